From an optimization exercise on the open Yosys and OpenROAD flow, aimed at a short achievable clock period and few clock cycles; shortcuts taken in it are not production practice.
RTL that was checked went through simulation tests only; none was proved equivalent to the original.
Runs are listed by start time; runs that overlapped did not see each other's results, and the first one shown may already differ from the original design.
Not every run is shown, and edits may drop behaviour that the tests do not exercise.
Function not checked in runs 10, 12, 14, 16, 19 and 20: the RTL went through the layout flow alone.
Power figures rest on the tool's default switching activity, not on a simulated workload.

===== flow/design.v =====
module alu(A, B, C, Carry_in, Opcode, Flags);
input [15:0] A, B;
input [7:0] Opcode;
input Carry_in;
output reg [15:0] C;
output reg [4:0] Flags;
parameter WAIT    = 8'b00000000;
parameter ADD     = 8'b00000101;
parameter ADDI    = 8'b01010000;  
parameter ADDU    = 8'b00000110;
parameter ADDUI   = 8'b01100000;  
parameter ADDC    = 8'b00000111;
parameter ADDCI   = 8'b01110000;  
parameter SUB     = 8'b00001001;
parameter SUBI    = 8'b10010000;  
parameter SUBC    = 8'b00001010;
parameter SUBCI   = 8'b10100000;  
parameter CMP     = 8'b00001011;
parameter CMPI    = 8'b10110000;  
parameter CMPU    = 8'b00001111;
parameter CMPUI   = 8'b11110000;  
parameter AND     = 8'b00000001;
parameter ANDI    = 8'b00010000;  
parameter OR      = 8'b00000010;
parameter ORI     = 8'b00100000;  
parameter XOR     = 8'b00000011;
parameter XORI    = 8'b00110000;  
parameter NOT     = 8'b00000100;
parameter LSH     = 8'b10000100;
parameter LSHI    = 8'b10000000;
parameter RSH     = 8'b10000101;
parameter RSHI    = 8'b10000001;
parameter ALSH    = 8'b10000110;
parameter ARSH    = 8'b10000111;
parameter ALSHI   = 8'b10000010;
parameter ARSHI   = 8'b10000011;
wire [15:0] A_sf = {~A[15], A[14:0]};
wire [15:0] B_sf = {~B[15], B[14:0]};
wire cmp_lt  = A_sf < B_sf;
wire cmp_gt  = B_sf < A_sf;
wire cmpu_lt = A < B;
wire cmpu_gt = B < A;
wire [7:0] Op_n = (Opcode[7:4] == 4'b0000 || Opcode[7:4] == 4'b1000) ? Opcode : {Opcode[7:4], 4'b0000};
always @(A, B, Carry_in, Op_n, cmp_lt, cmp_gt, cmpu_lt, cmpu_gt)
begin
	case (Op_n)
	WAIT:
		begin
		Flags[4:0] = 5'b00000;
		C = 0;
		end
	ADD, ADDI:
		begin
			{Flags[4], C} = A + B;  
			if (C == 0) Flags[1] = 1'b1;
			else Flags[1] = 1'b0;
			if( (~A[15] & ~B[15] & C[15]) | (A[15] & B[15] & ~C[15]) ) Flags[2] = 1'b1;  
			else Flags[2] = 1'b0;
			Flags[0] = 1'b0; Flags[4:3] = 2'b00;
		end
	ADDU, ADDUI:
		begin
			C = A + B;
			Flags[4:0] = 5'b00000;
		end
	ADDC, ADDCI:
		begin
			{Flags[4], C} = A + B + Carry_in;  
			if (C == 0) Flags[1] = 1'b1; 
			else Flags[1] = 1'b0;
			if( (~A[15] & ~B[15] & C[15]) | (A[15] & B[15] & ~C[15]) ) Flags[2] = 1'b1;  
			else Flags[2] = 1'b0;
			Flags[0] = 1'b0; Flags[4:3] = 2'b00;
		end
	SUB, SUBI:
		begin
			{Flags[4], C} = A - B;  
			if (C == 0) Flags[1] = 1'b1;
			else Flags[1] = 1'b0;
			if( (~A[15] & B[15] & C[15]) | (A[15] & ~B[15] & ~C[15]) ) Flags[2] = 1'b1;  
			else Flags[2] = 1'b0;
			Flags[3] = 1'b0; Flags[0] = 1'b0;
		end
	SUBC, SUBCI:
		begin
			{Flags[4], C} = A - B - Carry_in;  
			if (C == 0) Flags[1] = 1'b1;
			else Flags[1] = 1'b0;
			if( (~A[15] & B[15] & C[15]) | (A[15] & ~B[15] & ~C[15]) ) Flags[2] = 1'b1;  
			else Flags[2] = 1'b0;
			Flags[3] = 1'b0; Flags[0] = 1'b0;
		end
	CMP, CMPI:
		begin
			Flags[4:0] = {1'b0, cmp_lt, 1'b0, ~cmp_lt & ~cmp_gt, ~cmp_lt & cmp_gt};
			C = A;  
		end
	CMPU, CMPUI:
		begin
			Flags[4:0] = {1'b0, cmpu_lt, 1'b0, ~cmpu_lt & ~cmpu_gt, ~cmpu_lt & cmpu_gt};
			C = A;  
		end
	AND, ANDI:
		begin
			C = A & B;
			Flags[4:0] = 5'b00000;
		end
	OR, ORI:
		begin
			C = A | B;
			Flags[4:0] = 5'b00000;
		end
	XOR, XORI:
		begin
			C = A ^ B;
			Flags[4:0] = 5'b00000;
		end
	NOT:
		begin
		C = ~A;
		Flags[4:0] = 5'b00000;
		end
	LSH, LSHI:
		begin
			C = A << B;
			Flags[4:0] = 5'b00000;
		end
	RSH, RSHI:
		begin
			C = A >> B;
			Flags[4:0] = 5'b00000;
		end
	ALSH, ALSHI:
		begin
			C = A <<< B;
			Flags[4:0] = 5'b00000;
		end
	ARSH, ARSHI:
		begin
			C = A >>> B;
			Flags[4:0] = 5'b00000;
		end
	default:
		begin
			C = 0;
			Flags[4:0] = 5'b11111;  
		end
	endcase
end
endmodule
module register(A,B,clock,en,reset);
	input [15:0] A;
	input reset, clock, en;
	output reg [15:0] B;
	always @(posedge clock, negedge reset) begin
		if (reset == 0) B <= 0;
		else if (en == 1) B <= A;
		else B <= B;
	end
endmodule
module program_counter(clock, reset, pc_en, pc_mux, addr, disp, j_en, dest);
input clock, reset, pc_en, pc_mux, j_en;
input [7:0] disp;
input [15:0] dest;
wire [15:0] increment;
output reg[15:0] addr;
assign increment = pc_mux ? $signed(disp) : 1;
always @(posedge clock, negedge reset) begin
	if (reset == 1'b0) addr <= 1'b0;
	else if (j_en == 1) addr <= dest;
	else if (pc_en == 1) addr <= addr + $signed(increment);
	else addr = addr;
end
endmodule
module datapath(clock, reset, flags_en, regfile_en, alu_mux, opcode, mem_in, flags_out, alu_bus, a_in, b_in, button_mux, accel_mux, button_in, accel_in);
input clock, reset, flags_en, regfile_en, alu_mux, button_mux, accel_mux;
input [15:0] opcode, mem_in, button_in, accel_in;
output reg [4:0] flags_out;
output reg [15:0] alu_bus;
output reg [15:0] a_in, b_in;
reg [15:0] b_in0, r_en;
wire [4:0] flags_in;
wire [15:0] c, r_out0, r_out1, r_out2, r_out3, r_out4, r_out5, r_out6, r_out7, r_out8, r_out9, r_out10, r_out11, r_out12, r_out13, r_out14, r_out15;
register r15 (alu_bus, r_out15, clock, r_en[15], reset);
register r14 (alu_bus, r_out14, clock, r_en[14], reset);
register r13 (alu_bus, r_out13, clock, r_en[13], reset);
register r12 (alu_bus, r_out12, clock, r_en[12], reset);
register r11 (alu_bus, r_out11, clock, r_en[11], reset);
register r10 (alu_bus, r_out10, clock, r_en[10], reset);
register r9 (alu_bus, r_out9, clock, r_en[9], reset);
register r8 (alu_bus, r_out8, clock, r_en[8], reset);
register r7 (alu_bus, r_out7, clock, r_en[7], reset);
register r6 (alu_bus, r_out6, clock, r_en[6], reset);
register r5 (alu_bus, r_out5, clock, r_en[5], reset);
register r4 (alu_bus, r_out4, clock, r_en[4], reset);
register r3 (alu_bus, r_out3, clock, r_en[3], reset);
register r2 (alu_bus, r_out2, clock, r_en[2], reset);
register r1 (alu_bus, r_out1, clock, r_en[1], reset);
register r0 (alu_bus, r_out0, clock, r_en[0], reset);
always @(opcode, regfile_en) begin
	if (regfile_en == 1'b0) r_en = 16'b0000000000000000;
	else begin
		case (opcode[11:8])
			4'b0000: r_en = 16'b0000000000000001;
			4'b0001: r_en = 16'b0000000000000010;
			4'b0010: r_en = 16'b0000000000000100;
			4'b0011: r_en = 16'b0000000000001000;
			4'b0100: r_en = 16'b0000000000010000;
			4'b0101: r_en = 16'b0000000000100000;
			4'b0110: r_en = 16'b0000000001000000;
			4'b0111: r_en = 16'b0000000010000000;
			4'b1000: r_en = 16'b0000000100000000;
			4'b1001: r_en = 16'b0000001000000000;
			4'b1010: r_en = 16'b0000010000000000;
			4'b1011: r_en = 16'b0000100000000000;
			4'b1100: r_en = 16'b0001000000000000;
			4'b1101: r_en = 16'b0010000000000000;
			4'b1110: r_en = 16'b0100000000000000;
			4'b1111: r_en = 16'b1000000000000000;
		endcase
	end
end
always @(opcode, r_out0, r_out1, r_out2, r_out3, r_out4, r_out5, r_out6, r_out7, r_out8, r_out9, r_out10, r_out11, r_out12, r_out13, r_out14, r_out15) begin
	case (opcode[11:8])
		4'b0000: a_in = r_out0;
		4'b0001: a_in = r_out1;
		4'b0010: a_in = r_out2;
		4'b0011: a_in = r_out3;
		4'b0100: a_in = r_out4;
		4'b0101: a_in = r_out5;
		4'b0110: a_in = r_out6;
		4'b0111: a_in = r_out7;
		4'b1000: a_in = r_out8;
		4'b1001: a_in = r_out9;
		4'b1010: a_in = r_out10;
		4'b1011: a_in = r_out11;
		4'b1100: a_in = r_out12;
		4'b1101: a_in = r_out13;
		4'b1110: a_in = r_out14;
		4'b1111: a_in = r_out15;
	endcase
	case (opcode[3:0])
		4'b0000: b_in0 = r_out0;
		4'b0001: b_in0 = r_out1;
		4'b0010: b_in0 = r_out2;
		4'b0011: b_in0 = r_out3;
		4'b0100: b_in0 = r_out4;
		4'b0101: b_in0 = r_out5;
		4'b0110: b_in0 = r_out6;
		4'b0111: b_in0 = r_out7;
		4'b1000: b_in0 = r_out8;
		4'b1001: b_in0 = r_out9;
		4'b1010: b_in0 = r_out10;
		4'b1011: b_in0 = r_out11;
		4'b1100: b_in0 = r_out12;
		4'b1101: b_in0 = r_out13;
		4'b1110: b_in0 = r_out14;
		4'b1111: b_in0 = r_out15;
	endcase
	if (opcode[13] | opcode[12]) b_in = (opcode[7:0]);
	else if (opcode[15] & ~opcode[14] & ~opcode[13] & ~opcode[12] & ~opcode[7] & ~opcode[6]) b_in = opcode[3:0];
	else b_in = b_in0;
end
alu alu1(.A(a_in), .B(b_in), .C(c), .Carry_in(flags_out[4]), .Opcode({opcode[15:12], opcode[7:4]}), .Flags(flags_in));
always @(alu_mux, button_mux, accel_mux, button_in, accel_in, mem_in, c) begin
	if (alu_mux == 1) alu_bus = mem_in;
	else if (button_mux == 1) alu_bus = button_in;
	else if (accel_mux == 1) alu_bus = accel_in;
	else alu_bus = c;
end
always @(negedge reset, posedge clock) begin
	if (reset == 0) flags_out <= 0;
	else if (flags_en == 1) flags_out <= flags_in;
	else flags_out <= flags_out;
end
endmodule
module fsm_v3 (clock, reset, opcode, flags, pc_en, regfile_en, we_a, alu_mux, ls_ctrl, ir_en, flags_en, pc_mux, j_en, button_mux, accel_mux);
input clock, reset;
input [15:0] opcode;
input [4:0] flags;
reg [3:0] current_state, next_state;
output reg pc_en, regfile_en, we_a, alu_mux, ls_ctrl, ir_en, flags_en, pc_mux, j_en;
output button_mux, accel_mux;
parameter [3:0]
 s0 = 4'b0000,
 s1 = 4'b0001,
 s2 = 4'b0010,
 s3 = 4'b0011,
 s4 = 4'b0100,
 s5 = 4'b0101,
 s6 = 4'b0110,
 s7 = 4'b0111,
 s8 = 4'b1000,
 s9 = 4'b1001,
 s10 = 4'b1010,
 s11 = 4'b1011,
 s12 = 4'b1100,
 s13 = 4'b1101,
 s14 = 4'b1110,
 s15 = 4'b1111;
assign button_mux = (current_state == s9) ? 1'b1 : 1'b0;
assign accel_mux = (current_state == s10) ? 1'b1 : 1'b0;
always @(posedge clock, negedge reset) begin
	if (reset == 0) current_state <= s15;
	else current_state <= next_state;
end
always @(current_state, flags, opcode) begin
	case(current_state)
		s0: next_state = s1;
		s1: begin
			case({opcode[15:12], (opcode[15:12] == 4'b1100) ? 4'b0000 : opcode[7:4]})  
				8'b0100_0000: next_state = s4;  
				8'b0100_0100: next_state = s3;  
				8'b0000_0000: next_state = s15;  
				8'b0000_0100: next_state = s9;  
				8'b0000_1000: next_state = s10;  
				8'b1100_0000: begin  
					case(opcode[11:8])
						4'b0000: begin if(flags[1]) next_state = s7; else next_state = s6; end  
						4'b0001: begin if(~flags[1]) next_state = s7; else next_state = s6; end  
						4'b1101: begin if(flags[0] | flags[1]) next_state = s7; else next_state = s6; end  
						4'b0010: begin if(flags[4]) next_state = s7; else next_state = s6; end  
						4'b0011: begin if(~flags[4]) next_state = s7; else next_state = s6; end  
						4'b0100: begin if(flags[3]) next_state = s7; else next_state = s6; end  
						4'b0101: begin if(~flags[3]) next_state = s7; else next_state = s6; end  
						4'b1010: begin if(~flags[3] & ~flags[1]) next_state = s7; else next_state = s6; end  
						4'b1011: begin if(flags[3] | flags[1]) next_state = s7; else next_state = s6; end  
						4'b0110: begin if(flags[0]) next_state = s7; else next_state = s6; end  
						4'b0111: begin if(~flags[0]) next_state = s7; else next_state = s6; end  
						4'b1000: begin if(flags[2]) next_state = s7; else next_state = s6; end  
						4'b1001: begin if(~flags[2]) next_state = s7; else next_state = s6; end  
						4'b1100: begin if(~flags[0] & ~flags[1]) next_state = s7; else next_state = s6; end  
						4'b1110: next_state = s7;  
						4'b1111: next_state = s6;  
					endcase
				end
				8'b0100_1100: begin  
					case(opcode[11:8])
						4'b0000: begin if(flags[1]) next_state = s8; else next_state = s6; end  
						4'b0001: begin if(~flags[1]) next_state = s8; else next_state = s6; end  
						4'b1101: begin if(flags[0] | flags[1]) next_state = s8; else next_state = s6; end  
						4'b0010: begin if(flags[4]) next_state = s8; else next_state = s6; end  
						4'b0011: begin if(~flags[4]) next_state = s8; else next_state = s6; end  
						4'b0100: begin if(flags[3]) next_state = s8; else next_state = s6; end  
						4'b0101: begin if(~flags[3]) next_state = s8; else next_state = s6; end  
						4'b1010: begin if(~flags[3] & ~flags[1]) next_state = s8; else next_state = s6; end  
						4'b1011: begin if(flags[3] | flags[1]) next_state = s8; else next_state = s6; end  
						4'b0110: begin if(flags[0]) next_state = s8; else next_state = s6; end  
						4'b0111: begin if(~flags[0]) next_state = s8; else next_state = s6; end  
						4'b1000: begin if(flags[2]) next_state = s8; else next_state = s6; end  
						4'b1001: begin if(~flags[2]) next_state = s8; else next_state = s6; end  
						4'b1100: begin if(~flags[0] & ~flags[1]) next_state = s8; else next_state = s6; end  
						4'b1110: next_state = s8;  
						4'b1111: next_state = s6;  
					endcase
				end
				default: next_state = s2;  
			endcase
		end
		s2: next_state = s15;
		s3: next_state = s15;
		s4: next_state = s5;
		s5: next_state = s15;
		s6: next_state = s15;
		s7: next_state = s15;
		s8: next_state = s15;
		s9: next_state = s15;
		s10: next_state = s15;
		s15: next_state = s0;
		default: next_state = s15;
	endcase
end
always @(current_state) begin
	case(current_state)
		s15: begin  
			pc_en = 0;
			regfile_en = 0;
			we_a = 0;
			alu_mux = 0;
			ls_ctrl = 0;
			ir_en = 0;
			flags_en = 0;
			pc_mux = 0;
			j_en = 0;
		end
		s0: begin  
			pc_en = 0;
			regfile_en = 0;
			we_a = 0;
			alu_mux = 0;
			ls_ctrl = 0;
			ir_en = 1;
			flags_en = 0;
			pc_mux = 0;
			j_en = 0;
		end
		s1: begin  
			pc_en = 0;
			regfile_en = 0;
			we_a = 0;
			alu_mux = 0;
			ls_ctrl = 0;
			ir_en = 0;
			flags_en = 0;
			pc_mux = 0;
			j_en = 0;
		end
		s2: begin  
			pc_en = 1;
			regfile_en = 1;
			we_a = 0;
			alu_mux = 0;
			ls_ctrl = 0;
			ir_en = 0;
			flags_en = 1;
			pc_mux = 0;
			j_en = 0;
		end
		s3: begin  
			pc_en = 1;
			regfile_en = 0;
			we_a = 1;
			alu_mux = 0;
			ls_ctrl = 1;
			ir_en = 0;
			flags_en = 0;
			pc_mux = 0;
			j_en = 0;
			end
		s4: begin  
			pc_en = 0;
			regfile_en = 0;
			we_a = 0;
			alu_mux = 0;
			ls_ctrl = 1;
			ir_en = 0;
			flags_en = 0;
			pc_mux = 0;
			j_en = 0;
		end
		s5: begin  
			pc_en = 1;
			regfile_en = 1;
			we_a = 0;
			alu_mux = 1;
			ls_ctrl = 0;
			ir_en = 0;
			flags_en = 0;
			pc_mux = 0;
			j_en = 0;
		end
		s6: begin  
			pc_en = 1;
			regfile_en = 0;
			we_a = 0;
			alu_mux = 0;
			ls_ctrl = 0;
			ir_en = 0;
			flags_en = 0;
			pc_mux = 0;
			j_en = 0;
		end
		s7: begin  
			pc_en = 1;
			regfile_en = 0;
			we_a = 0;
			alu_mux = 0;
			ls_ctrl = 0;
			ir_en = 0;
			flags_en = 0;
			pc_mux = 1;
			j_en = 0;
		end
		s8: begin  
			pc_en = 0;
			regfile_en = 0;
			we_a = 0;
			alu_mux = 0;
			ls_ctrl = 0;
			ir_en = 0;
			flags_en = 0;
			pc_mux = 0;
			j_en = 1;
		end
		s9: begin  
			pc_en = 1;
			regfile_en = 1;
			we_a = 0;
			alu_mux = 0;
			ls_ctrl = 0;
			ir_en = 0;
			flags_en = 0;
			pc_mux = 0;
			j_en = 0;
		end
		s10: begin  
			pc_en = 1;
			regfile_en = 1;
			we_a = 0;
			alu_mux = 0;
			ls_ctrl = 0;
			ir_en = 0;
			flags_en = 0;
			pc_mux = 0;
			j_en = 0;
		end
		default: begin  
			pc_en = 0;
			regfile_en = 0;
			we_a = 0;
			alu_mux = 0;
			ls_ctrl = 0;
			ir_en = 0;
			flags_en = 0;
			pc_mux = 0;
			j_en = 0;
		end
	endcase
end
endmodule
module mario_cpu (
	input clock, reset,
	input up_button, down_button, left_button, right_button,
	input [15:0] mem_rdata,
	output [15:0] mem_addr,
	output [15:0] mem_wdata,
	output mem_we
);
wire [4:0] flags;
wire [15:0] alu_bus;
wire [15:0] addr, a_in, b_in, opcode, button_in, accel_in;
wire ls_ctrl, flags_en, regfile_en, alu_mux, pc_en, ir_en, pc_mux, j_en, button_mux, accel_mux;
assign button_in[15:2] = 14'd0;
assign button_in[1] = ~up_button;
assign button_in[0] = ~down_button;
assign accel_in[15] = ~left_button;
assign accel_in[14:0] = ~$signed(right_button);
program_counter pc1(
	.clock(clock),
	.reset(reset),
	.pc_en(pc_en),
	.addr(addr),
	.pc_mux(pc_mux),
	.disp(opcode[7:0]),
	.j_en(j_en),
	.dest(b_in)
);
assign mem_addr = ls_ctrl ? b_in : addr;
assign mem_wdata = a_in;
datapath dp1(
	.clock(clock),
	.reset(reset),
	.flags_en(flags_en),
	.regfile_en(regfile_en),
	.alu_mux(alu_mux),
	.opcode(opcode),
	.mem_in(mem_rdata),
	.flags_out(flags),
	.alu_bus(alu_bus),
	.a_in(a_in),
	.b_in(b_in),
	.button_mux(button_mux),
	.accel_mux(accel_mux),
	.button_in(button_in),
	.accel_in(accel_in)
);
register instruction_register(
	.A(mem_rdata),
	.B(opcode),
	.clock(clock),
	.en(ir_en),
	.reset(reset)
);
fsm_v3 decoder(
	.clock(clock),
	.reset(reset),
	.opcode(opcode),
	.flags(flags),
	.pc_en(pc_en),
	.regfile_en(regfile_en),
	.we_a(mem_we),
	.alu_mux(alu_mux),
	.ls_ctrl(ls_ctrl),
	.ir_en(ir_en),
	.flags_en(flags_en),
	.pc_mux(pc_mux),
	.j_en(j_en),
	.button_mux(button_mux),
	.accel_mux(accel_mux)
);
endmodule

===== flow/run.sh =====
#!/bin/bash
# synth_recipe.tcl (not shown) runs the flow's synth.tcl, then flattens the netlist and writes it again
# the make line also repeats each setting of config.mk as NAME=value (left out here)
make -C /OpenROAD-flow-scripts/flow DESIGN_CONFIG=/design/flow/config.mk WORK_HOME=/design/flow/orfs CLKGATE_MAP_FILE= SYNTH_SCRIPT=/design/flow/synth_recipe.tcl finish

===== flow/config.mk =====
export PLATFORM = sky130hd
export DESIGN_NAME = mario_cpu
export DESIGN_NICKNAME = mario_cpu
export VERILOG_FILES = /design/flow/design.v
export SDC_FILE = /design/flow/constraint.sdc
export NUM_CORES = 4
export LEC_CHECK = 0
export CAP_MARGIN = 20
export CORE_MARGIN = 2
export CORE_UTILIZATION = 40
export SLEW_MARGIN = 20

===== flow/constraint.sdc =====
create_clock -name core_clock -period 9.0 [get_ports {clock}]
set_input_delay 1.8000 -clock core_clock [delete_from_list [all_inputs] [get_ports {clock}]]
set_output_delay 1.8000 -clock core_clock [all_outputs]
set_load 0.01 [all_outputs]

==> results of run 1 <==
==> worst min-delay path by stage <==
stage                        startpoint  cells after the start                  endpoint
2_1_floorplan  dp1.r12.B[4]$_DFFE_PN0P_                      2  dp1.r12.B[4]$_DFFE_PN0P_
5_1_grt         dp1.r0.B[4]$_DFFE_PN0P_                      2   dp1.r0.B[4]$_DFFE_PN0P_
3_3_place_gp   dp1.r0.B[10]$_DFFE_PN0P_                      2  dp1.r0.B[10]$_DFFE_PN0P_
3_5_place_dp    dp1.r1.B[4]$_DFFE_PN0P_                      2   dp1.r1.B[4]$_DFFE_PN0P_
4_1_cts        dp1.r3.B[15]$_DFFE_PN0P_                      2  dp1.r3.B[15]$_DFFE_PN0P_
6_report        dp1.r0.B[2]$_DFFE_PN0P_                      2   dp1.r0.B[2]$_DFFE_PN0P_
==> kinds of logic (layout without fill, tap and decap cells) <==
group | after synthesis | after routing | share of synthesized area [%]
AOI/OAI and AO/OA | 967 | 967 | 26.8
xor gates and xnor gates | 60 | 60 | 2.23
adders and majority gates | 91 | 91 | 4.77
buffers and inverters | 308 | 309 | 5.34
DFF | 297 | 297 | 30.7
muxes | 236 | 236 | 10.7
other | 0 | 1 | 0
and+or+nand+nor | 989 | 989 | 19.4
==> through the flow <==
step,hold WS [ns],worst slack (ns)
after floorplan,0.456,2.87
after global placement,0.490,1.57
after detailed placement,0.492,1.50
after CTS,0.511,1.50
after global routing,0.534,0.992
final,0.518,1.20
==> Yosys cell counts, types with 15 or more instances <==
| cell | n |
|---|---|
| nand2_1 | 394 |
| dfrtp_1 | 293 |
| o21ai_0 | 273 |
| nor2_1 | 221 |
| a21oi_1 | 156 |
| mux2_2 | 145 |
| clkbuf_1 | 144 |
| mux2i_1 | 87 |
| ha_1 | 84 |
| inv_1 | 75 |
| a31oi_1 | 71 |
| nand3_1 | 60 |
| buf_2 | 56 |
| nor3_1 | 53 |
| a22oi_1 | 47 |
| nor2b_1 | 39 |
| a221oi_1 | 38 |
| xnor2_1 | 37 |
| a211oi_1 | 33 |
| nand2b_1 | 33 |
| o21ai_1 | 30 |
| o22ai_1 | 30 |
| and3_1 | 29 |
| and2_1 | 27 |
| o211ai_1 | 24 |
| a32oi_1 | 23 |
| a22o_1 | 21 |
| xor2_1 | 21 |
| nand3b_1 | 17 |
| o221ai_1 | 17 |
| o21a_1 | 16 |
| a21o_1 | 15 |
| nor3b_1 | 15 |
==> final cells by class <==
cell class	instances	area, um2
Multi-Input combinational cell	2343	15500
Inverter	80	300
Fill cell	6002	33300
Clock inverter	15	175
Tap cell	782	978
Sequential cell	297	7450
Timing Repair Buffer	169	1440
Clock buffer	45	986
Antenna cell	1	2.50
==> cell usage in the layout, fill, tap and decap left out, drive strengths merged, types with 29 or more instances in the layout <==
cell / n
o21ai: 303
nor2b: 39
ha: 84
nor2: 222
dfrtp: 293
buf: 116
nand2b: 33
o22ai: 30
clkdlybuf4s50: 53
clkbuf: 45
xnor2: 39
a22oi: 47
a21oi: 157
inv: 81
and3: 29
nand3: 60
a221oi: 39
nor3: 53
a211oi: 34
mux2: 146
a31oi: 72
mux2i: 87
nand2: 394
==> critical path, delay by kind of cell, from the launching register on <==
kind	cells	cell delay, ns
compound gates	8	3.00
fa+ha+maj	2	0.86
xor+xnor	2	0.42
simple gates	7	2.23
flops	1	1.07
==> metal layers <==
| metal | global-route usage [%] | part of all wire [%] |
|---|---|---|
| met1 | 48.4 | 38 |
| met2 | 59.9 | 44 |
| met3 | 7.26 | 9.4 |
| met4 | 26.2 | 8.3 |
| met5 | 0 | 0 |
==> results.toml, run 1 <==
[global_routing]
grt_first_pass_wirelength_mm = 176
grt-ovfl-total = 0
grt_max_degree = 174
antenna_found_initial = 0
track_usage_pct = 38.5
grt_pass1_vias = 24200

[cells_and_area]
final_util_pct = 44.7
drive_gt1_share_pct = 13.4
fin_cells = 3732
area_growth_pct = 11.0
stdcell_area_um2 = 26900
nets = 3035

[clocking]
cts.path.max_buffers = 3
insertion_delay_ns = 0.57
htreeDepth = 2
cts_root_buf = "clkbuf_16"
post_cts_buffers = 0
hold_buffers = 0
numCtsBuffers = 35
clock_sinks = 297
cts_resized = 0
cts.clk_slew.worst_paths_ns = 0.06
tritoncts = "built"

[setup_path]
worstReg2RegStart = "instruction_register.B[3]$_DFFE_PN0P_"
slowest_stage = "dfrtp_2"
cp-end-kind = "register"
cp_max_fo = 44
endpoint = "dp1.flags_out[4]$_DFFE_PN0P_"
crit_type = "register to register"
critPathLaunch = "instruction_register.B[3]$_DFFE_PN0P_"
crit_chain = "nor2b_1 -> a22o_1 -> a221oi_1 -> a211oi_2 -> nor2_4 -> ha_1 -> nor2_1 -> o31a_1 -> nor2_1 -> o21ai_0 -> maj3_2 -> o21ai_1 -> a21oi_1 -> xnor2_1 -> nor4_1 -> nand2_1 -> xnor2_1 -> a221oi_1 -> nor2_1"
r2r_slack_ns = 1.20
timing.rr.end = "dp1.flags_out[4]$_DFFE_PN0P_"
crit_arrival_ns = 8.22
critPathMaxStageDelay_ns = 1.07
r2r_cells = 19
cpMostUsedCell = "nor2_1"
cp-start-kind = "register"
cp.required_ns = 9.42

[sta]
slew_viol_final = 0
setup_tns_ns = 0
fmax_mhz = 128
period_minus_slack_ns = 7.80
slew_headroom_pct = 19.5
rsz0062_at_grt = "false"
clock_skew_ns = 0.0275
worst_pin_slew_ns = 1.20
setup_viol = 0
finalHoldViolations = 0
period_share_pct = 86.7

[die]
die_h_um = 250
initial_utilization_pct = 40.2
fp.dieW_um = 250
io_pins = 55
design.core.area_um2 = 60100
die_area_um2 = 62500
num_rows = 90

[placed_design]
dpl.hpwl_mm = 90.8
place_area_um2 = 25700
place_inst = 3670
portBuffers = 54
place.gp.congestion = 1.07

[logic_synthesis]
synthFlopType = "dfrtp_1"
yosysSeqAreaShare_pct = 30.7
synthTopCellsByArea = "dfrtp_1, mux2_2, nand2_1, o21ai_0, ha_1"
synth_edf_count = 0
postSynthAreaPerCell_um2 = 8.21
yosys_warnings = 5
syn-num-nets = 3057
synth_top_area_share_pct = 30.3
yosys.area.top_type = "dfrtp_1"
synth_cell_types = 106
netlist_area_um2 = 24200
synthCells = 2948
synth_seq_cells = 297
async_flop_share_pct = 100

[routing]
drt_iter0_markers = 3178
drcViolationCount = 0
drtPass1Iterations = 6
ant_nets = 0
wl_per_cell_um = 33.1
num_vias = 25500
detail_route.vias_per_cell = 6.84
wirelength_mm = 123

[min_path]
min_path_type = "register to register"

[run]
cap_violations = 0

[outcome]
outcome = "complete, no violations"
Testbench counts, summed over its fixed seeds: cycles 184,365.
Power of run 1 is left out: the tool's default activity adds up to more than one toggle a clock period on the data nets, which glitch-free logic cannot reach.
==> run 2, diff against run 1 <==
==> flow/design.v (replaced) <==
module mario_cpu (
	input clock, reset,
	input up_button, down_button, left_button, right_button,
	input [15:0] mem_rdata,
	output [15:0] mem_addr,
	output [15:0] mem_wdata,
	output mem_we
);
reg [15:0] pcF;           
reg        vD;            
reg [15:0] pcD;           
reg        vE;            
reg [15:0] IR, pcE, BT;   
reg [15:0] dsel, ssel;    
reg        hz;            
reg [4:0]  FL;            
reg        ld1, ld2;      
reg [3:0]  ld1d;
reg [15:0] ld2sel;
reg [15:0] LDR;
reg [255:0] rf;
reg isLD, isST, isJ, isBR, isWAIT, isB1, isB2, isALU;
reg o_add, o_sub, o_cin, o_cmp, o_cmpu, o_and, o_or, o_xor, o_lsh, o_rsh, o_bad;
reg f_zf, f_c;            
reg b_imm8, b_imm4;
wire [3:0] cnd = IR[11:8];
reg cond;
always @(*) begin
	case (cnd)
		4'h0: cond = FL[1];
		4'h1: cond = ~FL[1];
		4'h2: cond = FL[4];
		4'h3: cond = ~FL[4];
		4'h4: cond = FL[3];
		4'h5: cond = ~FL[3];
		4'h6: cond = FL[0];
		4'h7: cond = ~FL[0];
		4'h8: cond = FL[2];
		4'h9: cond = ~FL[2];
		4'hA: cond = ~FL[3] & ~FL[1];
		4'hB: cond = FL[3] | FL[1];
		4'hC: cond = ~FL[0] & ~FL[1];
		4'hD: cond = FL[0] | FL[1];
		4'hE: cond = 1'b1;
		default: cond = 1'b0;
	endcase
end
reg [15:0] Rd, Rs;
integer k;
always @(*) begin
	Rd = 16'd0;
	Rs = 16'd0;
	for (k = 0; k < 16; k = k + 1) begin
		Rd = Rd | (rf[16*k +: 16] & {16{dsel[k]}});
		Rs = Rs | (rf[16*k +: 16] & {16{ssel[k]}});
	end
end
wire exe      = vE & ~hz;
wire halt     = exe & isWAIT;
wire take_br  = exe & isBR & cond;
wire take_j   = exe & isJ & cond;
wire memop    = exe & (isLD | isST);
wire replay   = vE & hz;
wire redirect = take_br | take_j | replay;
wire fetch    = ~memop & ~halt;
wire [15:0] fa = take_j ? Rs : take_br ? BT : replay ? pcE : pcF;
assign mem_addr  = memop ? Rs : fa;
assign mem_we    = exe & isST;
assign mem_wdata = Rd;
wire [15:0] A = Rd;
wire [15:0] B = b_imm8 ? {8'd0, IR[7:0]} : b_imm4 ? {12'd0, IR[3:0]} : Rs;
wire [15:0] Bx = o_sub ? ~B : B;
wire ci = o_sub ? ~(o_cin & FL[4]) : (o_cin & FL[4]);
wire [16:0] S = {1'b0, A} + {1'b0, Bx} + {16'd0, ci};
wire zero = (S[15:0] == 16'd0);
wire ovf  = (A[15] == Bx[15]) & (S[15] != A[15]);
wire eq   = (A == B);
wire ltu  = A < B;
wire lts  = {~A[15], A[14:0]} < {~B[15], B[14:0]};
wire cmp_lt = o_cmpu ? ltu : lts;
wire [15:0] shl = A << B;
wire [15:0] shr = A >> B;
wire [15:0] res =
	({16{o_add | o_sub}} & S[15:0]) |
	({16{o_cmp | o_cmpu}} & A) |
	({16{o_and}} & (A & B)) |
	({16{o_or}}  & (A | B)) |
	({16{o_xor}} & (A ^ B)) |
	({16{o_lsh}} & shl) |
	({16{o_rsh}} & shr) |
	({16{isB1}}  & {14'd0, ~up_button, ~down_button}) |
	({16{isB2}}  & {~left_button, {15{~right_button}}});
wire [4:0] fl_new = o_bad ? 5'b11111 :
	{f_c & ~S[16],
	 (o_cmp | o_cmpu) & cmp_lt,
	 f_zf & ovf,
	 (f_zf & zero) | ((o_cmp | o_cmpu) & eq),
	 (o_cmp | o_cmpu) & ~cmp_lt & ~eq};
wire wr_e = exe & (isALU | isB1 | isB2);
wire [15:0] wdata = ld2 ? LDR : res;
wire [15:0] w = mem_rdata;
wire [3:0] op = w[15:12], ext = w[7:4];
wire n_isLD = (op == 4'h4) & (ext == 4'h0);
wire n_isST = (op == 4'h4) & (ext == 4'h4);
wire n_isJ  = (op == 4'h4) & (ext == 4'hC);
wire n_isBR = (op == 4'hC);
wire n_isWAIT = (op == 4'h0) & (ext == 4'h0);
wire n_isB1 = (op == 4'h0) & (ext == 4'h4);
wire n_isB2 = (op == 4'h0) & (ext == 4'h8);
wire n_isALU = ~(n_isLD | n_isST | n_isJ | n_isBR | n_isWAIT | n_isB1 | n_isB2);
wire r0 = (op == 4'h0);
wire [3:0] key = r0 ? ext : op;    
wire kok = ~r0 ? ((op != 4'h4) & (op != 4'h8) & (op != 4'hC) & (op != 4'hD) & (op != 4'hE)) : 1'b1;
wire n_add  = kok & ((key == 4'h5) | (key == 4'h6) | (key == 4'h7));
wire n_sub  = kok & ((key == 4'h9) | (key == 4'hA));
wire n_cin  = kok & ((key == 4'h7) | (key == 4'hA));
wire n_cmp  = kok & (key == 4'hB);
wire n_cmpu = kok & (key == 4'hF);
wire n_and  = kok & (key == 4'h1);
wire n_or   = kok & (key == 4'h2);
wire n_xor  = kok & (key == 4'h3);
wire n_sh   = (op == 4'h8) & ~ext[3];
wire n_lsh  = n_sh & ~ext[0];
wire n_rsh  = n_sh & ext[0];
wire n_bad  = n_isALU & ~(n_add | n_sub | n_cmp | n_cmpu | n_and | n_or | n_xor | n_sh);
wire n_zf   = kok & ((key == 4'h5) | (key == 4'h7) | (key == 4'h9) | (key == 4'hA));
wire ld_now = exe & isLD;
wire [15:0] n_dsel = 16'd1 << w[11:8];
wire [15:0] n_ssel = 16'd1 << w[3:0];
always @(posedge clock, negedge reset) begin
	if (!reset) begin
		pcF <= 16'd0; vD <= 1'b0; pcD <= 16'd0;
		vE <= 1'b0; IR <= 16'd0; pcE <= 16'd0; BT <= 16'd0;
		dsel <= 16'd0; ssel <= 16'd0; hz <= 1'b0;
		FL <= 5'd0; ld1 <= 1'b0; ld2 <= 1'b0; ld1d <= 4'd0; ld2sel <= 16'd0; LDR <= 16'd0;
		isLD <= 1'b0; isST <= 1'b0; isJ <= 1'b0; isBR <= 1'b0; isWAIT <= 1'b0;
		isB1 <= 1'b0; isB2 <= 1'b0; isALU <= 1'b0;
		o_add <= 1'b0; o_sub <= 1'b0; o_cin <= 1'b0; o_cmp <= 1'b0; o_cmpu <= 1'b0;
		o_and <= 1'b0; o_or <= 1'b0; o_xor <= 1'b0; o_lsh <= 1'b0; o_rsh <= 1'b0; o_bad <= 1'b0;
		f_zf <= 1'b0; f_c <= 1'b0; b_imm8 <= 1'b0; b_imm4 <= 1'b0;
	end else begin
		if (fetch) begin
			pcF <= fa + 16'd1;
			pcD <= fa;
		end
		vD <= fetch;
		ld1 <= ld_now;
		ld1d <= IR[11:8];
		ld2 <= ld1;
		ld2sel <= 16'd1 << ld1d;
		LDR <= mem_rdata;
		if (exe & isALU) FL <= fl_new;
		if (!halt) begin
			vE <= vD & ~redirect;
			IR <= w;
			pcE <= pcD;
			BT <= pcD + {{8{w[7]}}, w[7:0]};
			dsel <= n_dsel;
			ssel <= n_ssel;
			hz <= ld_now & ((w[11:8] == IR[11:8]) | (w[3:0] == IR[11:8]));
			isLD <= n_isLD; isST <= n_isST; isJ <= n_isJ; isBR <= n_isBR; isWAIT <= n_isWAIT;
			isB1 <= n_isB1; isB2 <= n_isB2; isALU <= n_isALU;
			o_add <= n_add; o_sub <= n_sub; o_cin <= n_cin; o_cmp <= n_cmp; o_cmpu <= n_cmpu;
			o_and <= n_and; o_or <= n_or; o_xor <= n_xor; o_lsh <= n_lsh; o_rsh <= n_rsh; o_bad <= n_bad;
			f_zf <= n_zf; f_c <= n_sub;
			b_imm8 <= op[1] | op[0];
			b_imm4 <= (op == 4'h8) & (ext[3:2] == 2'b00);
		end
	end
end
genvar g;
generate
	for (g = 0; g < 16; g = g + 1) begin : regs
		always @(posedge clock, negedge reset) begin
			if (!reset) rf[16*g +: 16] <= 16'd0;
			else if ((wr_e & dsel[g]) | (ld2 & ld2sel[g])) rf[16*g +: 16] <= wdata;
		end
	end
endgenerate
endmodule
--- a/flow/config.mk
+++ b/flow/config.mk
@@ -5,7 +5,10 @@
 export SDC_FILE = /design/flow/constraint.sdc
 export NUM_CORES = 4
 export LEC_CHECK = 0
+export ABC_CLOCK_PERIOD_IN_PS = 2500
 export CAP_MARGIN = 20
 export CORE_MARGIN = 2
 export CORE_UTILIZATION = 40
+export SETUP_SLACK_MARGIN = 5
 export SLEW_MARGIN = 20
+export TNS_END_PERCENT = 100
==> run 2 against run 1 <==
Compared with the run above: still clean; sequential cell count rose by 135; setup slack better by 2.8 ns; count of clock-buffer cells in the layout grew 26; final area is 21% higher; critical path type unchanged.
==> results.toml, run 2 <==
[logic_synthesis]
synth_seq_cells = 432
yosys.area.top_type = "dfrtp_1"
synth_top_area_share_pct = 43.3
netlist_area_um2 = 25000
yosys_warnings = 1
synth_xor_area_share_pct = 2.14
synthAdderAreaFrac_pct = 4.25
postSynthAreaPerCell_um2 = 9.54
synthCells = 2619
synth_cell_types = 89
async_flop_share_pct = 100
synth.most_common_cell = "dfrtp_1"
syn-num-nets = 2724
yosys.area_share.simple_pct = 13.7
synth_top_family_by_area = "compound AO/OA/AOI/OAI gates"
synth.area.mux_share_pct = 7.52
synth_compound_area_share_pct = 24.3
synth_edf_count = 0
synthTopCellsByArea = "dfrtp_1, mux2_2, nand2_1, ha_1, a22oi_1"
yosysSeqAreaShare_pct = 43.3
synthFlopType = "dfrtp_1"
synth_common_cells = "dfrtp_1, nand2_1, o21ai_0"

[clocking]
htreeDepth = 2
cts_root_buf = "clkbuf_16"
clock_sinks = 432
numCtsBuffers = 47
tritoncts = "built"
cts.path.max_buffers = 3
insertion_delay_ns = 0.63
cts.clk_slew.worst_paths_ns = 0.06

[power_and_ir_drop]
leakage_nw = 14.2
powerDensity_nw_per_um2 = 263
irDropWorstVdd_uv = 161
total_power_mw = 8.56

[routing]
drt_iter0_markers = 3393
detail_route.vias_per_cell = 6.51
drtPass1Iterations = 7
ant_nets = 0
num_vias = 24100
wl_per_cell_um = 29.8
drcViolationCount = 0
wirelength_mm = 110

[sta]
fmax_mhz = 201
period_share_pct = 55.4
rsz0062_at_grt = "true"
clock_skew_ns = 0.0704
setup_viol = 0
whs_ns = 0.360
slew_viol_final = 0
worst_pin_slew_ns = 1.11
period_minus_slack_ns = 4.98
finalHoldViolations = 0
slew_headroom_pct = 25.6
setup_tns_ns = 0

[setup_path]
cp-end-kind = "register"
crit_type = "register to register"
cp-start-kind = "register"
worstReg2RegStart = "ssel[10]$_DFFE_PN0N_"
r2r_slack_ns = 4.02
r2r_cells = 19
cp.required_ns = 9.49
cp_max_fo = 3
crit_arrival_ns = 5.47
timing.rr.end = "FL[1]$_DFFE_PN0P_"

[global_routing]
grt_first_pass_wirelength_mm = 158
busiest_layer = "met2"
gr-usage-met3_pct = 8.32
track_usage_pct = 33.5
grt_pass1_vias = 23300
grt_max_degree = 141
antenna_found_initial = 0
grt-ovfl-total = 0
grt_use_met2_pct = 50.1
use_met1_pct = 44.2

[cells_and_area]
fillers = 5443
drive_gt1_share_pct = 29.6
nets = 2927
mostFrequentLayoutCells = "dfrtp_1, nand2_1, buf_4"
final_common_cell = "dfrtp_1"
area_growth_pct = 30.1
top_register = "rf"
largest_reg_flops = 256

[die]
die_area_um2 = 64500
fp.dieW_um = 254
initial_utilization_pct = 40.5
design.core.area_um2 = 61700
die_h_um = 254
io_pins = 55
num_rows = 91

[min_path]
min_to = "ld2$_DFF_PN0_"
min_path_cells = 0
min_path_type = "register to register"
worstHoldStart = "ld1$_DFF_PN0_"

[placed_design]
portBuffers = 54
place.gp.congestion = 1.04
dpl.hpwl_mm = 68.2

[run]
cap_violations = 0

[outcome]
outcome = "complete, no violations"
run 2: cell count changes after synthesis, sizes merged, moves of 22 or more:
cell    previous run  this run
clkbuf           145       122
a221oi            39        89
a31oi             72        16
o22ai             30         8
nand3             60        21
o21ai            303       189
a22oi             47       117
dfrtp            293       432
nor2b             39        13
a21oi            157        99
nor2             222       139
mux2i             87        31
a22o              21       100
run 2: worst max-delay path, stage by stage (launching register included):
cell       delay, ns
dfrtp_2         0.44
buf_12          0.14
a22o_1          0.19
a221oi_2        0.22
and4_4          0.33
a21oi_4         0.08
buf_12          0.17
inv_16          0.05
xnor2_4         0.05
fa_2            0.37
buf_4           0.15
a21o_1          0.16
a211oi_2        0.23
a21oi_1         0.10
or4_1           0.51
or4_1           0.53
or3_4           0.35
or4_4           0.44
nor4_4          0.19
a2bb2oi_2       0.15
run 2: repair_timing:
action                     CTS  global route
resized for setup          498           180
setup buffers              177            43
setup endpoints to repair  306           301
gates cloned                10             2
hold buffers                 0             0
pin swaps                  106            72
run 2: worst max-delay path by stage:
stage	start	to	slack, ns	cells after the start
after floorplan	ssel[4]$_DFFE_PN0N_	FL[1]$_DFFE_PN0P_	4.26	21
after global placement	ssel[0]$_DFFE_PN0N_	FL[1]$_DFFE_PN0P_	2.82	19
after detailed placement	ssel[0]$_DFFE_PN0N_	FL[1]$_DFFE_PN0P_	2.74	19
after CTS	ssel[0]$_DFFE_PN0N_	FL[1]$_DFFE_PN0P_	4.08	17
after global routing	ssel[0]$_DFFE_PN0N_	FL[1]$_DFFE_PN0P_	3.93	18
final	ssel[10]$_DFFE_PN0N_	FL[1]$_DFFE_PN0P_	4.02	19
run 2: per-stage QoR:
| step | utilization [%] | worst slack, ns | instance area [um2] | instances |
|---|---|---|---|---|
| after detailed placement | 43.0 | 2.74 | 26500 | 3375 |
| after CTS | 50.7 | 4.08 | 31300 | 3649 |
| final | 52.7 | 4.02 | 32500 | 3699 |
| after global placement | 43.0 | 2.82 | 26500 | 3371 |
| after global routing | 52.7 | 3.93 | 32500 | 3697 |
| after floorplan | - | 4.26 | 25400 | 2619 |
run 2: routing by layer:
metal | vias to the layer above | wire (um)
li1 | 10100 | -
met1 | 11800 | 43100
met2 | 1709 | 47100
met3 | 475 | 12700
met4 | 0 | 7460
met5 | - | 0
run 2: cells by family after synthesis:
group,Yosys count
simple gates,743
mux,170
xor+xnor,61
fa+ha+maj,83
buf+inv,291
flops,432
compound gates,839
run 2: layout make-up:
class | count | area (um2) | area share, %
tap | 837 | 1050 | 3.22
clock buffer | 71 | 1400 | 4.30
timing repair inverter | 3 | 26.3 | 0.0808
multi-input combinational | 1898 | 14700 | 45.3
sequential | 432 | 10800 | 33.3
clock inverter | 16 | 238 | 0.731
timing repair buffer | 356 | 3850 | 11.8
antenna | 2 | 5.00 | 0.0154
inverter | 84 | 382 | 1.17
run 2: power by group:
part | internal (mW) | switching [mW] | leakage [nW]
Clock | 1.22 | 0.844 | 0.807
Combinational | 1.49 | 1.97 | 7.89
Sequential | 2.47 | 0.566 | 5.51
Testbench counts for the RTL of run 2, summed over its fixed seeds: cycles 54,002.
==> run 3, diff against run 2 <==
==> flow/design.v (replaced) <==
module mario_cpu (
	input clock, reset,
	input up_button, down_button, left_button, right_button,
	input [15:0] mem_rdata,
	output [15:0] mem_addr,
	output [15:0] mem_wdata,
	output mem_we
);
reg [15:0] MA;            
reg        MAd;           
reg        WE;            
reg        vD;            
reg [15:0] pcD;           
reg [15:0] LFA;           
reg        vE;            
reg [15:0] pcE, pcE1, BTE;  
reg [15:0] A, B;          
reg [3:0]  dE;            
reg [15:0] csel;          
reg        predE;         
reg [4:0]  FL;            
reg        ld1;           
reg [3:0]  ld1d;
reg [255:0] rf;
reg isLD, isST, isJ, isBR, isWAIT, isB1, isB2, isALU;
reg o_add, o_sub, o_cin, o_cmp, o_cmpu, o_and, o_or, o_xor, o_lsh, o_rsh, o_bad;
reg f_zf;
assign mem_addr  = MA;
assign mem_we    = WE;
assign mem_wdata = A;
wire cond = |(csel & {1'b0, 1'b1, FL[0] | FL[1], ~FL[0] & ~FL[1], FL[3] | FL[1], ~FL[3] & ~FL[1],
                      ~FL[2], FL[2], ~FL[0], FL[0], ~FL[3], FL[3], ~FL[4], FL[4], ~FL[1], FL[1]});
wire br_fix = vE & isBR & (cond ^ predE);
wire j_tk   = vE & isJ & cond;
wire e_wait = vE & isWAIT;
wire e_redir = br_fix | j_tk | e_wait;
wire [15:0] e_tgt = j_tk ? B : e_wait ? pcE : cond ? BTE : pcE1;
wire [15:0] Bx = o_sub ? ~B : B;
wire ci = o_sub ? ~(o_cin & FL[4]) : (o_cin & FL[4]);
wire [16:0] S = {1'b0, A} + {1'b0, Bx} + {16'd0, ci};
wire zero = (S[15:0] == 16'd0);
wire ovf  = (A[15] == Bx[15]) & (S[15] != A[15]);
wire eq   = (A == B);
wire ltu  = A < B;
wire lts  = {~A[15], A[14:0]} < {~B[15], B[14:0]};
wire cmp_lt = o_cmpu ? ltu : lts;
wire [15:0] shl = A << B;
wire [15:0] shr = A >> B;
wire [15:0] res =
	({16{o_add | o_sub}} & S[15:0]) |
	({16{o_cmp | o_cmpu}} & A) |
	({16{o_and}} & (A & B)) |
	({16{o_or}}  & (A | B)) |
	({16{o_xor}} & (A ^ B)) |
	({16{o_lsh}} & shl) |
	({16{o_rsh}} & shr) |
	({16{isB1}}  & {14'd0, ~up_button, ~down_button}) |
	({16{isB2}}  & {~left_button, {15{~right_button}}});
wire [4:0] fl_new = o_bad ? 5'b11111 :
	{o_sub & ~S[16],
	 (o_cmp | o_cmpu) & cmp_lt,
	 f_zf & ovf,
	 (f_zf & zero) | ((o_cmp | o_cmpu) & eq),
	 (o_cmp | o_cmpu) & ~cmp_lt & ~eq};
wire wr_e = vE & (isALU | isB1 | isB2);
wire [15:0] w = mem_rdata;
wire [3:0] op = w[15:12], ext = w[7:4], wd = w[11:8], ws = w[3:0];
wire n_isLD = (op == 4'h4) & (ext == 4'h0);
wire n_isST = (op == 4'h4) & (ext == 4'h4);
wire n_isJ  = (op == 4'h4) & (ext == 4'hC);
wire n_isBR = (op == 4'hC);
wire n_isWAIT = (op == 4'h0) & (ext == 4'h0);
wire n_isB1 = (op == 4'h0) & (ext == 4'h4);
wire n_isB2 = (op == 4'h0) & (ext == 4'h8);
wire n_isALU = ~(n_isLD | n_isST | n_isJ | n_isBR | n_isWAIT | n_isB1 | n_isB2);
wire r0 = (op == 4'h0);
wire [3:0] key = r0 ? ext : op;
wire kok = ~r0 ? ((op != 4'h4) & (op != 4'h8) & (op != 4'hC) & (op != 4'hD) & (op != 4'hE)) : 1'b1;
wire n_add  = kok & ((key == 4'h5) | (key == 4'h6) | (key == 4'h7));
wire n_sub  = kok & ((key == 4'h9) | (key == 4'hA));
wire n_cin  = kok & ((key == 4'h7) | (key == 4'hA));
wire n_cmp  = kok & (key == 4'hB);
wire n_cmpu = kok & (key == 4'hF);
wire n_and  = kok & (key == 4'h1);
wire n_or   = kok & (key == 4'h2);
wire n_xor  = kok & (key == 4'h3);
wire n_sh   = (op == 4'h8) & ~ext[3];
wire n_lsh  = n_sh & ~ext[0];
wire n_rsh  = n_sh & ext[0];
wire n_bad  = n_isALU & ~(n_add | n_sub | n_cmp | n_cmpu | n_and | n_or | n_xor | n_sh);
wire n_zf   = kok & ((key == 4'h5) | (key == 4'h7) | (key == 4'h9) | (key == 4'hA));
wire imm8   = op[1] | op[0];
wire imm4   = (op == 4'h8) & (ext[3:2] == 2'b00);
wire n_mem  = n_isLD | n_isST;
wire n_pred = n_isBR & ((w[7] & (wd != 4'hF)) | (wd == 4'hE));
wire d_ok = vD & ~e_redir;                         
wire hz   = vE & isLD & ((wd == dE) | (ws == dE));  
wire d_go = d_ok & ~hz;
wire [15:0] rd_d = rf[16*wd +: 16];
wire [15:0] rd_s = rf[16*ws +: 16];
wire fw_d = wr_e & (dE == wd);
wire fw_s = wr_e & (dE == ws);
wire [15:0] va = fw_d ? res : rd_d;
wire [15:0] vs = fw_s ? res : rd_s;
wire [15:0] vb = imm8 ? {8'd0, w[7:0]} : imm4 ? {12'd0, ws} : vs;
wire [15:0] bt = pcD + {{8{w[7]}}, w[7:0]};
wire [15:0] seq = LFA + 16'd1;
reg [15:0] ma_n;
reg mad_n, vd_n;
always @(*) begin
	mad_n = 1'b0;
	vd_n = ~MAd;
	if (e_redir) begin
		ma_n = e_tgt; vd_n = 1'b0;
	end else if (d_ok & hz) begin
		ma_n = pcD; vd_n = 1'b0;
	end else if (d_ok & n_mem) begin
		ma_n = vs; mad_n = 1'b1;
	end else if (d_ok & n_pred) begin
		ma_n = bt; vd_n = 1'b0;
	end else begin
		ma_n = seq;
	end
end
always @(posedge clock, negedge reset) begin
	if (!reset) begin
		MA <= 16'd0; LFA <= 16'd0; MAd <= 1'b0; WE <= 1'b0; vD <= 1'b0; pcD <= 16'd0;
		vE <= 1'b0; pcE <= 16'd0; pcE1 <= 16'd0; BTE <= 16'd0;
		A <= 16'd0; B <= 16'd0; dE <= 4'd0; csel <= 16'd0; predE <= 1'b0;
		FL <= 5'd0; ld1 <= 1'b0; ld1d <= 4'd0;
		isLD <= 1'b0; isST <= 1'b0; isJ <= 1'b0; isBR <= 1'b0; isWAIT <= 1'b0;
		isB1 <= 1'b0; isB2 <= 1'b0; isALU <= 1'b0;
		o_add <= 1'b0; o_sub <= 1'b0; o_cin <= 1'b0; o_cmp <= 1'b0; o_cmpu <= 1'b0;
		o_and <= 1'b0; o_or <= 1'b0; o_xor <= 1'b0; o_lsh <= 1'b0; o_rsh <= 1'b0; o_bad <= 1'b0;
		f_zf <= 1'b0;
	end else begin
		MA <= ma_n;
		if (!mad_n) LFA <= ma_n;
		MAd <= mad_n;
		WE <= d_go & n_isST;
		vD <= vd_n;
		pcD <= MA;
		ld1 <= vE & isLD;
		ld1d <= dE;
		if (vE & isALU) FL <= fl_new;
		vE <= d_go;
		pcE <= pcD;
		pcE1 <= pcD + 16'd1;
		BTE <= bt;
		A <= va;
		B <= vb;
		dE <= wd;
		csel <= 16'd1 << wd;
		predE <= n_pred;
		isLD <= n_isLD; isST <= n_isST; isJ <= n_isJ; isBR <= n_isBR; isWAIT <= n_isWAIT;
		isB1 <= n_isB1; isB2 <= n_isB2; isALU <= n_isALU;
		o_add <= n_add; o_sub <= n_sub; o_cin <= n_cin; o_cmp <= n_cmp; o_cmpu <= n_cmpu;
		o_and <= n_and; o_or <= n_or; o_xor <= n_xor; o_lsh <= n_lsh; o_rsh <= n_rsh; o_bad <= n_bad;
		f_zf <= n_zf;
	end
end
genvar g;
generate
	for (g = 0; g < 16; g = g + 1) begin : regs
		always @(posedge clock, negedge reset) begin
			if (!reset) rf[16*g +: 16] <= 16'd0;
			else if (wr_e & (dE == g)) rf[16*g +: 16] <= res;
			else if (ld1 & (ld1d == g)) rf[16*g +: 16] <= mem_rdata;
		end
	end
endgenerate
endmodule
==> run 3 against run 2 <==
Compared with the run above: setup slack gained 1.0 ns; register-to-register slack gained 1.0 ns; global-route usage shrank 5.8 points; count of clock-buffer cells in the layout shrank 4; cell count grew 0.38%; sequential share of layout area grew 1.5 points; clock power shrank 3%; area after synthesis grew 12%; clock skew shrank 0.031 ns; sequential power grew 14%; largest power group unchanged.
==> results.toml, run 3 <==
[setup_path]
r2r_slack_ns = 5.06
r2r_cells = 12
worstReg2RegStart = "B[0]$_DFF_PN0_"
cp-end-kind = "register"
cp.required_ns = 9.45
cp-start-kind = "register"
cp_max_fo = 28
crit_arrival_ns = 4.39
crit_type = "register to register"
timing.rr.end = "MA[12]$_DFF_PN0_"

[cells_and_area]
nets = 2844
mostFrequentLayoutCells = "dfrtp_1, nand2_1, a21oi_1"
final_common_cell = "dfrtp_1"
largest_reg_flops = 256
drive_gt1_share_pct = 18.6
top_register = "rf"
area_growth_pct = 11.6

[clocking]
insertion_delay_ns = 0.61
tritoncts = "built"
numCtsBuffers = 47
cts_root_buf = "clkbuf_16"
clock_sinks = 437
cts.clk_slew.worst_paths_ns = 0.06
htreeDepth = 2
cts.path.max_buffers = 3

[sta]
worst_pin_slew_ns = 1.04
period_share_pct = 43.8
fmax_mhz = 254
slew_viol_final = 0
slew_headroom_pct = 30.6
whs_ns = 0.365
rsz0062_at_grt = "true"
clock_skew_ns = 0.0394
finalHoldViolations = 0
setup_viol = 0
setup_tns_ns = 0
postLayoutSetupSlackWorst_ns = 5.06
period_minus_slack_ns = 3.94

[routing]
drt_iter0_markers = 2999
ant_nets = 0
drtPass1Iterations = 8
detail_route.vias_per_cell = 6.38
num_vias = 23700
wl_per_cell_um = 27.2
wirelength_mm = 101
drcViolationCount = 0

[placed_design]
portBuffers = 54
place.gp.congestion = 0.973
pre_cts_ws_ns = 3.63
dpl.hpwl_mm = 65.2

[global_routing]
grt-ovfl-total = 0
grt_first_pass_wirelength_mm = 149
grt_pass1_vias = 22800
grt_max_degree = 150
antenna_found_initial = 7
track_usage_pct = 27.7

[logic_synthesis]
synth_compound_area_share_pct = 16.0
synth_edf_count = 0
yosys_warnings = 1
synthFlopType = "dfrtp_1"
synthTopCellsByArea = "dfrtp_1, mux4_2, mux2i_1, mux2_2, a21oi_1"
synth_top_area_share_pct = 38.9
yosys.area_share.simple_pct = 12.5
netlist_area_um2 = 28100
synthAdderAreaFrac_pct = 3.82
syn-num-nets = 2906
synthCells = 2800
async_flop_share_pct = 100
synth.most_common_cell = "dfrtp_1"
synth_seq_cells = 437
synth_top_family_by_area = "multiplexers"
synth_common_cells = "dfrtp_1, nand2_1, a21oi_1"
yosysSeqAreaShare_pct = 38.9
synth_xor_area_share_pct = 2.37
yosys.area.top_type = "dfrtp_1"
synth_cell_types = 79
postSynthAreaPerCell_um2 = 10.0
synth.area.mux_share_pct = 22.1

[min_path]
worstHoldStart = "MA[15]$_DFF_PN0_"
min_path_cells = 0
min_to = "pcD[15]$_DFF_PN0_"
min_path_type = "register to register"

[die]
num_rows = 97
fp.dieW_um = 269
die_area_um2 = 72400
design.core.area_um2 = 69800
io_pins = 55
initial_utilization_pct = 40.3
die_h_um = 269

[outcome]
outcome = "complete, no violations"

[power_and_ir_drop]
powerDensity_nw_per_um2 = 296
irDropWorstVdd_uv = 151
leakage_nw = 12.7

[run]
cap_violations = 0
## run 3: cell count changes after synthesis, moves of 41 or more
cell      previous run  this run
mux4_2               0       157
a22o_1             100         0
mux2i_1             31       135
nor2_1             139       210
a21oi_1             97       241
o21ai_0            166       207
nand2_1            384       259
a22oi_1            117         2
a211oi_1            25       105
a221oi_1            86        10
nor2b_1             13        86
clkbuf_1           121       187
## run 3: layout make-up
type / instances / area (um2)
Fill cell: 6539 / 38400
Clock inverter: 14 / 185
Multi-Input combinational cell: 2059 / 16300
Antenna cell: 3 / 7.51
Tap cell: 940 / 1180
Clock buffer: 67 / 1350
Inverter: 71 / 273
Sequential cell: 437 / 10900
Timing Repair Buffer: 122 / 1170
## run 3: how the worst max path moves through the flow
stage                         startpoint                 end  cells past startpoint
after floorplan             mem_rdata[1]  LFA[6]$_DFFE_PN0N_                     12
after global placement     mem_rdata[14]  LFA[3]$_DFFE_PN0N_                      8
after detailed placement   mem_rdata[14]     MA[3]$_DFF_PN0_                      8
after CTS                  mem_rdata[15]  LFA[3]$_DFFE_PN0N_                      8
after global routing      B[8]$_DFF_PN0_    MA[12]$_DFF_PN0_                      8
final                     B[0]$_DFF_PN0_    MA[12]$_DFF_PN0_                     12
## run 3: timing repair
item	4_1_cts	5_1_grt
endpoints found under the setup margin	103	42
pin swaps	2	2
cloned	1	0
resized for setup	52	38
hold buffers	0	0
setup buffers	4	1
## run 3: routing by layer
metal / GRT usage [%] / share of wire, % / routed length [um]
met1: 38.1 / 41 / 41000
met2: 43.0 / 45 / 45600
met3: 5.48 / 9.8 / 9940
met4: 11.2 / 4.3 / 4340
met5: 0 / 0.025 / 25
## run 3: power breakdown
part / switching [mW] / internal (mW)
Sequential: 0.778 / 2.68
Clock: 0.839 / 1.16
Combinational: 2.04 / 1.79
## run 3: cells by family (layout without fill, tap and decap cells)
group           after synthesis  count (layout)
buf+inv                     304             274
flops                       437             437
fa+ha+maj                    84              84
other cells                   0               3
compound gates              735             735
mux                         410             410
simple gates                754             754
xor+xnor                     76              76
## run 3: critical path, stage by stage (launching register included)
cell and delay (ns):
dfrtp_1 0.37, buf_6 0.18, xor2_1 0.21, fa_2 0.40, fa_1 0.46, a211oi_2 0.29
o21ai_1 0.15, a31o_2 0.29, nor2_1 0.16, or4_1 0.12, and3_1 0.72, a211o_1 0.31
a21oi_1 0.09
## run 3: metrics by stage
step | power [mW] | cell area, um2 | cells | util, %
floorplan | 5.77 | 28100 | 2800 | -
global placement | 7.01 | 29500 | 3622 | 42.2
detailed placement | 7.14 | 29500 | 3623 | 42.2
CTS | 9.18 | 31300 | 3709 | 44.8
global route | 9.76 | 31400 | 3711 | 44.9
finish | 9.28 | 31400 | 3713 | 44.9
Testbench counts for the RTL of run 3, summed over its fixed seeds: cycles 56,235.
==> run 4, diff against run 3 <==
--- a/flow/design.v
+++ b/flow/design.v
@@ -9,32 +9,43 @@
 reg [15:0] MA;            
 reg        MAd;           
 reg        WE;            
+reg [15:0] WD;            
 reg        vD;            
 reg [15:0] pcD;           
 reg [15:0] LFA;           
 reg        vE;            
-reg [15:0] pcE, pcE1, BTE;  
+reg [15:0] pcE, pcE1;     
+reg [7:0]  dispE;         
 reg [15:0] A, B;          
 reg [3:0]  dE;            
 reg [15:0] csel;          
 reg        predE;         
+reg        predD;         
+reg        LBv;           
+reg [15:0] LBpc, LBtgt;
 reg [4:0]  FL;            
-reg        ld1;           
-reg [3:0]  ld1d;
+reg        ld1, ld2;      
+reg [3:0]  ld1d, ld2d;
+reg        hzE;           
 reg [255:0] rf;
 reg isLD, isST, isJ, isBR, isWAIT, isB1, isB2, isALU;
 reg o_add, o_sub, o_cin, o_cmp, o_cmpu, o_and, o_or, o_xor, o_lsh, o_rsh, o_bad;
 reg f_zf;
 assign mem_addr  = MA;
 assign mem_we    = WE;
-assign mem_wdata = A;
+assign mem_wdata = WD;
 wire cond = |(csel & {1'b0, 1'b1, FL[0] | FL[1], ~FL[0] & ~FL[1], FL[3] | FL[1], ~FL[3] & ~FL[1],
                       ~FL[2], FL[2], ~FL[0], FL[0], ~FL[3], FL[3], ~FL[4], FL[4], ~FL[1], FL[1]});
-wire br_fix = vE & isBR & (cond ^ predE);
-wire j_tk   = vE & isJ & cond;
-wire e_wait = vE & isWAIT;
-wire e_redir = br_fix | j_tk | e_wait;
-wire [15:0] e_tgt = j_tk ? B : e_wait ? pcE : cond ? BTE : pcE1;
+wire exe    = vE & ~hzE;
+wire [15:0] BTE = pcE + {{8{dispE[7]}}, dispE};
+wire br_tk  = isBR & cond;
+wire br_fix = exe & (br_tk ^ predE);
+wire j_tk   = exe & isJ & cond;
+wire e_rep  = vE & (hzE | isWAIT);      
+wire e_redir = br_fix | j_tk | e_rep;
+wire memE   = exe & (isLD | isST);
+wire early  = e_redir | memE;
+wire [15:0] early_val = (j_tk | memE) ? B : e_rep ? pcE : br_tk ? BTE : pcE1;
 wire [15:0] Bx = o_sub ? ~B : B;
 wire ci = o_sub ? ~(o_cin & FL[4]) : (o_cin & FL[4]);
 wire [16:0] S = {1'b0, A} + {1'b0, Bx} + {16'd0, ci};
@@ -62,7 +73,7 @@
 	 f_zf & ovf,
 	 (f_zf & zero) | ((o_cmp | o_cmpu) & eq),
 	 (o_cmp | o_cmpu) & ~cmp_lt & ~eq};
-wire wr_e = vE & (isALU | isB1 | isB2);
+wire wr_e = exe & (isALU | isB1 | isB2);
 wire [15:0] w = mem_rdata;
 wire [3:0] op = w[15:12], ext = w[7:4], wd = w[11:8], ws = w[3:0];
 wire n_isLD = (op == 4'h4) & (ext == 4'h0);
@@ -92,10 +103,9 @@
 wire imm8   = op[1] | op[0];
 wire imm4   = (op == 4'h8) & (ext[3:2] == 2'b00);
 wire n_mem  = n_isLD | n_isST;
-wire n_pred = n_isBR & ((w[7] & (wd != 4'hF)) | (wd == 4'hE));
 wire d_ok = vD & ~e_redir;                         
-wire hz   = vE & isLD & ((wd == dE) | (ws == dE));  
-wire d_go = d_ok & ~hz;
+wire ldE  = exe & isLD;
+wire hz   = ~n_isBR & ((ldE & ((wd == dE) | (ws == dE))) | (ld1 & ((wd == ld1d) | (ws == ld1d))));
 wire [15:0] rd_d = rf[16*wd +: 16];
 wire [15:0] rd_s = rf[16*ws +: 16];
 wire fw_d = wr_e & (dE == wd);
@@ -103,31 +113,16 @@
 wire [15:0] va = fw_d ? res : rd_d;
 wire [15:0] vs = fw_s ? res : rd_s;
 wire [15:0] vb = imm8 ? {8'd0, w[7:0]} : imm4 ? {12'd0, ws} : vs;
-wire [15:0] bt = pcD + {{8{w[7]}}, w[7:0]};
-wire [15:0] seq = LFA + 16'd1;
-reg [15:0] ma_n;
-reg mad_n, vd_n;
-always @(*) begin
-	mad_n = 1'b0;
-	vd_n = ~MAd;
-	if (e_redir) begin
-		ma_n = e_tgt; vd_n = 1'b0;
-	end else if (d_ok & hz) begin
-		ma_n = pcD; vd_n = 1'b0;
-	end else if (d_ok & n_mem) begin
-		ma_n = vs; mad_n = 1'b1;
-	end else if (d_ok & n_pred) begin
-		ma_n = bt; vd_n = 1'b0;
-	end else begin
-		ma_n = seq;
-	end
-end
+wire hit = LBv & (LFA == LBpc);
+wire [15:0] seq = hit ? LBtgt : LFA + 16'd1;
+wire [15:0] ma_n = early ? early_val : seq;
+wire vd_n = ~MAd & ~e_redir;
 always @(posedge clock, negedge reset) begin
 	if (!reset) begin
-		MA <= 16'd0; LFA <= 16'd0; MAd <= 1'b0; WE <= 1'b0; vD <= 1'b0; pcD <= 16'd0;
-		vE <= 1'b0; pcE <= 16'd0; pcE1 <= 16'd0; BTE <= 16'd0;
-		A <= 16'd0; B <= 16'd0; dE <= 4'd0; csel <= 16'd0; predE <= 1'b0;
-		FL <= 5'd0; ld1 <= 1'b0; ld1d <= 4'd0;
+		MA <= 16'd0; LFA <= 16'd0; MAd <= 1'b0; WE <= 1'b0; WD <= 16'd0; hzE <= 1'b0; vD <= 1'b0; pcD <= 16'd0;
+		vE <= 1'b0; pcE <= 16'd0; pcE1 <= 16'd0; dispE <= 8'd0;
+		A <= 16'd0; B <= 16'd0; dE <= 4'd0; csel <= 16'd0; predE <= 1'b0; predD <= 1'b0; LBv <= 1'b0; LBpc <= 16'd0; LBtgt <= 16'd0;
+		FL <= 5'd0; ld1 <= 1'b0; ld1d <= 4'd0; ld2 <= 1'b0; ld2d <= 4'd0;
 		isLD <= 1'b0; isST <= 1'b0; isJ <= 1'b0; isBR <= 1'b0; isWAIT <= 1'b0;
 		isB1 <= 1'b0; isB2 <= 1'b0; isALU <= 1'b0;
 		o_add <= 1'b0; o_sub <= 1'b0; o_cin <= 1'b0; o_cmp <= 1'b0; o_cmpu <= 1'b0;
@@ -135,23 +130,33 @@
 		f_zf <= 1'b0;
 	end else begin
 		MA <= ma_n;
-		if (!mad_n) LFA <= ma_n;
-		MAd <= mad_n;
-		WE <= d_go & n_isST;
+		if (!memE) LFA <= ma_n;
+		MAd <= memE;
+		WE <= memE & isST;
+		WD <= A;
 		vD <= vd_n;
 		pcD <= MA;
-		ld1 <= vE & isLD;
+		ld1 <= ldE;
 		ld1d <= dE;
-		if (vE & isALU) FL <= fl_new;
-		vE <= d_go;
+		ld2 <= ld1;
+		ld2d <= ld1d;
+		if (exe & isALU) FL <= fl_new;
+		vE <= d_ok;
+		hzE <= hz;
 		pcE <= pcD;
 		pcE1 <= pcD + 16'd1;
-		BTE <= bt;
+		dispE <= w[7:0];
 		A <= va;
 		B <= vb;
 		dE <= wd;
 		csel <= 16'd1 << wd;
-		predE <= n_pred;
+		predD <= hit;
+		predE <= predD;
+				if (exe & br_tk & dispE[7]) begin
+			LBv <= 1'b1;
+			LBpc <= pcE;
+			LBtgt <= BTE;
+		end
 		isLD <= n_isLD; isST <= n_isST; isJ <= n_isJ; isBR <= n_isBR; isWAIT <= n_isWAIT;
 		isB1 <= n_isB1; isB2 <= n_isB2; isALU <= n_isALU;
 		o_add <= n_add; o_sub <= n_sub; o_cin <= n_cin; o_cmp <= n_cmp; o_cmpu <= n_cmpu;
@@ -165,7 +170,7 @@
 		always @(posedge clock, negedge reset) begin
 			if (!reset) rf[16*g +: 16] <= 16'd0;
 			else if (wr_e & (dE == g)) rf[16*g +: 16] <= res;
-			else if (ld1 & (ld1d == g)) rf[16*g +: 16] <= mem_rdata;
+			else if (ld2 & (ld2d == g)) rf[16*g +: 16] <= mem_rdata;
 		end
 	end
 endgenerate
==> run 4 against run 3 <==
Compared with the run above: wire length decreased by 0.28%; first-iteration DRC count is 9.7% lower; register-to-register slack worse by 0.07 ns; largest cell class unchanged; critical path type unchanged; synthesized cell count is 0.61% higher; sequential share of layout area up 1.8 points; highest routed layer is now met4; final area rose by 5.8%; worst hold slack got worse by 0.011 ns; non-clock buffer count down 2.
==> results.toml, run 4 <==
[setup_path]
timing.rr.end = "FL[1]$_DFFE_PN0P_"
worstReg2RegStart = "B[0]$_DFF_PN0_"
critical_path.top_delay_family = "simple AND/OR/NAND/NOR gates"
crit_type = "register to register"
r2r_slack_ns = 4.99
cp-start-kind = "register"
crit_arrival_ns = 4.54
crit_cells = 11
critPathMaxStageDelay_ns = 0.48
crit_chain = "buf_12 -> xor2_1 -> fa_1 -> fa_1 -> xor2_1 -> or4_1 -> or3_1 -> or4_1 -> nor4b_1 -> nand4b_1 -> o31ai_1"
endpoint = "FL[1]$_DFFE_PN0P_"
path_buf_inv = 1
critPathLaunch = "B[0]$_DFF_PN0_"
cp_max_fo = 38
cp.required_ns = 9.53
r2r_cells = 11
slowest_stage = "fa_1"
cp-end-kind = "register"

[cells_and_area]
mostFrequentLayoutCells = "dfrtp_1, nand2_1, o21ai_0"
stdcell_area_um2 = 33200
final_common_cell = "dfrtp_1"
nets = 2869
top_register = "rf"
drive_gt1_share_pct = 19.9
fillers = 6790
area_growth_pct = 11.4
largest_reg_flops = 256

[placed_design]
dpl.hpwl_mm = 62.6
place.gp.congestion = 0.939
place_area_um2 = 31200
portBuffers = 54

[logic_synthesis]
synthCells = 2817
yosys_warnings = 1
synth_cell_types = 84
synth_edf_count = 0
netlist_area_um2 = 29800
yosys.area.top_type = "dfrtp_1"
synth_top_area_share_pct = 40.8
syn-num-nets = 2923
synth_common_cells = "dfrtp_1, nand2_1, o21ai_0"
async_flop_share_pct = 100
postSynthAreaPerCell_um2 = 10.6
synthTopCellsByArea = "dfrtp_1, mux4_2, mux2_2, mux2i_1, o21ai_0"
synth_seq_cells = 486
synthFlopType = "dfrtp_1"
synth.most_common_cell = "dfrtp_1"
yosysSeqAreaShare_pct = 40.8

[global_routing]
track_usage_pct = 26.0
grt_max_degree = 172
grt_pass1_vias = 23500
grt_first_pass_wirelength_mm = 151
grt-ovfl-total = 0
antenna_found_initial = 6

[clocking]
tritoncts = "built"
cts_root_buf = "clkbuf_16"
cts.path.max_buffers = 3
clock_sinks = 486
cts.clk_slew.worst_paths_ns = 0.06
hold_buffers = 0
insertion_delay_ns = 0.63
numCtsBuffers = 55
htreeDepth = 2

[routing]
detail_route.vias_per_cell = 6.22
drt_iter0_markers = 2707
drcViolationCount = 0
wl_per_cell_um = 26.6
drtPass1Iterations = 8
num_vias = 23500
ant_nets = 0
wirelength_mm = 101

[die]
initial_utilization_pct = 40.2
io_pins = 55
die_h_um = 277
die_area_um2 = 76700
num_rows = 100
fp.dieW_um = 277
design.core.area_um2 = 74100

[sta]
finalHoldViolations = 0
clock_skew_ns = 0.0334
fmax_mhz = 249
worst_pin_slew_ns = 1.15
slew_headroom_pct = 23.4
period_minus_slack_ns = 4.01
rsz0062_at_grt = "true"
setup_tns_ns = 0
setup_viol = 0
slew_viol_final = 0
period_share_pct = 44.6

[min_path]
min_path_type = "register to register"

[power_and_ir_drop]
irDropWorstVdd_uv = 149
leakage_nw = 13.9
powerDensity_nw_per_um2 = 309

[outcome]
outcome = "complete, no violations"

[run]
cap_violations = 0
[run 4: worst min path at each step]
| stage | startpoint | endpoint | depth (start not counted) | slack (ns) |
|---|---|---|---|---|
| global placement | predD$_DFF_PN0_ | predE$_DFF_PN0_ | 0 | 0.34 |
| global route | predD$_DFF_PN0_ | predE$_DFF_PN0_ | 0 | 0.38 |
| finish | predD$_DFF_PN0_ | predE$_DFF_PN0_ | 0 | 0.35 |
| floorplan | predD$_DFF_PN0_ | predE$_DFF_PN0_ | 0 | 0.33 |
| detailed placement | predD$_DFF_PN0_ | predE$_DFF_PN0_ | 0 | 0.34 |
| CTS | predD$_DFF_PN0_ | predE$_DFF_PN0_ | 0 | 0.35 |
[run 4: metrics by stage]
stage	util, %	std cells	total power [mW]	setup slack, ns	hold slack (ns)
final	44.8	3779	10.3	4.99	0.354
after global routing	44.8	3776	10.8	4.80	0.382
after CTS	44.6	3772	10.2	5.01	0.349
after detailed placement	42.1	3670	7.86	3.86	0.336
after global placement	42.0	3669	7.72	3.04	0.338
after floorplan	-	2817	6.46	5.02	0.331
[run 4: cell type report]
cell class	count	area, um2	area share (%)
flip-flops and latches	486	12200	36.7
repair buffers	120	1110	3.34
clock inverters	26	245	0.739
diodes	3	7.51	0.0226
multi-input cells	2042	16600	50.1
well taps	969	1210	3.65
inverters	58	225	0.679
clock buffers	75	1600	4.83
[run 4: repair_timing]
| action | CTS | global route |
|---|---|---|
| resized for setup | 10 | 10 |
| pin swaps | 1 | 2 |
| endpoints found under the setup margin | 96 | 87 |
| setup buffers | 1 | 2 |
[run 4: power breakdown]
group | internal, mW | leakage (nW) | total, mW | switching, mW
sequential | 3.01 | 5.94 | 3.78 | 0.768
clock | 1.31 | 0.924 | 2.27 | 0.963
combinational | 2.02 | 7.02 | 4.20 | 2.18
total | 6.35 | 13.9 | 10.3 | 3.91
[run 4: cell families after synthesis]
logic type,Yosys count,share of synthesized area [%]
xor gates and xnor gates,97,2.85
muxes,454,23.4
and+or+nand+nor,721,11.3
buffers and inverters,289,3.94
DFF,486,40.8
adders and majority gates,84,3.60
AOI/OAI and AO/OA,686,14.1
[run 4: per-layer routing]
layer / up-vias / track usage, % / wire length, um
met1: 11800 / 33.9 / 39900
li1: 10200 / - / -
met4: 0 / 12.0 / 5070
met2: 1199 / 42.6 / 47300
met5: - / 0 / 0
met3: 301 / 4.32 / 8380
Testbench counts for the RTL of run 4, summed over its fixed seeds: cycles 55,964.
==> run 5, diff against run 4 <==
==> flow/flow/run.sh (new file) <==
#!/bin/bash
# The standard layout, with timing repair aiming below the clock period: the
# setup margin makes repair_timing work until the slack exceeds it.
set -euo pipefail
MARGIN=$(cat flow/margin.txt)
bash standard.sh SETUP_SLACK_MARGIN=$MARGIN finish > standard_flow.log 2>&1
==> flow/flow/margin.txt (new file) <==
6.5
==> flow/standard.sh (new file) <==
#!/bin/bash
# synth_recipe.tcl (not shown) runs the flow's synth.tcl, then flattens the netlist and writes it again
# the make line also repeats each setting of config.mk as NAME=value (left out here)
make -C /OpenROAD-flow-scripts/flow DESIGN_CONFIG=/design/flow/config.mk WORK_HOME=/design/flow/orfs CLKGATE_MAP_FILE= SYNTH_SCRIPT=/design/flow/synth_recipe.tcl "${@:-finish}"
--- a/flow/config.mk
+++ b/flow/config.mk
@@ -5,10 +5,8 @@
 export SDC_FILE = /design/flow/constraint.sdc
 export NUM_CORES = 4
 export LEC_CHECK = 0
-export ABC_CLOCK_PERIOD_IN_PS = 2500
 export CAP_MARGIN = 20
 export CORE_MARGIN = 2
 export CORE_UTILIZATION = 40
-export SETUP_SLACK_MARGIN = 5
 export SLEW_MARGIN = 20
 export TNS_END_PERCENT = 100
removed: flow/run.sh
==> run 5 against run 4 <==
Compared with the run above: still clean; register-to-register slack better by 0.35 ns; sequential power is 4% higher; synthesized cell count stayed put; worst hold slack better by 0.0036 ns; die area stayed put; critical path type unchanged; largest power group unchanged.
==> results.toml, run 5 <==
[setup_path]
cpMostUsedCell = "buf_12"
cp.required_ns = 9.53
path_buf_inv = 5
crit_chain = "buf_12 -> xor2_4 -> fa_2 -> fa_2 -> buf_6 -> a211oi_4 -> o21a_1 -> buf_6 -> o31ai_2 -> a21o_1 -> a41o_1 -> mux2i_2 -> a21oi_4 -> buf_12 -> buf_12 -> a21oi_2"
critical_path.top_delay_family = "compound AO/OA/AOI/OAI gates"
critPathMaxStageDelay_ns = 0.43
crit_type = "register to register"
cp_max_fo = 8
r2r_slack_ns = 5.34
slowest_stage = "dfrtp_2"
cp-start-kind = "register"
crit_arrival_ns = 4.19
cp-end-kind = "register"

[logic_synthesis]
yosys.area.top_type = "dfrtp_1"
postSynthAreaPerCell_um2 = 10.6
synth_cell_types = 84
synth_edf_count = 0
synth_top_area_share_pct = 40.8
synthTopCellsByArea = "dfrtp_1, mux4_2, mux2_2, mux2i_1, o21ai_0"
synth_top_family_by_area = "multiplexers"
synth.area.mux_share_pct = 23.4
synth_xor_area_share_pct = 2.85
synthFlopType = "dfrtp_1"
synth_common_cells = "dfrtp_1, nand2_1, o21ai_0"
synth.most_common_cell = "dfrtp_1"
syn-num-nets = 2923
synth_seq_cells = 486
synth_compound_area_share_pct = 14.1
yosysSeqAreaShare_pct = 40.8
synthCells = 2817
async_flop_share_pct = 100
yosys.area_share.simple_pct = 11.3
yosys_warnings = 1
netlist_area_um2 = 29800
synthAdderAreaFrac_pct = 3.60

[die]
design.core.area_um2 = 74100
num_rows = 100
fp.dieW_um = 277
io_pins = 55
die_area_um2 = 76700
die_h_um = 277
initial_utilization_pct = 40.2

[cells_and_area]
mostFrequentLayoutCells = "dfrtp_1, nand2_1, mux4_2"
fin_cells = 3990
drive_gt1_share_pct = 38.0
top_register = "rf"
final_common_cell = "dfrtp_1"
stdcell_area_um2 = 38700
area_growth_pct = 29.8
nets = 3082
final_util_pct = 52.2
largest_reg_flops = 256
fillers = 6266

[clocking]
cts_root_buf = "clkbuf_16"
htreeDepth = 2
cts.clk_slew.worst_paths_ns = 0.06
insertion_delay_ns = 0.65
numCtsBuffers = 55
cts.path.max_buffers = 3
tritoncts = "built"
hold_buffers = 0
clock_sinks = 486

[power_and_ir_drop]
irDropWorstVdd_uv = 178
leakage_nw = 16.2
powerDensity_nw_per_um2 = 313

[global_routing]
antenna_found_initial = 3
grt_first_pass_wirelength_mm = 169
grt_max_degree = 108
grt_pass1_vias = 25300
track_usage_pct = 29.5
grt-ovfl-total = 0

[sta]
period_share_pct = 40.7
period_minus_slack_ns = 3.66
setup_viol = 0
clock_skew_ns = 0.0510
slew_headroom_pct = 24.5
finalHoldViolations = 0
worst_pin_slew_ns = 1.13
setup_tns_ns = 0
rsz0062_at_grt = "true"
postLayoutSetupSlackWorst_ns = 5.34
slew_viol_final = 0
fmax_mhz = 273

[routing]
drcViolationCount = 0
ant_nets = 0
detail_route.vias_per_cell = 6.44
num_vias = 25700
wirelength_mm = 118
drtPass1Iterations = 6
drt_iter0_markers = 3211
wl_per_cell_um = 29.6

[run]
cap_violations = 0

[placed_design]
portBuffers = 54
dpl.hpwl_mm = 63.5
place.gp.congestion = 0.949
pre_cts_ws_ns = 4.00
place_inst = 3665
place_area_um2 = 31500

[outcome]
outcome = "complete, no violations"

[min_path]
min_path_type = "register to register"
[run 5: changes by cell type in the layout (fill, tap and decap cells not counted), sizes merged, moves of 7 or more]
cell           before  now
buf                75  294
clkdlybuf4s50      42    1
bufbuf              0   21
clkbuf             75   90
clkinv             22    9
bufinv              2    9
[run 5: cells by family (layout without fill, tap and decap cells)]
logic type / after synthesis / in the layout
AO/OA/AOI/OAI: 686 / 691
multiplexers: 454 / 454
flip-flops: 486 / 486
other: 0 / 1
adder cells (fa/ha/maj): 84 / 84
buffers and inverters: 289 / 487
XOR/XNOR: 97 / 97
AND/OR/NAND/NOR: 721 / 721
[run 5: repair_timing]
item / CTS / global route
pin swaps: 52 / 40
endpoints found under the setup margin: 806 / 684
buffers inserted: 110 / 58
gates resized for setup: 525 / 229
gates cloned: 44 / 10
[run 5: final cells by class]
class,instances,area (um2),share of cell area (%)
antenna,1,2.50,0.00647
clock buffer,81,1620,4.20
tap,969,1210,3.14
multi-input combinational,2047,18600,48.1
sequential,486,12200,31.6
timing repair buffer,328,4380,11.3
clock inverter,20,400,1.04
inverter,58,248,0.641
[run 5: worst reg2reg max path, stage by stage (launching register included)]
cell	delay, ns
dfrtp_2	0.43
buf_12	0.15
xor2_4	0.15
fa_2	0.40
fa_2	0.39
buf_6	0.14
a211oi_4	0.22
o21a_1	0.18
buf_6	0.11
o31ai_2	0.06
a21o_1	0.22
a41o_1	0.23
mux2i_2	0.18
a21oi_4	0.30
buf_12	0.20
buf_12	0.13
a21oi_2	0.04
[run 5: final timing paths]
path                                  from  depth (start not counted)             endpoint
min                        predD$_DFF_PN0_                          0      predE$_DFF_PN0_
min reg2reg                predD$_DFF_PN0_                          0      predE$_DFF_PN0_
min in group asynchronous            reset                          1    pcE[11]$_DFF_PN0_
max reg2reg                 B[0]$_DFF_PN0_                         16  rf[222]$_DFFE_PN0P_
max                         B[0]$_DFF_PN0_                         16  rf[222]$_DFFE_PN0P_
max in group asynchronous            reset                          2       B[2]$_DFF_PN0_
[run 5: routing by layer]
layer,up-vias,wire length (um),track usage (%)
met4,6,7880,16.5
met3,456,12800,6.46
met2,1602,53500,46.4
met5,-,92,0
li1,10700,-,-
met1,12900,43800,37.9
[run 5: power breakdown]
part / switching (mW) / internal, mW
registers: 0.916 / 3.02
logic: 2.78 / 2.90
clock network: 0.990 / 1.51
total: 4.69 / 7.43
[run 5: stage by stage]
| stage | hold WS [ns] | total power [mW] |
|---|---|---|
| CTS | 0.361 | 11.3 |
| global placement | 0.341 | 7.78 |
| global route | 0.377 | 12.7 |
| finish | 0.358 | 12.1 |
| floorplan | 0.331 | 6.64 |
| detailed placement | 0.335 | 7.93 |
==> run 6, diff against run 5 <==
--- a/flow/design.v
+++ b/flow/design.v
@@ -17,6 +17,8 @@
 reg [15:0] pcE, pcE1;     
 reg [7:0]  dispE;         
 reg [15:0] A, B;          
+reg [3:0]  Bs;            
+reg [15:0] AD;            
 reg [3:0]  dE;            
 reg [15:0] csel;          
 reg        predE;         
@@ -24,6 +26,7 @@
 reg        LBv;           
 reg [15:0] LBpc, LBtgt;
 reg [4:0]  FL;            
+reg        ci;            
 reg        ld1, ld2;      
 reg [3:0]  ld1d, ld2d;
 reg        hzE;           
@@ -45,20 +48,19 @@
 wire e_redir = br_fix | j_tk | e_rep;
 wire memE   = exe & (isLD | isST);
 wire early  = e_redir | memE;
-wire [15:0] early_val = (j_tk | memE) ? B : e_rep ? pcE : br_tk ? BTE : pcE1;
-wire [15:0] Bx = o_sub ? ~B : B;
-wire ci = o_sub ? ~(o_cin & FL[4]) : (o_cin & FL[4]);
-wire [16:0] S = {1'b0, A} + {1'b0, Bx} + {16'd0, ci};
-wire zero = (S[15:0] == 16'd0);
-wire ovf  = (A[15] == Bx[15]) & (S[15] != A[15]);
-wire eq   = (A == B);
-wire ltu  = A < B;
-wire lts  = {~A[15], A[14:0]} < {~B[15], B[14:0]};
-wire cmp_lt = o_cmpu ? ltu : lts;
-wire [15:0] shl = A << B;
-wire [15:0] shr = A >> B;
+wire [15:0] early_val = (j_tk | memE) ? AD : e_rep ? pcE : br_tk ? BTE : pcE1;
+wire [15:0] S16 = A + B + {15'd0, ci};
+wire [16:0] S = {1'b0, A} + {1'b0, B} + {16'd0, ci};    
+wire [15:0] sp = A ^ B;
+wire [15:0] st = A | B;
+wire zero = &(sp ~^ {st[14:0], ci});
+wire shbig = |B[15:4];
+wire ovf  = (A[15] == B[15]) & (S16[15] != A[15]);
+wire lt   = o_cmpu ? ~S[16] : (S16[15] ^ ovf);
+wire [15:0] shl = shbig ? 16'd0 : A << Bs;
+wire [15:0] shr = shbig ? 16'd0 : A >> Bs;
 wire [15:0] res =
-	({16{o_add | o_sub}} & S[15:0]) |
+	({16{o_add | o_sub}} & S16) |
 	({16{o_cmp | o_cmpu}} & A) |
 	({16{o_and}} & (A & B)) |
 	({16{o_or}}  & (A | B)) |
@@ -69,10 +71,10 @@
 	({16{isB2}}  & {~left_button, {15{~right_button}}});
 wire [4:0] fl_new = o_bad ? 5'b11111 :
 	{o_sub & ~S[16],
-	 (o_cmp | o_cmpu) & cmp_lt,
+	 (o_cmp | o_cmpu) & lt,
 	 f_zf & ovf,
-	 (f_zf & zero) | ((o_cmp | o_cmpu) & eq),
-	 (o_cmp | o_cmpu) & ~cmp_lt & ~eq};
+	 (f_zf | o_cmp | o_cmpu) & zero,
+	 (o_cmp | o_cmpu) & ~lt & ~zero};
 wire wr_e = exe & (isALU | isB1 | isB2);
 wire [15:0] w = mem_rdata;
 wire [3:0] op = w[15:12], ext = w[7:4], wd = w[11:8], ws = w[3:0];
@@ -105,7 +107,10 @@
 wire n_mem  = n_isLD | n_isST;
 wire d_ok = vD & ~e_redir;                         
 wire ldE  = exe & isLD;
-wire hz   = ~n_isBR & ((ldE & ((wd == dE) | (ws == dE))) | (ld1 & ((wd == ld1d) | (ws == ld1d))));
+wire use_d = ~(n_isBR | n_isJ | n_isWAIT | n_isLD);
+wire use_s = ~(n_isBR | n_isWAIT | n_isB1 | n_isB2 | imm8 | imm4);
+wire hz   = (ldE & ((use_d & (wd == dE)) | (use_s & (ws == dE)))) |
+            (ld1 & ((use_d & (wd == ld1d)) | (use_s & (ws == ld1d))));
 wire [15:0] rd_d = rf[16*wd +: 16];
 wire [15:0] rd_s = rf[16*ws +: 16];
 wire fw_d = wr_e & (dE == wd);
@@ -113,6 +118,9 @@
 wire [15:0] va = fw_d ? res : rd_d;
 wire [15:0] vs = fw_s ? res : rd_s;
 wire [15:0] vb = imm8 ? {8'd0, w[7:0]} : imm4 ? {12'd0, ws} : vs;
+wire inv_b = n_sub | n_cmp | n_cmpu;
+wire c4 = (exe & isALU) ? fl_new[4] : FL[4];
+wire ci_n = inv_b ? ~(n_cin & c4) : (n_cin & c4);
 wire hit = LBv & (LFA == LBpc);
 wire [15:0] seq = hit ? LBtgt : LFA + 16'd1;
 wire [15:0] ma_n = early ? early_val : seq;
@@ -121,8 +129,8 @@
 	if (!reset) begin
 		MA <= 16'd0; LFA <= 16'd0; MAd <= 1'b0; WE <= 1'b0; WD <= 16'd0; hzE <= 1'b0; vD <= 1'b0; pcD <= 16'd0;
 		vE <= 1'b0; pcE <= 16'd0; pcE1 <= 16'd0; dispE <= 8'd0;
-		A <= 16'd0; B <= 16'd0; dE <= 4'd0; csel <= 16'd0; predE <= 1'b0; predD <= 1'b0; LBv <= 1'b0; LBpc <= 16'd0; LBtgt <= 16'd0;
-		FL <= 5'd0; ld1 <= 1'b0; ld1d <= 4'd0; ld2 <= 1'b0; ld2d <= 4'd0;
+		A <= 16'd0; B <= 16'd0; Bs <= 4'd0; AD <= 16'd0; dE <= 4'd0; csel <= 16'd0; predE <= 1'b0; predD <= 1'b0; LBv <= 1'b0; LBpc <= 16'd0; LBtgt <= 16'd0;
+		FL <= 5'd0; ci <= 1'b0; ld1 <= 1'b0; ld1d <= 4'd0; ld2 <= 1'b0; ld2d <= 4'd0;
 		isLD <= 1'b0; isST <= 1'b0; isJ <= 1'b0; isBR <= 1'b0; isWAIT <= 1'b0;
 		isB1 <= 1'b0; isB2 <= 1'b0; isALU <= 1'b0;
 		o_add <= 1'b0; o_sub <= 1'b0; o_cin <= 1'b0; o_cmp <= 1'b0; o_cmpu <= 1'b0;
@@ -147,7 +155,10 @@
 		pcE1 <= pcD + 16'd1;
 		dispE <= w[7:0];
 		A <= va;
-		B <= vb;
+		B <= vb ^ {16{inv_b}};
+		Bs <= vb[3:0];
+		if (n_mem | n_isJ) AD <= vs;
+		ci <= ci_n;
 		dE <= wd;
 		csel <= 16'd1 << wd;
 		predD <= hit;
==> run 6 against run 5 <==
Compared with the run above: still clean on timing, DRC and antenna; count of clock-buffer cells in the layout decreased by 4; sequential cell count up 20; worst hold slack worse by 0.0044 ns; area after synthesis is 1.5% higher; sequential power shrank 4%; critical path depth is the same; sequential share of layout area down 0.26 points; synthesized cell count up 2.2%; cell count is 3.2% higher; critical path type unchanged; critical endpoint is now A[15]$_DFF_PN0_; largest cell class unchanged; largest power group unchanged.
==> results.toml, run 6 <==
[routing]
num_vias = 26700
detail_route.vias_per_cell = 6.48
drcViolationCount = 0
wl_per_cell_um = 29.5
drt_iter0_markers = 3305
drtPass1Iterations = 8
wirelength_mm = 121
ant_nets = 0

[clocking]
hold_buffers = 0
cts_root_buf = "clkbuf_16"
cts.clk_slew.worst_paths_ns = 0.07
clock_sinks = 506
htreeDepth = 2
cts.path.max_buffers = 3
tritoncts = "built"
numCtsBuffers = 57
insertion_delay_ns = 0.66

[setup_path]
cp-start-kind = "register"
cp_max_fo = 5
cp-end-kind = "register"
crit_type = "register to register"
crit_arrival_ns = 4.23
cp.required_ns = 9.54

[power_and_ir_drop]
switching_share_pct = 37.5
irDropWorstVdd_uv = 173
clkPwrFrac_pct = 22.6
p_sw_mw = 4.21
powerDensity_nw_per_um2 = 277
p_seq_share_pct = 33.6
internal_power_mw = 7.01
leakage_nw = 17.0
total_power_mw = 11.2
pwr-share-comb_pct = 43.8

[die]
io_pins = 55
num_rows = 100
die_h_um = 279
die_area_um2 = 77700
design.core.area_um2 = 74600
fp.dieW_um = 279
initial_utilization_pct = 40.5

[sta]
period_minus_slack_ns = 3.69
setup_tns_ns = 0
postLayoutSetupSlackWorst_ns = 5.31
whs_ns = 0.353
clock_skew_ns = 0.0287
slew_headroom_pct = 16.3
period_share_pct = 41.0
finalHoldViolations = 0
rsz0062_at_grt = "true"
worst_pin_slew_ns = 1.24
fmax_mhz = 271
setup_viol = 0
slew_viol_final = 0

[logic_synthesis]
synth_common_cells = "dfrtp_1, nand2_1, nor2_1"
synth_top_area_share_pct = 41.9
postSynthAreaPerCell_um2 = 10.5
synth_seq_cells = 506
synthTopCellsByArea = "dfrtp_1, mux4_2, mux2i_1, nand2_1, a21oi_1"
yosys.area.top_type = "dfrtp_1"
synthFlopType = "dfrtp_1"
synth_cell_types = 83
synthCells = 2879
syn-num-nets = 2954
yosysSeqAreaShare_pct = 41.9
async_flop_share_pct = 100
synth.most_common_cell = "dfrtp_1"
yosys_warnings = 1
netlist_area_um2 = 30200
synth_edf_count = 0

[min_path]
min_path_type = "register to register"

[global_routing]
grt_first_pass_wirelength_mm = 172
antenna_found_initial = 2
grt_pass1_vias = 25700
grt_max_degree = 96
track_usage_pct = 29.7
grt-ovfl-total = 0

[placed_design]
place_area_um2 = 32100
place.gp.congestion = 0.936
dpl.hpwl_mm = 63.5
place_inst = 3712
pre_cts_ws_ns = 3.76
portBuffers = 54

[cells_and_area]
mostFrequentLayoutCells = "dfrtp_1, nand2_1, mux2i_1"
largest_reg_flops = 256
stdcell_area_um2 = 40600
final_common_cell = "dfrtp_1"
top_register = "rf"
fin_cells = 4118
nets = 3176
area_growth_pct = 34.3
drive_gt1_share_pct = 39.6
final_util_pct = 54.4

[outcome]
outcome = "complete, no violations"

[run]
cap_violations = 0
[run 6: cells by family after synthesis]
kind of cell | Yosys count | synth area share, %
buf+inv | 324 | 4.20
compound gates | 672 | 13.6
fa+ha+maj | 55 | 2.36
simple gates | 747 | 11.2
xor+xnor | 105 | 3.04
flops | 506 | 41.9
mux | 470 | 23.7
[run 6: cell type report]
type / instances / area [um2]
well taps: 969 / 1210
clock inverters: 29 / 424
diodes: 1 / 2.50
multi-input cells: 2057 / 18800
inverters: 67 / 334
flip-flops and latches: 506 / 12700
clock buffers: 77 / 1610
repair buffers: 411 / 5480
fillers: 6020 / 34000
repair inverters: 1 / 5.00
[run 6: power groups by stage]
stage	Combinational (mW)	Clock [mW]	Sequential, mW
2_1_floorplan	2.64	0	3.47
4_1_cts	4.18	2.55	3.72
5_1_grt	5.19	2.65	3.83
6_report	4.91	2.54	3.77
3_3_place_gp	3.34	0	3.75
3_5_place_dp	3.43	0	3.78
[run 6: layer usage]
metal / GRT usage, % / vias to the layer above / routed length, um
met1: 39.9 / 13500 / 46600
met2: 45.6 / 1744 / 54200
met4: 14.8 / 0 / 7230
met3: 6.39 / 436 / 13300
li1: - / 11000 / -
met5: 0 / - / 0
[run 6: worst paths after layout]
check | start | to | slack [ns] | cells past startpoint
hold / removal | predD$_DFF_PN0_ | predE$_DFF_PN0_ | 0.35 | 0
min in group asynchronous | reset | LBtgt[10]$_DFFE_PN0P_ | 1.17 | 1
setup reg to reg | A[1]$_DFF_PN0_ | A[15]$_DFF_PN0_ | 5.31 | 16
max in group asynchronous | reset | pcD[2]$_DFF_PN0_ | 6.69 | 2
hold reg to reg | predD$_DFF_PN0_ | predE$_DFF_PN0_ | 0.35 | 0
setup / recovery | A[1]$_DFF_PN0_ | A[15]$_DFF_PN0_ | 5.31 | 16
[run 6: timing repair]
item                       in CTS  in global routing
resized for setup             601                301
buffers inserted              151                 75
cloned                         57                 16
pin swaps                      82                 73
setup endpoints to repair     766                445
[run 6: critical path, stage by stage, from the launching register on]
cell      delay (ns)
dfrtp_4         0.55
inv_4           0.09
ha_4            0.20
nor2b_4         0.13
o31a_1          0.32
o211ai_1        0.21
buf_4           0.17
a21o_1          0.14
a21oi_2         0.06
o21ai_1         0.15
nand2_1         0.09
fa_2            0.45
a221oi_4        0.31
o21ai_4         0.14
buf_12          0.17
buf_12          0.14
mux2_4          0.27
Testbench counts for the RTL of run 6, summed over its fixed seeds: cycles 55,691.
==> run 7, diff against run 6 <==
--- a/flow/design.v
+++ b/flow/design.v
@@ -19,6 +19,10 @@
 reg [15:0] A, B;          
 reg [3:0]  Bs;            
 reg [15:0] AD;            
+reg        fA, fB, fS;    
+reg [15:0] RES, RESB;     
+reg        RESv;          
+reg [3:0]  RESd;
 reg [3:0]  dE;            
 reg [15:0] csel;          
 reg        predE;         
@@ -48,23 +52,27 @@
 wire e_redir = br_fix | j_tk | e_rep;
 wire memE   = exe & (isLD | isST);
 wire early  = e_redir | memE;
-wire [15:0] early_val = (j_tk | memE) ? AD : e_rep ? pcE : br_tk ? BTE : pcE1;
-wire [15:0] S16 = A + B + {15'd0, ci};
-wire [16:0] S = {1'b0, A} + {1'b0, B} + {16'd0, ci};    
-wire [15:0] sp = A ^ B;
-wire [15:0] st = A | B;
+wire [15:0] early_val = (j_tk | memE) ? ADe : e_rep ? pcE : br_tk ? BTE : pcE1;
+wire [15:0] Ae  = fA ? RES : A;
+wire [15:0] Be  = fB ? RESB : B;
+wire [3:0]  Bse = fB ? RES[3:0] : Bs;
+wire [15:0] ADe = fS ? RES : AD;
+wire [15:0] S16 = Ae + Be + {15'd0, ci};
+wire [16:0] S = {1'b0, Ae} + {1'b0, Be} + {16'd0, ci};    
+wire [15:0] sp = Ae ^ Be;
+wire [15:0] st = Ae | Be;
 wire zero = &(sp ~^ {st[14:0], ci});
-wire shbig = |B[15:4];
-wire ovf  = (A[15] == B[15]) & (S16[15] != A[15]);
+wire shbig = |Be[15:4];
+wire ovf  = (Ae[15] == Be[15]) & (S16[15] != Ae[15]);
 wire lt   = o_cmpu ? ~S[16] : (S16[15] ^ ovf);
-wire [15:0] shl = shbig ? 16'd0 : A << Bs;
-wire [15:0] shr = shbig ? 16'd0 : A >> Bs;
+wire [15:0] shl = shbig ? 16'd0 : Ae << Bse;
+wire [15:0] shr = shbig ? 16'd0 : Ae >> Bse;
 wire [15:0] res =
 	({16{o_add | o_sub}} & S16) |
-	({16{o_cmp | o_cmpu}} & A) |
-	({16{o_and}} & (A & B)) |
-	({16{o_or}}  & (A | B)) |
-	({16{o_xor}} & (A ^ B)) |
+	({16{o_cmp | o_cmpu}} & Ae) |
+	({16{o_and}} & (Ae & Be)) |
+	({16{o_or}}  & (Ae | Be)) |
+	({16{o_xor}} & (Ae ^ Be)) |
 	({16{o_lsh}} & shl) |
 	({16{o_rsh}} & shr) |
 	({16{isB1}}  & {14'd0, ~up_button, ~down_button}) |
@@ -113,10 +121,10 @@
             (ld1 & ((use_d & (wd == ld1d)) | (use_s & (ws == ld1d))));
 wire [15:0] rd_d = rf[16*wd +: 16];
 wire [15:0] rd_s = rf[16*ws +: 16];
+wire [15:0] va = (RESv & (RESd == wd)) ? RES : rd_d;
+wire [15:0] vs = (RESv & (RESd == ws)) ? RES : rd_s;
 wire fw_d = wr_e & (dE == wd);
 wire fw_s = wr_e & (dE == ws);
-wire [15:0] va = fw_d ? res : rd_d;
-wire [15:0] vs = fw_s ? res : rd_s;
 wire [15:0] vb = imm8 ? {8'd0, w[7:0]} : imm4 ? {12'd0, ws} : vs;
 wire inv_b = n_sub | n_cmp | n_cmpu;
 wire c4 = (exe & isALU) ? fl_new[4] : FL[4];
@@ -129,7 +137,7 @@
 	if (!reset) begin
 		MA <= 16'd0; LFA <= 16'd0; MAd <= 1'b0; WE <= 1'b0; WD <= 16'd0; hzE <= 1'b0; vD <= 1'b0; pcD <= 16'd0;
 		vE <= 1'b0; pcE <= 16'd0; pcE1 <= 16'd0; dispE <= 8'd0;
-		A <= 16'd0; B <= 16'd0; Bs <= 4'd0; AD <= 16'd0; dE <= 4'd0; csel <= 16'd0; predE <= 1'b0; predD <= 1'b0; LBv <= 1'b0; LBpc <= 16'd0; LBtgt <= 16'd0;
+		A <= 16'd0; B <= 16'd0; fA <= 1'b0; fB <= 1'b0; fS <= 1'b0; RES <= 16'd0; RESB <= 16'd0; RESv <= 1'b0; RESd <= 4'd0; Bs <= 4'd0; AD <= 16'd0; dE <= 4'd0; csel <= 16'd0; predE <= 1'b0; predD <= 1'b0; LBv <= 1'b0; LBpc <= 16'd0; LBtgt <= 16'd0;
 		FL <= 5'd0; ci <= 1'b0; ld1 <= 1'b0; ld1d <= 4'd0; ld2 <= 1'b0; ld2d <= 4'd0;
 		isLD <= 1'b0; isST <= 1'b0; isJ <= 1'b0; isBR <= 1'b0; isWAIT <= 1'b0;
 		isB1 <= 1'b0; isB2 <= 1'b0; isALU <= 1'b0;
@@ -141,7 +149,7 @@
 		if (!memE) LFA <= ma_n;
 		MAd <= memE;
 		WE <= memE & isST;
-		WD <= A;
+		WD <= Ae;
 		vD <= vd_n;
 		pcD <= MA;
 		ld1 <= ldE;
@@ -156,6 +164,13 @@
 		dispE <= w[7:0];
 		A <= va;
 		B <= vb ^ {16{inv_b}};
+		fA <= fw_d;
+		fB <= fw_s & ~(imm8 | imm4);
+		fS <= fw_s;
+		RES <= res;
+		RESB <= res ^ {16{inv_b}};
+		RESv <= wr_e;
+		RESd <= dE;
 		Bs <= vb[3:0];
 		if (n_mem | n_isJ) AD <= vs;
 		ci <= ci_n;
@@ -163,7 +178,7 @@
 		csel <= 16'd1 << wd;
 		predD <= hit;
 		predE <= predD;
-				if (exe & br_tk & dispE[7]) begin
+		if (exe & br_tk & dispE[7]) begin
 			LBv <= 1'b1;
 			LBpc <= pcE;
 			LBtgt <= BTE;
@@ -180,7 +195,7 @@
 	for (g = 0; g < 16; g = g + 1) begin : regs
 		always @(posedge clock, negedge reset) begin
 			if (!reset) rf[16*g +: 16] <= 16'd0;
-			else if (wr_e & (dE == g)) rf[16*g +: 16] <= res;
+			else if (RESv & (RESd == g)) rf[16*g +: 16] <= RES;
 			else if (ld2 & (ld2d == g)) rf[16*g +: 16] <= mem_rdata;
 		end
 	end
==> run 7 against run 6 <==
Compared with the run above: still clean on timing, DRC and antenna; non-clock buffer count down 13; clock skew increased by 0.016 ns; fmax shrank 14%; critical path type unchanged; worst hold slack better by 0.0099 ns; largest power group unchanged; register-to-register slack worse by 0.61 ns.
==> results.toml, run 7 <==
[die]
die_area_um2 = 81800
design.core.area_um2 = 78900
die_h_um = 286
io_pins = 55
num_rows = 103
fp.dieW_um = 286
initial_utilization_pct = 40.3

[logic_synthesis]
synth_cell_types = 90
synth.most_common_cell = "dfrtp_1"
synthTopCellsByArea = "dfrtp_1, mux4_2, mux2i_1, nor2_1, a21oi_1"
synth_edf_count = 0
yosys_warnings = 1
async_flop_share_pct = 100
syn-num-nets = 3119
yosys.area.top_type = "dfrtp_1"
synthCells = 3044
netlist_area_um2 = 31800
synth_seq_cells = 542
postSynthAreaPerCell_um2 = 10.5
synthFlopType = "dfrtp_1"
synth_top_area_share_pct = 42.6
yosysSeqAreaShare_pct = 42.6
synth_common_cells = "dfrtp_1, mux2i_1, nor2_1"

[sta]
period_minus_slack_ns = 4.30
rsz0062_at_grt = "true"
slew_viol_final = 0
setup_tns_ns = 0
finalHoldViolations = 0
worst_pin_slew_ns = 1.12
clock_skew_ns = 0.0451
setup_viol = 0
fmax_mhz = 232
postLayoutSetupSlackWorst_ns = 4.70
period_share_pct = 47.8
slew_headroom_pct = 25.2

[cells_and_area]
fin_cells = 4341
area_growth_pct = 30.9
top_register = "rf"
nets = 3317
final_common_cell = "dfrtp_1"
drive_gt1_share_pct = 32.3
stdcell_area_um2 = 41700
mostFrequentLayoutCells = "dfrtp_1, nor2_1, mux2i_1"
largest_reg_flops = 256

[power_and_ir_drop]
total_power_mw = 12.0
internal_power_mw = 7.37
p_seq_share_pct = 36.4
clkPwrFrac_pct = 21.7
leakage_nw = 17.7
powerDensity_nw_per_um2 = 288
p_sw_mw = 4.65
switching_share_pct = 38.7
irDropWorstVdd_uv = 197
pwr-share-comb_pct = 41.9

[routing]
drcViolationCount = 0
wirelength_mm = 126
ant_nets = 0
drt_iter0_markers = 3524
num_vias = 27400
wl_per_cell_um = 29.1
detail_route.vias_per_cell = 6.31
drtPass1Iterations = 6

[clocking]
cts.clk_slew.worst_paths_ns = 0.07
clock_sinks = 542
numCtsBuffers = 59
hold_buffers = 0
insertion_delay_ns = 0.66
tritoncts = "built"
cts_root_buf = "clkbuf_16"
cts.path.max_buffers = 3
htreeDepth = 2

[global_routing]
grt-ovfl-total = 0
grt_max_degree = 173
track_usage_pct = 29.6
grt_pass1_vias = 26600
grt_first_pass_wirelength_mm = 179
antenna_found_initial = 2

[setup_path]
crit_arrival_ns = 4.86
crit_type = "register to register"
cp.required_ns = 9.56
cp_max_fo = 5
cp-start-kind = "register"
r2r_cells = 15
r2r_slack_ns = 4.70
cp-end-kind = "register"
worstReg2RegStart = "fB$_DFF_PN0_"
timing.rr.end = "RESB[15]$_DFF_PN0_"

[placed_design]
portBuffers = 54
place_inst = 3941
pre_cts_ws_ns = 3.98
dpl.hpwl_mm = 69.6
place.gp.congestion = 0.930
place_area_um2 = 33400

[outcome]
outcome = "complete, no violations"

[min_path]
worstHoldStart = "predD$_DFF_PN0_"
min_to = "predE$_DFF_PN0_"
min_path_type = "register to register"
min_path_cells = 0

[run]
cap_violations = 0
==> run 7: changes by cell type after synthesis, sizes merged, moves of 32 or more <==
cell,before,now
mux2i,199,360
nor2,226,339
a211oi,52,13
dfrtp,506,542
a21oi,205,240
nor2b,47,14
nand2,274,242
==> run 7: metrics by stage <==
stage	util (%)	hold slack, ns
finish	52.8	0.363
global route	52.8	0.370
floorplan	-	0.331
CTS	50.6	0.347
detailed placement	42.4	0.338
global placement	42.4	0.336
==> run 7: critical path: stages, from the launching register on <==
cell and delay [ns]:
dfrtp_2 0.44, buf_12 0.17, mux2i_4 0.35, ha_4 0.26, nor2b_4 0.12, o31a_1 0.27, o211a_1 0.26, o31a_1 0.26
o21a_1 0.20, a311o_1 0.36, a21o_1 0.18, a21o_1 0.16, fa_2 0.44, a221oi_2 0.28, a21boi_4 0.27, xor2_1 0.19
==> run 7: logic make-up after synthesis <==
kind of cell	share of synthesized area, %
AOI/OAI and AO/OA	11.5
xor gates and xnor gates	3.33
adders and majority gates	2.18
buffers and inverters	4.20
DFF	42.6
muxes	25.0
and+or+nand+nor	11.2
==> run 7: cell type report <==
class,count,area (um2)
Tap cell,1050,1310
Fill cell,6563,37200
Antenna cell,1,2.50
Sequential cell,542,13600
Clock inverter,28,419
Inverter,58,277
Timing Repair Buffer,398,5280
Clock buffer,81,1660
Multi-Input combinational cell,2183,19100
==> run 7: power groups by stage <==
stage | combinational, mW | sequential, mW | clock, mW
floorplan | 2.96 | 3.81 | 0
global placement | 3.73 | 4.27 | 0
detailed placement | 3.82 | 4.32 | 0
CTS | 4.43 | 4.32 | 2.64
global route | 5.34 | 4.46 | 2.74
finish | 5.03 | 4.37 | 2.61
==> run 7: per-layer routing <==
layer | global-route usage, % | vias to the layer above | share of wire [%]
met1 | 38.1 | 13700 | 38
met2 | 45.6 | 1772 | 45
met5 | 0 | - | 0.0095
met3 | 7.12 | 485 | 10
li1 | - | 11400 | -
met4 | 17.0 | 2 | 6.7
==> run 7: repair_timing <==
item	in CTS	in global routing
hold endpoints to repair	0	0
setup buffers	148	82
gates cloned	50	10
gates resized for setup	619	200
pin swaps	69	76
setup endpoints to repair	758	420
==> run 7: worst max path at each step <==
stage,to,cells after the start,from
after global placement,B[7]$_DFF_PN0_,7,mem_rdata[0]
final,RESB[15]$_DFF_PN0_,15,fB$_DFF_PN0_
after floorplan,RESB[15]$_DFF_PN0_,17,fB$_DFF_PN0_
after detailed placement,B[7]$_DFF_PN0_,7,mem_rdata[0]
after global routing,RESB[15]$_DFF_PN0_,16,fA$_DFF_PN0_
after CTS,RESB[15]$_DFF_PN0_,15,fB$_DFF_PN0_
Testbench counts for the RTL of run 7, summed over its fixed seeds: cycles 55,691.
==> run 8, diff against run 7 <==
==> flow/flow/run.sh (replaced) <==
#!/bin/bash
# The standard layout (bash standard.sh), with extra make settings from
# flow/args.txt: a setup margin that makes repair_timing work below the
# clock period, and the like. Each tool's output goes to its log under orfs/logs;
# make's own output goes to standard_flow.log.
set -euo pipefail
mapfile -t ARGS < <(grep -v '^#' flow/args.txt | grep -v '^$')
bash standard.sh "${ARGS[@]}" finish > standard_flow.log 2>&1
==> flow/flow/args.txt (new file) <==
SETUP_SLACK_MARGIN=6.5
ADDER_MAP_FILE=
removed: flow/flow/margin.txt
==> run 8 against run 7 <==
Compared with the run above: still clean on timing, DRC and antenna; count of clock-buffer cells in the layout grew 4; via count barely moved; clock skew shrank 0.017 ns; wire length down 2.7%; non-clock buffer count grew 49; power rose by 5.4%; final area increased by 0.20%; first-iteration DRC count is 18% lower; worst hold slack worse by 0.0067 ns; die area up 0.67%; critical path type is now input port to register; critical endpoint is now B[3]$_DFF_PN0_; largest power group unchanged.
==> results.toml, run 8 <==
[outcome]
outcome = "complete, no violations"

[cells_and_area]
seq_area_um2 = 13600
largest_reg_flops = 256
stdcell_area_um2 = 41700
fillers = 6629
mostFrequentLayoutCells = "dfrtp_1, mux2i_1, nor2_1"
drive_gt1_share_pct = 35.4
top_register = "rf"
diodes = 0
nets = 3332
multiInputGateArea_um2 = 19600
final_util_pct = 52.8
area_growth_pct = 30.3
final_common_cell = "dfrtp_1"
fin_cells = 4400

[routing]
drcViolationCount = 0
drtPass1Iterations = 8
ant_nets = 0
drt_iter0_markers = 2890
wirelength_mm = 123
wl_per_cell_um = 28.0
detail_route.vias_per_cell = 6.22
num_vias = 27400

[sta]
period_share_pct = 36.7
period_minus_slack_ns = 3.31
slew_viol_final = 0
fmax_mhz = 302
setup_tns_ns = 0
slew_headroom_pct = 5.70
worst_pin_slew_ns = 1.41
finalHoldViolations = 0
rsz0062_at_grt = "true"
clock_skew_ns = 0.0285
setup_viol = 0

[die]
num_rows = 103
die_area_um2 = 82400
fp.dieW_um = 287
die_h_um = 287
initial_utilization_pct = 40.5
io_pins = 55
design.core.area_um2 = 79100

[clocking]
cts_root_buf = "clkbuf_16"
tritoncts = "built"
htreeDepth = 2
clock_sinks = 542
insertion_delay_ns = 0.66
numCtsBuffers = 59
cts.clk_slew.worst_paths_ns = 0.06
cts.path.max_buffers = 3
hold_buffers = 0

[logic_synthesis]
synth_top_family_by_area = "multiplexers"
netlist_area_um2 = 32000
synthCells = 3073
synth.area.mux_share_pct = 25.6
synthTopCellsByArea = "dfrtp_1, mux4_2, mux2i_1, a21oi_1, nor2_1"
postSynthAreaPerCell_um2 = 10.4
synth.most_common_cell = "dfrtp_1"
yosys.area_share.simple_pct = 11.3
synth_xor_area_share_pct = 4.30
synth_top_area_share_pct = 42.3
yosys_warnings = 1
synth_common_cells = "dfrtp_1, mux2i_1, nor2_1"
syn-num-nets = 3095
synthAdderAreaFrac_pct = 0.234
yosysSeqAreaShare_pct = 42.3
synthFlopType = "dfrtp_1"
synth_cell_types = 102
async_flop_share_pct = 100
synth_compound_area_share_pct = 12.2
yosys.area.top_type = "dfrtp_1"
synth_seq_cells = 542
synth_edf_count = 0

[power_and_ir_drop]
switching_share_pct = 39.7
leakage_nw = 17.3
irDropWorstVdd_uv = 176
total_power_mw = 12.7
pwr-share-comb_pct = 46.0
p_seq_share_pct = 34.9
p_sw_mw = 5.03
internal_power_mw = 7.63
clkPwrFrac_pct = 19.1
powerDensity_nw_per_um2 = 303

[global_routing]
grt-ovfl-total = 0
grt_first_pass_wirelength_mm = 181
grt_pass1_vias = 27600
antenna_found_initial = 4
track_usage_pct = 29.4
grt_max_degree = 160

[run]
cap_violations = 0

[setup_path]
slowest_stage = "mux4_2"
timing.rr.end = "ci$_DFF_PN0_"
critPathMaxStageDelay_ns = 0.56
crit_arrival_ns = 3.84
cp-end-kind = "register"
worstReg2RegStart = "fA$_DFF_PN0_"
crit_chain = "buf_16 -> buf_4 -> mux4_2 -> mux4_2 -> mux2_4 -> mux2_4 -> xor2_1"
cp.required_ns = 9.54
crit_type = "input port to register"
r2r_slack_ns = 5.80
r2r_cells = 14
cp-start-kind = "input port"
cp_max_fo = 7

[placed_design]
place.gp.congestion = 0.957
dpl.hpwl_mm = 70.1
portBuffers = 54
place_area_um2 = 33800
place_inst = 3964

[min_path]
min_path_cells = 0
worstHoldStart = "predD$_DFF_PN0_"
min_to = "predE$_DFF_PN0_"
min_path_type = "register to register"
==> run 8: cell types whose count changed after synthesis, moves of 18 or more <==
cell,delta
ha_1,-49
mux2_2,+35
mux2i_1,-32
nor2_1,-28
nand2_1,+27
clkbuf_1,+20
a21oi_1,+19
o21ai_0,+19
inv_1,-18
==> run 8: timing repair <==
action	4_1_cts	5_1_grt
pin swaps	115	115
resized for setup	612	191
endpoints found under the hold margin	0	0
buffers inserted	231	64
gates cloned	37	3
setup endpoints to repair	511	514
==> run 8: final cells by class <==
cell class                 instances  share of cell area, %
clock buffer                      85                   4.13
clock inverter                    16                  0.372
inverter                          39                  0.432
multi-input combinational       2221                   46.9
sequential                       542                   32.6
tap                             1050                   3.15
timing repair buffer             447                   12.4
==> run 8: cell families (layout without fill, tap and decap cells) <==
kind of cell	Yosys count	after routing
AO/OA/AOI/OAI	652	652
XOR/XNOR	152	152
adder cells (fa/ha/maj)	7	7
buffers and inverters	313	587
flip-flops	542	542
multiplexers	591	592
AND/OR/NAND/NOR	816	818
==> run 8: how the worst max path moves through the flow <==
stage	startpoint	endpoint	slack, ns	depth (start not counted)
3_5_place_dp	mem_rdata[12]	B[5]$_DFF_PN0_	3.49	7
5_1_grt	mem_rdata[0]	B[1]$_DFF_PN0_	5.68	7
2_1_floorplan	mem_rdata[0]	AD[14]$_DFFE_PN0P_	5.21	7
6_report	mem_rdata[0]	B[3]$_DFF_PN0_	5.69	7
4_1_cts	mem_rdata[0]	B[1]$_DFF_PN0_	5.74	7
3_3_place_gp	mem_rdata[13]	B[11]$_DFF_PN0_	3.61	8
==> run 8: metal layers <==
layer	wire (um)	up-vias	global-route usage (%)	part of all wire, %
met3	11400	458	5.45	9.3
met2	57000	1604	47.2	46
met4	7680	4	15.4	6.2
met5	21	-	0	0.017
met1	46900	13700	37.9	38
li1	-	11600	-	-
==> run 8: power groups by stage <==
stage | Clock (mW) | Sequential, mW | Combinational, mW
floorplan | 0 | 3.89 | 3.23
global placement | 0 | 4.38 | 4.04
detailed placement | 0 | 4.43 | 4.12
CTS | 2.44 | 4.38 | 5.22
global route | 2.54 | 4.52 | 6.16
finish | 2.41 | 4.43 | 5.83
==> run 8: per-stage QoR <==
stage          worst slack (ns)  hold slack [ns]
2_1_floorplan              5.21            0.331
3_3_place_gp               3.61            0.340
3_5_place_dp               3.49            0.340
4_1_cts                    5.74            0.356
5_1_grt                    5.68            0.368
6_report                   5.69            0.357
==> run 8: worst max-delay path, delay by kind of cell <==
kind | cells | cell delay [ns]
xor+xnor | 1 | 0.14
mux | 4 | 1.63
buf+inv | 2 | 0.27
==> run 9, diff against run 8 <==
==> flow/design.v: back to that of run 6 <==
==> run 9 against run 8 <==
Compared with the run above: still clean; non-clock buffer count unchanged; power decreased by 4.4%; final area decreased by 1.1%; via count decreased by 1.1%; area after synthesis decreased by 6.5%; critical path depth unchanged; utilization increased by 2.8 points; synthesized cell count decreased by 4.6%; worst hold slack got worse by 0.0021 ns; count of clock-buffer cells in the layout decreased by 4; cell count decreased by 4.9%; fmax decreased by 1.5%; critical path type unchanged; critical endpoint is now B[0]$_DFF_PN0_.
==> results.toml, run 9 <==
[outcome]
outcome = "complete, no violations"

[cells_and_area]
drive_gt1_share_pct = 44.0
fillers = 5928
final_common_cell = "dfrtp_1"
nets = 3192
area_growth_pct = 37.8
mostFrequentLayoutCells = "dfrtp_1, mux2i_1, mux4_2"
seq_area_um2 = 12700
multiInputGateArea_um2 = 19300
largest_reg_flops = 256
top_register = "rf"

[clocking]
insertion_delay_ns = 0.62
numCtsBuffers = 55
clock_sinks = 506
cts.path.max_buffers = 3
cts_root_buf = "clkbuf_16"
htreeDepth = 2
tritoncts = "built"
cts.clk_slew.worst_paths_ns = 0.07

[global_routing]
grt_max_degree = 89
grt_pass1_vias = 26000
grt-ovfl-total = 0
track_usage_pct = 29.6
antenna_found_initial = 3
grt_first_pass_wirelength_mm = 171

[placed_design]
dpl.hpwl_mm = 62.8
pre_cts_ws_ns = 3.75
portBuffers = 54
place.gp.congestion = 0.938

[logic_synthesis]
synth_cell_types = 79
synthCells = 2931
yosys_warnings = 1
synthTopCellsByArea = "dfrtp_1, mux4_2, mux2i_1, o21ai_0, nand2_1"
yosys.area.top_type = "dfrtp_1"
synthFlopType = "dfrtp_1"
postSynthAreaPerCell_um2 = 10.2
synth_seq_cells = 506
synth_edf_count = 0
yosysSeqAreaShare_pct = 42.3
syn-num-nets = 2953
netlist_area_um2 = 30000
synth_top_area_share_pct = 42.3
async_flop_share_pct = 100
synth_common_cells = "dfrtp_1, nand2_1, o21ai_0"
synth.most_common_cell = "dfrtp_1"

[die]
die_area_um2 = 77100
die_h_um = 278
io_pins = 55
fp.dieW_um = 278
design.core.area_um2 = 74300
num_rows = 100
initial_utilization_pct = 40.3

[routing]
drcViolationCount = 0
drtPass1Iterations = 5
wl_per_cell_um = 29.0
detail_route.vias_per_cell = 6.47
num_vias = 27100
drt_iter0_markers = 3303
wirelength_mm = 122
ant_nets = 0

[sta]
postLayoutSetupSlackWorst_ns = 5.64
setup_tns_ns = 0
slew_headroom_pct = 30.6
period_minus_slack_ns = 3.36
rsz0062_at_grt = "true"
fmax_mhz = 298
slew_viol_final = 0
clock_skew_ns = 0.0164
period_share_pct = 37.3
worst_pin_slew_ns = 1.04
setup_viol = 0
finalHoldViolations = 0

[setup_path]
slowest_stage = "mux4_2"
crit_chain = "buf_16 -> buf_16 -> mux4_2 -> mux4_2 -> mux2_4 -> mux2_4 -> xor2_1"
path_buf_inv = 2
cp.required_ns = 9.50
crit_type = "input port to register"
critical_path.top_delay_family = "multiplexers"
cp_max_fo = 8
critPathMaxStageDelay_ns = 0.50
crit_arrival_ns = 3.85
cp-end-kind = "register"
cp-start-kind = "input port"

[run]
cap_violations = 0

[min_path]
min_path_type = "register to register"

[power_and_ir_drop]
leakage_nw = 18.1
irDropWorstVdd_uv = 178
powerDensity_nw_per_um2 = 293
run 9: logic make-up after synthesis:
| group | Yosys count | share of synthesized area, % |
|---|---|---|
| simple gates | 799 | 11.8 |
| compound gates | 685 | 13.5 |
| flops | 506 | 42.3 |
| mux | 496 | 24.4 |
| buf+inv | 307 | 3.95 |
| xor+xnor | 130 | 3.80 |
| fa+ha+maj | 8 | 0.271 |
run 9: final timing paths:
path | from | endpoint | slack, ns | depth (start not counted)
max | mem_rdata[0] | B[0]$_DFF_PN0_ | 5.64 | 7
min | predD$_DFF_PN0_ | predE$_DFF_PN0_ | 0.35 | 0
max reg2reg | A[5]$_DFF_PN0_ | A[15]$_DFF_PN0_ | 5.71 | 11
min reg2reg | predD$_DFF_PN0_ | predE$_DFF_PN0_ | 0.35 | 0
max in group asynchronous | reset | A[9]$_DFF_PN0_ | 6.64 | 3
min in group asynchronous | reset | MA[1]$_DFF_PN0_ | 1.10 | 1
run 9: layer usage:
metal	wire length, um	global-route usage [%]	vias to the layer above
met5	29	0	-
met4	8400	17.6	4
met3	13500	7.03	530
met2	55100	46.3	1741
met1	44600	37.5	13600
li1	-	-	11200
run 9: final cells by class:
class                      instances  area share (%)
inverter                          37           0.418
clock inverter                    22           0.845
tap                              969            2.94
antenna                            1         0.00606
timing repair buffer             447            14.2
sequential                       506            30.8
multi-input combinational       2123            46.7
clock buffer                      81            4.03
run 9: repair_timing:
action | in CTS | in global routing
pin swaps | 83 | 90
hold buffers | 0 | 0
endpoints found under the setup margin | 618 | 534
resized for setup | 604 | 632
buffers inserted | 181 | 77
gates cloned | 48 | 18
run 9: through the flow:
stage	hold WS, ns	total power, mW	utilization (%)	instances	area, um2
5_1_grt	0.364	12.6	55.6	4185	41300
4_1_cts	0.352	11.0	51.1	4090	38000
3_5_place_dp	0.337	7.50	42.8	3758	31800
3_3_place_gp	0.337	7.35	42.8	3757	31800
6_report	0.354	12.1	55.6	4186	41300
2_1_floorplan	0.331	6.41	-	2931	31200
run 9: power by group:
| part | switching, mW | leakage (nW) | internal [mW] |
|---|---|---|---|
| clock network | 1.01 | 0.987 | 1.51 |
| logic | 2.63 | 10.7 | 2.90 |
| registers | 0.953 | 6.44 | 3.11 |
Testbench counts for the RTL of run 9, summed over its fixed seeds: cycles 55,691.
==> run 10, diff against run 9 <==
--- a/flow/design.v
+++ b/flow/design.v
@@ -19,6 +19,10 @@
 reg [15:0] A, B;          
 reg [3:0]  Bs;            
 reg [15:0] AD;            
+reg        fA, fB, fS;    
+reg [15:0] RES, RESB;     
+reg        RESv;          
+reg [3:0]  RESd;
 reg [3:0]  dE;            
 reg [15:0] csel;          
 reg        predE;         
@@ -48,23 +52,27 @@
 wire e_redir = br_fix | j_tk | e_rep;
 wire memE   = exe & (isLD | isST);
 wire early  = e_redir | memE;
-wire [15:0] early_val = (j_tk | memE) ? AD : e_rep ? pcE : br_tk ? BTE : pcE1;
-wire [15:0] S16 = A + B + {15'd0, ci};
-wire [16:0] S = {1'b0, A} + {1'b0, B} + {16'd0, ci};    
-wire [15:0] sp = A ^ B;
-wire [15:0] st = A | B;
+wire [15:0] early_val = (j_tk | memE) ? ADe : e_rep ? pcE : br_tk ? BTE : pcE1;
+wire [15:0] Ae  = fA ? RES : A;
+wire [15:0] Be  = fB ? RESB : B;
+wire [3:0]  Bse = fB ? RES[3:0] : Bs;
+wire [15:0] ADe = fS ? RES : AD;
+wire [15:0] S16 = Ae + Be + {15'd0, ci};
+wire [16:0] S = {1'b0, Ae} + {1'b0, Be} + {16'd0, ci};    
+wire [15:0] sp = Ae ^ Be;
+wire [15:0] st = Ae | Be;
 wire zero = &(sp ~^ {st[14:0], ci});
-wire shbig = |B[15:4];
-wire ovf  = (A[15] == B[15]) & (S16[15] != A[15]);
+wire shbig = |Be[15:4];
+wire ovf  = (Ae[15] == Be[15]) & (S16[15] != Ae[15]);
 wire lt   = o_cmpu ? ~S[16] : (S16[15] ^ ovf);
-wire [15:0] shl = shbig ? 16'd0 : A << Bs;
-wire [15:0] shr = shbig ? 16'd0 : A >> Bs;
+wire [15:0] shl = shbig ? 16'd0 : Ae << Bse;
+wire [15:0] shr = shbig ? 16'd0 : Ae >> Bse;
 wire [15:0] res =
 	({16{o_add | o_sub}} & S16) |
-	({16{o_cmp | o_cmpu}} & A) |
-	({16{o_and}} & (A & B)) |
-	({16{o_or}}  & (A | B)) |
-	({16{o_xor}} & (A ^ B)) |
+	({16{o_cmp | o_cmpu}} & Ae) |
+	({16{o_and}} & (Ae & Be)) |
+	({16{o_or}}  & (Ae | Be)) |
+	({16{o_xor}} & (Ae ^ Be)) |
 	({16{o_lsh}} & shl) |
 	({16{o_rsh}} & shr) |
 	({16{isB1}}  & {14'd0, ~up_button, ~down_button}) |
@@ -113,12 +121,17 @@
             (ld1 & ((use_d & (wd == ld1d)) | (use_s & (ws == ld1d))));
 wire [15:0] rd_d = rf[16*wd +: 16];
 wire [15:0] rd_s = rf[16*ws +: 16];
+wire rf_d = ~(RESv & (RESd == wd));
+wire rf_s = ~(RESv & (RESd == ws));
+wire [15:0] va = rf_d ? rd_d : RES;
+wire [15:0] vs = rf_s ? rd_s : RES;
 wire fw_d = wr_e & (dE == wd);
 wire fw_s = wr_e & (dE == ws);
-wire [15:0] va = fw_d ? res : rd_d;
-wire [15:0] vs = fw_s ? res : rd_s;
 wire [15:0] vb = imm8 ? {8'd0, w[7:0]} : imm4 ? {12'd0, ws} : vs;
 wire inv_b = n_sub | n_cmp | n_cmpu;
+wire [15:0] b_other = imm8 ? {8'd0, w[7:0]} : imm4 ? {12'd0, ws} : RES;
+wire b_rd = ~imm8 & ~imm4 & rf_s;
+wire [15:0] b_n = b_rd ? (rd_s ^ {16{inv_b}}) : (b_other ^ {16{inv_b}});
 wire c4 = (exe & isALU) ? fl_new[4] : FL[4];
 wire ci_n = inv_b ? ~(n_cin & c4) : (n_cin & c4);
 wire hit = LBv & (LFA == LBpc);
@@ -129,7 +142,7 @@
 	if (!reset) begin
 		MA <= 16'd0; LFA <= 16'd0; MAd <= 1'b0; WE <= 1'b0; WD <= 16'd0; hzE <= 1'b0; vD <= 1'b0; pcD <= 16'd0;
 		vE <= 1'b0; pcE <= 16'd0; pcE1 <= 16'd0; dispE <= 8'd0;
-		A <= 16'd0; B <= 16'd0; Bs <= 4'd0; AD <= 16'd0; dE <= 4'd0; csel <= 16'd0; predE <= 1'b0; predD <= 1'b0; LBv <= 1'b0; LBpc <= 16'd0; LBtgt <= 16'd0;
+		A <= 16'd0; B <= 16'd0; fA <= 1'b0; fB <= 1'b0; fS <= 1'b0; RES <= 16'd0; RESB <= 16'd0; RESv <= 1'b0; RESd <= 4'd0; Bs <= 4'd0; AD <= 16'd0; dE <= 4'd0; csel <= 16'd0; predE <= 1'b0; predD <= 1'b0; LBv <= 1'b0; LBpc <= 16'd0; LBtgt <= 16'd0;
 		FL <= 5'd0; ci <= 1'b0; ld1 <= 1'b0; ld1d <= 4'd0; ld2 <= 1'b0; ld2d <= 4'd0;
 		isLD <= 1'b0; isST <= 1'b0; isJ <= 1'b0; isBR <= 1'b0; isWAIT <= 1'b0;
 		isB1 <= 1'b0; isB2 <= 1'b0; isALU <= 1'b0;
@@ -141,7 +154,7 @@
 		if (!memE) LFA <= ma_n;
 		MAd <= memE;
 		WE <= memE & isST;
-		WD <= A;
+		WD <= Ae;
 		vD <= vd_n;
 		pcD <= MA;
 		ld1 <= ldE;
@@ -155,15 +168,22 @@
 		pcE1 <= pcD + 16'd1;
 		dispE <= w[7:0];
 		A <= va;
-		B <= vb ^ {16{inv_b}};
+		B <= b_n;
+		fA <= fw_d;
+		fB <= fw_s & ~(imm8 | imm4);
+		fS <= fw_s;
+		RES <= res;
+		RESB <= res ^ {16{inv_b}};
+		RESv <= wr_e;
+		RESd <= dE;
 		Bs <= vb[3:0];
-		if (n_mem | n_isJ) AD <= vs;
+		AD <= vs;
 		ci <= ci_n;
 		dE <= wd;
 		csel <= 16'd1 << wd;
 		predD <= hit;
 		predE <= predD;
-				if (exe & br_tk & dispE[7]) begin
+		if (exe & br_tk & dispE[7]) begin
 			LBv <= 1'b1;
 			LBpc <= pcE;
 			LBtgt <= BTE;
@@ -180,7 +200,7 @@
 	for (g = 0; g < 16; g = g + 1) begin : regs
 		always @(posedge clock, negedge reset) begin
 			if (!reset) rf[16*g +: 16] <= 16'd0;
-			else if (wr_e & (dE == g)) rf[16*g +: 16] <= res;
+			else if (RESv & (RESd == g)) rf[16*g +: 16] <= RES;
 			else if (ld2 & (ld2d == g)) rf[16*g +: 16] <= mem_rdata;
 		end
 	end
==> run 10 against run 9 <==
Compared with the run above: critical path depth is 6 higher; setup slack worse by 0.020 ns; clock skew is 0.024 ns higher; combinational power is 0.9% lower; final area is 1.0% higher; power is 4.3% higher; worst hold slack better by 0.016 ns; area after synthesis is 4.0% higher; sequential power is 11% higher; fmax is 0.58% lower; clock power is 6% higher.
==> results.toml, run 10 <==
[die]
num_rows = 102
io_pins = 55
fp.dieW_um = 283
die_h_um = 283
die_area_um2 = 80200
design.core.area_um2 = 77300
initial_utilization_pct = 40.3

[routing]
wl_per_cell_um = 28.5
detail_route.vias_per_cell = 6.21
num_vias = 27100
drt_iter0_markers = 2983
drcViolationCount = 0
ant_nets = 0
drtPass1Iterations = 6
wirelength_mm = 124

[sta]
finalHoldViolations = 0
clock_skew_ns = 0.0400
setup_viol = 0
fmax_mhz = 296
rsz0062_at_grt = "true"
slew_viol_final = 0
period_share_pct = 37.5
setup_tns_ns = 0
period_minus_slack_ns = 3.38
slew_headroom_pct = 21.8
worst_pin_slew_ns = 1.17

[logic_synthesis]
yosysSeqAreaShare_pct = 43.5
synth_top_area_share_pct = 43.5
synth_seq_cells = 542
yosys_warnings = 1
yosys.area.top_type = "dfrtp_1"
synthCells = 3031
postSynthAreaPerCell_um2 = 10.3
synth.most_common_cell = "dfrtp_1"
synth_edf_count = 0
syn-num-nets = 3053
async_flop_share_pct = 100
synthTopCellsByArea = "dfrtp_1, mux4_2, mux2i_1, a21oi_1, nor2_1"
synth_common_cells = "dfrtp_1, nor2_1, mux2i_1"
netlist_area_um2 = 31200
synthFlopType = "dfrtp_1"
synth_cell_types = 85

[clocking]
numCtsBuffers = 59
cts_root_buf = "clkbuf_16"
cts.path.max_buffers = 3
cts.clk_slew.worst_paths_ns = 0.07
htreeDepth = 2
insertion_delay_ns = 0.67
clock_sinks = 542
tritoncts = "built"

[power_and_ir_drop]
irDropWorstVdd_uv = 204
leakage_nw = 17.3
powerDensity_nw_per_um2 = 303

[run]
cap_violations = 0

[outcome]
outcome = "complete, no violations"

[cells_and_area]
largest_reg_flops = 256
drive_gt1_share_pct = 34.9
top_register = "rf"
fillers = 6423
stdcell_area_um2 = 41700
mostFrequentLayoutCells = "dfrtp_1, mux2i_1, nor2_1"
area_growth_pct = 33.8
final_common_cell = "dfrtp_1"
nets = 3303

[global_routing]
grt_first_pass_wirelength_mm = 177
track_usage_pct = 29.4
grt_pass1_vias = 26800
grt_max_degree = 113
grt-ovfl-total = 0
antenna_found_initial = 2

[placed_design]
portBuffers = 54
dpl.hpwl_mm = 67.2
place.gp.congestion = 0.951
place_area_um2 = 33100

[setup_path]
cp-end-kind = "register"
crit_arrival_ns = 3.93
cp.required_ns = 9.55
cp-start-kind = "register"
crit_type = "register to register"
cp_max_fo = 5

[min_path]
min_path_type = "register to register"
-- run 10: layer usage --
layer | vias to the layer above | routed length, um | track usage, %
met5 | - | 24 | 0
met4 | 4 | 8540 | 17.7
met3 | 426 | 11300 | 5.74
met2 | 1594 | 56800 | 46.4
met1 | 13600 | 47700 | 37.5
li1 | 11500 | - | -
-- run 10: repair_timing --
item,in CTS,in global routing
resized for setup,663,211
pin swaps,111,119
cloned,46,10
hold buffers,0,0
setup buffers,198,74
setup endpoints to repair,730,417
-- run 10: cell type report --
cell class	instances	area, um2	share of cell area, %
Multi-Input combinational cell	2202	19100	45.7
Sequential cell	542	13600	32.6
Timing Repair Buffer	433	5390	12.9
Clock buffer	85	1720	4.13
Tap cell	1040	1300	3.12
Clock inverter	24	394	0.945
Inverter	43	213	0.510
Antenna cell	3	7.51	0.0180
-- run 10: worst paths after layout --
path,slack [ns],end,cells after the start,from
worst max-delay path,5.62,ci$_DFF_PN0_,13,fA$_DFF_PN0_
worst min-delay path,0.37,predE$_DFF_PN0_,0,predD$_DFF_PN0_
worst max register to register,5.62,ci$_DFF_PN0_,13,fA$_DFF_PN0_
worst min register to register,0.37,predE$_DFF_PN0_,0,predD$_DFF_PN0_
max in group asynchronous,6.72,rf[135]$_DFFE_PN0P_,2,reset
min in group asynchronous,1.08,pcE[10]$_DFF_PN0_,1,reset
-- run 10: power by group --
part | internal, mW | total, mW | switching [mW]
clock | 1.56 | 2.66 | 1.10
sequential | 3.37 | 4.49 | 1.12
combinational | 2.76 | 5.48 | 2.72
-- run 10: stage by stage --
stage / hold WS (ns) / util, % / setup WS [ns] / cells / total power, mW
2_1_floorplan: 0.331 / - / 5.33 / 3031 / 6.92
3_3_place_gp: 0.341 / 42.8 / 3.78 / 3932 / 8.19
3_5_place_dp: 0.341 / 42.8 / 3.74 / 3932 / 8.31
4_1_cts: 0.352 / 51.7 / 5.74 / 4285 / 11.9
5_1_grt: 0.376 / 53.9 / 5.63 / 4369 / 13.1
6_report: 0.371 / 53.9 / 5.62 / 4372 / 12.6
-- run 10: critical path, stage by stage (launching register included) --
cell and delay [ns]:
dfrtp_2 0.41, buf_12 0.16, mux2i_4 0.35, inv_4 0.09, maj3_2 0.34, o211ai_1 0.29, a21boi_2 0.12, o221a_4 0.30
nor3_4 0.25, nor4_4 0.05, buf_6 0.16, a311o_1 0.36, o21ai_1 0.21, o2bb2ai_1 0.16
-- run 10: logic make-up (layout without fill, tap and decap cells) --
kind of cell	count (synthesis)	count (layout)	share of synthesized area, %
other cells	0	3	0
flops	542	542	43.5
xor+xnor	151	151	4.24
fa+ha+maj	8	8	0.265
mux	552	554	24.5
buf+inv	295	585	3.67
simple gates	819	825	11.5
compound gates	664	664	12.3
==> run 11, diff against run 10 <==
--- a/flow/design.v
+++ b/flow/design.v
@@ -121,17 +121,12 @@
             (ld1 & ((use_d & (wd == ld1d)) | (use_s & (ws == ld1d))));
 wire [15:0] rd_d = rf[16*wd +: 16];
 wire [15:0] rd_s = rf[16*ws +: 16];
-wire rf_d = ~(RESv & (RESd == wd));
-wire rf_s = ~(RESv & (RESd == ws));
-wire [15:0] va = rf_d ? rd_d : RES;
-wire [15:0] vs = rf_s ? rd_s : RES;
+wire [15:0] va = (RESv & (RESd == wd)) ? RES : rd_d;
+wire [15:0] vs = (RESv & (RESd == ws)) ? RES : rd_s;
 wire fw_d = wr_e & (dE == wd);
 wire fw_s = wr_e & (dE == ws);
 wire [15:0] vb = imm8 ? {8'd0, w[7:0]} : imm4 ? {12'd0, ws} : vs;
 wire inv_b = n_sub | n_cmp | n_cmpu;
-wire [15:0] b_other = imm8 ? {8'd0, w[7:0]} : imm4 ? {12'd0, ws} : RES;
-wire b_rd = ~imm8 & ~imm4 & rf_s;
-wire [15:0] b_n = b_rd ? (rd_s ^ {16{inv_b}}) : (b_other ^ {16{inv_b}});
 wire c4 = (exe & isALU) ? fl_new[4] : FL[4];
 wire ci_n = inv_b ? ~(n_cin & c4) : (n_cin & c4);
 wire hit = LBv & (LFA == LBpc);
@@ -168,7 +163,7 @@
 		pcE1 <= pcD + 16'd1;
 		dispE <= w[7:0];
 		A <= va;
-		B <= b_n;
+		B <= vb ^ {16{inv_b}};
 		fA <= fw_d;
 		fB <= fw_s & ~(imm8 | imm4);
 		fS <= fw_s;
@@ -177,7 +172,7 @@
 		RESv <= wr_e;
 		RESd <= dE;
 		Bs <= vb[3:0];
-		AD <= vs;
+		if (n_mem | n_isJ) AD <= vs;
 		ci <= ci_n;
 		dE <= wd;
 		csel <= 16'd1 << wd;
==> flow/flow/args.txt (replaced) <==
SETUP_SLACK_MARGIN=7.0
ADDER_MAP_FILE=
==> run 11 against run 10 <==
Compared with the run above: still clean; register-to-register slack better by 0.19 ns; final area rose by 5.4%; die area rose by 2.7%; critical path depth shrank 8; synthesized cell count increased by 1.4%; first-iteration DRC count increased by 11%; clock power is essentially flat; count of clock-buffer cells in the layout decreased by 6; critical endpoint is now AD[10]$_DFFE_PN0P_.
==> results.toml, run 11 <==
[power_and_ir_drop]
p_sw_mw = 5.14
internal_power_mw = 7.94
switching_share_pct = 39.3
clkPwrFrac_pct = 20.5
leakage_nw = 18.3
pwr-share-comb_pct = 45.1
irDropWorstVdd_uv = 195
p_seq_share_pct = 34.4
powerDensity_nw_per_um2 = 297

[clocking]
htreeDepth = 2
tritoncts = "built"
numCtsBuffers = 59
insertion_delay_ns = 0.67
hold_buffers = 0
cts_root_buf = "clkbuf_16"
clock_sinks = 542
cts.clk_slew.worst_paths_ns = 0.07
cts.path.max_buffers = 3

[cells_and_area]
largest_reg_flops = 256
final_common_cell = "dfrtp_1"
fillers = 6374
final_util_pct = 55.6
nets = 3431
area_growth_pct = 37.3
fin_cells = 4507
diodes = 0
top_register = "rf"
mostFrequentLayoutCells = "dfrtp_1, mux2i_1, buf_4"
drive_gt1_share_pct = 39.4

[routing]
drtPass1Iterations = 6
ant_nets = 0
drt_iter0_markers = 3326
drcViolationCount = 0
num_vias = 28400
detail_route.vias_per_cell = 6.30
wirelength_mm = 133
wl_per_cell_um = 29.5

[sta]
slew_viol_final = 0
period_minus_slack_ns = 3.32
whs_ns = 0.369
rsz0062_at_grt = "true"
clock_skew_ns = 0.0487
worst_pin_slew_ns = 0.997
period_share_pct = 36.9
setup_viol = 0
finalHoldViolations = 0
slew_headroom_pct = 31.6
fmax_mhz = 301
setup_tns_ns = 0

[logic_synthesis]
postSynthAreaPerCell_um2 = 10.4
synth.most_common_cell = "dfrtp_1"
synth_seq_cells = 542
yosys_warnings = 1
synthTopCellsByArea = "dfrtp_1, mux4_2, mux2i_1, a21oi_1, nor2_1"
yosys.area.top_type = "dfrtp_1"
synth_top_area_share_pct = 42.3
synth_edf_count = 0
netlist_area_um2 = 32000
synth_cell_types = 102
synthFlopType = "dfrtp_1"
synth_common_cells = "dfrtp_1, mux2i_1, nor2_1"
yosysSeqAreaShare_pct = 42.3
async_flop_share_pct = 100
syn-num-nets = 3095
synthCells = 3073

[global_routing]
grt_first_pass_wirelength_mm = 189
antenna_found_initial = 2
grt_max_degree = 78
track_usage_pct = 30.8
grt_pass1_vias = 28100
grt-ovfl-total = 0

[setup_path]
cp_max_fo = 23
cp-end-kind = "register"
cp-start-kind = "input port"
crit_arrival_ns = 3.85
cp.required_ns = 9.53
crit_type = "input port to register"

[die]
initial_utilization_pct = 40.5
num_rows = 103
fp.dieW_um = 287
die_h_um = 287
io_pins = 55
design.core.area_um2 = 79100
die_area_um2 = 82400

[min_path]
min_path_type = "register to register"

[outcome]
outcome = "complete, no violations"

[placed_design]
dpl.hpwl_mm = 69.2
portBuffers = 54
place_inst = 3957
place.gp.congestion = 0.959

[run]
cap_violations = 0
-- run 11: logic make-up after synthesis --
logic type,share of synthesized area [%]
and+or+nand+nor,11.3
AOI/OAI and AO/OA,12.2
muxes,25.6
DFF,42.3
buffers and inverters,3.96
xor gates and xnor gates,4.30
adders and majority gates,0.234
-- run 11: final timing paths --
path | endpoint | slack, ns | startpoint | cells after the start
worst max register to register | ci$_DFF_PN0_ | 5.81 | fA$_DFF_PN0_ | 15
min in group asynchronous | RES[2]$_DFF_PN0_ | 1.09 | reset | 1
max in group asynchronous | rf[122]$_DFFE_PN0P_ | 7.10 | reset | 2
worst min register to register | predE$_DFF_PN0_ | 0.37 | predD$_DFF_PN0_ | 0
worst max-delay path | AD[10]$_DFFE_PN0P_ | 5.68 | mem_rdata[0] | 5
worst min-delay path | predE$_DFF_PN0_ | 0.37 | predD$_DFF_PN0_ | 0
-- run 11: critical path, stage by stage --
cell	delay, ns
bufbuf_16	0.35
mux4_2	0.53
mux4_2	0.57
mux2_4	0.31
mux2_2	0.27
-- run 11: routing by layer --
layer	up-vias	part of all wire [%]	routed length [um]	GRT usage (%)
li1	11800	-	-	-
met1	14200	37	48800	39.0
met2	1839	46	60700	48.8
met3	550	9.8	13000	6.09
met4	4	7.8	10300	18.6
met5	-	0.056	74	0
-- run 11: per-stage QoR --
step | total power [mW] | cell area (um2) | setup slack (ns)
final | 13.1 | 44000 | 5.68
after global routing | 13.6 | 44000 | 5.64
after CTS | 12.4 | 42000 | 5.72
after detailed placement | 8.58 | 34100 | 3.67
after global placement | 8.45 | 34100 | 3.67
after floorplan | 7.24 | 34000 | 5.21
-- run 11: timing repair --
item                       CTS  global route
setup endpoints to repair  924           440
resized for setup          674           249
pin swaps                  130           115
setup buffers              281            95
cloned                      54            11
-- run 11: area by class of cell --
type	instances	area [um2]	share of cell area (%)
Timing Repair Buffer	536	6380	14.5
Multi-Input combinational cell	2231	20300	46.2
Inverter	39	228	0.518
Tap cell	1050	1310	2.99
Clock buffer	79	1640	3.73
Clock inverter	30	473	1.08
Sequential cell	542	13600	31.0
-- run 11: power by group through the flow --
stage	clock [mW]	sequential [mW]	combinational (mW)
6_report	2.68	4.51	5.89
5_1_grt	2.81	4.59	6.23
4_1_cts	2.69	4.41	5.32
3_5_place_dp	0	4.44	4.15
3_3_place_gp	0	4.38	4.07
2_1_floorplan	0	3.89	3.34
Testbench counts for the RTL of run 11, summed over its fixed seeds: cycles 55,691.
==> run 12, diff against run 11 <==
--- a/flow/design.v
+++ b/flow/design.v
@@ -20,6 +20,7 @@
 reg [3:0]  Bs;            
 reg [15:0] AD;            
 reg        fA, fB, fS;    
+reg        fAn, fBn;      
 reg [15:0] RES, RESB;     
 reg        RESv;          
 reg [3:0]  RESd;
@@ -53,8 +54,8 @@
 wire memE   = exe & (isLD | isST);
 wire early  = e_redir | memE;
 wire [15:0] early_val = (j_tk | memE) ? ADe : e_rep ? pcE : br_tk ? BTE : pcE1;
-wire [15:0] Ae  = fA ? RES : A;
-wire [15:0] Be  = fB ? RESB : B;
+wire [15:0] Ae  = {fAn ? A[15:8] : RES[15:8], fA ? RES[7:0] : A[7:0]};
+wire [15:0] Be  = {fBn ? B[15:8] : RESB[15:8], fB ? RESB[7:0] : B[7:0]};
 wire [3:0]  Bse = fB ? RES[3:0] : Bs;
 wire [15:0] ADe = fS ? RES : AD;
 wire [15:0] S16 = Ae + Be + {15'd0, ci};
@@ -137,7 +138,7 @@
 	if (!reset) begin
 		MA <= 16'd0; LFA <= 16'd0; MAd <= 1'b0; WE <= 1'b0; WD <= 16'd0; hzE <= 1'b0; vD <= 1'b0; pcD <= 16'd0;
 		vE <= 1'b0; pcE <= 16'd0; pcE1 <= 16'd0; dispE <= 8'd0;
-		A <= 16'd0; B <= 16'd0; fA <= 1'b0; fB <= 1'b0; fS <= 1'b0; RES <= 16'd0; RESB <= 16'd0; RESv <= 1'b0; RESd <= 4'd0; Bs <= 4'd0; AD <= 16'd0; dE <= 4'd0; csel <= 16'd0; predE <= 1'b0; predD <= 1'b0; LBv <= 1'b0; LBpc <= 16'd0; LBtgt <= 16'd0;
+		A <= 16'd0; B <= 16'd0; fA <= 1'b0; fB <= 1'b0; fAn <= 1'b1; fBn <= 1'b1; fS <= 1'b0; RES <= 16'd0; RESB <= 16'd0; RESv <= 1'b0; RESd <= 4'd0; Bs <= 4'd0; AD <= 16'd0; dE <= 4'd0; csel <= 16'd0; predE <= 1'b0; predD <= 1'b0; LBv <= 1'b0; LBpc <= 16'd0; LBtgt <= 16'd0;
 		FL <= 5'd0; ci <= 1'b0; ld1 <= 1'b0; ld1d <= 4'd0; ld2 <= 1'b0; ld2d <= 4'd0;
 		isLD <= 1'b0; isST <= 1'b0; isJ <= 1'b0; isBR <= 1'b0; isWAIT <= 1'b0;
 		isB1 <= 1'b0; isB2 <= 1'b0; isALU <= 1'b0;
@@ -166,6 +167,8 @@
 		B <= vb ^ {16{inv_b}};
 		fA <= fw_d;
 		fB <= fw_s & ~(imm8 | imm4);
+		fAn <= ~fw_d;
+		fBn <= ~(fw_s & ~(imm8 | imm4));
 		fS <= fw_s;
 		RES <= res;
 		RESB <= res ^ {16{inv_b}};
==> flow/flow/args.txt (replaced) <==
SETUP_SLACK_MARGIN=6.5
ADDER_MAP_FILE=
==> run 12 against run 11 <==
Compared with the run above: fmax fell by 2.3%; non-clock buffer count fell by 109; clock skew decreased by 0.021 ns; via count shrank 4.2%; synthesized cell count increased by 0.52%; sequential cell count grew 2; sequential power decreased by 1%; power down 4.2%; clock power is 6% higher; cell count down 2.0%; global-route usage is 1.9 points lower.
==> results.toml, run 12 <==
[logic_synthesis]
yosys.area_share.simple_pct = 11.1
synth_cell_types = 78
synth.area.mux_share_pct = 24.4
yosysSeqAreaShare_pct = 43.1
synthCells = 3089
synth_seq_cells = 544
synth_top_family_by_area = "multiplexers"
synthTopCellsByArea = "dfrtp_1, mux4_2, mux2i_1, a21oi_1, nor2_1"
synth_compound_area_share_pct = 13.0
async_flop_share_pct = 100
synth_xor_area_share_pct = 4.41
synth.most_common_cell = "dfrtp_1"
postSynthAreaPerCell_um2 = 10.2
synth_common_cells = "dfrtp_1, nor2_1, mux2i_1"
yosys.area.top_type = "dfrtp_1"
synthAdderAreaFrac_pct = 0.159
yosys_warnings = 1
synthFlopType = "dfrtp_1"
synth_edf_count = 0
synth_top_area_share_pct = 43.0
syn-num-nets = 3111
netlist_area_um2 = 31600

[routing]
drt_iter0_markers = 2990
wirelength_mm = 121
drtPass1Iterations = 5
detail_route.vias_per_cell = 6.16
wl_per_cell_um = 27.4
drcViolationCount = 0
num_vias = 27200
ant_nets = 0

[die]
design.core.area_um2 = 78600
fp.dieW_um = 285
die_area_um2 = 81200
io_pins = 55
initial_utilization_pct = 40.2
num_rows = 103
die_h_um = 285

[power_and_ir_drop]
switching_share_pct = 37.8
powerDensity_nw_per_um2 = 301
clkPwrFrac_pct = 22.6
internal_power_mw = 7.79
leakage_nw = 17.2
p_sw_mw = 4.74
irDropWorstVdd_uv = 214
total_power_mw = 12.5
pwr-share-comb_pct = 41.9
p_seq_share_pct = 35.5

[sta]
clock_skew_ns = 0.0279
finalHoldViolations = 0
fmax_mhz = 294
whs_ns = 0.355
slew_headroom_pct = 30.4
worst_pin_slew_ns = 1.02
postLayoutSetupSlackWorst_ns = 5.60
rsz0062_at_grt = "true"
setup_viol = 0
period_share_pct = 37.7
slew_viol_final = 0
period_minus_slack_ns = 3.40
setup_tns_ns = 0

[placed_design]
pre_cts_ws_ns = 3.49
place_area_um2 = 33300
portBuffers = 54
dpl.hpwl_mm = 67.4
place.gp.congestion = 0.944

[cells_and_area]
diodes = 0
top_register = "rf"
mostFrequentLayoutCells = "dfrtp_1, nor2_1, nand2_1"
area_growth_pct = 31.9
final_common_cell = "dfrtp_1"
largest_reg_flops = 256
drive_gt1_share_pct = 32.8
stdcell_area_um2 = 41600
nets = 3336

[setup_path]
crit_type = "register to register"
cp.required_ns = 9.51
cp-end-kind = "register"
cp-start-kind = "register"
crit_arrival_ns = 3.91
cp_max_fo = 6

[outcome]
outcome = "complete, no violations"

[clocking]
htreeDepth = 2
insertion_delay_ns = 0.65
cts_root_buf = "clkbuf_16"
cts.path.max_buffers = 3
clock_sinks = 544
numCtsBuffers = 60
tritoncts = "built"
cts.clk_slew.worst_paths_ns = 0.06

[run]
cap_violations = 0

[global_routing]
grt_pass1_vias = 26900
grt_max_degree = 130
antenna_found_initial = 0
track_usage_pct = 28.8
grt-ovfl-total = 0
grt_first_pass_wirelength_mm = 177

[min_path]
min_path_type = "register to register"
[run 12: changes by cell type in the layout (fill, tap and decap cells not counted), moves of 15 or more]
cell and change:
nor2_1 +15, mux2_4 -32, buf_12 -16, nand2_1 +41
buf_16 -15, a21oi_1 +28, buf_4 -67, o21ai_0 +114
xnor2_1 +17, o21ai_1 -71, buf_6 -18
[run 12: critical path: stages, from the launching register on]
cell and delay [ns]:
dfstp_4 0.64, or4b_2 0.65, o22ai_4 0.20, and3_4 0.26, nand2_2 0.14, nor2_4 0.20, a311oi_1 0.15, o21ai_4 0.15
mux2_2 0.37, or4_1 0.51
[run 12: logic make-up after synthesis]
logic type,Yosys count
multiplexers,551
buffers and inverters,313
flip-flops,544
AO/OA/AOI/OAI,701
AND/OR/NAND/NOR,816
XOR/XNOR,159
adder cells (fa/ha/maj),5
[run 12: power by group through the flow]
stage	Sequential [mW]	Clock, mW	Combinational, mW
3_5_place_dp	4.39	0	3.82
6_report	4.45	2.83	5.25
2_1_floorplan	3.88	0	3.01
5_1_grt	4.54	2.96	5.58
4_1_cts	4.38	2.84	4.71
3_3_place_gp	4.35	0	3.74
[run 12: path summary, 6_finish.rpt]
kind / start / to / slack [ns] / cells past startpoint
max reg2reg: fBn$_DFF_PN1_ / RESB[15]$_DFF_PN0_ / 5.60 / 9
min: predD$_DFF_PN0_ / predE$_DFF_PN0_ / 0.35 / 0
max in group asynchronous: reset / B[7]$_DFF_PN0_ / 6.69 / 2
max: fBn$_DFF_PN1_ / RESB[15]$_DFF_PN0_ / 5.60 / 9
min in group asynchronous: reset / pcD[14]$_DFF_PN0_ / 1.14 / 1
min reg2reg: predD$_DFF_PN0_ / predE$_DFF_PN0_ / 0.35 / 0
[run 12: layout make-up]
type / count / area (um2)
multi-input combinational: 2236 / 18900
inverter: 45 / 198
sequential: 544 / 13700
clock buffer: 81 / 1710
clock inverter: 33 / 569
tap: 1050 / 1310
timing repair buffer: 427 / 5290
fill: 6566 / 37000
[run 12: what timing repair did]
item                       CTS  global route
cloned                      48             7
hold endpoints to repair     0             0
buffers inserted           193            71
hold buffers                 0             0
gates resized for setup    623           175
setup endpoints to repair  686           304
pin swaps                  110            88
[run 12: stage by stage]
stage / cells / utilization [%]
2_1_floorplan: 3089 / -
3_3_place_gp: 3983 / 42.4
3_5_place_dp: 3983 / 42.4
4_1_cts: 4338 / 51.2
5_1_grt: 4416 / 53.0
6_report: 4416 / 53.0
[run 12: routing by layer]
layer / track usage, % / up-vias / part of all wire [%]
met5: 0 / - / 0
met2: 47.1 / 1498 / 46
met1: 36.4 / 13700 / 38
met3: 5.54 / 424 / 8.3
li1: - / 11600 / -
met4: 15.3 / 0 / 6.8
==> run 13, diff against run 12 <==
--- a/flow/design.v
+++ b/flow/design.v
@@ -20,7 +20,6 @@
 reg [3:0]  Bs;            
 reg [15:0] AD;            
 reg        fA, fB, fS;    
-reg        fAn, fBn;      
 reg [15:0] RES, RESB;     
 reg        RESv;          
 reg [3:0]  RESd;
@@ -54,8 +53,8 @@
 wire memE   = exe & (isLD | isST);
 wire early  = e_redir | memE;
 wire [15:0] early_val = (j_tk | memE) ? ADe : e_rep ? pcE : br_tk ? BTE : pcE1;
-wire [15:0] Ae  = {fAn ? A[15:8] : RES[15:8], fA ? RES[7:0] : A[7:0]};
-wire [15:0] Be  = {fBn ? B[15:8] : RESB[15:8], fB ? RESB[7:0] : B[7:0]};
+wire [15:0] Ae  = fA ? RES : A;
+wire [15:0] Be  = fB ? RESB : B;
 wire [3:0]  Bse = fB ? RES[3:0] : Bs;
 wire [15:0] ADe = fS ? RES : AD;
 wire [15:0] S16 = Ae + Be + {15'd0, ci};
@@ -138,7 +137,7 @@
 	if (!reset) begin
 		MA <= 16'd0; LFA <= 16'd0; MAd <= 1'b0; WE <= 1'b0; WD <= 16'd0; hzE <= 1'b0; vD <= 1'b0; pcD <= 16'd0;
 		vE <= 1'b0; pcE <= 16'd0; pcE1 <= 16'd0; dispE <= 8'd0;
-		A <= 16'd0; B <= 16'd0; fA <= 1'b0; fB <= 1'b0; fAn <= 1'b1; fBn <= 1'b1; fS <= 1'b0; RES <= 16'd0; RESB <= 16'd0; RESv <= 1'b0; RESd <= 4'd0; Bs <= 4'd0; AD <= 16'd0; dE <= 4'd0; csel <= 16'd0; predE <= 1'b0; predD <= 1'b0; LBv <= 1'b0; LBpc <= 16'd0; LBtgt <= 16'd0;
+		A <= 16'd0; B <= 16'd0; fA <= 1'b0; fB <= 1'b0; fS <= 1'b0; RES <= 16'd0; RESB <= 16'd0; RESv <= 1'b0; RESd <= 4'd0; Bs <= 4'd0; AD <= 16'd0; dE <= 4'd0; csel <= 16'd0; predE <= 1'b0; predD <= 1'b0; LBv <= 1'b0; LBpc <= 16'd0; LBtgt <= 16'd0;
 		FL <= 5'd0; ci <= 1'b0; ld1 <= 1'b0; ld1d <= 4'd0; ld2 <= 1'b0; ld2d <= 4'd0;
 		isLD <= 1'b0; isST <= 1'b0; isJ <= 1'b0; isBR <= 1'b0; isWAIT <= 1'b0;
 		isB1 <= 1'b0; isB2 <= 1'b0; isALU <= 1'b0;
@@ -167,8 +166,6 @@
 		B <= vb ^ {16{inv_b}};
 		fA <= fw_d;
 		fB <= fw_s & ~(imm8 | imm4);
-		fAn <= ~fw_d;
-		fBn <= ~(fw_s & ~(imm8 | imm4));
 		fS <= fw_s;
 		RES <= res;
 		RESB <= res ^ {16{inv_b}};
--- a/flow/config.mk
+++ b/flow/config.mk
@@ -7,6 +7,6 @@
 export LEC_CHECK = 0
 export CAP_MARGIN = 20
 export CORE_MARGIN = 2
-export CORE_UTILIZATION = 40
+export CORE_UTILIZATION = 60
 export SLEW_MARGIN = 20
 export TNS_END_PERCENT = 100
==> run 13 against run 12 <==
Compared with the run above: still clean on timing, DRC and antenna; clock power shrank 8.1%; die area shrank 32%; setup slack gained 0.10 ns; via count grew 4.7%; sequential share of layout area shrank 0.50 points; global-route usage grew 15 points; combinational power grew 9.1%; sequential power grew 1%; critical path depth shrank 2; synthesized cell count shrank 0.52%; area after synthesis grew 1.5%; critical path type is now input port to register; largest cell class unchanged.
==> results.toml, run 13 <==
[sta]
period_minus_slack_ns = 3.30
rsz0062_at_grt = "true"
slew_viol_final = 0
whs_ns = 0.358
finalHoldViolations = 0
period_share_pct = 36.6
setup_viol = 0
worst_pin_slew_ns = 1.05
fmax_mhz = 303
clock_skew_ns = 0.0321
setup_tns_ns = 0
slew_headroom_pct = 28.3

[setup_path]
cp-start-kind = "input port"
cp_max_fo = 6
r2r_cells = 13
cp-end-kind = "register"
crit_type = "input port to register"
cp.required_ns = 9.54
crit_arrival_ns = 3.83

[placed_design]
place.gp.congestion = 0.945
dpl.hpwl_mm = 65.7
place_area_um2 = 33300
portBuffers = 54

[logic_synthesis]
yosys.area.top_type = "dfrtp_1"
postSynthAreaPerCell_um2 = 10.4
synth_top_area_share_pct = 42.3
yosys_warnings = 1
synth_edf_count = 0
yosysSeqAreaShare_pct = 42.3
synthCells = 3073
synth_common_cells = "dfrtp_1, mux2i_1, nor2_1"
synthTopCellsByArea = "dfrtp_1, mux4_2, mux2i_1, a21oi_1, nor2_1"
synth.most_common_cell = "dfrtp_1"
synth_seq_cells = 542
syn-num-nets = 3095
netlist_area_um2 = 32000
synthFlopType = "dfrtp_1"
async_flop_share_pct = 100
synth_cell_types = 102

[routing]
drtPass1Iterations = 6
num_vias = 28500
detail_route.vias_per_cell = 6.97
drt_iter0_markers = 3751
wl_per_cell_um = 30.8
drcViolationCount = 0
wirelength_mm = 126
ant_nets = 0

[global_routing]
track_usage_pct = 44.2
grt_max_degree = 115
grt-ovfl-total = 0
antenna_found_initial = 3
grt_first_pass_wirelength_mm = 182
grt_pass1_vias = 28100

[clocking]
hold_buffers = 0
numCtsBuffers = 58
tritoncts = "built"
cts_root_buf = "clkbuf_16"
insertion_delay_ns = 0.66
htreeDepth = 2
cts.path.max_buffers = 3
clock_sinks = 542
cts.clk_slew.worst_paths_ns = 0.06

[cells_and_area]
stdcell_area_um2 = 42100
drive_gt1_share_pct = 36.2
mostFrequentLayoutCells = "dfrtp_1, mux2i_1, nor2_1"
nets = 3366
final_common_cell = "dfrtp_1"
area_growth_pct = 31.4
largest_reg_flops = 256
top_register = "rf"
fillers = 3071

[power_and_ir_drop]
leakage_nw = 17.8
irDropWorstVdd_uv = 204
powerDensity_nw_per_um2 = 305

[run]
cap_violations = 0

[die]
num_rows = 84
fp.dieW_um = 235
design.core.area_um2 = 52700
io_pins = 55
die_area_um2 = 55300
initial_utilization_pct = 60.8
die_h_um = 235

[min_path]
min_path_cells = 0
min_path_type = "register to register"

[outcome]
outcome = "complete, no violations"
==> run 13: cell types whose count changed in the layout (fill, tap and decap cells not counted), sizes merged, moves of 9 or more <==
| cell | change |
|---|---|
| nand2 | -31 |
| xnor2 | -10 |
| o21ai | -36 |
| mux2i | +15 |
| a21oi | -12 |
| or2 | +9 |
| mux2 | +26 |
| nor3 | +10 |
| buf | +48 |
==> run 13: worst paths after layout <==
kind / from / endpoint / slack, ns
min: predD$_DFF_PN0_ / predE$_DFF_PN0_ / 0.36
max in group asynchronous: reset / fA$_DFF_PN0_ / 6.68
min reg2reg: predD$_DFF_PN0_ / predE$_DFF_PN0_ / 0.36
max: mem_rdata[0] / B[1]$_DFF_PN0_ / 5.70
max reg2reg: fA$_DFF_PN0_ / RESB[14]$_DFF_PN0_ / 5.88
min in group asynchronous: reset / pcE[8]$_DFF_PN0_ / 1.11
==> run 13: where the power goes <==
part | switching, mW | total, mW | internal, mW
clock network | 1.07 | 2.60 | 1.52
registers | 1.13 | 4.50 | 3.37
logic | 2.82 | 5.73 | 2.91
total | 5.02 | 12.8 | 7.80
==> run 13: layout make-up <==
cell class / count / area, um2 / area share (%)
diodes: 3 / 7.51 / 0.0178
repair buffers: 480 / 5820 / 13.8
inverters: 39 / 186 / 0.443
well taps: 688 / 861 / 2.05
multi-input cells: 2223 / 19500 / 46.4
clock inverters: 29 / 388 / 0.921
clock buffers: 80 / 1660 / 3.95
flip-flops and latches: 542 / 13600 / 32.4
==> run 13: kinds of logic after synthesis <==
family / Yosys count / share of synthesized area, %
and+or+nand+nor: 816 / 11.3
AOI/OAI and AO/OA: 652 / 12.2
muxes: 591 / 25.6
DFF: 542 / 42.3
buffers and inverters: 313 / 3.96
xor gates and xnor gates: 152 / 4.30
adders and majority gates: 7 / 0.234
==> run 13: through the flow <==
stage | util, % | total power, mW | std cells | setup slack (ns)
2_1_floorplan | - | 7.12 | 3073 | 5.21
4_1_cts | 77.4 | 12.1 | 4012 | 5.73
3_5_place_dp | 63.3 | 8.45 | 3605 | 3.61
5_1_grt | 79.9 | 13.3 | 4081 | 5.69
6_report | 79.9 | 12.8 | 4084 | 5.70
3_3_place_gp | 63.3 | 8.30 | 3605 | 3.74
==> run 13: worst max-delay path, cell delays in order <==
cell and delay (ns):
buf_16 0.14, buf_16 0.15, mux4_2 0.50, mux4_2 0.52
mux2_4 0.29, mux2_4 0.28, xor2_2 0.14
==> run 13: routing by layer <==
metal	track usage, %	up-vias	routed length [um]
met5	0	-	0
met4	30.9	0	10500
met3	12.1	654	14300
met2	66.5	2040	56500
met1	55.6	14100	44500
li1	-	11700	-
==> run 13: repair_timing <==
item / CTS / global route
pin swaps: 144 / 80
endpoints found under the setup margin: 617 / 277
gates cloned: 49 / 4
buffers inserted: 249 / 65
resized for setup: 651 / 165
Testbench counts for the RTL of run 13, summed over its fixed seeds: cycles 55,691.
==> run 14, diff against run 13 <==
--- a/flow/design.v
+++ b/flow/design.v
@@ -1,3 +1,100 @@
+module ks_pg (input a, b, output gn, pn, x);
+assign gn = ~(a & b);
+assign pn = ~(a | b);
+assign x  = a ^ b;
+endmodule
+module ks_nt (input gh, ph, gl, pl, output gn, pn);
+assign gn = ~(gh | (ph & gl));
+assign pn = ~(ph & pl);
+endmodule
+module ks_ni (input ghn, phn, gln, pln, output g, p);
+assign g = ~(ghn & (phn | gln));
+assign p = ~(phn | pln);
+endmodule
+module ks_inv (input a, output y);
+assign y = ~a;
+endmodule
+module ks_xor (input a, b, output y);
+assign y = a ^ b;
+endmodule
+module alu_add (
+	input  [15:0] a, b,
+	input         ci,
+	output [15:0] s,
+	output        co
+);
+wire [16:0] g0n, p0n;    
+wire [15:0] x;
+genvar i;
+assign g0n[0] = ~ci;
+assign p0n[0] = 1'b1;     
+generate
+	for (i = 0; i < 16; i = i + 1) begin : pg
+		ks_pg u (.a(a[i]), .b(b[i]), .gn(g0n[i+1]), .pn(p0n[i+1]), .x(x[i]));
+	end
+endgenerate
+wire [16:0] g1, p1;
+generate
+	for (i = 0; i < 17; i = i + 1) begin : l1
+		if (i >= 1) begin : n
+			ks_ni u (.ghn(g0n[i]), .phn(p0n[i]), .gln(g0n[i-1]), .pln(p0n[i-1]), .g(g1[i]), .p(p1[i]));
+		end else begin : t
+			ks_inv ug (.a(g0n[i]), .y(g1[i]));
+			assign p1[i] = 1'b0;
+		end
+	end
+endgenerate
+wire [16:0] g2n, p2n;
+generate
+	for (i = 0; i < 17; i = i + 1) begin : l2
+		if (i >= 2) begin : n
+			ks_nt u (.gh(g1[i]), .ph(p1[i]), .gl(g1[i-2]), .pl(p1[i-2]), .gn(g2n[i]), .pn(p2n[i]));
+		end else begin : t
+			ks_inv ug (.a(g1[i]), .y(g2n[i]));
+			ks_inv up (.a(p1[i]), .y(p2n[i]));
+		end
+	end
+endgenerate
+wire [16:0] g3, p3;
+generate
+	for (i = 0; i < 17; i = i + 1) begin : l3
+		if (i >= 4) begin : n
+			ks_ni u (.ghn(g2n[i]), .phn(p2n[i]), .gln(g2n[i-4]), .pln(p2n[i-4]), .g(g3[i]), .p(p3[i]));
+		end else begin : t
+			ks_inv ug (.a(g2n[i]), .y(g3[i]));
+			ks_inv up (.a(p2n[i]), .y(p3[i]));
+		end
+	end
+endgenerate
+wire [16:0] g4n, p4n;
+generate
+	for (i = 0; i < 17; i = i + 1) begin : l4
+		if (i >= 8) begin : n
+			ks_nt u (.gh(g3[i]), .ph(p3[i]), .gl(g3[i-8]), .pl(p3[i-8]), .gn(g4n[i]), .pn(p4n[i]));
+		end else begin : t
+			ks_inv ug (.a(g3[i]), .y(g4n[i]));
+			ks_inv up (.a(p3[i]), .y(p4n[i]));
+		end
+	end
+endgenerate
+wire [16:0] g5;
+generate
+	for (i = 0; i < 17; i = i + 1) begin : l5
+		if (i >= 16) begin : n
+			wire unused_p;
+			ks_ni u (.ghn(g4n[i]), .phn(p4n[i]), .gln(g4n[i-16]), .pln(p4n[i-16]), .g(g5[i]), .p(unused_p));
+		end else begin : t
+			ks_inv ug (.a(g4n[i]), .y(g5[i]));
+		end
+	end
+endgenerate
+generate
+	for (i = 0; i < 16; i = i + 1) begin : sum
+		ks_xor u (.a(x[i]), .b(g5[i]), .y(s[i]));
+	end
+endgenerate
+assign co = g5[16];
+endmodule
 module mario_cpu (
 	input clock, reset,
 	input up_button, down_button, left_button, right_button,
@@ -57,8 +154,10 @@
 wire [15:0] Be  = fB ? RESB : B;
 wire [3:0]  Bse = fB ? RES[3:0] : Bs;
 wire [15:0] ADe = fS ? RES : AD;
-wire [15:0] S16 = Ae + Be + {15'd0, ci};
-wire [16:0] S = {1'b0, Ae} + {1'b0, Be} + {16'd0, ci};    
+wire [15:0] S16;
+wire [16:0] S;
+alu_add add (.a(Ae), .b(Be), .ci(ci), .s(S16), .co(S[16]));
+assign S[15:0] = S16;
 wire [15:0] sp = Ae ^ Be;
 wire [15:0] st = Ae | Be;
 wire zero = &(sp ~^ {st[14:0], ci});
--- a/flow/config.mk
+++ b/flow/config.mk
@@ -7,6 +7,8 @@
 export LEC_CHECK = 0
 export CAP_MARGIN = 20
 export CORE_MARGIN = 2
-export CORE_UTILIZATION = 60
+export CORE_UTILIZATION = 40
 export SLEW_MARGIN = 20
+export SYNTH_HIERARCHICAL = 1
+export SYNTH_MINIMUM_KEEP_SIZE = 0
 export TNS_END_PERCENT = 100
==> run 14 against run 13 <==
Compared with the run above: non-clock buffer count decreased by 3; critical path type unchanged; area after synthesis increased by 1.2%; clock power decreased by 2%; clock skew decreased by 0.0019 ns; final area increased by 2.2%; critical endpoint is now B[6]$_DFF_PN0_; power decreased by 3.0%; fmax increased by 2.2%; highest routed layer unchanged; sequential cell count unchanged; first-iteration DRC count decreased by 7.1%.
==> results.toml, run 14 <==
[outcome]
outcome = "complete, no violations"

[global_routing]
use_met1_pct = 38.6
grt_first_pass_wirelength_mm = 183
grt_use_met2_pct = 46.3
antenna_found_initial = 2
grt_pass1_vias = 27000
grt-ovfl-total = 0
track_usage_pct = 29.8
grt_max_degree = 157
busiest_layer = "met2"
gr-usage-met3_pct = 6.40

[routing]
ant_nets = 0
drt_iter0_markers = 3483
wirelength_mm = 128
drtPass1Iterations = 6
wl_per_cell_um = 28.1
detail_route.vias_per_cell = 6.17
drcViolationCount = 0
num_vias = 28100

[sta]
period_minus_slack_ns = 3.23
postLayoutSetupSlackWorst_ns = 5.77
rsz0062_at_grt = "true"
period_share_pct = 35.8
slew_headroom_pct = 32.6
fmax_mhz = 310
setup_tns_ns = 0
slew_viol_final = 0
worst_pin_slew_ns = 1.01
setup_viol = 0
finalHoldViolations = 0
clock_skew_ns = 0.0302

[setup_path]
cp-end-kind = "register"
r2r_cells = 15
cp_max_fo = 8
cp.required_ns = 9.53
crit_type = "input port to register"
cp-start-kind = "input port"
crit_arrival_ns = 3.75

[logic_synthesis]
synthCells = 3183
postSynthAreaPerCell_um2 = 10.2
netlist_area_um2 = 32400
yosys_warnings = 7
syn-num-nets = 3205

[cells_and_area]
area_growth_pct = 32.7
drive_gt1_share_pct = 35.4
nets = 3478
fin_cells = 4556
largest_reg_flops = 256
final_util_pct = 53.5
final_common_cell = "dfrtp_1"
mostFrequentLayoutCells = "dfrtp_1, mux2i_1, nor2_1"
top_register = "rf"

[placed_design]
portBuffers = 54
pre_cts_ws_ns = 3.83
dpl.hpwl_mm = 66.9
place.gp.congestion = 0.888
place_inst = 4093

[min_path]
min_path_type = "register to register"
min_path_cells = 0

[die]
design.core.area_um2 = 80400
io_pins = 55
initial_utilization_pct = 40.3
die_area_um2 = 83300
die_h_um = 289
fp.dieW_um = 289
num_rows = 104

[run]
cap_violations = 0

[clocking]
cts.clk_slew.worst_paths_ns = 0.06
cts_root_buf = "clkbuf_16"
insertion_delay_ns = 0.67
tritoncts = "built"
hold_buffers = 0
clock_sinks = 542
cts.path.max_buffers = 3
htreeDepth = 2
numCtsBuffers = 59

[power_and_ir_drop]
irDropWorstVdd_uv = 184
leakage_nw = 18.0
powerDensity_nw_per_um2 = 289
[run 14: cell types whose count changed in the layout (fill, tap and decap cells not counted), sizes merged, moves of 8 or more]
cell    delta
inv       +43
xor2      +38
nor2      +32
mux2i     +28
mux2      -25
o21ai     +22
xnor2     -16
a21oi     +12
nand2b    -11
or2       -11
nand2     +10
nor3       +9
o211ai     -9
clkinv     -8
[run 14: power by group]
part	internal, mW	switching (mW)	leakage, nW
clock	1.48	1.08	0.963
combinational	2.69	2.78	10.6
sequential	3.34	1.07	6.48
total	7.51	4.92	18.0
[run 14: worst max-delay path, stage by stage]
cell    delay, ns
buf_16       0.14
buf_16       0.15
mux4_2       0.50
mux4_2       0.54
mux2_4       0.30
nor2_2       0.08
nor2_1       0.05
xor2_1       0.15
[run 14: timing repair]
item	CTS	global route
setup endpoints to repair	702	257
gates cloned	52	8
pin swaps	113	97
buffers inserted	228	74
resized for setup	623	216
[run 14: cell type report]
type | count | area (um2)
diodes | 2 | 5.00
inverters | 85 | 432
multi-input cells | 2291 | 19700
flip-flops and latches | 542 | 13600
fillers | 6742 | 37400
repair buffers | 477 | 5960
clock inverters | 21 | 312
clock buffers | 78 | 1650
well taps | 1060 | 1330
[run 14: worst paths after layout]
check,startpoint,endpoint,slack [ns]
worst min-delay path,predD$_DFF_PN0_,predE$_DFF_PN0_,0.36
worst max register to register,fA$_DFF_PN0_,RESB[12]$_DFF_PN0_,5.80
min in group asynchronous,reset,rf[59]$_DFFE_PN0P_,1.10
max in group asynchronous,reset,rf[129]$_DFFE_PN0P_,6.69
worst max-delay path,mem_rdata[0],B[6]$_DFF_PN0_,5.77
worst min register to register,predD$_DFF_PN0_,predE$_DFF_PN0_,0.36
[run 14: stage by stage]
step	total power [mW]	hold slack (ns)	instance area, um2
finish	12.4	0.364	43000
global route	13.0	0.361	43000
CTS	11.8	0.349	41300
detailed placement	8.42	0.336	34300
global placement	8.35	0.336	34300
floorplan	7.13	0.331	33800
[run 14: routing by layer]
metal / up-vias / routed length, um
li1: 12000 / -
met1: 14000 / 48800
met2: 1704 / 57800
met3: 470 / 12100
met4: 0 / 9200
met5: - / 0
==> run 15, diff against run 14 <==
--- a/flow/design.v
+++ b/flow/design.v
@@ -95,6 +95,27 @@
 endgenerate
 assign co = g5[16];
 endmodule
+module rf_read (
+	input  [255:0] rf,
+	input  [3:0]   sel,
+	output [15:0]  q
+);
+assign q = rf[16*sel +: 16];
+endmodule
+module mux16 (
+	input  [15:0] a, b,
+	input         s,
+	output [15:0] y
+);
+assign y = s ? a : b;
+endmodule
+module xmux16 (
+	input  [15:0] a, b,
+	input         s, inv,
+	output [15:0] y
+);
+assign y = s ? (a ^ {16{inv}}) : b;
+endmodule
 module mario_cpu (
 	input clock, reset,
 	input up_button, down_button, left_button, right_button,
@@ -117,6 +138,7 @@
 reg [3:0]  Bs;            
 reg [15:0] AD;            
 reg        fA, fB, fS;    
+reg        fAn, fBn;      
 reg [15:0] RES, RESB;     
 reg        RESv;          
 reg [3:0]  RESd;
@@ -150,8 +172,8 @@
 wire memE   = exe & (isLD | isST);
 wire early  = e_redir | memE;
 wire [15:0] early_val = (j_tk | memE) ? ADe : e_rep ? pcE : br_tk ? BTE : pcE1;
-wire [15:0] Ae  = fA ? RES : A;
-wire [15:0] Be  = fB ? RESB : B;
+wire [15:0] Ae  = {fAn ? A[15:8] : RES[15:8], fA ? RES[7:0] : A[7:0]};
+wire [15:0] Be  = {fBn ? B[15:8] : RESB[15:8], fB ? RESB[7:0] : B[7:0]};
 wire [3:0]  Bse = fB ? RES[3:0] : Bs;
 wire [15:0] ADe = fS ? RES : AD;
 wire [15:0] S16;
@@ -218,14 +240,23 @@
 wire use_s = ~(n_isBR | n_isWAIT | n_isB1 | n_isB2 | imm8 | imm4);
 wire hz   = (ldE & ((use_d & (wd == dE)) | (use_s & (ws == dE)))) |
             (ld1 & ((use_d & (wd == ld1d)) | (use_s & (ws == ld1d))));
-wire [15:0] rd_d = rf[16*wd +: 16];
-wire [15:0] rd_s = rf[16*ws +: 16];
-wire [15:0] va = (RESv & (RESd == wd)) ? RES : rd_d;
-wire [15:0] vs = (RESv & (RESd == ws)) ? RES : rd_s;
+wire [15:0] rd_d, rd_s;
+rf_read read_d (.rf(rf), .sel(wd), .q(rd_d));
+rf_read read_s (.rf(rf), .sel(ws), .q(rd_s));
+wire rf_d = ~(RESv & (RESd == wd));
+wire rf_s = ~(RESv & (RESd == ws));
+wire [15:0] va, vs;
+mux16 sel_a (.a(rd_d), .b(RES), .s(rf_d), .y(va));
+mux16 sel_s (.a(rd_s), .b(RES), .s(rf_s), .y(vs));
 wire fw_d = wr_e & (dE == wd);
 wire fw_s = wr_e & (dE == ws);
 wire [15:0] vb = imm8 ? {8'd0, w[7:0]} : imm4 ? {12'd0, ws} : vs;
-wire inv_b = n_sub | n_cmp | n_cmpu;
+wire inv_b = r0 ? ((ext == 4'h9) | (ext == 4'hA) | (ext == 4'hB) | (ext == 4'hF))
+                : ((op == 4'h9) | (op == 4'hA) | (op == 4'hB) | (op == 4'hF));
+wire [15:0] b_other = (imm8 ? {8'd0, w[7:0]} : imm4 ? {12'd0, ws} : RES) ^ {16{inv_b}};
+wire b_rd = ~imm8 & ~imm4 & rf_s;
+wire [15:0] b_n;
+xmux16 sel_b (.a(rd_s), .b(b_other), .s(b_rd), .inv(inv_b), .y(b_n));
 wire c4 = (exe & isALU) ? fl_new[4] : FL[4];
 wire ci_n = inv_b ? ~(n_cin & c4) : (n_cin & c4);
 wire hit = LBv & (LFA == LBpc);
@@ -236,7 +267,7 @@
 	if (!reset) begin
 		MA <= 16'd0; LFA <= 16'd0; MAd <= 1'b0; WE <= 1'b0; WD <= 16'd0; hzE <= 1'b0; vD <= 1'b0; pcD <= 16'd0;
 		vE <= 1'b0; pcE <= 16'd0; pcE1 <= 16'd0; dispE <= 8'd0;
-		A <= 16'd0; B <= 16'd0; fA <= 1'b0; fB <= 1'b0; fS <= 1'b0; RES <= 16'd0; RESB <= 16'd0; RESv <= 1'b0; RESd <= 4'd0; Bs <= 4'd0; AD <= 16'd0; dE <= 4'd0; csel <= 16'd0; predE <= 1'b0; predD <= 1'b0; LBv <= 1'b0; LBpc <= 16'd0; LBtgt <= 16'd0;
+		A <= 16'd0; B <= 16'd0; fA <= 1'b0; fB <= 1'b0; fAn <= 1'b1; fBn <= 1'b1; fS <= 1'b0; RES <= 16'd0; RESB <= 16'd0; RESv <= 1'b0; RESd <= 4'd0; Bs <= 4'd0; AD <= 16'd0; dE <= 4'd0; csel <= 16'd0; predE <= 1'b0; predD <= 1'b0; LBv <= 1'b0; LBpc <= 16'd0; LBtgt <= 16'd0;
 		FL <= 5'd0; ci <= 1'b0; ld1 <= 1'b0; ld1d <= 4'd0; ld2 <= 1'b0; ld2d <= 4'd0;
 		isLD <= 1'b0; isST <= 1'b0; isJ <= 1'b0; isBR <= 1'b0; isWAIT <= 1'b0;
 		isB1 <= 1'b0; isB2 <= 1'b0; isALU <= 1'b0;
@@ -262,16 +293,18 @@
 		pcE1 <= pcD + 16'd1;
 		dispE <= w[7:0];
 		A <= va;
-		B <= vb ^ {16{inv_b}};
+		B <= b_n;
 		fA <= fw_d;
 		fB <= fw_s & ~(imm8 | imm4);
+		fAn <= ~fw_d;
+		fBn <= ~(fw_s & ~(imm8 | imm4));
 		fS <= fw_s;
 		RES <= res;
 		RESB <= res ^ {16{inv_b}};
 		RESv <= wr_e;
 		RESd <= dE;
 		Bs <= vb[3:0];
-		if (n_mem | n_isJ) AD <= vs;
+		AD <= vs;
 		ci <= ci_n;
 		dE <= wd;
 		csel <= 16'd1 << wd;
==> run 15 against run 14 <==
Compared with the run above: still clean; area after synthesis increased by 1.4%; clock power up 7%; via count is 1.8% higher; combinational power decreased by 2%; fmax increased by 2.4%; sequential share of layout area shrank 0.22 points; sequential cell count is 2 higher; count of clock-buffer cells in the layout grew 8; critical endpoint is now Bs[1]$_DFF_PN0_; largest cell class unchanged.
==> results.toml, run 15 <==
[outcome]
outcome = "complete, no violations"

[clocking]
insertion_delay_ns = 0.69
htreeDepth = 2
cts.path.max_buffers = 3
tritoncts = "built"
clock_sinks = 544
hold_buffers = 0
cts_root_buf = "clkbuf_16"
cts.clk_slew.worst_paths_ns = 0.06
numCtsBuffers = 61

[setup_path]
critPathMaxStageDelay_ns = 0.51
cp-end-kind = "register"
crit_chain = "buf_16 -> buf_16 -> mux4_2 -> a22oi_2 -> nand2_2 -> mux2_4 -> mux2_4"
slowest_stage = "mux4_2"
crit_type = "input port to register"
path_buf_inv = 2
cp-start-kind = "input port"
cp.required_ns = 9.52
critical_path.top_delay_family = "multiplexers"
cp_max_fo = 7
crit_arrival_ns = 3.67

[routing]
wirelength_mm = 125
drcViolationCount = 0
drt_iter0_markers = 3268
wl_per_cell_um = 26.6
ant_nets = 0
num_vias = 28600
drtPass1Iterations = 6
detail_route.vias_per_cell = 6.11

[sta]
clock_skew_ns = 0.0602
period_share_pct = 35.0
setup_tns_ns = 0
worst_pin_slew_ns = 0.969
slew_viol_final = 0
setup_viol = 0
finalHoldViolations = 0
fmax_mhz = 317
period_minus_slack_ns = 3.15
rsz0062_at_grt = "true"
slew_headroom_pct = 35.3

[die]
io_pins = 55
die_h_um = 291
die_area_um2 = 84500
fp.dieW_um = 291
num_rows = 105
initial_utilization_pct = 40.2
design.core.area_um2 = 81700

[logic_synthesis]
synthCells = 3293
postSynthAreaPerCell_um2 = 9.98
netlist_area_um2 = 32900
syn-num-nets = 3315
yosys_warnings = 7

[power_and_ir_drop]
irDropWorstVdd_uv = 178
p_sw_mw = 4.84
clkPwrFrac_pct = 22.1
p_seq_share_pct = 34.2
internal_power_mw = 7.48
switching_share_pct = 39.3
powerDensity_nw_per_um2 = 283
leakage_nw = 18.2
pwr-share-comb_pct = 43.7
total_power_mw = 12.3

[run]
cap_violations = 0

[cells_and_area]
drive_gt1_share_pct = 36.7
nets = 3587
area_growth_pct = 32.3
multiInputGateArea_um2 = 20200
final_common_cell = "dfrtp_1"
final_util_pct = 53.2
largest_reg_flops = 256
fillers = 6937
mostFrequentLayoutCells = "dfrtp_1, nor2_1, mux2i_1"
seq_area_um2 = 13700
top_register = "rf"

[global_routing]
grt-ovfl-total = 0
grt_pass1_vias = 27600
antenna_found_initial = 3
grt_first_pass_wirelength_mm = 183
track_usage_pct = 28.6
grt_max_degree = 126

[min_path]
min_path_type = "register to register"

[placed_design]
portBuffers = 54
dpl.hpwl_mm = 68.9
place.gp.congestion = 0.952
[run 15: final timing paths]
kind,start,end,slack (ns),cells past startpoint
hold reg to reg,MA[8]$_DFF_PN0_,pcD[8]$_DFF_PN0_,0.37,0
setup / recovery,mem_rdata[0],Bs[1]$_DFF_PN0_,5.85,7
min in group asynchronous,reset,MA[10]$_DFF_PN0_,1.07,1
hold / removal,MA[8]$_DFF_PN0_,pcD[8]$_DFF_PN0_,0.37,0
max in group asynchronous,reset,rf[171]$_DFFE_PN0P_,6.80,2
setup reg to reg,fA$_DFF_PN0_,RES[15]$_DFF_PN0_,5.94,14
[run 15: layer usage]
metal  share of wire [%]  global-route usage [%]
met5               0.018                       0
met4                 6.6                    16.1
met3                 9.0                    5.71
met2                  45                    43.8
met1                  39                    38.0
[run 15: area by class of cell]
type                    instances  share of cell area, %
inverters                      97                   1.10
clock buffers                  86                   4.19
repair buffers                483                   12.8
diodes                          1                0.00575
multi-input cells            2378                   46.5
well taps                    1070                   3.08
flip-flops and latches        544                   31.4
clock inverters                25                  0.895
[run 15: what timing repair did]
action,4_1_cts,5_1_grt
resized for setup,701,217
pin swaps,112,129
endpoints found under the setup margin,427,366
hold endpoints to repair,0,0
buffers inserted,233,79
gates cloned,44,2
[run 15: power groups by stage]
stage               registers [mW]  clock network, mW  logic (mW)
floorplan                     3.79                  0        3.06
global placement              4.17                  0        3.92
detailed placement            4.19                  0        3.96
CTS                           4.15               2.75        4.86
global route                  4.30               2.86        5.72
finish                        4.21               2.73        5.38
[run 15: through the flow]
| step | instances | hold slack (ns) | cell area (um2) | worst slack, ns |
|---|---|---|---|---|
| final | 4684 | 0.366 | 43500 | 5.85 |
| after global routing | 4683 | 0.378 | 43500 | 5.85 |
| after CTS | 4602 | 0.369 | 41900 | 5.88 |
| after detailed placement | 4214 | 0.358 | 34700 | 4.10 |
| after global placement | 4214 | 0.336 | 34700 | 4.11 |
| after floorplan | 3293 | 0.331 | 33900 | 5.55 |
[run 15: worst reg2reg max path, stage by stage (launching register included)]
cell,delay (ns)
dfrtp_4,0.43
buf_12,0.17
mux2i_4,0.39
clkinvlp_4,0.28
nand2_4,0.13
o21ai_4,0.07
a21oi_4,0.17
o21ai_2,0.07
a21oi_2,0.13
inv_2,0.06
xor2_2,0.18
buf_4,0.16
a222oi_1,0.29
o211ai_1,0.22
buf_4,0.19
Testbench counts for the RTL of run 15, summed over its fixed seeds: cycles 55,691.
==> run 16, diff against run 15 <==
--- a/flow/design.v
+++ b/flow/design.v
@@ -19,8 +19,8 @@
 endmodule
 module alu_add (
 	input  [15:0] a, b,
-	input         ci,
-	output [15:0] s,
+	input         ci, inv,
+	output [15:0] s, sn,
 	output        co
 );
 wire [16:0] g0n, p0n;    
@@ -88,13 +88,55 @@
 		end
 	end
 endgenerate
+wire [15:0] xn;
 generate
 	for (i = 0; i < 16; i = i + 1) begin : sum
 		ks_xor u (.a(x[i]), .b(g5[i]), .y(s[i]));
+		ks_xor ui (.a(x[i]), .b(inv), .y(xn[i]));
+		ks_xor un (.a(xn[i]), .b(g5[i]), .y(sn[i]));
 	end
 endgenerate
 assign co = g5[16];
 endmodule
+module opmux (
+	input  [15:0] r, q,
+	input         s_lo, s_hi_n,
+	output [15:0] y
+);
+assign y = {s_hi_n ? q[15:8] : r[15:8], s_lo ? r[7:0] : q[7:0]};
+endmodule
+module dec_inv (
+	input  [3:0] op, ext,
+	output       inv
+);
+wire [3:0] k = (op == 4'h0) ? ext : op;
+assign inv = (k == 4'h9) | (k == 4'hA) | (k == 4'hB) | (k == 4'hF);
+endmodule
+module zero16 (
+	input  [15:0] a, b,
+	input         ci,
+	output        z
+);
+wire [15:0] t = (a ^ b) ~^ {a[14:0] | b[14:0], ci};
+assign z = &t;
+endmodule
+module brfix (
+	input  zero, zok, bad, fe, z_old, w0, pr, zc, ec, ok,
+	output fix
+);
+wire z = fe ? (bad | (zok & zero)) : z_old;
+assign fix = ok & (zc ? (z ^ w0 ^ pr) : (ec & (~w0 ^ pr)));
+endmodule
+module bt_calc (
+	input  [15:0] pc,
+	input  [7:0]  d,
+	output [15:0] t
+);
+wire [8:0] lo = {1'b0, pc[7:0]} + {1'b0, d};
+wire [7:0] hm = pc[15:8] - 8'd1;
+wire [7:0] hp = pc[15:8] + 8'd1;
+assign t = {d[7] ? (lo[8] ? pc[15:8] : hm) : (lo[8] ? hp : pc[15:8]), lo[7:0]};
+endmodule
 module rf_read (
 	input  [255:0] rf,
 	input  [3:0]   sel,
@@ -143,9 +185,10 @@
 reg        RESv;          
 reg [3:0]  RESd;
 reg [3:0]  dE;            
-reg [15:0] csel;          
+reg        condE;         
 reg        predE;         
 reg        predD;         
+reg        resE;          
 reg        LBv;           
 reg [15:0] LBpc, LBtgt;
 reg [4:0]  FL;            
@@ -157,39 +200,45 @@
 reg isLD, isST, isJ, isBR, isWAIT, isB1, isB2, isALU;
 reg o_add, o_sub, o_cin, o_cmp, o_cmpu, o_and, o_or, o_xor, o_lsh, o_rsh, o_bad;
 reg f_zf;
+reg o_as;                 
 assign mem_addr  = MA;
 assign mem_we    = WE;
 assign mem_wdata = WD;
-wire cond = |(csel & {1'b0, 1'b1, FL[0] | FL[1], ~FL[0] & ~FL[1], FL[3] | FL[1], ~FL[3] & ~FL[1],
-                      ~FL[2], FL[2], ~FL[0], FL[0], ~FL[3], FL[3], ~FL[4], FL[4], ~FL[1], FL[1]});
+wire cond = condE;
 wire exe    = vE & ~hzE;
 wire [15:0] BTE = pcE + {{8{dispE[7]}}, dispE};
 wire br_tk  = isBR & cond;
-wire br_fix = exe & (br_tk ^ predE);
+wire br_fix = exe & ~resE & (br_tk ^ predE);
 wire j_tk   = exe & isJ & cond;
 wire e_rep  = vE & (hzE | isWAIT);      
 wire e_redir = br_fix | j_tk | e_rep;
 wire memE   = exe & (isLD | isST);
 wire early  = e_redir | memE;
 wire [15:0] early_val = (j_tk | memE) ? ADe : e_rep ? pcE : br_tk ? BTE : pcE1;
-wire [15:0] Ae  = {fAn ? A[15:8] : RES[15:8], fA ? RES[7:0] : A[7:0]};
-wire [15:0] Be  = {fBn ? B[15:8] : RESB[15:8], fB ? RESB[7:0] : B[7:0]};
+wire [15:0] Ae, Be, Aa, Ba;
+opmux op_a  (.r(RES),  .q(A), .s_lo(fA), .s_hi_n(fAn), .y(Ae));
+opmux op_b  (.r(RESB), .q(B), .s_lo(fB), .s_hi_n(fBn), .y(Be));
+opmux op_aa (.r(RES),  .q(A), .s_lo(fA), .s_hi_n(fAn), .y(Aa));
+opmux op_ba (.r(RESB), .q(B), .s_lo(fB), .s_hi_n(fBn), .y(Ba));
 wire [3:0]  Bse = fB ? RES[3:0] : Bs;
 wire [15:0] ADe = fS ? RES : AD;
-wire [15:0] S16;
+wire [15:0] S16, S16n;
 wire [16:0] S;
-alu_add add (.a(Ae), .b(Be), .ci(ci), .s(S16), .co(S[16]));
+alu_add add (.a(Aa), .b(Ba), .ci(ci), .inv(inv_b1), .s(S16), .sn(S16n), .co(S[16]));
 assign S[15:0] = S16;
 wire [15:0] sp = Ae ^ Be;
 wire [15:0] st = Ae | Be;
-wire zero = &(sp ~^ {st[14:0], ci});
+wire [15:0] Az, Bz;
+opmux op_az (.r(RES),  .q(A), .s_lo(fA), .s_hi_n(fAn), .y(Az));
+opmux op_bz (.r(RESB), .q(B), .s_lo(fB), .s_hi_n(fBn), .y(Bz));
+wire zero;
+zero16 zdet (.a(Az), .b(Bz), .ci(ci), .z(zero));
 wire shbig = |Be[15:4];
 wire ovf  = (Ae[15] == Be[15]) & (S16[15] != Ae[15]);
 wire lt   = o_cmpu ? ~S[16] : (S16[15] ^ ovf);
 wire [15:0] shl = shbig ? 16'd0 : Ae << Bse;
 wire [15:0] shr = shbig ? 16'd0 : Ae >> Bse;
-wire [15:0] res =
-	({16{o_add | o_sub}} & S16) |
+wire [15:0] res_o =
 	({16{o_cmp | o_cmpu}} & Ae) |
 	({16{o_and}} & (Ae & Be)) |
 	({16{o_or}}  & (Ae | Be)) |
@@ -198,6 +247,9 @@
 	({16{o_rsh}} & shr) |
 	({16{isB1}}  & {14'd0, ~up_button, ~down_button}) |
 	({16{isB2}}  & {~left_button, {15{~right_button}}});
+wire [15:0] res, resb;
+mux16 res_m  (.a(S16),  .b(res_o), .s(o_as), .y(res));
+mux16 resb_m (.a(S16n), .b(res_o ^ {16{inv_b1}}), .s(o_as), .y(resb));
 wire [4:0] fl_new = o_bad ? 5'b11111 :
 	{o_sub & ~S[16],
 	 (o_cmp | o_cmpu) & lt,
@@ -235,6 +287,10 @@
 wire imm4   = (op == 4'h8) & (ext[3:2] == 2'b00);
 wire n_mem  = n_isLD | n_isST;
 wire d_ok = vD & ~e_redir;                         
+wire [4:0] FLx = (exe & isALU) ? fl_new : FL;
+wire [15:0] csel_n = 16'd1 << wd;
+wire cond_n = |(csel_n & {1'b0, 1'b1, FLx[0] | FLx[1], ~FLx[0] & ~FLx[1], FLx[3] | FLx[1], ~FLx[3] & ~FLx[1],
+                          ~FLx[2], FLx[2], ~FLx[0], FLx[0], ~FLx[3], FLx[3], ~FLx[4], FLx[4], ~FLx[1], FLx[1]});
 wire ldE  = exe & isLD;
 wire use_d = ~(n_isBR | n_isJ | n_isWAIT | n_isLD);
 wire use_s = ~(n_isBR | n_isWAIT | n_isB1 | n_isB2 | imm8 | imm4);
@@ -251,32 +307,51 @@
 wire fw_d = wr_e & (dE == wd);
 wire fw_s = wr_e & (dE == ws);
 wire [15:0] vb = imm8 ? {8'd0, w[7:0]} : imm4 ? {12'd0, ws} : vs;
-wire inv_b = r0 ? ((ext == 4'h9) | (ext == 4'hA) | (ext == 4'hB) | (ext == 4'hF))
-                : ((op == 4'h9) | (op == 4'hA) | (op == 4'hB) | (op == 4'hF));
+wire inv_b, inv_b1, inv_b2;
+dec_inv dinv0 (.op(op), .ext(ext), .inv(inv_b));
+dec_inv dinv1 (.op(op), .ext(ext), .inv(inv_b1));
+dec_inv dinv2 (.op(op), .ext(ext), .inv(inv_b2));
 wire [15:0] b_other = (imm8 ? {8'd0, w[7:0]} : imm4 ? {12'd0, ws} : RES) ^ {16{inv_b}};
 wire b_rd = ~imm8 & ~imm4 & rf_s;
 wire [15:0] b_n;
-xmux16 sel_b (.a(rd_s), .b(b_other), .s(b_rd), .inv(inv_b), .y(b_n));
+xmux16 sel_b (.a(rd_s), .b(b_other), .s(b_rd), .inv(inv_b2), .y(b_n));
 wire c4 = (exe & isALU) ? fl_new[4] : FL[4];
 wire ci_n = inv_b ? ~(n_cin & c4) : (n_cin & c4);
+wire fl_e  = exe & isALU;                          
+wire zc    = (wd[3:1] == 3'b000);
+wire ec    = (wd[3:1] == 3'b111);
+wire br_ok = d_ok & n_isBR & ~memE;
+wire res_d = br_ok & (zc | ec);
+wire fix_ma, fix_lfa, fix_d;
+brfix bf_ma  (.zero(zero), .zok(f_zf | o_cmp | o_cmpu), .bad(o_bad), .fe(fl_e), .z_old(FL[1]),
+              .w0(wd[0]), .pr(predD), .zc(zc), .ec(ec), .ok(br_ok), .fix(fix_ma));
+brfix bf_lfa (.zero(zero), .zok(f_zf | o_cmp | o_cmpu), .bad(o_bad), .fe(fl_e), .z_old(FL[1]),
+              .w0(wd[0]), .pr(predD), .zc(zc), .ec(ec), .ok(br_ok), .fix(fix_lfa));
+brfix bf_d   (.zero(zero), .zok(f_zf | o_cmp | o_cmpu), .bad(o_bad), .fe(fl_e), .z_old(FL[1]),
+              .w0(wd[0]), .pr(predD), .zc(zc), .ec(ec), .ok(br_ok), .fix(fix_d));
+wire [15:0] bt_d;
+bt_calc btc (.pc(pcD), .d(w[7:0]), .t(bt_d));
+wire [15:0] d_tgt = predD ? pcD + 16'd1 : bt_d;
 wire hit = LBv & (LFA == LBpc);
 wire [15:0] seq = hit ? LBtgt : LFA + 16'd1;
-wire [15:0] ma_n = early ? early_val : seq;
-wire vd_n = ~MAd & ~e_redir;
+wire [15:0] ma_n, lfa_n;
+mux16 ma_m  (.a(d_tgt), .b(early ? early_val : seq), .s(fix_ma), .y(ma_n));
+mux16 lfa_m (.a(d_tgt), .b(memE ? LFA : early ? early_val : seq), .s(fix_lfa), .y(lfa_n));
+wire vd_n = ~MAd & ~e_redir & ~fix_d;
 always @(posedge clock, negedge reset) begin
 	if (!reset) begin
 		MA <= 16'd0; LFA <= 16'd0; MAd <= 1'b0; WE <= 1'b0; WD <= 16'd0; hzE <= 1'b0; vD <= 1'b0; pcD <= 16'd0;
 		vE <= 1'b0; pcE <= 16'd0; pcE1 <= 16'd0; dispE <= 8'd0;
-		A <= 16'd0; B <= 16'd0; fA <= 1'b0; fB <= 1'b0; fAn <= 1'b1; fBn <= 1'b1; fS <= 1'b0; RES <= 16'd0; RESB <= 16'd0; RESv <= 1'b0; RESd <= 4'd0; Bs <= 4'd0; AD <= 16'd0; dE <= 4'd0; csel <= 16'd0; predE <= 1'b0; predD <= 1'b0; LBv <= 1'b0; LBpc <= 16'd0; LBtgt <= 16'd0;
+		A <= 16'd0; B <= 16'd0; fA <= 1'b0; fB <= 1'b0; fAn <= 1'b1; fBn <= 1'b1; fS <= 1'b0; RES <= 16'd0; RESB <= 16'd0; RESv <= 1'b0; RESd <= 4'd0; Bs <= 4'd0; AD <= 16'd0; dE <= 4'd0; condE <= 1'b0; predE <= 1'b0; predD <= 1'b0; resE <= 1'b0; LBv <= 1'b0; LBpc <= 16'd0; LBtgt <= 16'd0;
 		FL <= 5'd0; ci <= 1'b0; ld1 <= 1'b0; ld1d <= 4'd0; ld2 <= 1'b0; ld2d <= 4'd0;
 		isLD <= 1'b0; isST <= 1'b0; isJ <= 1'b0; isBR <= 1'b0; isWAIT <= 1'b0;
 		isB1 <= 1'b0; isB2 <= 1'b0; isALU <= 1'b0;
 		o_add <= 1'b0; o_sub <= 1'b0; o_cin <= 1'b0; o_cmp <= 1'b0; o_cmpu <= 1'b0;
 		o_and <= 1'b0; o_or <= 1'b0; o_xor <= 1'b0; o_lsh <= 1'b0; o_rsh <= 1'b0; o_bad <= 1'b0;
-		f_zf <= 1'b0;
+		f_zf <= 1'b0; o_as <= 1'b0;
 	end else begin
 		MA <= ma_n;
-		if (!memE) LFA <= ma_n;
+		LFA <= lfa_n;
 		MAd <= memE;
 		WE <= memE & isST;
 		WD <= Ae;
@@ -300,14 +375,15 @@
 		fBn <= ~(fw_s & ~(imm8 | imm4));
 		fS <= fw_s;
 		RES <= res;
-		RESB <= res ^ {16{inv_b}};
+		RESB <= resb;
 		RESv <= wr_e;
 		RESd <= dE;
 		Bs <= vb[3:0];
 		AD <= vs;
 		ci <= ci_n;
 		dE <= wd;
-		csel <= 16'd1 << wd;
+		condE <= cond_n;
+		resE <= res_d;
 		predD <= hit;
 		predE <= predD;
 		if (exe & br_tk & dispE[7]) begin
@@ -320,6 +396,7 @@
 		o_add <= n_add; o_sub <= n_sub; o_cin <= n_cin; o_cmp <= n_cmp; o_cmpu <= n_cmpu;
 		o_and <= n_and; o_or <= n_or; o_xor <= n_xor; o_lsh <= n_lsh; o_rsh <= n_rsh; o_bad <= n_bad;
 		f_zf <= n_zf;
+		o_as <= n_add | n_sub;
 	end
 end
 genvar g;
==> run 16 against run 15 <==
Compared with the run above: still clean on timing, DRC and antenna; utilization fell by 3.1 points; register-to-register slack worse by 1.0 ns; global-route usage down 0.059 points; synthesized cell count up 8.7%; clock skew is 0.018 ns lower; critical path type is now register to register; critical endpoint is now condE$_DFF_PN0_; largest cell class unchanged; largest power group unchanged.
==> results.toml, run 16 <==
[outcome]
outcome = "complete, no violations"

[placed_design]
dpl.hpwl_mm = 78.0
place.gp.congestion = 0.929
portBuffers = 54
place_inst = 4577
place_area_um2 = 37600

[setup_path]
crit_type = "register to register"
cp-start-kind = "register"
worstReg2RegStart = "fB$_DFF_PN0_"
path_buf_inv = 4
r2r_slack_ns = 4.94
cp.required_ns = 9.52
critPathLaunch = "fB$_DFF_PN0_"
cp-end-kind = "register"
crit_arrival_ns = 4.58
slowest_stage = "dfrtp_4"
cpMostUsedCell = "buf_6"
crit_chain = "buf_12 -> buf_4 -> mux2_4 -> xnor2_1 -> and4b_1 -> a311oi_1 -> or4_4 -> nor4_4 -> buf_6 -> buf_6 -> a2111oi_4 -> o21ai_1 -> a21boi_2 -> mux4_2 -> mux2i_2 -> xor2_1"
critical_path.top_delay_family = "multiplexers"
critPathMaxStageDelay_ns = 0.52
cp_max_fo = 7

[sta]
rsz0062_at_grt = "true"
clock_skew_ns = 0.0417
period_share_pct = 45.1
worst_pin_slew_ns = 1.11
slew_viol_final = 0
period_minus_slack_ns = 4.06
fmax_mhz = 246
setup_tns_ns = 0
slew_headroom_pct = 26.0
setup_viol = 0
whs_ns = 0.403
finalHoldViolations = 0

[run]
cap_violations = 0

[routing]
drcViolationCount = 0
ant_nets = 0
wirelength_mm = 137
drt_iter0_markers = 3311
wl_per_cell_um = 27.7
detail_route.vias_per_cell = 6.20
num_vias = 30600
drtPass1Iterations = 8

[cells_and_area]
final_common_cell = "dfrtp_1"
largest_reg_flops = 256
mostFrequentLayoutCells = "dfrtp_1, nand2_1, nor2_1"
drive_gt1_share_pct = 33.0
nets = 3734
fin_cells = 4937
seq_area_um2 = 13300
top_register = "rf"
fillers = 7870
area_growth_pct = 24.2
stdcell_area_um2 = 45000
multiInputGateArea_um2 = 23000

[logic_synthesis]
netlist_area_um2 = 36200
synthCells = 3579
syn-num-nets = 3601
postSynthAreaPerCell_um2 = 10.1
yosys_warnings = 7

[die]
design.core.area_um2 = 89900
num_rows = 110
die_h_um = 305
fp.dieW_um = 305
io_pins = 55
initial_utilization_pct = 40.3
die_area_um2 = 93000

[clocking]
cts.path.max_buffers = 3
cts.clk_slew.worst_paths_ns = 0.06
insertion_delay_ns = 0.63
tritoncts = "built"
numCtsBuffers = 66
cts_root_buf = "clkbuf_16"
clock_sinks = 531
hold_buffers = 0
htreeDepth = 3

[global_routing]
grt-ovfl-total = 0
track_usage_pct = 28.5
grt_pass1_vias = 29100
grt_max_degree = 144
antenna_found_initial = 7
grt_first_pass_wirelength_mm = 199

[power_and_ir_drop]
irDropWorstVdd_uv = 191
total_power_mw = 12.8
powerDensity_nw_per_um2 = 285
leakage_nw = 18.9

[min_path]
worstHoldStart = "MAd$_DFF_PN0_"
min_path_type = "register to register"
run 16: worst reg2reg max path: stages (launching register included):
cell	delay [ns]
dfrtp_4	0.52
buf_12	0.16
buf_4	0.15
mux2_4	0.30
xnor2_1	0.26
and4b_1	0.23
a311oi_1	0.36
or4_4	0.21
nor4_4	0.04
buf_6	0.16
buf_6	0.13
a2111oi_4	0.28
o21ai_1	0.08
a21boi_2	0.18
mux4_2	0.49
mux2i_2	0.19
xor2_1	0.21
run 16: final timing paths:
kind | endpoint | cells past startpoint
worst max-delay path | condE$_DFF_PN0_ | 16
worst min-delay path | vD$_DFF_PN0_ | 1
worst max register to register | condE$_DFF_PN0_ | 16
worst min register to register | vD$_DFF_PN0_ | 1
max in group asynchronous | pcE[5]$_DFF_PN0_ | 2
min in group asynchronous | rf[199]$_DFFE_PN0P_ | 1
run 16: area by class of cell:
| cell class | instances | area share, % |
|---|---|---|
| Clock inverter | 25 | 0.673 |
| Clock buffer | 91 | 4.26 |
| Sequential cell | 531 | 29.6 |
| Timing Repair Buffer | 370 | 10.6 |
| Antenna cell | 1 | 0.00556 |
| Tap cell | 1176 | 3.27 |
| Inverter | 65 | 0.564 |
| Multi-Input combinational cell | 2678 | 51.0 |
run 16: power breakdown:
part	internal, mW	switching, mW	leakage [nW]
Sequential	3.28	1.04	6.35
Combinational	2.76	2.98	11.4
Clock	1.64	1.12	1.09
Total	7.68	5.14	18.9
run 16: what timing repair did:
| item | in CTS | in global routing |
|---|---|---|
| setup buffers | 148 | 45 |
| gates cloned | 45 | 5 |
| pin swaps | 83 | 89 |
| gates resized for setup | 574 | 163 |
| setup endpoints to repair | 538 | 385 |
run 16: routing by layer:
| layer | track usage, % | part of all wire, % | up-vias |
|---|---|---|---|
| met4 | 14.2 | 5.6 | 2 |
| met3 | 6.06 | 9.7 | 395 |
| met1 | 38.3 | 40 | 15300 |
| li1 | - | - | 13200 |
| met5 | 0 | 0.012 | - |
| met2 | 43.7 | 45 | 1734 |
run 16: through the flow:
stage               setup WS (ns)  util [%]
detailed placement           3.94      41.8
CTS                          4.98      48.8
global route                 4.83      50.1
global placement             3.91      41.8
finish                       4.94      50.1
floorplan                    5.39         -
==> run 17, diff against run 16 <==
--- a/flow/design.v
+++ b/flow/design.v
@@ -112,31 +112,6 @@
 wire [3:0] k = (op == 4'h0) ? ext : op;
 assign inv = (k == 4'h9) | (k == 4'hA) | (k == 4'hB) | (k == 4'hF);
 endmodule
-module zero16 (
-	input  [15:0] a, b,
-	input         ci,
-	output        z
-);
-wire [15:0] t = (a ^ b) ~^ {a[14:0] | b[14:0], ci};
-assign z = &t;
-endmodule
-module brfix (
-	input  zero, zok, bad, fe, z_old, w0, pr, zc, ec, ok,
-	output fix
-);
-wire z = fe ? (bad | (zok & zero)) : z_old;
-assign fix = ok & (zc ? (z ^ w0 ^ pr) : (ec & (~w0 ^ pr)));
-endmodule
-module bt_calc (
-	input  [15:0] pc,
-	input  [7:0]  d,
-	output [15:0] t
-);
-wire [8:0] lo = {1'b0, pc[7:0]} + {1'b0, d};
-wire [7:0] hm = pc[15:8] - 8'd1;
-wire [7:0] hp = pc[15:8] + 8'd1;
-assign t = {d[7] ? (lo[8] ? pc[15:8] : hm) : (lo[8] ? hp : pc[15:8]), lo[7:0]};
-endmodule
 module rf_read (
 	input  [255:0] rf,
 	input  [3:0]   sel,
@@ -185,10 +160,9 @@
 reg        RESv;          
 reg [3:0]  RESd;
 reg [3:0]  dE;            
-reg        condE;         
+reg [15:0] csel;          
 reg        predE;         
 reg        predD;         
-reg        resE;          
 reg        LBv;           
 reg [15:0] LBpc, LBtgt;
 reg [4:0]  FL;            
@@ -204,11 +178,12 @@
 assign mem_addr  = MA;
 assign mem_we    = WE;
 assign mem_wdata = WD;
-wire cond = condE;
+wire cond = |(csel & {1'b0, 1'b1, FL[0] | FL[1], ~FL[0] & ~FL[1], FL[3] | FL[1], ~FL[3] & ~FL[1],
+                      ~FL[2], FL[2], ~FL[0], FL[0], ~FL[3], FL[3], ~FL[4], FL[4], ~FL[1], FL[1]});
 wire exe    = vE & ~hzE;
 wire [15:0] BTE = pcE + {{8{dispE[7]}}, dispE};
 wire br_tk  = isBR & cond;
-wire br_fix = exe & ~resE & (br_tk ^ predE);
+wire br_fix = exe & (br_tk ^ predE);
 wire j_tk   = exe & isJ & cond;
 wire e_rep  = vE & (hzE | isWAIT);      
 wire e_redir = br_fix | j_tk | e_rep;
@@ -228,11 +203,7 @@
 assign S[15:0] = S16;
 wire [15:0] sp = Ae ^ Be;
 wire [15:0] st = Ae | Be;
-wire [15:0] Az, Bz;
-opmux op_az (.r(RES),  .q(A), .s_lo(fA), .s_hi_n(fAn), .y(Az));
-opmux op_bz (.r(RESB), .q(B), .s_lo(fB), .s_hi_n(fBn), .y(Bz));
-wire zero;
-zero16 zdet (.a(Az), .b(Bz), .ci(ci), .z(zero));
+wire zero = &(sp ~^ {st[14:0], ci});
 wire shbig = |Be[15:4];
 wire ovf  = (Ae[15] == Be[15]) & (S16[15] != Ae[15]);
 wire lt   = o_cmpu ? ~S[16] : (S16[15] ^ ovf);
@@ -287,10 +258,6 @@
 wire imm4   = (op == 4'h8) & (ext[3:2] == 2'b00);
 wire n_mem  = n_isLD | n_isST;
 wire d_ok = vD & ~e_redir;                         
-wire [4:0] FLx = (exe & isALU) ? fl_new : FL;
-wire [15:0] csel_n = 16'd1 << wd;
-wire cond_n = |(csel_n & {1'b0, 1'b1, FLx[0] | FLx[1], ~FLx[0] & ~FLx[1], FLx[3] | FLx[1], ~FLx[3] & ~FLx[1],
-                          ~FLx[2], FLx[2], ~FLx[0], FLx[0], ~FLx[3], FLx[3], ~FLx[4], FLx[4], ~FLx[1], FLx[1]});
 wire ldE  = exe & isLD;
 wire use_d = ~(n_isBR | n_isJ | n_isWAIT | n_isLD);
 wire use_s = ~(n_isBR | n_isWAIT | n_isB1 | n_isB2 | imm8 | imm4);
@@ -317,32 +284,15 @@
 xmux16 sel_b (.a(rd_s), .b(b_other), .s(b_rd), .inv(inv_b2), .y(b_n));
 wire c4 = (exe & isALU) ? fl_new[4] : FL[4];
 wire ci_n = inv_b ? ~(n_cin & c4) : (n_cin & c4);
-wire fl_e  = exe & isALU;                          
-wire zc    = (wd[3:1] == 3'b000);
-wire ec    = (wd[3:1] == 3'b111);
-wire br_ok = d_ok & n_isBR & ~memE;
-wire res_d = br_ok & (zc | ec);
-wire fix_ma, fix_lfa, fix_d;
-brfix bf_ma  (.zero(zero), .zok(f_zf | o_cmp | o_cmpu), .bad(o_bad), .fe(fl_e), .z_old(FL[1]),
-              .w0(wd[0]), .pr(predD), .zc(zc), .ec(ec), .ok(br_ok), .fix(fix_ma));
-brfix bf_lfa (.zero(zero), .zok(f_zf | o_cmp | o_cmpu), .bad(o_bad), .fe(fl_e), .z_old(FL[1]),
-              .w0(wd[0]), .pr(predD), .zc(zc), .ec(ec), .ok(br_ok), .fix(fix_lfa));
-brfix bf_d   (.zero(zero), .zok(f_zf | o_cmp | o_cmpu), .bad(o_bad), .fe(fl_e), .z_old(FL[1]),
-              .w0(wd[0]), .pr(predD), .zc(zc), .ec(ec), .ok(br_ok), .fix(fix_d));
-wire [15:0] bt_d;
-bt_calc btc (.pc(pcD), .d(w[7:0]), .t(bt_d));
-wire [15:0] d_tgt = predD ? pcD + 16'd1 : bt_d;
 wire hit = LBv & (LFA == LBpc);
 wire [15:0] seq = hit ? LBtgt : LFA + 16'd1;
-wire [15:0] ma_n, lfa_n;
-mux16 ma_m  (.a(d_tgt), .b(early ? early_val : seq), .s(fix_ma), .y(ma_n));
-mux16 lfa_m (.a(d_tgt), .b(memE ? LFA : early ? early_val : seq), .s(fix_lfa), .y(lfa_n));
-wire vd_n = ~MAd & ~e_redir & ~fix_d;
+wire [15:0] ma_n = early ? early_val : seq;
+wire vd_n = ~MAd & ~e_redir;
 always @(posedge clock, negedge reset) begin
 	if (!reset) begin
 		MA <= 16'd0; LFA <= 16'd0; MAd <= 1'b0; WE <= 1'b0; WD <= 16'd0; hzE <= 1'b0; vD <= 1'b0; pcD <= 16'd0;
 		vE <= 1'b0; pcE <= 16'd0; pcE1 <= 16'd0; dispE <= 8'd0;
-		A <= 16'd0; B <= 16'd0; fA <= 1'b0; fB <= 1'b0; fAn <= 1'b1; fBn <= 1'b1; fS <= 1'b0; RES <= 16'd0; RESB <= 16'd0; RESv <= 1'b0; RESd <= 4'd0; Bs <= 4'd0; AD <= 16'd0; dE <= 4'd0; condE <= 1'b0; predE <= 1'b0; predD <= 1'b0; resE <= 1'b0; LBv <= 1'b0; LBpc <= 16'd0; LBtgt <= 16'd0;
+		A <= 16'd0; B <= 16'd0; fA <= 1'b0; fB <= 1'b0; fAn <= 1'b1; fBn <= 1'b1; fS <= 1'b0; RES <= 16'd0; RESB <= 16'd0; RESv <= 1'b0; RESd <= 4'd0; Bs <= 4'd0; AD <= 16'd0; dE <= 4'd0; csel <= 16'd0; predE <= 1'b0; predD <= 1'b0; LBv <= 1'b0; LBpc <= 16'd0; LBtgt <= 16'd0;
 		FL <= 5'd0; ci <= 1'b0; ld1 <= 1'b0; ld1d <= 4'd0; ld2 <= 1'b0; ld2d <= 4'd0;
 		isLD <= 1'b0; isST <= 1'b0; isJ <= 1'b0; isBR <= 1'b0; isWAIT <= 1'b0;
 		isB1 <= 1'b0; isB2 <= 1'b0; isALU <= 1'b0;
@@ -351,7 +301,7 @@
 		f_zf <= 1'b0; o_as <= 1'b0;
 	end else begin
 		MA <= ma_n;
-		LFA <= lfa_n;
+		if (!memE) LFA <= ma_n;
 		MAd <= memE;
 		WE <= memE & isST;
 		WD <= Ae;
@@ -382,8 +332,7 @@
 		AD <= vs;
 		ci <= ci_n;
 		dE <= wd;
-		condE <= cond_n;
-		resE <= res_d;
+		csel <= 16'd1 << wd;
 		predD <= hit;
 		predE <= predD;
 		if (exe & br_tk & dispE[7]) begin
==> run 17 against run 16 <==
Compared with the run above: first-iteration DRC count grew 5.0%; still clean on timing, DRC and antenna; largest cell class unchanged; cell count shrank 0.73%; combinational power shrank 1%; sequential power shrank 3%.
==> results.toml, run 17 <==
[outcome]
outcome = "complete, no violations"

[sta]
slew_headroom_pct = 31.4
fmax_mhz = 326
period_minus_slack_ns = 3.07
rsz0062_at_grt = "true"
worst_pin_slew_ns = 1.03
period_share_pct = 34.1
setup_tns_ns = 0
finalHoldViolations = 0
clock_skew_ns = 0.0763
setup_viol = 0
slew_viol_final = 0

[routing]
wirelength_mm = 134
num_vias = 30000
detail_route.vias_per_cell = 6.13
ant_nets = 0
drcViolationCount = 0
drtPass1Iterations = 6
drt_iter0_markers = 3476
wl_per_cell_um = 27.4

[clocking]
clock_sinks = 544
numCtsBuffers = 60
hold_buffers = 0
cts.path.max_buffers = 3
cts.clk_slew.worst_paths_ns = 0.07
cts_root_buf = "clkbuf_16"
htreeDepth = 2
tritoncts = "built"
insertion_delay_ns = 0.70

[placed_design]
portBuffers = 54
place.gp.congestion = 0.922
place_inst = 4363
dpl.hpwl_mm = 70.5

[global_routing]
antenna_found_initial = 3
grt-ovfl-total = 0
grt_first_pass_wirelength_mm = 192
grt_pass1_vias = 29000
track_usage_pct = 28.7
grt_max_degree = 143

[setup_path]
crit_type = "input port to register"
crit_arrival_ns = 3.67
cp-start-kind = "input port"
cp.required_ns = 9.61
cp_max_fo = 6
cp-end-kind = "register"

[cells_and_area]
drive_gt1_share_pct = 38.7
final_common_cell = "dfrtp_1"
diodes = 0
largest_reg_flops = 256
area_growth_pct = 32.5
mostFrequentLayoutCells = "dfrtp_1, nor2_1, mux2i_1"
top_register = "rf"
nets = 3730
fin_cells = 4901

[die]
die_h_um = 298
initial_utilization_pct = 40.4
num_rows = 107
die_area_um2 = 88700
fp.dieW_um = 298
design.core.area_um2 = 85400
io_pins = 55

[min_path]
min_path_type = "register to register"

[logic_synthesis]
syn-num-nets = 3416
postSynthAreaPerCell_um2 = 10.2
netlist_area_um2 = 34500
yosys_warnings = 7
synthCells = 3394

[run]
cap_violations = 0

[power_and_ir_drop]
total_power_mw = 12.5
leakage_nw = 19.4
powerDensity_nw_per_um2 = 273
irDropWorstVdd_uv = 192
## run 17: cell count changes in the layout (fill, tap and decap cells not counted), sizes merged, moves of 10 or more
cell,previous run,this run
buf,339,514
inv,67,55
o211ai,22,11
a32oi,16,3
nor2,362,372
mux2i,278,299
a21oi,261,304
xor2,129,114
xnor2,117,102
nand2,346,313
dfrtp,529,542
mux2,231,167
## run 17: metrics by stage
stage               util, %  hold slack [ns]  area, um2  worst slack (ns)
floorplan                 -            0.331      35100              5.41
global placement       42.0            0.336      35900              3.85
detailed placement     42.0            0.336      35900              3.80
CTS                    51.5            0.350      44000              5.95
global route           53.6            0.360      45800              5.87
finish                 53.6            0.362      45800              5.93
## run 17: metal layers
| metal | routed length, um | share of wire (%) | track usage [%] | vias up |
|---|---|---|---|---|
| met5 | 13 | 0.0097 | 0 | - |
| met4 | 9220 | 6.9 | 15.9 | 2 |
| met3 | 13200 | 9.8 | 6.19 | 505 |
| met2 | 60600 | 45 | 44.9 | 1852 |
| met1 | 51100 | 38 | 37.1 | 14900 |
| li1 | - | - | - | 12800 |
## run 17: final timing paths
| check | cells after the start | startpoint | end | slack, ns |
|---|---|---|---|---|
| worst max-delay path | 9 | mem_rdata[0] | B[11]$_DFF_PN0_ | 5.93 |
| worst min-delay path | 0 | predD$_DFF_PN0_ | predE$_DFF_PN0_ | 0.36 |
| worst max register to register | 12 | fB$_DFF_PN0_ | FL[0]$_DFFE_PN0P_ | 5.93 |
| worst min register to register | 0 | predD$_DFF_PN0_ | predE$_DFF_PN0_ | 0.36 |
| max in group asynchronous | 2 | reset | rf[181]$_DFFE_PN0P_ | 6.71 |
| min in group asynchronous | 1 | reset | rf[82]$_DFFE_PN0P_ | 1.08 |
## run 17: where the power goes
group	switching (mW)	internal (mW)
combinational	2.95	2.73
sequential	0.849	3.32
clock	1.12	1.50
total	4.92	7.55
## run 17: critical path, cell delays in order
cell and delay [ns]:
buf_16 0.13, buf_4 0.13, buf_12 0.10, buf_16 0.13
mux4_2 0.52, a22oi_2 0.28, nand2_4 0.16, xnor2_1 0.16
a21oi_1 0.24
## run 17: layout make-up
type | instances | area, um2
sequential | 544 | 13700
clock inverter | 25 | 394
inverter | 58 | 234
clock buffer | 86 | 1670
fill | 7160 | 39700
timing repair buffer | 544 | 6630
multi-input combinational | 2500 | 21700
tap | 1144 | 1430
## run 17: repair_timing
item	CTS	global route
setup buffers	277	84
pin swaps	194	128
endpoints found under the setup margin	652	320
cloned	58	8
resized for setup	814	197
Testbench counts for the RTL of run 17, summed over its fixed seeds: cycles 55,691.
==> run 18, diff against run 17 <==
--- a/flow/config.mk
+++ b/flow/config.mk
@@ -7,7 +7,7 @@
 export LEC_CHECK = 0
 export CAP_MARGIN = 20
 export CORE_MARGIN = 2
-export CORE_UTILIZATION = 40
+export CORE_UTILIZATION = 60
 export SLEW_MARGIN = 20
 export SYNTH_HIERARCHICAL = 1
 export SYNTH_MINIMUM_KEEP_SIZE = 0
==> run 18 against run 17 <==
Compared with the run above: still clean on timing, DRC and antenna; power about the same; sequential power up 2%; via count up 3.3%; clock skew down 0.044 ns; critical path depth up 1; wire length up 0.89%; synthesized cell count unchanged; combinational power down 2%; fmax down 2.3%; worst hold slack worse by 0.012 ns; non-clock buffer count down 19; critical path type unchanged.
==> results.toml, run 18 <==
[global_routing]
antenna_found_initial = 4
grt_max_degree = 183
gr-usage-met3_pct = 12.3
use_met1_pct = 56.1
grt_pass1_vias = 30000
grt_first_pass_wirelength_mm = 195
grt_use_met2_pct = 66.2
busiest_layer = "met2"
grt-ovfl-total = 0
track_usage_pct = 44.1

[routing]
wirelength_mm = 135
drt_iter0_markers = 3911
ant_nets = 0
drtPass1Iterations = 8
wl_per_cell_um = 30.1
detail_route.vias_per_cell = 6.90
num_vias = 31000
drcViolationCount = 0

[power_and_ir_drop]
irDropWorstVdd_uv = 194
total_power_mw = 12.5
leakage_nw = 19.2
powerDensity_nw_per_um2 = 279

[sta]
worst_pin_slew_ns = 0.918
slew_viol_final = 0
finalHoldViolations = 0
fmax_mhz = 318
rsz0062_at_grt = "true"
setup_viol = 0
period_minus_slack_ns = 3.14
slew_headroom_pct = 38.8
setup_tns_ns = 0
clock_skew_ns = 0.0325
period_share_pct = 34.9

[die]
io_pins = 55
die_h_um = 244
die_area_um2 = 59500
num_rows = 87
initial_utilization_pct = 61.0
fp.dieW_um = 244
design.core.area_um2 = 56600

[logic_synthesis]
postSynthAreaPerCell_um2 = 10.2
syn-num-nets = 3416
yosys_warnings = 7
synthCells = 3394
netlist_area_um2 = 34500

[clocking]
clock_sinks = 544
htreeDepth = 2
insertion_delay_ns = 0.66
numCtsBuffers = 59
hold_buffers = 0
tritoncts = "built"
cts.clk_slew.worst_paths_ns = 0.06
cts.path.max_buffers = 3
cts_root_buf = "clkbuf_16"

[min_path]
min_to = "predE$_DFF_PN0_"
min_path_type = "register to register"
min_path_cells = 0
worstHoldStart = "predD$_DFF_PN0_"

[outcome]
outcome = "complete, no violations"

[setup_path]
worstReg2RegStart = "fAn$_DFF_PN1_"
crit_arrival_ns = 3.65
critPathMaxStageDelay_ns = 0.32
timing.rr.end = "RESB[1]$_DFF_PN0_"
cpMostUsedCell = "buf_12"
crit_type = "input port to register"
cp-start-kind = "input port"
r2r_cells = 10
cp.required_ns = 9.51
cp-end-kind = "register"
r2r_slack_ns = 5.89
slowest_stage = "maj3_2"
cp_max_fo = 8
crit_chain = "buf_12 -> buf_12 -> buf_4 -> buf_6 -> maj3_2 -> a22o_4 -> buf_12 -> xor2_2 -> xor2_1 -> mux2_4"

[placed_design]
place_area_um2 = 35400
place.gp.congestion = 0.946
dpl.hpwl_mm = 71.0
portBuffers = 54

[cells_and_area]
largest_reg_flops = 256
mostFrequentLayoutCells = "dfrtp_1, nor2_1, buf_4"
drive_gt1_share_pct = 37.9
fillers = 3475
diodes = 0
nets = 3714
top_register = "rf"
stdcell_area_um2 = 44800
final_common_cell = "dfrtp_1"
area_growth_pct = 29.6

[run]
cap_violations = 0
-- run 18: area by class of cell --
| class | count | area (um2) | area share [%] |
|---|---|---|---|
| Clock inverter | 28 | 369 | 0.825 |
| Sequential cell | 544 | 13700 | 30.5 |
| Timing Repair Buffer | 525 | 6180 | 13.8 |
| Inverter | 58 | 234 | 0.523 |
| Tap cell | 756 | 946 | 2.11 |
| Clock buffer | 82 | 1680 | 3.76 |
| Multi-Input combinational cell | 2504 | 21700 | 48.4 |
-- run 18: worst max-delay path, delay by kind of cell --
family	cells	cell delay [ns]
buffers and inverters	5	0.61
XOR/XNOR	2	0.36
adder cells (fa/ha/maj)	1	0.32
AO/OA/AOI/OAI	1	0.27
multiplexers	1	0.27
-- run 18: worst max path at each step --
| stage | from | end | depth (start not counted) |
|---|---|---|---|
| 4_1_cts | mem_rdata[0] | Bs[1]$_DFF_PN0_ | 7 |
| 3_3_place_gp | mem_rdata[3] | B[5]$_DFF_PN0_ | 7 |
| 6_report | mem_rdata[12] | RESB[9]$_DFF_PN0_ | 10 |
| 3_5_place_dp | mem_rdata[0] | Bs[1]$_DFF_PN0_ | 7 |
| 5_1_grt | fAn$_DFF_PN1_ | FL[0]$_DFFE_PN0P_ | 11 |
| 2_1_floorplan | mem_rdata[12] | B[4]$_DFF_PN0_ | 10 |
-- run 18: stage by stage --
| step | hold WS (ns) | cells | util (%) | setup WS, ns |
|---|---|---|---|---|
| detailed placement | 0.335 | 3975 | 62.5 | 4.01 |
| global placement | 0.341 | 3971 | 62.4 | 3.70 |
| global route | 0.356 | 4497 | 79.1 | 5.83 |
| finish | 0.350 | 4497 | 79.1 | 5.86 |
| CTS | 0.349 | 4401 | 76.2 | 5.95 |
| floorplan | 0.331 | 3394 | - | 5.41 |
-- run 18: metal layers --
layer	wire length, um	share of wire, %
met5	46	0.034
met4	10900	8.1
met3	16100	12
met2	59800	44
met1	48400	36
-- run 18: what timing repair did --
item | CTS | global route
setup buffers | 257 | 90
pin swaps | 148 | 105
cloned | 59 | 6
gates resized for setup | 702 | 187
setup endpoints to repair | 511 | 470
-- run 18: power by group --
part | internal [mW] | switching (mW)
clock | 1.51 | 1.09
sequential | 3.32 | 0.954
combinational | 2.64 | 2.95
total | 7.47 | 5.00
==> run 19, diff against run 18 <==
--- a/flow/design.v
+++ b/flow/design.v
@@ -112,6 +112,37 @@
 wire [3:0] k = (op == 4'h0) ? ext : op;
 assign inv = (k == 4'h9) | (k == 4'hA) | (k == 4'hB) | (k == 4'hF);
 endmodule
+module zbit (input a, b, ap, bp, output t);
+assign t = (a ^ b) ~^ (ap | bp);
+endmodule
+module zbit0 (input a, b, ci, output t);
+assign t = (a ^ b) ~^ ci;
+endmodule
+module nand4m (input a, b, c, d, output y);
+assign y = ~(a & b & c & d);
+endmodule
+module nor4m (input a, b, c, d, output y);
+assign y = ~(a | b | c | d);
+endmodule
+module zero16 (
+	input  [15:0] a, b,
+	input         ci,
+	output        z
+);
+wire [15:0] t;
+wire [3:0] n;
+genvar i;
+zbit0 b0 (.a(a[0]), .b(b[0]), .ci(ci), .t(t[0]));
+generate
+	for (i = 1; i < 16; i = i + 1) begin : bits
+		zbit u (.a(a[i]), .b(b[i]), .ap(a[i-1]), .bp(b[i-1]), .t(t[i]));
+	end
+	for (i = 0; i < 4; i = i + 1) begin : grp
+		nand4m u (.a(t[4*i]), .b(t[4*i+1]), .c(t[4*i+2]), .d(t[4*i+3]), .y(n[i]));
+	end
+endgenerate
+nor4m top (.a(n[0]), .b(n[1]), .c(n[2]), .d(n[3]), .y(z));
+endmodule
 module rf_read (
 	input  [255:0] rf,
 	input  [3:0]   sel,
@@ -203,7 +234,11 @@
 assign S[15:0] = S16;
 wire [15:0] sp = Ae ^ Be;
 wire [15:0] st = Ae | Be;
-wire zero = &(sp ~^ {st[14:0], ci});
+wire [15:0] Az, Bz;
+opmux op_az (.r(RES),  .q(A), .s_lo(fA), .s_hi_n(fAn), .y(Az));
+opmux op_bz (.r(RESB), .q(B), .s_lo(fB), .s_hi_n(fBn), .y(Bz));
+wire zero;
+zero16 zdet (.a(Az), .b(Bz), .ci(ci), .z(zero));
 wire shbig = |Be[15:4];
 wire ovf  = (Ae[15] == Be[15]) & (S16[15] != Ae[15]);
 wire lt   = o_cmpu ? ~S[16] : (S16[15] ^ ovf);
--- a/flow/config.mk
+++ b/flow/config.mk
@@ -7,7 +7,7 @@
 export LEC_CHECK = 0
 export CAP_MARGIN = 20
 export CORE_MARGIN = 2
-export CORE_UTILIZATION = 60
+export CORE_UTILIZATION = 40
 export SLEW_MARGIN = 20
 export SYNTH_HIERARCHICAL = 1
 export SYNTH_MINIMUM_KEEP_SIZE = 0
==> run 19 against run 18 <==
Compared with the run above: still clean on timing, DRC and antenna; non-clock buffer count fell by 56; sequential power fell by 1%; combinational power fell by 4.3%; global-route usage fell by 15 points; clock power fell by 3%; wire length fell by 1.7%; fmax fell by 0.92%; critical endpoint is now RESB[2]$_DFF_PN0_.
==> results.toml, run 19 <==
[clocking]
cts.clk_slew.worst_paths_ns = 0.07
htreeDepth = 2
hold_buffers = 0
cts_root_buf = "clkbuf_16"
tritoncts = "built"
insertion_delay_ns = 0.70
clock_sinks = 544
numCtsBuffers = 58
cts.path.max_buffers = 3

[placed_design]
dpl.hpwl_mm = 70.5
place_area_um2 = 36000
place.gp.congestion = 0.922
portBuffers = 54

[cells_and_area]
fillers = 7155
stdcell_area_um2 = 45100
top_register = "rf"
final_common_cell = "dfrtp_1"
drive_gt1_share_pct = 38.4
largest_reg_flops = 256
mostFrequentLayoutCells = "dfrtp_1, mux2i_1, nor2_1"
final_util_pct = 52.7
nets = 3580
area_growth_pct = 30.0

[power_and_ir_drop]
switching_share_pct = 39.1
powerDensity_nw_per_um2 = 268
p_seq_share_pct = 34.9
leakage_nw = 19.3
p_sw_mw = 4.72
internal_power_mw = 7.35
irDropWorstVdd_uv = 188
pwr-share-comb_pct = 44.3
clkPwrFrac_pct = 20.9
total_power_mw = 12.1

[die]
die_h_um = 298
num_rows = 107
die_area_um2 = 89000
io_pins = 55
initial_utilization_pct = 40.5
fp.dieW_um = 298
design.core.area_um2 = 85500

[sta]
clock_skew_ns = 0.0594
fmax_mhz = 315
finalHoldViolations = 0
period_share_pct = 35.2
worst_pin_slew_ns = 1.07
slew_headroom_pct = 28.2
whs_ns = 0.366
period_minus_slack_ns = 3.17
slew_viol_final = 0
rsz0062_at_grt = "true"
setup_viol = 0
setup_tns_ns = 0

[logic_synthesis]
yosys_warnings = 7
netlist_area_um2 = 34600
syn-num-nets = 3336
postSynthAreaPerCell_um2 = 10.5
synthCells = 3314

[outcome]
outcome = "complete, no violations"

[routing]
num_vias = 29200
wirelength_mm = 133
detail_route.vias_per_cell = 6.14
wl_per_cell_um = 28.0
drt_iter0_markers = 3610
ant_nets = 0
drcViolationCount = 0
drtPass1Iterations = 5

[setup_path]
r2r_slack_ns = 5.83
critPathLaunch = "fAn$_DFF_PN1_"
cp_max_fo = 7
worstReg2RegStart = "fAn$_DFF_PN1_"
cp-start-kind = "register"
crit_arrival_ns = 3.70
r2r_cells = 10
timing.rr.end = "RESB[2]$_DFF_PN0_"
cp.required_ns = 9.53
cp-end-kind = "register"
endpoint = "RESB[2]$_DFF_PN0_"
crit_type = "register to register"

[global_routing]
grt_first_pass_wirelength_mm = 192
grt-ovfl-total = 0
antenna_found_initial = 2
grt_pass1_vias = 27800
grt_max_degree = 163
track_usage_pct = 28.8

[run]
cap_violations = 0

[min_path]
min_path_type = "register to register"
==> run 19: changes by cell type in the layout (fill, tap and decap cells not counted), sizes merged, moves of 8 or more <==
cell and change:
clkbuf +15, nor2 -28, nor3 -11, xnor2 +17, a21oi -50, o2111ai +8, o211ai +8, mux2 +32
buf -58, nand3 -8, a32oi +13, o21ai -18, nand2 -20
==> run 19: power groups by stage <==
| stage | registers (mW) | logic [mW] | clock network, mW |
|---|---|---|---|
| global placement | 4.18 | 4.21 | 0 |
| finish | 4.21 | 5.35 | 2.52 |
| floorplan | 3.79 | 3.37 | 0 |
| detailed placement | 4.18 | 4.29 | 0 |
| CTS | 4.16 | 4.91 | 2.54 |
| global route | 4.29 | 5.67 | 2.65 |
==> run 19: worst min path at each step <==
stage	cells past startpoint	start	end
after floorplan	0	predD$_DFF_PN0_	predE$_DFF_PN0_
after global placement	0	predD$_DFF_PN0_	predE$_DFF_PN0_
after detailed placement	0	predD$_DFF_PN0_	predE$_DFF_PN0_
after CTS	0	predD$_DFF_PN0_	predE$_DFF_PN0_
after global routing	0	predD$_DFF_PN0_	predE$_DFF_PN0_
final	0	predD$_DFF_PN0_	predE$_DFF_PN0_
==> run 19: timing repair <==
action	4_1_cts	5_1_grt
setup buffers	225	65
cloned	57	7
pin swaps	156	147
resized for setup	711	266
hold endpoints to repair	0	0
endpoints found under the setup margin	675	430
==> run 19: stage by stage <==
stage | cells | setup slack [ns]
2_1_floorplan | 3314 | 5.54
3_3_place_gp | 4287 | 3.66
3_5_place_dp | 4288 | 3.58
4_1_cts | 4677 | 5.87
5_1_grt | 4749 | 5.78
6_report | 4750 | 5.83
==> run 19: worst max-delay path: stages (launching register included) <==
cell and delay, ns:
dfstp_4 0.65, buf_12 0.13, mux2_4 0.38, mux4_2 0.49, mux2_4 0.29, a32oi_2 0.14, nor2_1 0.08, a21oi_2 0.17
o211ai_1 0.22, xor2_1 0.21, mux2_4 0.28
==> run 19: final cells by class <==
| cell class | instances | area [um2] | area share (%) |
|---|---|---|---|
| inverter | 54 | 211 | 0.469 |
| timing repair buffer | 469 | 5940 | 13.2 |
| clock inverter | 15 | 206 | 0.458 |
| antenna | 1 | 2.50 | 0.00555 |
| tap | 1144 | 1430 | 3.18 |
| clock buffer | 92 | 1780 | 3.95 |
| multi-input combinational | 2431 | 21800 | 48.5 |
| sequential | 544 | 13700 | 30.3 |
==> run 19: per-layer routing <==
layer  track usage (%)  vias to the layer above  wire [um]
met5                 0                        -          0
met4              13.9                        0       7510
met3              7.36                      419      14900
met2              43.3                     1767      58700
met1              38.9                    14600      52000
li1                  -                    12400          -
==> run 20, diff against run 19 <==
--- a/flow/design.v
+++ b/flow/design.v
@@ -112,37 +112,6 @@
 wire [3:0] k = (op == 4'h0) ? ext : op;
 assign inv = (k == 4'h9) | (k == 4'hA) | (k == 4'hB) | (k == 4'hF);
 endmodule
-module zbit (input a, b, ap, bp, output t);
-assign t = (a ^ b) ~^ (ap | bp);
-endmodule
-module zbit0 (input a, b, ci, output t);
-assign t = (a ^ b) ~^ ci;
-endmodule
-module nand4m (input a, b, c, d, output y);
-assign y = ~(a & b & c & d);
-endmodule
-module nor4m (input a, b, c, d, output y);
-assign y = ~(a | b | c | d);
-endmodule
-module zero16 (
-	input  [15:0] a, b,
-	input         ci,
-	output        z
-);
-wire [15:0] t;
-wire [3:0] n;
-genvar i;
-zbit0 b0 (.a(a[0]), .b(b[0]), .ci(ci), .t(t[0]));
-generate
-	for (i = 1; i < 16; i = i + 1) begin : bits
-		zbit u (.a(a[i]), .b(b[i]), .ap(a[i-1]), .bp(b[i-1]), .t(t[i]));
-	end
-	for (i = 0; i < 4; i = i + 1) begin : grp
-		nand4m u (.a(t[4*i]), .b(t[4*i+1]), .c(t[4*i+2]), .d(t[4*i+3]), .y(n[i]));
-	end
-endgenerate
-nor4m top (.a(n[0]), .b(n[1]), .c(n[2]), .d(n[3]), .y(z));
-endmodule
 module rf_read (
 	input  [255:0] rf,
 	input  [3:0]   sel,
@@ -234,11 +203,7 @@
 assign S[15:0] = S16;
 wire [15:0] sp = Ae ^ Be;
 wire [15:0] st = Ae | Be;
-wire [15:0] Az, Bz;
-opmux op_az (.r(RES),  .q(A), .s_lo(fA), .s_hi_n(fAn), .y(Az));
-opmux op_bz (.r(RESB), .q(B), .s_lo(fB), .s_hi_n(fBn), .y(Bz));
-wire zero;
-zero16 zdet (.a(Az), .b(Bz), .ci(ci), .z(zero));
+wire zero = &(sp ~^ {st[14:0], ci});
 wire shbig = |Be[15:4];
 wire ovf  = (Ae[15] == Be[15]) & (S16[15] != Ae[15]);
 wire lt   = o_cmpu ? ~S[16] : (S16[15] ^ ovf);
@@ -327,7 +292,7 @@
 	if (!reset) begin
 		MA <= 16'd0; LFA <= 16'd0; MAd <= 1'b0; WE <= 1'b0; WD <= 16'd0; hzE <= 1'b0; vD <= 1'b0; pcD <= 16'd0;
 		vE <= 1'b0; pcE <= 16'd0; pcE1 <= 16'd0; dispE <= 8'd0;
-		A <= 16'd0; B <= 16'd0; fA <= 1'b0; fB <= 1'b0; fAn <= 1'b1; fBn <= 1'b1; fS <= 1'b0; RES <= 16'd0; RESB <= 16'd0; RESv <= 1'b0; RESd <= 4'd0; Bs <= 4'd0; AD <= 16'd0; dE <= 4'd0; csel <= 16'd0; predE <= 1'b0; predD <= 1'b0; LBv <= 1'b0; LBpc <= 16'd0; LBtgt <= 16'd0;
+		A <= 16'd0; B <= 16'd0; fA <= 1'b0; fB <= 1'b0; fAn <= 1'b0; fBn <= 1'b0; fS <= 1'b0; RES <= 16'd0; RESB <= 16'd0; RESv <= 1'b0; RESd <= 4'd0; Bs <= 4'd0; AD <= 16'd0; dE <= 4'd0; csel <= 16'd0; predE <= 1'b0; predD <= 1'b0; LBv <= 1'b0; LBpc <= 16'd0; LBtgt <= 16'd0;
 		FL <= 5'd0; ci <= 1'b0; ld1 <= 1'b0; ld1d <= 4'd0; ld2 <= 1'b0; ld2d <= 4'd0;
 		isLD <= 1'b0; isST <= 1'b0; isJ <= 1'b0; isBR <= 1'b0; isWAIT <= 1'b0;
 		isB1 <= 1'b0; isB2 <= 1'b0; isALU <= 1'b0;
==> run 20 against run 19 <==
Compared with the run above: setup slack better by 0.036 ns; combinational power up 6.5%; cell count grew 2.5%; first-iteration DRC count is 9.1% lower; clock skew shrank 0.036 ns; utilization increased by 0.81 points; synthesized cell count up 2.4%; die area is 0.31% lower; fmax is 1.2% higher.
==> results.toml, run 20 <==
[outcome]
outcome = "complete, no violations"

[power_and_ir_drop]
leakage_nw = 19.3
irDropWorstVdd_uv = 166
powerDensity_nw_per_um2 = 277

[global_routing]
antenna_found_initial = 4
grt_pass1_vias = 29000
track_usage_pct = 29.3
grt-ovfl-total = 0
grt_first_pass_wirelength_mm = 195
grt_max_degree = 124

[setup_path]
slowest_stage = "mux4_2"
crit_chain = "buf_16 -> buf_16 -> buf_12 -> mux4_2 -> a22oi_1 -> nand2_2 -> mux2_4 -> mux2_4"
crit_arrival_ns = 3.66
cp-end-kind = "register"
critPathMaxStageDelay_ns = 0.49
crit_type = "input port to register"
critical_path.top_delay_family = "multiplexers"
cp_max_fo = 6
cp.required_ns = 9.53
cp-start-kind = "input port"
path_buf_inv = 3

[run]
cap_violations = 0

[logic_synthesis]
yosys_warnings = 7
syn-num-nets = 3416
postSynthAreaPerCell_um2 = 10.2
synthCells = 3394
netlist_area_um2 = 34500

[cells_and_area]
drive_gt1_share_pct = 38.7
final_common_cell = "dfrtp_1"
area_growth_pct = 32.3
nets = 3699
largest_reg_flops = 256
final_util_pct = 53.5
fin_cells = 4870
mostFrequentLayoutCells = "dfrtp_1, nor2_1, mux2i_1"
top_register = "rf"

[routing]
dr.max_layer_used = "met5"
routed-wl-met2_mm = 60.0
drcViolationCount = 0
wl_per_cell_um = 27.5
drtPass1Iterations = 5
wl_met3_mm = 13.0
ant_nets = 0
drt_iter0_markers = 3283
wirelength_mm = 134
drt-met1-wl_mm = 51.9
num_vias = 29800
detail_route.vias_per_cell = 6.11

[sta]
setup_viol = 0
slew_headroom_pct = 28.2
period_minus_slack_ns = 3.13
rsz0062_at_grt = "true"
worst_pin_slew_ns = 1.08
setup_tns_ns = 0
period_share_pct = 34.8
postLayoutSetupSlackWorst_ns = 5.87
finalHoldViolations = 0
clock_skew_ns = 0.0238
slew_viol_final = 0
fmax_mhz = 319

[die]
initial_utilization_pct = 40.4
die_h_um = 298
io_pins = 55
design.core.area_um2 = 85400
die_area_um2 = 88700
fp.dieW_um = 298
num_rows = 107

[clocking]
cts.path.max_buffers = 3
hold_buffers = 0
cts.clk_slew.worst_paths_ns = 0.07
htreeDepth = 2
insertion_delay_ns = 0.66
numCtsBuffers = 60
cts_root_buf = "clkbuf_16"
clock_sinks = 544
tritoncts = "built"

[min_path]
min_path_type = "register to register"

[placed_design]
place_inst = 4366
place.gp.congestion = 0.922
portBuffers = 54
dpl.hpwl_mm = 70.9
pre_cts_ws_ns = 3.89
## run 20: metrics by stage
step | total power, mW | hold slack (ns) | cell area (um2)
2_1_floorplan | 7.15 | 0.331 | 35000
3_3_place_gp | 8.43 | 0.335 | 35900
3_5_place_dp | 8.50 | 0.335 | 35900
4_1_cts | 12.1 | 0.350 | 43900
5_1_grt | 13.2 | 0.356 | 45700
6_report | 12.6 | 0.350 | 45700
## run 20: worst paths after layout
path / startpoint / endpoint / slack, ns / cells after the start
setup / recovery: mem_rdata[0] / Bs[2]$_DFF_PN0_ / 5.87 / 8
hold reg to reg: predD$_DFF_PN0_ / predE$_DFF_PN0_ / 0.35 / 0
hold / removal: predD$_DFF_PN0_ / predE$_DFF_PN0_ / 0.35 / 0
setup reg to reg: fA$_DFF_PN0_ / FL[0]$_DFFE_PN0P_ / 5.97 / 15
max in group asynchronous: reset / pcD[0]$_DFF_PN0_ / 6.79 / 2
min in group asynchronous: reset / rf[104]$_DFFE_PN0P_ / 1.08 / 1
## run 20: layer usage
layer / GRT usage [%] / vias up
met5: 0.433 / -
met4: 16.2 / 6
met3: 6.72 / 488
met2: 45.3 / 1711
met1: 37.9 / 14900
li1: - / 12700
## run 20: what timing repair did
| action | CTS | global route |
|---|---|---|
| endpoints found under the hold margin | 0 | 0 |
| resized for setup | 767 | 235 |
| buffers inserted | 259 | 66 |
| setup endpoints to repair | 508 | 358 |
| pin swaps | 150 | 140 |
| cloned | 64 | 4 |
## run 20: cell type report
| type | instances | area, um2 |
|---|---|---|
| well taps | 1144 | 1430 |
| clock inverters | 31 | 492 |
| fillers | 7129 | 39700 |
| repair buffers | 509 | 6260 |
| diodes | 1 | 2.50 |
| inverters | 58 | 234 |
| flip-flops and latches | 544 | 13700 |
| clock buffers | 79 | 1680 |
| multi-input cells | 2504 | 21900 |
## run 20: power by group
part | internal, mW | total (mW) | switching [mW] | leakage [nW]
logic | 2.74 | 5.70 | 2.97 | 11.8
clock network | 1.63 | 2.75 | 1.12 | 1.05
registers | 3.32 | 4.18 | 0.865 | 6.53
total | 7.69 | 12.6 | 4.95 | 19.3
==> run 21, diff against run 20 <==
--- a/flow/design.v
+++ b/flow/design.v
@@ -292,7 +292,7 @@
 	if (!reset) begin
 		MA <= 16'd0; LFA <= 16'd0; MAd <= 1'b0; WE <= 1'b0; WD <= 16'd0; hzE <= 1'b0; vD <= 1'b0; pcD <= 16'd0;
 		vE <= 1'b0; pcE <= 16'd0; pcE1 <= 16'd0; dispE <= 8'd0;
-		A <= 16'd0; B <= 16'd0; fA <= 1'b0; fB <= 1'b0; fAn <= 1'b0; fBn <= 1'b0; fS <= 1'b0; RES <= 16'd0; RESB <= 16'd0; RESv <= 1'b0; RESd <= 4'd0; Bs <= 4'd0; AD <= 16'd0; dE <= 4'd0; csel <= 16'd0; predE <= 1'b0; predD <= 1'b0; LBv <= 1'b0; LBpc <= 16'd0; LBtgt <= 16'd0;
+		A <= 16'd0; B <= 16'd0; fA <= 1'b0; fB <= 1'b0; fAn <= 1'b1; fBn <= 1'b1; fS <= 1'b0; RES <= 16'd0; RESB <= 16'd0; RESv <= 1'b0; RESd <= 4'd0; Bs <= 4'd0; AD <= 16'd0; dE <= 4'd0; csel <= 16'd0; predE <= 1'b0; predD <= 1'b0; LBv <= 1'b0; LBpc <= 16'd0; LBtgt <= 16'd0;
 		FL <= 5'd0; ci <= 1'b0; ld1 <= 1'b0; ld1d <= 4'd0; ld2 <= 1'b0; ld2d <= 4'd0;
 		isLD <= 1'b0; isST <= 1'b0; isJ <= 1'b0; isBR <= 1'b0; isWAIT <= 1'b0;
 		isB1 <= 1'b0; isB2 <= 1'b0; isALU <= 1'b0;
==> flow/flow/args.txt (replaced) <==
SETUP_SLACK_MARGIN=7.5
ADDER_MAP_FILE=
==> run 21 against run 20 <==
Compared with the run above: still clean; sequential power up 2%; area after synthesis about the same; count of clock-buffer cells in the layout up 11; power up 4.4%; cell count up 5.1%; global-route usage up 2.5 points; wire length up 18%; combinational power up 6.1%; worst hold slack better by 0.013 ns; register-to-register slack worse by 0.05 ns; first-iteration DRC count up 39%; largest cell class unchanged.
==> results.toml, run 21 <==
[routing]
drtPass1Iterations = 9
detail_route.vias_per_cell = 6.49
num_vias = 33200
drt_iter0_markers = 4551
drcViolationCount = 0
ant_nets = 0
wl_per_cell_um = 30.9
wirelength_mm = 158

[global_routing]
grt_max_degree = 45
grt-ovfl-total = 0
track_usage_pct = 31.8
grt_pass1_vias = 30900
grt_first_pass_wirelength_mm = 211
antenna_found_initial = 2

[run]
cap_violations = 0

[sta]
worst_pin_slew_ns = 1.05
period_minus_slack_ns = 3.19
finalHoldViolations = 0
postLayoutSetupSlackWorst_ns = 5.81
setup_tns_ns = 0
whs_ns = 0.363
slew_headroom_pct = 30.3
setup_viol = 0
fmax_mhz = 314
clock_skew_ns = 0.0464
rsz0062_at_grt = "true"
period_share_pct = 35.4
slew_viol_final = 0

[setup_path]
r2r_cells = 10
cp-end-kind = "register"
cp-start-kind = "input port"
critPathMaxStageDelay_ns = 0.52
r2r_slack_ns = 5.92
slowest_stage = "or4b_4"
cp_max_fo = 7
cp.required_ns = 9.55
worstReg2RegStart = "fAn$_DFF_PN1_"
crit_chain = "buf_12 -> buf_12 -> or2_4 -> or4b_4 -> nor2_4 -> nor2_4 -> clkbuf_16 -> mux2i_2 -> xnor2_1 -> nor2_1 -> a21oi_1"
timing.rr.end = "RESB[1]$_DFF_PN0_"
crit_type = "input port to register"
crit_arrival_ns = 3.74

[power_and_ir_drop]
irDropWorstVdd_uv = 153
powerDensity_nw_per_um2 = 259
leakage_nw = 21.8

[cells_and_area]
fillers = 6402
top_register = "rf"
mostFrequentLayoutCells = "dfrtp_1, nor2_1, buf_4"
area_growth_pct = 47.3
nets = 3941
final_common_cell = "dfrtp_1"
largest_reg_flops = 256
drive_gt1_share_pct = 44.9

[clocking]
hold_buffers = 0
numCtsBuffers = 67
htreeDepth = 3
tritoncts = "built"
cts_root_buf = "clkbuf_16"
clock_sinks = 544
cts.path.max_buffers = 3
insertion_delay_ns = 0.67
cts.clk_slew.worst_paths_ns = 0.06

[logic_synthesis]
postSynthAreaPerCell_um2 = 10.2
syn-num-nets = 3416
synthCells = 3394
netlist_area_um2 = 34500
yosys_warnings = 7

[placed_design]
pre_cts_ws_ns = 4.24
dpl.hpwl_mm = 72.2
portBuffers = 54
place.gp.congestion = 0.934

[die]
die_area_um2 = 88700
io_pins = 55
design.core.area_um2 = 85400
fp.dieW_um = 298
initial_utilization_pct = 40.4
die_h_um = 298
num_rows = 107

[min_path]
min_to = "pcD[2]$_DFF_PN0_"
worstHoldStart = "MA[2]$_DFF_PN0_"
min_path_cells = 0
min_path_type = "register to register"

[outcome]
outcome = "complete, no violations"
[run 21: area by class of cell]
cell class	instances	area, um2	share of cell area (%)
multi-input cells	2505	22700	44.6
flip-flops and latches	544	13700	26.9
repair buffers	743	10500	20.7
clock buffers	90	1840	3.62
well taps	1144	1430	2.81
clock inverters	31	439	0.863
inverters	58	263	0.517
diodes	1	2.50	0.00492
[run 21: worst max-delay path: cells and delay by family]
| family | cells | cell delay, ns |
|---|---|---|
| AOI/OAI and AO/OA | 1 | 0.14 |
| xor gates and xnor gates | 1 | 0.14 |
| buffers and inverters | 3 | 0.41 |
| muxes | 1 | 0.20 |
| and+or+nand+nor | 5 | 1.05 |
[run 21: worst max path at each step]
stage	startpoint	endpoint	slack, ns	depth (start not counted)
6_report	mem_rdata[12]	B[3]$_DFF_PN0_	5.81	11
3_5_place_dp	mem_rdata[0]	Bs[0]$_DFF_PN0_	4.24	7
4_1_cts	MA[15]$_DFF_PN0_	mem_addr[15]	5.93	1
3_3_place_gp	mem_rdata[10]	A[11]$_DFF_PN0_	4.26	6
5_1_grt	mem_rdata[12]	B[0]$_DFF_PN0_	5.80	11
2_1_floorplan	mem_rdata[12]	B[4]$_DFF_PN0_	5.41	10
[run 21: what timing repair did]
item | 4_1_cts | 5_1_grt
pin swaps | 233 | 172
buffers inserted | 334 | 133
endpoints found under the setup margin | 1063 | 816
gates resized for setup | 974 | 337
cloned | 106 | 55
[run 21: per-stage QoR]
stage                     cell area (um2)  util (%)  cells  power, mW
after floorplan                     36100         -   3394       7.28
after global placement              36300      42.6   4366       8.52
after detailed placement            36400      42.6   4366       8.61
after CTS                           47100      55.2   4927       12.3
after global routing                50900      59.5   5115       13.6
final                               50900      59.5   5116       13.2
[run 21: power by group]
| group | leakage [nW] | total, mW | internal, mW | switching (mW) |
|---|---|---|---|---|
| Sequential | 6.52 | 4.27 | 3.32 | 0.947 |
| Combinational | 14.1 | 6.05 | 2.91 | 3.13 |
| Clock | 1.10 | 2.88 | 1.66 | 1.21 |
| Total | 21.8 | 13.2 | 7.90 | 5.29 |
[run 21: per-layer routing]
metal | up-vias | track usage [%] | part of all wire (%)
li1 | 13300 | - | -
met5 | - | 0 | 0.066
met4 | 6 | 18.6 | 8.9
met2 | 2702 | 48.7 | 43
met1 | 16300 | 40.6 | 35
met3 | 879 | 8.29 | 13
Testbench counts for the RTL of run 21, summed over its fixed seeds: cycles 55,691.
==> run 22, diff against run 21 <==
==> flow/flow/args.txt (replaced) <==
SETUP_SLACK_MARGIN=6.5
ADDER_MAP_FILE=
--- a/flow/config.mk
+++ b/flow/config.mk
@@ -7,7 +7,7 @@
 export LEC_CHECK = 0
 export CAP_MARGIN = 20
 export CORE_MARGIN = 2
-export CORE_UTILIZATION = 40
+export CORE_UTILIZATION = 50
 export SLEW_MARGIN = 20
 export SYNTH_HIERARCHICAL = 1
 export SYNTH_MINIMUM_KEEP_SIZE = 0
==> run 22 against run 21 <==
Compared with the run above: still clean; synthesized cell count did not move; non-clock buffer count fell by 233; register-to-register slack is essentially flat; largest power group unchanged; highest routed layer unchanged.
==> results.toml, run 22 <==
[outcome]
outcome = "complete, no violations"

[global_routing]
track_usage_pct = 36.9
gr-usage-met3_pct = 7.67
grt_pass1_vias = 29300
antenna_found_initial = 2
grt_use_met2_pct = 57.9
busiest_layer = "met2"
grt_first_pass_wirelength_mm = 194
grt_max_degree = 147
use_met1_pct = 48.0
grt-ovfl-total = 0

[die]
die_h_um = 267
num_rows = 96
fp.dieW_um = 267
design.core.area_um2 = 68500
initial_utilization_pct = 50.5
io_pins = 55
die_area_um2 = 71200

[sta]
finalHoldViolations = 0
clock_skew_ns = 0.0462
setup_viol = 0
worst_pin_slew_ns = 1.04
period_minus_slack_ns = 3.11
rsz0062_at_grt = "true"
fmax_mhz = 321
period_share_pct = 34.6
slew_viol_final = 0
slew_headroom_pct = 29.8
setup_tns_ns = 0

[setup_path]
cp_max_fo = 6
cp-end-kind = "register"
crit_arrival_ns = 3.67
cp.required_ns = 9.55
crit_type = "input port to register"
cp-start-kind = "input port"

[routing]
wl_per_cell_um = 29.2
drt_iter0_markers = 3427
detail_route.vias_per_cell = 6.52
num_vias = 30000
drcViolationCount = 0
ant_nets = 0
drtPass1Iterations = 6
wirelength_mm = 134

[placed_design]
dpl.hpwl_mm = 72.1
place.gp.congestion = 0.975
portBuffers = 54

[cells_and_area]
area_growth_pct = 29.4
drive_gt1_share_pct = 38.0
fillers = 5158
final_common_cell = "dfrtp_1"
largest_reg_flops = 256
top_register = "rf"
diodes = 0
nets = 3696
mostFrequentLayoutCells = "dfrtp_1, nor2_1, mux2i_1"
final_util_pct = 65.3

[clocking]
numCtsBuffers = 60
insertion_delay_ns = 0.67
clock_sinks = 544
cts.clk_slew.worst_paths_ns = 0.06
htreeDepth = 2
cts_root_buf = "clkbuf_16"
cts.path.max_buffers = 3
tritoncts = "built"
hold_buffers = 0

[logic_synthesis]
yosys_warnings = 7
synthCells = 3394
postSynthAreaPerCell_um2 = 10.2
syn-num-nets = 3416
netlist_area_um2 = 34500

[min_path]
min_path_type = "register to register"

[power_and_ir_drop]
total_power_mw = 12.2
leakage_nw = 19.1
irDropWorstVdd_uv = 185
powerDensity_nw_per_um2 = 273

[run]
cap_violations = 0
run 22: per-stage QoR:
stage | setup slack [ns] | cells | hold slack (ns) | cell area (um2)
after floorplan | 5.41 | 3394 | 0.331 | 35100
after global placement | 3.94 | 4104 | 0.348 | 35600
after detailed placement | 3.84 | 4105 | 0.347 | 35600
after CTS | 5.92 | 4506 | 0.360 | 43000
after global routing | 5.87 | 4602 | 0.367 | 44700
final | 5.89 | 4602 | 0.360 | 44700
run 22: power by group:
part	switching, mW	total (mW)	leakage [nW]	internal [mW]
registers	0.865	4.19	6.53	3.32
logic	2.90	5.53	11.6	2.63
clock network	1.09	2.50	0.962	1.41
total	4.86	12.2	19.1	7.35
run 22: metal layers:
layer	vias to the layer above	routed length, um	share of wire, %
li1	12700	-	-
met1	15000	51700	38
met2	1860	60400	45
met3	483	13000	9.7
met4	4	8980	6.7
met5	-	120	0.089
run 22: repair_timing:
item	in CTS	in global routing
resized for setup	717	188
pin swaps	160	118
cloned	56	5
setup buffers	237	91
setup endpoints to repair	514	353
run 22: worst paths after layout:
check,startpoint,end,slack [ns],cells past startpoint
worst min register to register,predD$_DFF_PN0_,predE$_DFF_PN0_,0.36,0
worst min-delay path,predD$_DFF_PN0_,predE$_DFF_PN0_,0.36,0
worst max register to register,fAn$_DFF_PN1_,RESB[1]$_DFF_PN0_,5.91,10
min in group asynchronous,reset,pcD[8]$_DFF_PN0_,1.08,1
worst max-delay path,mem_rdata[0],Bs[0]$_DFF_PN0_,5.89,7
max in group asynchronous,reset,RES[4]$_DFF_PN0_,6.69,3
run 22: cell type report:
cell class	count	area, um2	area share (%)
Tap cell	882	1100	2.47
Clock buffer	88	1750	3.91
Sequential cell	544	13700	30.6
Inverter	58	234	0.523
Multi-Input combinational cell	2500	21700	48.5
Clock inverter	20	229	0.512
Timing Repair Buffer	510	6060	13.6
run 22: critical path, cell delays in order:
cell and delay, ns:
buf_16 0.14, buf_16 0.16, mux4_2 0.52, a22oi_2 0.33
nand2_2 0.15, mux2_4 0.30, mux2_4 0.26

re-timing with driven ports:
No port has a modelled driver above. Below, the same layouts with a new extraction and two added sets of constraints. Step 1: set_driving_cell puts a clkbuf_16 on clock and a buf_2 on each other input, an assumption about the parent block. Step 2 also shifts input and output timing later by t, the mid clock arrival at the registers, as if the neighbouring blocks saw the same clock. a / b / c = ideal / step 1 / step 2; a / b = the first two.
| run | t (ns) | setup slack, ns | clock arrival spread, ns |
|---|---|---|---|
| run 1 | 0.612 | 1.197 / 1.197 / 1.197 | 0.027 / 0.028 |
| run 2 | 0.650 | 4.017 / 4.017 / 4.017 | 0.070 / 0.070 |
| run 3 | 0.649 | 5.058 / 5.046 / 4.437 | 0.039 / 0.039 |
| run 4 | 0.684 | 4.986 / 4.986 / 4.505 | 0.037 / 0.037 |
| run 5 | 0.693 | 5.340 / 5.340 / 5.131 | 0.057 / 0.057 |
| run 6 | 0.715 | 5.307 / 5.307 / 4.644 | 0.030 / 0.030 |
| run 7 | 0.705 | 4.698 / 4.698 / 4.698 | 0.045 / 0.045 |
| run 8 | 0.710 | 5.694 / 5.529 / 4.819 | 0.028 / 0.029 |
| run 9 | 0.685 | 5.644 / 5.500 / 4.815 | 0.019 / 0.018 |
| run 10 | 0.714 | 5.625 / 5.437 / 4.722 | 0.042 / 0.043 |
| run 11 | 0.714 | 5.681 / 5.511 / 4.797 | 0.049 / 0.049 |
| run 12 | 0.708 | 5.603 / 5.533 / 4.824 | 0.031 / 0.031 |
| run 13 | 0.712 | 5.703 / 5.495 / 4.783 | 0.033 / 0.033 |
| run 14 | 0.726 | 5.775 / 5.511 / 4.785 | 0.033 / 0.033 |
| run 15 | 0.720 | 5.850 / 5.699 / 4.980 | 0.065 / 0.065 |
| run 16 | 0.673 | 4.943 / 4.943 / 4.732 | 0.044 / 0.044 |
| run 17 | 0.730 | 5.931 / 5.514 / 4.784 | 0.076 / 0.076 |
| run 18 | 0.704 | 5.859 / 5.581 / 4.877 | 0.034 / 0.034 |
| run 19 | 0.737 | 5.830 / 5.563 / 4.826 | 0.060 / 0.060 |
| run 20 | 0.716 | 5.866 / 5.793 / 5.078 | 0.024 / 0.025 |
| run 21 | 0.711 | 5.815 / 5.547 / 4.836 | 0.055 / 0.055 |
| run 22 | 0.713 | 5.887 / 5.688 / 4.975 | 0.050 / 0.050 |
After both steps setup and hold are still met in every run listed. For run 17, which loses most, drivers alone change the setup slack by -0.417 ns; drivers and shift together by -1.147 ns.
